What follows belongs to an exercise in optimizing a design on an open flow for small area; a production flow would make more cautious choices.
RTL that was checked went through simulation tests only; none was proved equivalent to the original.
Order is by start time. A run may have started before the one above it ended, and the first run may already hold edits.
The series may have gaps, and a smaller design here may also do less where the tests do not look.
The RTL of run 1 was laid out without a check of its function.
Power figures rest on the tool's default switching activity, not on a simulated workload. The flow treats the clock pin as an ideal source, which a real chip does not have.

<file path="run.sh">
#!/bin/bash
# synth_recipe.tcl (not shown) runs the flow's synth.tcl, then flattens the netlist and writes it again
# the make line also repeats each setting of config.mk as NAME=value (left out here)
make -C /OpenROAD-flow-scripts/flow DESIGN_CONFIG=/design/flow/config.mk WORK_HOME=/design/flow/orfs CLKGATE_MAP_FILE= SYNTH_SCRIPT=/design/flow/synth_recipe.tcl finish
</file>
<file path="config.mk">
export PLATFORM = sky130hd
export DESIGN_NAME = NV_NVDLA_NOCIF_DRAM_READ_ig
export DESIGN_NICKNAME = NV_NVDLA_NOCIF_DRAM_READ_ig
export VERILOG_FILES = /design/flow/design.v
export SDC_FILE = /design/flow/constraint.sdc
export NUM_CORES = 4
export LEC_CHECK = 0
export CAP_MARGIN = 20
export CORE_MARGIN = 2
export CORE_UTILIZATION = 40
export SLEW_MARGIN = 20
</file>
<file path="constraint.sdc">
create_clock -name core_clock -period 6.0 [get_ports {nvdla_core_clk}]
set_input_delay 1.2000 -clock core_clock [delete_from_list [all_inputs] [get_ports {nvdla_core_clk}]]
set_output_delay 1.2000 -clock core_clock [all_outputs]
set_load 0.01 [all_outputs]
</file>
<file path="design.v">
module read_ig_arb (
   req0
  ,req1
  ,req2
  ,req3
  ,req4
  ,req5
  ,req6
  ,req7
  ,req8
  ,req9
  ,wt0
  ,wt1
  ,wt2
  ,wt3
  ,wt4
  ,wt5
  ,wt6
  ,wt7
  ,wt8
  ,wt9
  ,gnt_busy
  ,clk
  ,reset_
  ,gnt0
  ,gnt1
  ,gnt2
  ,gnt3
  ,gnt4
  ,gnt5
  ,gnt6
  ,gnt7
  ,gnt8
  ,gnt9
  );
input req0;
input req1;
input req2;
input req3;
input req4;
input req5;
input req6;
input req7;
input req8;
input req9;
input [7:0] wt0;
input [7:0] wt1;
input [7:0] wt2;
input [7:0] wt3;
input [7:0] wt4;
input [7:0] wt5;
input [7:0] wt6;
input [7:0] wt7;
input [7:0] wt8;
input [7:0] wt9;
input gnt_busy;
input clk;
input reset_;
output gnt0;
output gnt1;
output gnt2;
output gnt3;
output gnt4;
output gnt5;
output gnt6;
output gnt7;
output gnt8;
output gnt9;
reg [9:0] gnt;
reg [9:0] gnt_pre;
reg [9:0] wrr_gnt;
reg [7:0] wt_left;
reg [7:0] wt_left_nxt;
wire [7:0] new_wt_left0;
wire [7:0] new_wt_left1;
wire [7:0] new_wt_left2;
wire [7:0] new_wt_left3;
wire [7:0] new_wt_left4;
wire [7:0] new_wt_left5;
wire [7:0] new_wt_left6;
wire [7:0] new_wt_left7;
wire [7:0] new_wt_left8;
wire [7:0] new_wt_left9;
wire [9:0] req;
assign req = {
  (req9 & (|wt9))
, (req8 & (|wt8))
, (req7 & (|wt7))
, (req6 & (|wt6))
, (req5 & (|wt5))
, (req4 & (|wt4))
, (req3 & (|wt3))
, (req2 & (|wt2))
, (req1 & (|wt1))
, (req0 & (|wt0))
};
assign {
 gnt9
,gnt8
,gnt7
,gnt6
,gnt5
,gnt4
,gnt3
,gnt2
,gnt1
,gnt0
} = gnt;
always @(
  gnt_busy
  or gnt_pre
  ) begin
    gnt = {10{!gnt_busy}} & gnt_pre;
end
assign new_wt_left0[7:0] = wt0 - 1'b1;
assign new_wt_left1[7:0] = wt1 - 1'b1;
assign new_wt_left2[7:0] = wt2 - 1'b1;
assign new_wt_left3[7:0] = wt3 - 1'b1;
assign new_wt_left4[7:0] = wt4 - 1'b1;
assign new_wt_left5[7:0] = wt5 - 1'b1;
assign new_wt_left6[7:0] = wt6 - 1'b1;
assign new_wt_left7[7:0] = wt7 - 1'b1;
assign new_wt_left8[7:0] = wt8 - 1'b1;
assign new_wt_left9[7:0] = wt9 - 1'b1;
always @(
  wt_left
  or req
  or wrr_gnt
  or new_wt_left0
  or new_wt_left1
  or new_wt_left2
  or new_wt_left3
  or new_wt_left4
  or new_wt_left5
  or new_wt_left6
  or new_wt_left7
  or new_wt_left8
  or new_wt_left9
  ) begin
    gnt_pre = {10{1'b0}};
    wt_left_nxt = wt_left;
        if (wt_left == 0 | !(|(req & wrr_gnt)) ) begin
            case (wrr_gnt)
                10'b0000000000 : begin
                    if (req[0]) begin
                         gnt_pre = 10'b0000000001;
                         wt_left_nxt = new_wt_left0;
                     end
                    else if (req[1]) begin
                         gnt_pre = 10'b0000000010;
                         wt_left_nxt = new_wt_left1;
                    end
                    else if (req[2]) begin
                         gnt_pre = 10'b0000000100;
                         wt_left_nxt = new_wt_left2;
                    end
                    else if (req[3]) begin
                         gnt_pre = 10'b0000001000;
                         wt_left_nxt = new_wt_left3;
                    end
                    else if (req[4]) begin
                         gnt_pre = 10'b0000010000;
                         wt_left_nxt = new_wt_left4;
                    end
                    else if (req[5]) begin
                         gnt_pre = 10'b0000100000;
                         wt_left_nxt = new_wt_left5;
                    end
                    else if (req[6]) begin
                         gnt_pre = 10'b0001000000;
                         wt_left_nxt = new_wt_left6;
                    end
                    else if (req[7]) begin
                         gnt_pre = 10'b0010000000;
                         wt_left_nxt = new_wt_left7;
                    end
                    else if (req[8]) begin
                         gnt_pre = 10'b0100000000;
                         wt_left_nxt = new_wt_left8;
                    end
                    else if (req[9]) begin
                         gnt_pre = 10'b1000000000;
                         wt_left_nxt = new_wt_left9;
                    end
                end
                10'b0000000001 : begin
                    if (req[1]) begin
                        gnt_pre = 10'b0000000010;
                        wt_left_nxt = new_wt_left1;
                    end
                    else if (req[2]) begin
                        gnt_pre = 10'b0000000100;
                        wt_left_nxt = new_wt_left2;
                    end
                    else if (req[3]) begin
                        gnt_pre = 10'b0000001000;
                        wt_left_nxt = new_wt_left3;
                    end
                    else if (req[4]) begin
                        gnt_pre = 10'b0000010000;
                        wt_left_nxt = new_wt_left4;
                    end
                    else if (req[5]) begin
                        gnt_pre = 10'b0000100000;
                        wt_left_nxt = new_wt_left5;
                    end
                    else if (req[6]) begin
                        gnt_pre = 10'b0001000000;
                        wt_left_nxt = new_wt_left6;
                    end
                    else if (req[7]) begin
                        gnt_pre = 10'b0010000000;
                        wt_left_nxt = new_wt_left7;
                    end
                    else if (req[8]) begin
                        gnt_pre = 10'b0100000000;
                        wt_left_nxt = new_wt_left8;
                    end
                    else if (req[9]) begin
                        gnt_pre = 10'b1000000000;
                        wt_left_nxt = new_wt_left9;
                    end
                    else if (req[0]) begin
                        gnt_pre = 10'b0000000001;
                        wt_left_nxt = new_wt_left0;
                    end
               end
                10'b0000000010 : begin
                    if (req[2]) begin
                        gnt_pre = 10'b0000000100;
                        wt_left_nxt = new_wt_left2;
                    end
                    else if (req[3]) begin
                        gnt_pre = 10'b0000001000;
                        wt_left_nxt = new_wt_left3;
                    end
                    else if (req[4]) begin
                        gnt_pre = 10'b0000010000;
                        wt_left_nxt = new_wt_left4;
                    end
                    else if (req[5]) begin
                        gnt_pre = 10'b0000100000;
                        wt_left_nxt = new_wt_left5;
                    end
                    else if (req[6]) begin
                        gnt_pre = 10'b0001000000;
                        wt_left_nxt = new_wt_left6;
                    end
                    else if (req[7]) begin
                        gnt_pre = 10'b0010000000;
                        wt_left_nxt = new_wt_left7;
                    end
                    else if (req[8]) begin
                        gnt_pre = 10'b0100000000;
                        wt_left_nxt = new_wt_left8;
                    end
                    else if (req[9]) begin
                        gnt_pre = 10'b1000000000;
                        wt_left_nxt = new_wt_left9;
                    end
                    else if (req[0]) begin
                        gnt_pre = 10'b0000000001;
                        wt_left_nxt = new_wt_left0;
                    end
                    else if (req[1]) begin
                        gnt_pre = 10'b0000000010;
                        wt_left_nxt = new_wt_left1;
                    end
               end
                10'b0000000100 : begin
                    if (req[3]) begin
                        gnt_pre = 10'b0000001000;
                        wt_left_nxt = new_wt_left3;
                    end
                    else if (req[4]) begin
                        gnt_pre = 10'b0000010000;
                        wt_left_nxt = new_wt_left4;
                    end
                    else if (req[5]) begin
                        gnt_pre = 10'b0000100000;
                        wt_left_nxt = new_wt_left5;
                    end
                    else if (req[6]) begin
                        gnt_pre = 10'b0001000000;
                        wt_left_nxt = new_wt_left6;
                    end
                    else if (req[7]) begin
                        gnt_pre = 10'b0010000000;
                        wt_left_nxt = new_wt_left7;
                    end
                    else if (req[8]) begin
                        gnt_pre = 10'b0100000000;
                        wt_left_nxt = new_wt_left8;
                    end
                    else if (req[9]) begin
                        gnt_pre = 10'b1000000000;
                        wt_left_nxt = new_wt_left9;
                    end
                    else if (req[0]) begin
                        gnt_pre = 10'b0000000001;
                        wt_left_nxt = new_wt_left0;
                    end
                    else if (req[1]) begin
                        gnt_pre = 10'b0000000010;
                        wt_left_nxt = new_wt_left1;
                    end
                    else if (req[2]) begin
                        gnt_pre = 10'b0000000100;
                        wt_left_nxt = new_wt_left2;
                    end
               end
                10'b0000001000 : begin
                    if (req[4]) begin
                        gnt_pre = 10'b0000010000;
                        wt_left_nxt = new_wt_left4;
                    end
                    else if (req[5]) begin
                        gnt_pre = 10'b0000100000;
                        wt_left_nxt = new_wt_left5;
                    end
                    else if (req[6]) begin
                        gnt_pre = 10'b0001000000;
                        wt_left_nxt = new_wt_left6;
                    end
                    else if (req[7]) begin
                        gnt_pre = 10'b0010000000;
                        wt_left_nxt = new_wt_left7;
                    end
                    else if (req[8]) begin
                        gnt_pre = 10'b0100000000;
                        wt_left_nxt = new_wt_left8;
                    end
                    else if (req[9]) begin
                        gnt_pre = 10'b1000000000;
                        wt_left_nxt = new_wt_left9;
                    end
                    else if (req[0]) begin
                        gnt_pre = 10'b0000000001;
                        wt_left_nxt = new_wt_left0;
                    end
                    else if (req[1]) begin
                        gnt_pre = 10'b0000000010;
                        wt_left_nxt = new_wt_left1;
                    end
                    else if (req[2]) begin
                        gnt_pre = 10'b0000000100;
                        wt_left_nxt = new_wt_left2;
                    end
                    else if (req[3]) begin
                        gnt_pre = 10'b0000001000;
                        wt_left_nxt = new_wt_left3;
                    end
               end
                10'b0000010000 : begin
                    if (req[5]) begin
                        gnt_pre = 10'b0000100000;
                        wt_left_nxt = new_wt_left5;
                    end
                    else if (req[6]) begin
                        gnt_pre = 10'b0001000000;
                        wt_left_nxt = new_wt_left6;
                    end
                    else if (req[7]) begin
                        gnt_pre = 10'b0010000000;
                        wt_left_nxt = new_wt_left7;
                    end
                    else if (req[8]) begin
                        gnt_pre = 10'b0100000000;
                        wt_left_nxt = new_wt_left8;
                    end
                    else if (req[9]) begin
                        gnt_pre = 10'b1000000000;
                        wt_left_nxt = new_wt_left9;
                    end
                    else if (req[0]) begin
                        gnt_pre = 10'b0000000001;
                        wt_left_nxt = new_wt_left0;
                    end
                    else if (req[1]) begin
                        gnt_pre = 10'b0000000010;
                        wt_left_nxt = new_wt_left1;
                    end
                    else if (req[2]) begin
                        gnt_pre = 10'b0000000100;
                        wt_left_nxt = new_wt_left2;
                    end
                    else if (req[3]) begin
                        gnt_pre = 10'b0000001000;
                        wt_left_nxt = new_wt_left3;
                    end
                    else if (req[4]) begin
                        gnt_pre = 10'b0000010000;
                        wt_left_nxt = new_wt_left4;
                    end
               end
                10'b0000100000 : begin
                    if (req[6]) begin
                        gnt_pre = 10'b0001000000;
                        wt_left_nxt = new_wt_left6;
                    end
                    else if (req[7]) begin
                        gnt_pre = 10'b0010000000;
                        wt_left_nxt = new_wt_left7;
                    end
                    else if (req[8]) begin
                        gnt_pre = 10'b0100000000;
                        wt_left_nxt = new_wt_left8;
                    end
                    else if (req[9]) begin
                        gnt_pre = 10'b1000000000;
                        wt_left_nxt = new_wt_left9;
                    end
                    else if (req[0]) begin
                        gnt_pre = 10'b0000000001;
                        wt_left_nxt = new_wt_left0;
                    end
                    else if (req[1]) begin
                        gnt_pre = 10'b0000000010;
                        wt_left_nxt = new_wt_left1;
                    end
                    else if (req[2]) begin
                        gnt_pre = 10'b0000000100;
                        wt_left_nxt = new_wt_left2;
                    end
                    else if (req[3]) begin
                        gnt_pre = 10'b0000001000;
                        wt_left_nxt = new_wt_left3;
                    end
                    else if (req[4]) begin
                        gnt_pre = 10'b0000010000;
                        wt_left_nxt = new_wt_left4;
                    end
                    else if (req[5]) begin
                        gnt_pre = 10'b0000100000;
                        wt_left_nxt = new_wt_left5;
                    end
               end
                10'b0001000000 : begin
                    if (req[7]) begin
                        gnt_pre = 10'b0010000000;
                        wt_left_nxt = new_wt_left7;
                    end
                    else if (req[8]) begin
                        gnt_pre = 10'b0100000000;
                        wt_left_nxt = new_wt_left8;
                    end
                    else if (req[9]) begin
                        gnt_pre = 10'b1000000000;
                        wt_left_nxt = new_wt_left9;
                    end
                    else if (req[0]) begin
                        gnt_pre = 10'b0000000001;
                        wt_left_nxt = new_wt_left0;
                    end
                    else if (req[1]) begin
                        gnt_pre = 10'b0000000010;
                        wt_left_nxt = new_wt_left1;
                    end
                    else if (req[2]) begin
                        gnt_pre = 10'b0000000100;
                        wt_left_nxt = new_wt_left2;
                    end
                    else if (req[3]) begin
                        gnt_pre = 10'b0000001000;
                        wt_left_nxt = new_wt_left3;
                    end
                    else if (req[4]) begin
                        gnt_pre = 10'b0000010000;
                        wt_left_nxt = new_wt_left4;
                    end
                    else if (req[5]) begin
                        gnt_pre = 10'b0000100000;
                        wt_left_nxt = new_wt_left5;
                    end
                    else if (req[6]) begin
                        gnt_pre = 10'b0001000000;
                        wt_left_nxt = new_wt_left6;
                    end
               end
                10'b0010000000 : begin
                    if (req[8]) begin
                        gnt_pre = 10'b0100000000;
                        wt_left_nxt = new_wt_left8;
                    end
                    else if (req[9]) begin
                        gnt_pre = 10'b1000000000;
                        wt_left_nxt = new_wt_left9;
                    end
                    else if (req[0]) begin
                        gnt_pre = 10'b0000000001;
                        wt_left_nxt = new_wt_left0;
                    end
                    else if (req[1]) begin
                        gnt_pre = 10'b0000000010;
                        wt_left_nxt = new_wt_left1;
                    end
                    else if (req[2]) begin
                        gnt_pre = 10'b0000000100;
                        wt_left_nxt = new_wt_left2;
                    end
                    else if (req[3]) begin
                        gnt_pre = 10'b0000001000;
                        wt_left_nxt = new_wt_left3;
                    end
                    else if (req[4]) begin
                        gnt_pre = 10'b0000010000;
                        wt_left_nxt = new_wt_left4;
                    end
                    else if (req[5]) begin
                        gnt_pre = 10'b0000100000;
                        wt_left_nxt = new_wt_left5;
                    end
                    else if (req[6]) begin
                        gnt_pre = 10'b0001000000;
                        wt_left_nxt = new_wt_left6;
                    end
                    else if (req[7]) begin
                        gnt_pre = 10'b0010000000;
                        wt_left_nxt = new_wt_left7;
                    end
               end
                10'b0100000000 : begin
                    if (req[9]) begin
                        gnt_pre = 10'b1000000000;
                        wt_left_nxt = new_wt_left9;
                    end
                    else if (req[0]) begin
                        gnt_pre = 10'b0000000001;
                        wt_left_nxt = new_wt_left0;
                    end
                    else if (req[1]) begin
                        gnt_pre = 10'b0000000010;
                        wt_left_nxt = new_wt_left1;
                    end
                    else if (req[2]) begin
                        gnt_pre = 10'b0000000100;
                        wt_left_nxt = new_wt_left2;
                    end
                    else if (req[3]) begin
                        gnt_pre = 10'b0000001000;
                        wt_left_nxt = new_wt_left3;
                    end
                    else if (req[4]) begin
                        gnt_pre = 10'b0000010000;
                        wt_left_nxt = new_wt_left4;
                    end
                    else if (req[5]) begin
                        gnt_pre = 10'b0000100000;
                        wt_left_nxt = new_wt_left5;
                    end
                    else if (req[6]) begin
                        gnt_pre = 10'b0001000000;
                        wt_left_nxt = new_wt_left6;
                    end
                    else if (req[7]) begin
                        gnt_pre = 10'b0010000000;
                        wt_left_nxt = new_wt_left7;
                    end
                    else if (req[8]) begin
                        gnt_pre = 10'b0100000000;
                        wt_left_nxt = new_wt_left8;
                    end
               end
                10'b1000000000 : begin
                    if (req[0]) begin
                        gnt_pre = 10'b0000000001;
                        wt_left_nxt = new_wt_left0;
                    end
                    else if (req[1]) begin
                        gnt_pre = 10'b0000000010;
                        wt_left_nxt = new_wt_left1;
                    end
                    else if (req[2]) begin
                        gnt_pre = 10'b0000000100;
                        wt_left_nxt = new_wt_left2;
                    end
                    else if (req[3]) begin
                        gnt_pre = 10'b0000001000;
                        wt_left_nxt = new_wt_left3;
                    end
                    else if (req[4]) begin
                        gnt_pre = 10'b0000010000;
                        wt_left_nxt = new_wt_left4;
                    end
                    else if (req[5]) begin
                        gnt_pre = 10'b0000100000;
                        wt_left_nxt = new_wt_left5;
                    end
                    else if (req[6]) begin
                        gnt_pre = 10'b0001000000;
                        wt_left_nxt = new_wt_left6;
                    end
                    else if (req[7]) begin
                        gnt_pre = 10'b0010000000;
                        wt_left_nxt = new_wt_left7;
                    end
                    else if (req[8]) begin
                        gnt_pre = 10'b0100000000;
                        wt_left_nxt = new_wt_left8;
                    end
                    else if (req[9]) begin
                        gnt_pre = 10'b1000000000;
                        wt_left_nxt = new_wt_left9;
                    end
               end
                default : begin
                            gnt_pre[9:0] = {10{1'b0}};
                            wt_left_nxt[7:0] = {8{1'b0}};
                          end
            endcase
        end else begin
            gnt_pre = wrr_gnt;
            wt_left_nxt = wt_left - 1'b1;
        end
end
always @(posedge clk or negedge reset_) begin
  if (!reset_) begin
    wrr_gnt <= {10{1'b0}};
    wt_left <= {8{1'b0}};
  end else begin
    if (!gnt_busy & req != {10{1'b0}}) begin
        wrr_gnt <= gnt;
        wt_left <= wt_left_nxt;
    end
  end
end
endmodule  
module NV_NVDLA_NOCIF_DRAM_READ_IG_bpt (
   nvdla_core_clk  
  ,nvdla_core_rstn  
  ,bpt2arb_req_ready  
  ,dma2bpt_cdt_lat_fifo_pop  
  ,dma2bpt_req_pd  
  ,dma2bpt_req_valid  
  ,tieoff_axid  
  ,tieoff_lat_fifo_depth  
  ,bpt2arb_req_pd  
  ,bpt2arb_req_valid  
  ,dma2bpt_req_ready  
  );
input nvdla_core_clk;
input nvdla_core_rstn;
input dma2bpt_req_valid;  
output dma2bpt_req_ready;  
input [32 +14:0] dma2bpt_req_pd;
input dma2bpt_cdt_lat_fifo_pop;
output bpt2arb_req_valid;  
input bpt2arb_req_ready;  
output [32 +10:0] bpt2arb_req_pd;
input [3:0] tieoff_axid;
input [7:0] tieoff_lat_fifo_depth;
reg [15:0] count_req;
reg lat_adv;
reg [7:0] lat_cnt_cur;
reg [9:0] lat_cnt_ext;
reg [9:0] lat_cnt_mod;
reg [9:0] lat_cnt_new;
reg [9:0] lat_cnt_nxt;
reg [7:0] lat_count_cnt;
reg [0:0] lat_count_dec;
reg [32 -1:0] out_addr;
wire [2:0] out_size;
reg [15:0] req_num;
wire [2:0] slot_needed;
wire [1:0] beat_size_NC;
wire bpt2arb_accept;
wire [32 -1:0] bpt2arb_addr;
wire [3:0] bpt2arb_axid;
wire bpt2arb_ftran;
wire bpt2arb_ltran;
wire bpt2arb_odd;
wire [2:0] bpt2arb_size;
wire bpt2arb_swizzle;
wire [2:0] end_offset;
wire [3:0] ftran_num;
wire [2:0] ftran_size;
wire [32 -1:0] in_addr;
wire [32 +14:0] in_pd;
wire [32 +14:0] in_pd_p;
wire in_rdy;
wire in_rdy_p;
wire [14:0] in_size;
wire in_vld;
wire in_vld_p;
wire [32 +14:0] in_vld_pd;
wire is_ftran;
wire is_ltran;
wire is_mtran;
wire is_single_tran;
wire [2:0] lat_count_inc;
wire [7:0] lat_fifo_free_slot;
wire lat_fifo_stall_enable;
wire [3:0] ltran_num;
wire [2:0] ltran_size;
wire mon_end_offset_c;
wire mon_lat_fifo_free_slot_c;
wire mon_out_beats_c;
wire [14:0] mtran_num;
wire out_inc;
wire out_odd;
wire out_swizzle;
wire req_enable;
wire req_rdy;
wire req_vld;
wire [2:0] size_offset;
wire [2:0] stt_offset;
NV_NVDLA_NOCIF_DRAM_READ_IG_BPT_pipe_p1 pipe_p1 (
   .nvdla_core_clk (nvdla_core_clk)  
  ,.nvdla_core_rstn (nvdla_core_rstn)  
  ,.dma2bpt_req_pd (dma2bpt_req_pd[32 +14:0])  
  ,.dma2bpt_req_valid (dma2bpt_req_valid)  
  ,.dma2bpt_req_ready (dma2bpt_req_ready)  
  ,.in_pd_p (in_pd_p[32 +14:0])  
  ,.in_vld_p (in_vld_p)  
  ,.in_rdy_p (in_rdy_p)  
  );
NV_NVDLA_NOCIF_DRAM_READ_IG_BPT_pipe_p2 pipe_p2 (
   .nvdla_core_clk (nvdla_core_clk)  
  ,.nvdla_core_rstn (nvdla_core_rstn)  
  ,.in_pd_p (in_pd_p[32 +14:0])  
  ,.in_vld_p (in_vld_p)  
  ,.in_rdy_p (in_rdy_p)  
  ,.in_pd (in_pd[32 +14:0])  
  ,.in_vld (in_vld)  
  ,.in_rdy (in_rdy)  
  );
assign in_rdy = req_rdy & is_ltran;
assign in_vld_pd = {(32 +15){in_vld}} & in_pd;
assign in_addr[32 -1:0] = in_vld_pd[32 -1:0];
assign in_size[14:0] = in_vld_pd[32 +14:32];
assign slot_needed = 1;
assign lat_fifo_stall_enable = (tieoff_lat_fifo_depth!=0);
always @(posedge nvdla_core_clk or negedge nvdla_core_rstn) begin
  if (!nvdla_core_rstn) begin
    lat_count_dec <= 1'b0;
  end else begin
  lat_count_dec <= dma2bpt_cdt_lat_fifo_pop;
  end
end
assign lat_count_inc = (bpt2arb_accept && lat_fifo_stall_enable ) ? slot_needed : 0;
always @(
  lat_count_inc
  or lat_count_dec
  ) begin
  lat_adv = lat_count_inc[2:0] != {{2{1'b0}}, lat_count_dec[0:0]};
end
always @(
  lat_cnt_cur
  or lat_count_inc
  or lat_count_dec
  or lat_adv
  ) begin
  lat_cnt_ext[9:0] = {1'b0, 1'b0, lat_cnt_cur};
  lat_cnt_mod[9:0] = lat_cnt_cur + lat_count_inc[2:0] - lat_count_dec[0:0];  
  lat_cnt_new[9:0] = (lat_adv)? lat_cnt_mod[9:0] : lat_cnt_ext[9:0];
  lat_cnt_nxt[9:0] = lat_cnt_new[9:0];
end
always @(posedge nvdla_core_clk or negedge nvdla_core_rstn) begin
  if (!nvdla_core_rstn) begin
    lat_cnt_cur[7:0] <= 0;
  end else begin
  lat_cnt_cur[7:0] <= lat_cnt_nxt[7:0];
  end
end
always @(
  lat_cnt_cur
  ) begin
  lat_count_cnt[7:0] = lat_cnt_cur[7:0];
end
assign {mon_lat_fifo_free_slot_c,lat_fifo_free_slot[7:0]} = tieoff_lat_fifo_depth - lat_count_cnt;
assign req_enable = (!lat_fifo_stall_enable) || ({{5{1'b0}}, slot_needed} <= lat_fifo_free_slot);
assign out_swizzle = 1'b0;  
assign out_odd = 1'b0;  
assign out_size = 3'b0;
always @(posedge nvdla_core_clk) begin
    if (bpt2arb_accept) begin
        if (is_ftran) begin
            out_addr <= in_addr + 8;
        end else begin
            out_addr <= out_addr + 8;
        end
    end
end
always @(
  *
  ) begin
       req_num = in_size + 1;
end
always @(posedge nvdla_core_clk or negedge nvdla_core_rstn) begin
  if (!nvdla_core_rstn) begin
    count_req <= {15{1'b0}};
  end else begin
    if (bpt2arb_accept) begin
        if (is_ltran) begin
            count_req <= 0;
        end else begin
            count_req <= count_req + 1;
        end
    end
  end
end
assign is_ftran = (count_req==0);
assign is_mtran = (count_req>0 && count_req<req_num-1);
assign is_ltran = (count_req==req_num-1);
assign bpt2arb_addr = (is_ftran) ? in_addr : out_addr;
assign bpt2arb_size = out_size; 
assign bpt2arb_swizzle = out_swizzle; 
assign bpt2arb_odd = out_odd; 
assign bpt2arb_ltran = is_ltran;
assign bpt2arb_ftran = is_ftran;
assign bpt2arb_axid = tieoff_axid[3:0];
assign req_rdy = req_enable & bpt2arb_req_ready;
assign req_vld = req_enable & in_vld;
assign bpt2arb_req_valid = req_vld;
assign bpt2arb_accept = bpt2arb_req_valid & req_rdy;
assign bpt2arb_req_pd[3:0] = bpt2arb_axid[3:0];
assign bpt2arb_req_pd[32 +3:4] = bpt2arb_addr[32 -1:0];
assign bpt2arb_req_pd[32 +6:32 +4] = bpt2arb_size[2:0]; 
assign bpt2arb_req_pd[32 +7] = bpt2arb_swizzle ; 
assign bpt2arb_req_pd[32 +8] = bpt2arb_odd ; 
assign bpt2arb_req_pd[32 +9] = bpt2arb_ltran ;
assign bpt2arb_req_pd[32 +10] = bpt2arb_ftran ;
endmodule  
module NV_NVDLA_NOCIF_DRAM_READ_IG_BPT_pipe_p1 (
   nvdla_core_clk
  ,nvdla_core_rstn
  ,dma2bpt_req_pd
  ,dma2bpt_req_valid
  ,in_rdy_p
  ,dma2bpt_req_ready
  ,in_pd_p
  ,in_vld_p
  );
input nvdla_core_clk;
input nvdla_core_rstn;
input [32 +14:0] dma2bpt_req_pd;
input dma2bpt_req_valid;
input in_rdy_p;
output dma2bpt_req_ready;
output [32 +14:0] in_pd_p;
output in_vld_p;
reg dma2bpt_req_ready;
reg [32 +14:0] in_pd_p;
reg in_vld_p;
reg [32 +14:0] p1_pipe_data;
reg [32 +14:0] p1_pipe_rand_data;
reg p1_pipe_rand_ready;
reg p1_pipe_rand_valid;
reg p1_pipe_ready;
reg p1_pipe_ready_bc;
reg [32 +14:0] p1_pipe_skid_data;
reg p1_pipe_skid_ready;
reg p1_pipe_skid_valid;
reg p1_pipe_valid;
reg p1_skid_catch;
reg [32 +14:0] p1_skid_data;
reg p1_skid_ready;
reg p1_skid_ready_flop;
reg p1_skid_valid;
always @(
     dma2bpt_req_valid
  or p1_pipe_rand_ready
  or dma2bpt_req_pd
  ) begin
  p1_pipe_rand_valid = dma2bpt_req_valid;
  dma2bpt_req_ready = p1_pipe_rand_ready;
  p1_pipe_rand_data = dma2bpt_req_pd[32 +14:0];
end
always @(
  p1_pipe_ready
  or p1_pipe_valid
  ) begin
  p1_pipe_ready_bc = p1_pipe_ready || !p1_pipe_valid;
end
always @(posedge nvdla_core_clk or negedge nvdla_core_rstn) begin
  if (!nvdla_core_rstn) begin
    p1_pipe_valid <= 1'b0;
  end else begin
  p1_pipe_valid <= (p1_pipe_ready_bc)? p1_pipe_rand_valid : 1'd1;
  end
end
always @(posedge nvdla_core_clk) begin
  p1_pipe_data <= (p1_pipe_ready_bc && p1_pipe_rand_valid)? p1_pipe_rand_data : p1_pipe_data;
end
always @(
  p1_pipe_ready_bc
  ) begin
  p1_pipe_rand_ready = p1_pipe_ready_bc;
end
always @(
  p1_pipe_valid
  or p1_skid_ready_flop
  or p1_pipe_skid_ready
  or p1_skid_valid
  ) begin
  p1_skid_catch = p1_pipe_valid && p1_skid_ready_flop && !p1_pipe_skid_ready;
  p1_skid_ready = (p1_skid_valid)? p1_pipe_skid_ready : !p1_skid_catch;
end
always @(posedge nvdla_core_clk or negedge nvdla_core_rstn) begin
  if (!nvdla_core_rstn) begin
    p1_skid_valid <= 1'b0;
    p1_skid_ready_flop <= 1'b1;
    p1_pipe_ready <= 1'b1;
  end else begin
  p1_skid_valid <= (p1_skid_valid)? !p1_pipe_skid_ready : p1_skid_catch;
  p1_skid_ready_flop <= p1_skid_ready;
  p1_pipe_ready <= p1_skid_ready;
  end
end
always @(posedge nvdla_core_clk) begin
  p1_skid_data <= (p1_skid_catch)? p1_pipe_data : p1_skid_data;
end
always @(
  p1_skid_ready_flop
  or p1_pipe_valid
  or p1_skid_valid
  or p1_pipe_data
  or p1_skid_data
  ) begin
  p1_pipe_skid_valid = (p1_skid_ready_flop)? p1_pipe_valid : p1_skid_valid;
  p1_pipe_skid_data = (p1_skid_ready_flop)? p1_pipe_data : p1_skid_data;
end
always @(
  p1_pipe_skid_valid
  or in_rdy_p
  or p1_pipe_skid_data
  ) begin
  in_vld_p = p1_pipe_skid_valid;
  p1_pipe_skid_ready = in_rdy_p;
  in_pd_p = p1_pipe_skid_data;
end
wire p1_assert_clk = nvdla_core_clk;
endmodule  
module NV_NVDLA_NOCIF_DRAM_READ_IG_BPT_pipe_p2 (
   nvdla_core_clk
  ,nvdla_core_rstn
  ,in_pd_p
  ,in_rdy
  ,in_vld_p
  ,in_pd
  ,in_rdy_p
  ,in_vld
  );
input nvdla_core_clk;
input nvdla_core_rstn;
input [32 +14:0] in_pd_p;
input in_rdy;
input in_vld_p;
output [32 +14:0] in_pd;
output in_rdy_p;
output in_vld;
reg [32 +14:0] in_pd;
reg in_rdy_p;
reg in_vld;
reg [32 +14:0] p2_pipe_data;
reg [32 +14:0] p2_pipe_rand_data;
reg p2_pipe_rand_ready;
reg p2_pipe_rand_valid;
reg p2_pipe_ready;
reg p2_pipe_ready_bc;
reg p2_pipe_valid;
reg p2_skid_catch;
reg [32 +14:0] p2_skid_data;
reg [32 +14:0] p2_skid_pipe_data;
reg p2_skid_pipe_ready;
reg p2_skid_pipe_valid;
reg p2_skid_ready;
reg p2_skid_ready_flop;
reg p2_skid_valid;
always @(
     in_vld_p
  or p2_pipe_rand_ready
  or in_pd_p
  ) begin
  p2_pipe_rand_valid = in_vld_p;
  in_rdy_p = p2_pipe_rand_ready;
  p2_pipe_rand_data = in_pd_p[32 +14:0];
end
always @(
  p2_pipe_rand_valid
  or p2_skid_ready_flop
  or p2_skid_pipe_ready
  or p2_skid_valid
  ) begin
  p2_skid_catch = p2_pipe_rand_valid && p2_skid_ready_flop && !p2_skid_pipe_ready;
  p2_skid_ready = (p2_skid_valid)? p2_skid_pipe_ready : !p2_skid_catch;
end
always @(posedge nvdla_core_clk or negedge nvdla_core_rstn) begin
  if (!nvdla_core_rstn) begin
    p2_skid_valid <= 1'b0;
    p2_skid_ready_flop <= 1'b1;
    p2_pipe_rand_ready <= 1'b1;
  end else begin
  p2_skid_valid <= (p2_skid_valid)? !p2_skid_pipe_ready : p2_skid_catch;
  p2_skid_ready_flop <= p2_skid_ready;
  p2_pipe_rand_ready <= p2_skid_ready;
  end
end
always @(posedge nvdla_core_clk) begin
  p2_skid_data <= (p2_skid_catch)? p2_pipe_rand_data : p2_skid_data;
end
always @(
  p2_skid_ready_flop
  or p2_pipe_rand_valid
  or p2_skid_valid
  or p2_pipe_rand_data
  or p2_skid_data
  ) begin
  p2_skid_pipe_valid = (p2_skid_ready_flop)? p2_pipe_rand_valid : p2_skid_valid;
  p2_skid_pipe_data = (p2_skid_ready_flop)? p2_pipe_rand_data : p2_skid_data;
end
always @(
  p2_pipe_ready
  or p2_pipe_valid
  ) begin
  p2_pipe_ready_bc = p2_pipe_ready || !p2_pipe_valid;
end
always @(posedge nvdla_core_clk or negedge nvdla_core_rstn) begin
  if (!nvdla_core_rstn) begin
    p2_pipe_valid <= 1'b0;
  end else begin
  p2_pipe_valid <= (p2_pipe_ready_bc)? p2_skid_pipe_valid : 1'd1;
  end
end
always @(posedge nvdla_core_clk) begin
  p2_pipe_data <= (p2_pipe_ready_bc && p2_skid_pipe_valid)? p2_skid_pipe_data : p2_pipe_data;
end
always @(
  p2_pipe_ready_bc
  ) begin
  p2_skid_pipe_ready = p2_pipe_ready_bc;
end
always @(
  p2_pipe_valid
  or in_rdy
  or p2_pipe_data
  ) begin
  in_vld = p2_pipe_valid;
  p2_pipe_ready = in_rdy;
  in_pd = p2_pipe_data;
end
wire p2_assert_clk = nvdla_core_clk;
endmodule  
module NV_NVDLA_NOCIF_DRAM_READ_IG_arb (
   arb2spt_req_ready  
   ,arb2spt_req_valid
   ,arb2spt_req_pd
   ,nvdla_core_clk
   ,nvdla_core_rstn
,bpt2arb_req0_pd
,bpt2arb_req0_valid
,bpt2arb_req0_ready
,client02mcif_rd_wt
,bpt2arb_req1_pd
,bpt2arb_req1_valid
,bpt2arb_req1_ready
,client12mcif_rd_wt
,bpt2arb_req2_pd
,bpt2arb_req2_valid
,bpt2arb_req2_ready
,client22mcif_rd_wt
,bpt2arb_req3_pd
,bpt2arb_req3_valid
,bpt2arb_req3_ready
,client32mcif_rd_wt
,bpt2arb_req4_pd
,bpt2arb_req4_valid
,bpt2arb_req4_ready
,client42mcif_rd_wt
,bpt2arb_req5_pd
,bpt2arb_req5_valid
,bpt2arb_req5_ready
,client52mcif_rd_wt
,bpt2arb_req6_pd
,bpt2arb_req6_valid
,bpt2arb_req6_ready
,client62mcif_rd_wt
,bpt2arb_req7_pd 
,bpt2arb_req7_valid
,bpt2arb_req7_ready
,client72mcif_rd_wt
);
input nvdla_core_clk;
input nvdla_core_rstn;
input arb2spt_req_ready;
output arb2spt_req_valid;
output [32 +10:0] arb2spt_req_pd;
input bpt2arb_req0_valid;
output bpt2arb_req0_ready;
input [32 +10:0] bpt2arb_req0_pd;
input [7:0] client02mcif_rd_wt;
input bpt2arb_req1_valid;
output bpt2arb_req1_ready;
input [32 +10:0] bpt2arb_req1_pd;
input [7:0] client12mcif_rd_wt;
input bpt2arb_req2_valid;
output bpt2arb_req2_ready;
input [32 +10:0] bpt2arb_req2_pd;
input [7:0] client22mcif_rd_wt;
input bpt2arb_req3_valid;
output bpt2arb_req3_ready;
input [32 +10:0] bpt2arb_req3_pd;
input [7:0] client32mcif_rd_wt;
input bpt2arb_req4_valid;
output bpt2arb_req4_ready;
input [32 +10:0] bpt2arb_req4_pd;
input [7:0] client42mcif_rd_wt;
input bpt2arb_req5_valid;
output bpt2arb_req5_ready;
input [32 +10:0] bpt2arb_req5_pd;
input [7:0] client52mcif_rd_wt;
input bpt2arb_req6_valid;
output bpt2arb_req6_ready;
input [32 +10:0] bpt2arb_req6_pd;
input [7:0] client62mcif_rd_wt;
input bpt2arb_req7_valid;
output bpt2arb_req7_ready;
input [32 +10:0] bpt2arb_req7_pd;
input [7:0] client72mcif_rd_wt;
reg [32 +10:0] arb_pd;
wire [8 -1:0] arb_gnt; 
wire gnt_busy;
wire  src0_req;
wire  src0_gnt;
wire [7:0]  wt0;
wire [42:0] arb_src0_pd;
wire  src1_req;
wire  src1_gnt;
wire [7:0]  wt1;
wire [42:0] arb_src1_pd;
wire  src2_req;
wire  src2_gnt;
wire [7:0]  wt2;
wire [42:0] arb_src2_pd;
wire  src3_req;
wire  src3_gnt;
wire [7:0]  wt3;
wire [42:0] arb_src3_pd;
wire  src4_req;
wire  src4_gnt;
wire [7:0]  wt4;
wire [42:0] arb_src4_pd;
wire  src5_req;
wire  src5_gnt;
wire [7:0]  wt5;
wire [42:0] arb_src5_pd;
wire  src6_req;
wire  src6_gnt;
wire [7:0]  wt6;
wire [42:0] arb_src6_pd;
wire  src7_req; 
wire  src7_gnt;
wire [7:0]  wt7;
wire [42:0] arb_src7_pd;
wire [42:0] arb_src8_pd;
wire  src8_req;
wire  src8_gnt;
wire [42:0] arb_src9_pd;
wire  src9_req;
wire  src9_gnt;
wire [42:0] arb_src10_pd;
wire  src10_req;
wire  src10_gnt;
wire [42:0] arb_src11_pd;
wire  src11_req;
wire  src11_gnt;
wire [42:0] arb_src12_pd;
wire  src12_req;
wire  src12_gnt;
wire [42:0] arb_src13_pd;
wire  src13_req;
wire  src13_gnt;
wire [42:0] arb_src14_pd;
wire  src14_req;
wire  src14_gnt;
wire [42:0] arb_src15_pd;
wire  src15_req;
wire  src15_gnt;
wire arb_src0_rdy, arb_src0_vld;
NV_NVDLA_NOCIF_DRAM_READ_IG_ARB_pipe_p1 pipe_p1_0 (
.nvdla_core_clk(nvdla_core_clk)
,.nvdla_core_rstn(nvdla_core_rstn)
,.arb_src0_rdy(arb_src0_rdy)
,.bpt2arb_req0_pd(bpt2arb_req0_pd)
,.bpt2arb_req0_valid(bpt2arb_req0_valid)
,.arb_src0_pd(arb_src0_pd)
,.arb_src0_vld(arb_src0_vld)
,.bpt2arb_req0_ready(bpt2arb_req0_ready)
);
assign src0_req = arb_src0_vld;
assign arb_src0_rdy = src0_gnt;
wire arb_src1_rdy, arb_src1_vld;
NV_NVDLA_NOCIF_DRAM_READ_IG_ARB_pipe_p1 pipe_p1_1 (
.nvdla_core_clk(nvdla_core_clk)
,.nvdla_core_rstn(nvdla_core_rstn)
,.arb_src0_rdy(arb_src1_rdy)
,.bpt2arb_req0_pd(bpt2arb_req1_pd)
,.bpt2arb_req0_valid(bpt2arb_req1_valid)
,.arb_src0_pd(arb_src1_pd)
,.arb_src0_vld(arb_src1_vld)
,.bpt2arb_req0_ready(bpt2arb_req1_ready)
);
assign src1_req = arb_src1_vld;
assign arb_src1_rdy = src1_gnt;
wire arb_src2_rdy, arb_src2_vld;
NV_NVDLA_NOCIF_DRAM_READ_IG_ARB_pipe_p1 pipe_p1_2 (
.nvdla_core_clk(nvdla_core_clk)
,.nvdla_core_rstn(nvdla_core_rstn)
,.arb_src0_rdy(arb_src2_rdy)
,.bpt2arb_req0_pd(bpt2arb_req2_pd)
,.bpt2arb_req0_valid(bpt2arb_req2_valid)
,.arb_src0_pd(arb_src2_pd)
,.arb_src0_vld(arb_src2_vld)
,.bpt2arb_req0_ready(bpt2arb_req2_ready)
);
assign src2_req = arb_src2_vld;
assign arb_src2_rdy = src2_gnt;
wire arb_src3_rdy, arb_src3_vld;
NV_NVDLA_NOCIF_DRAM_READ_IG_ARB_pipe_p1 pipe_p1_3 (
.nvdla_core_clk(nvdla_core_clk)
,.nvdla_core_rstn(nvdla_core_rstn)
,.arb_src0_rdy(arb_src3_rdy)
,.bpt2arb_req0_pd(bpt2arb_req3_pd)
,.bpt2arb_req0_valid(bpt2arb_req3_valid)
,.arb_src0_pd(arb_src3_pd)
,.arb_src0_vld(arb_src3_vld)
,.bpt2arb_req0_ready(bpt2arb_req3_ready)
);
assign src3_req = arb_src3_vld;
assign arb_src3_rdy = src3_gnt;
wire arb_src4_rdy, arb_src4_vld;
NV_NVDLA_NOCIF_DRAM_READ_IG_ARB_pipe_p1 pipe_p1_4 (
.nvdla_core_clk(nvdla_core_clk)
,.nvdla_core_rstn(nvdla_core_rstn)
,.arb_src0_rdy(arb_src4_rdy)
,.bpt2arb_req0_pd(bpt2arb_req4_pd)
,.bpt2arb_req0_valid(bpt2arb_req4_valid)
,.arb_src0_pd(arb_src4_pd)
,.arb_src0_vld(arb_src4_vld)
,.bpt2arb_req0_ready(bpt2arb_req4_ready)
);
assign src4_req = arb_src4_vld;
assign arb_src4_rdy = src4_gnt;
wire arb_src5_rdy, arb_src5_vld;
NV_NVDLA_NOCIF_DRAM_READ_IG_ARB_pipe_p1 pipe_p1_5 (
.nvdla_core_clk(nvdla_core_clk)
,.nvdla_core_rstn(nvdla_core_rstn)
,.arb_src0_rdy(arb_src5_rdy)
,.bpt2arb_req0_pd(bpt2arb_req5_pd)
,.bpt2arb_req0_valid(bpt2arb_req5_valid)
,.arb_src0_pd(arb_src5_pd)
,.arb_src0_vld(arb_src5_vld)
,.bpt2arb_req0_ready(bpt2arb_req5_ready)
);
assign src5_req = arb_src5_vld;
assign arb_src5_rdy = src5_gnt;
wire arb_src6_rdy, arb_src6_vld;
NV_NVDLA_NOCIF_DRAM_READ_IG_ARB_pipe_p1 pipe_p1_6 (
.nvdla_core_clk(nvdla_core_clk)
,.nvdla_core_rstn(nvdla_core_rstn)
,.arb_src0_rdy(arb_src6_rdy)
,.bpt2arb_req0_pd(bpt2arb_req6_pd)
,.bpt2arb_req0_valid(bpt2arb_req6_valid)
,.arb_src0_pd(arb_src6_pd)
,.arb_src0_vld(arb_src6_vld)
,.bpt2arb_req0_ready(bpt2arb_req6_ready)
);
assign src6_req = arb_src6_vld;
assign arb_src6_rdy = src6_gnt;
wire arb_src7_rdy, arb_src7_vld;
NV_NVDLA_NOCIF_DRAM_READ_IG_ARB_pipe_p1 pipe_p1_7 (
.nvdla_core_clk(nvdla_core_clk)
,.nvdla_core_rstn(nvdla_core_rstn)
,.arb_src0_rdy(arb_src7_rdy)
,.bpt2arb_req0_pd(bpt2arb_req7_pd)
,.bpt2arb_req0_valid(bpt2arb_req7_valid)
,.arb_src0_pd(arb_src7_pd)
,.arb_src0_vld(arb_src7_vld)
,.bpt2arb_req0_ready(bpt2arb_req7_ready)
);
assign src7_req = arb_src7_vld;
assign arb_src7_rdy = src7_gnt;
assign src8_req = 1'b0;
wire [7:0] wt8 = 0;
assign src9_req = 1'b0;
wire [7:0] wt9 = 0;
assign wt0 = client02mcif_rd_wt;
assign wt1 = client12mcif_rd_wt;
assign wt2 = client22mcif_rd_wt;
assign wt3 = client32mcif_rd_wt;
assign wt4 = client42mcif_rd_wt;
assign wt5 = client52mcif_rd_wt;
assign wt6 = client62mcif_rd_wt;
assign wt7 = client72mcif_rd_wt; 
read_ig_arb u_read_ig_arb (
   .req0 (src0_req)  
  ,.req1 (src1_req)  
  ,.req2 (src2_req)  
  ,.req3 (src3_req)  
  ,.req4 (src4_req)  
  ,.req5 (src5_req)  
  ,.req6 (src6_req)  
  ,.req7 (src7_req)  
  ,.req8 (src8_req)  
  ,.req9 (src9_req)  
  ,.wt0 (wt0[7:0])  
  ,.wt1 (wt1[7:0])  
  ,.wt2 (wt2[7:0])  
  ,.wt3 (wt3[7:0])  
  ,.wt4 (wt4[7:0])  
  ,.wt5 (wt5[7:0])  
  ,.wt6 (wt6[7:0])  
  ,.wt7 (wt7[7:0])  
  ,.wt8 (wt8[7:0])  
  ,.wt9 (wt9[7:0])  
  ,.gnt_busy (gnt_busy)  
  ,.clk (nvdla_core_clk)  
  ,.reset_ (nvdla_core_rstn)  
  ,.gnt0 (src0_gnt)  
  ,.gnt1 (src1_gnt)  
  ,.gnt2 (src2_gnt)  
  ,.gnt3 (src3_gnt)  
  ,.gnt4 (src4_gnt)  
  ,.gnt5 (src5_gnt)  
  ,.gnt6 (src6_gnt)  
  ,.gnt7 (src7_gnt)  
  ,.gnt8 (src8_gnt)  
  ,.gnt9 (src9_gnt)  
  );
always @(
  src0_gnt
  or arb_src0_pd
  or src1_gnt
  or arb_src1_pd
  or src2_gnt
  or arb_src2_pd
  or src3_gnt
  or arb_src3_pd
  or src4_gnt
  or arb_src4_pd
  or src5_gnt
  or arb_src5_pd
  or src6_gnt
  or arb_src6_pd
  or src7_gnt
  or arb_src7_pd
  ) begin
    case (1'b1 )
       src0_gnt: arb_pd = arb_src0_pd;
       src1_gnt: arb_pd = arb_src1_pd;
       src2_gnt: arb_pd = arb_src2_pd;
       src3_gnt: arb_pd = arb_src3_pd;
       src4_gnt: arb_pd = arb_src4_pd;
       src5_gnt: arb_pd = arb_src5_pd;
       src6_gnt: arb_pd = arb_src6_pd;
       src7_gnt: arb_pd = arb_src7_pd;
    default : begin
                arb_pd[32 +10:0] = {32 +11{1'b0}};
              end
    endcase
end
assign arb_gnt = {  src7_gnt,src6_gnt, src5_gnt, src4_gnt, src3_gnt, src2_gnt, src1_gnt, src0_gnt};
assign arb2spt_req_valid = |arb_gnt;
assign gnt_busy = !arb2spt_req_ready;
assign arb2spt_req_pd = arb_pd;
endmodule
module NV_NVDLA_NOCIF_DRAM_READ_IG_ARB_pipe_p1 (
   nvdla_core_clk
  ,nvdla_core_rstn
  ,arb_src0_rdy
  ,bpt2arb_req0_pd
  ,bpt2arb_req0_valid
  ,arb_src0_pd
  ,arb_src0_vld
  ,bpt2arb_req0_ready
  );
input nvdla_core_clk;
input nvdla_core_rstn;
input arb_src0_rdy;
input [32 +10:0] bpt2arb_req0_pd;
input bpt2arb_req0_valid;
output [32 +10:0] arb_src0_pd;
output arb_src0_vld;
output bpt2arb_req0_ready;
reg [32 +10:0] arb_src0_pd;
reg arb_src0_vld;
reg bpt2arb_req0_ready;
reg [32 +10:0] p1_pipe_data;
reg p1_pipe_ready;
reg p1_pipe_ready_bc;
reg [32 +10:0] p1_pipe_skid_data;
reg p1_pipe_skid_ready;
reg p1_pipe_skid_valid;
reg p1_pipe_valid;
reg p1_skid_catch;
reg [32 +10:0] p1_skid_data;
reg p1_skid_ready;
reg p1_skid_ready_flop;
reg p1_skid_valid;
always @(
  p1_pipe_ready
  or p1_pipe_valid
  ) begin
  p1_pipe_ready_bc = p1_pipe_ready || !p1_pipe_valid;
end
always @(posedge nvdla_core_clk or negedge nvdla_core_rstn) begin
  if (!nvdla_core_rstn) begin
    p1_pipe_valid <= 1'b0;
  end else begin
  p1_pipe_valid <= (p1_pipe_ready_bc)? bpt2arb_req0_valid : 1'd1;
  end
end
always @(posedge nvdla_core_clk) begin
  p1_pipe_data <= (p1_pipe_ready_bc && bpt2arb_req0_valid)? bpt2arb_req0_pd[32 +10:0] : p1_pipe_data;
end
always @(
  p1_pipe_ready_bc
  ) begin
  bpt2arb_req0_ready = p1_pipe_ready_bc;
end
always @(
  p1_pipe_valid
  or p1_skid_ready_flop
  or p1_pipe_skid_ready
  or p1_skid_valid
  ) begin
  p1_skid_catch = p1_pipe_valid && p1_skid_ready_flop && !p1_pipe_skid_ready;
  p1_skid_ready = (p1_skid_valid)? p1_pipe_skid_ready : !p1_skid_catch;
end
always @(posedge nvdla_core_clk or negedge nvdla_core_rstn) begin
  if (!nvdla_core_rstn) begin
    p1_skid_valid <= 1'b0;
    p1_skid_ready_flop <= 1'b1;
    p1_pipe_ready <= 1'b1;
  end else begin
  p1_skid_valid <= (p1_skid_valid)? !p1_pipe_skid_ready : p1_skid_catch;
  p1_skid_ready_flop <= p1_skid_ready;
  p1_pipe_ready <= p1_skid_ready;
  end
end
always @(posedge nvdla_core_clk) begin
  p1_skid_data <= (p1_skid_catch)? p1_pipe_data : p1_skid_data;
end
always @(
  p1_skid_ready_flop
  or p1_pipe_valid
  or p1_skid_valid
  or p1_pipe_data
  or p1_skid_data
  ) begin
  p1_pipe_skid_valid = (p1_skid_ready_flop)? p1_pipe_valid : p1_skid_valid;
  p1_pipe_skid_data = (p1_skid_ready_flop)? p1_pipe_data : p1_skid_data;
end
always @(
  p1_pipe_skid_valid
  or arb_src0_rdy
  or p1_pipe_skid_data
  ) begin
  arb_src0_vld = p1_pipe_skid_valid;
  p1_pipe_skid_ready = arb_src0_rdy;
  arb_src0_pd = p1_pipe_skid_data;
end
wire p1_assert_clk = nvdla_core_clk;
endmodule  
module NV_NVDLA_NOCIF_DRAM_READ_IG_spt (
   nvdla_core_clk  
  ,nvdla_core_rstn  
  ,arb2spt_req_valid  
  ,arb2spt_req_ready  
  ,arb2spt_req_pd  
  ,spt2cvt_req_valid  
  ,spt2cvt_req_ready  
  ,spt2cvt_req_pd  
  );
input nvdla_core_clk;
input nvdla_core_rstn;
input arb2spt_req_valid;  
output arb2spt_req_ready;  
input [32 +10:0] arb2spt_req_pd;
output spt2cvt_req_valid;  
input spt2cvt_req_ready;  
output [32 +10:0] spt2cvt_req_pd;
reg is_2nd_req;
reg [32 +10:0] p2_pipe_data;
reg [32 +10:0] p2_pipe_rand_data;
reg p2_pipe_rand_ready;
reg p2_pipe_rand_valid;
reg p2_pipe_ready;
reg p2_pipe_ready_bc;
reg [32 +10:0] p2_pipe_skid_data;
reg p2_pipe_skid_ready;
reg p2_pipe_skid_valid;
reg p2_pipe_valid;
reg p2_skid_catch;
reg [32 +10:0] p2_skid_data;
reg p2_skid_ready;
reg p2_skid_ready_flop;
reg p2_skid_valid;
reg [32 +10:0] spt2cvt_req_pd;
reg spt2cvt_req_valid;
reg spt_out_rdy;
wire [2:0] end_offset;
wire end_offset_c;
wire [32 -1:0] first_req_addr;
wire [2:0] first_req_size;
wire is_cross_256byte_boundary;
wire req_accept;
wire [32 -1:0] second_req_addr;
wire [2:0] second_req_size;
wire [32 -1:0] spt2cvt_addr;
wire [3:0] spt2cvt_axid;
wire spt2cvt_ftran;
wire spt2cvt_ltran;
wire spt2cvt_odd;
wire [2:0] spt2cvt_size;
wire spt2cvt_swizzle;
wire [32 +10:0] spt_out_pd;
wire spt_out_vld;
wire [32 -1:0] spt_req_addr;
wire [3:0] spt_req_axid;
wire spt_req_ftran;
wire spt_req_ltran;
wire spt_req_odd;
wire [2:0] spt_req_offset;
wire [32 +10:0] spt_req_pd;
wire spt_req_rdy;
wire [2:0] spt_req_size;
wire spt_req_swizzle;
wire spt_req_vld;
NV_NVDLA_NOCIF_DRAM_READ_IG_SPT_pipe_p1 pipe_p1 (
   .nvdla_core_clk (nvdla_core_clk)  
  ,.nvdla_core_rstn (nvdla_core_rstn)  
  ,.arb2spt_req_pd (arb2spt_req_pd[32 +10:0])  
  ,.arb2spt_req_valid (arb2spt_req_valid)  
  ,.spt_req_rdy (spt_req_rdy)  
  ,.arb2spt_req_ready (arb2spt_req_ready)  
  ,.spt_req_pd (spt_req_pd[32 +10:0])  
  ,.spt_req_vld (spt_req_vld)  
  );
assign spt_req_rdy = spt_out_rdy & (!is_cross_256byte_boundary || (is_cross_256byte_boundary & is_2nd_req));
assign spt_req_axid[3:0] = spt_req_pd[3:0];
assign spt_req_addr[32 -1:0] = spt_req_pd[32 -1+4:4];
assign spt_req_size[2:0] = spt_req_pd[32 +6:32 +4];
assign spt_req_swizzle = spt_req_pd[32 +7];
assign spt_req_odd = spt_req_pd[32 +8];
assign spt_req_ltran = spt_req_pd[32 +9];
assign spt_req_ftran = spt_req_pd[32 +10];
assign spt_req_offset = spt_req_addr[3 +2:3];
assign {end_offset_c,end_offset[2:0]} = spt_req_offset + spt_req_size;
assign is_cross_256byte_boundary = 1'b0;
assign first_req_size = (is_cross_256byte_boundary) ? (7 - spt_req_offset) : spt_req_size;
assign first_req_addr = spt_req_addr;
reg [32 -1:0] second_req_addr_i;
always @(spt_req_addr) begin
second_req_addr_i = spt_req_addr;
second_req_addr_i[4:0] = 0;
end
assign second_req_addr = second_req_addr_i;
assign second_req_size = end_offset;  
always @(posedge nvdla_core_clk or negedge nvdla_core_rstn) begin
  if (!nvdla_core_rstn) begin
    is_2nd_req <= 1'b0;
  end else begin
    if (req_accept) begin
        if (is_2nd_req) begin
            is_2nd_req <= 0;
        end else if (is_cross_256byte_boundary) begin
            is_2nd_req <= 1;
        end
    end
  end
end
assign spt2cvt_addr = (is_2nd_req) ? second_req_addr : first_req_addr;
assign spt2cvt_size = (is_2nd_req) ? second_req_size : first_req_size;
assign spt2cvt_swizzle = spt_req_swizzle;
assign spt2cvt_odd = spt_req_odd;
assign spt2cvt_ltran = spt_req_ltran;
assign spt2cvt_ftran = spt_req_ftran;
assign spt2cvt_axid = spt_req_axid;
assign req_accept = spt_out_vld & spt_out_rdy;
assign spt_out_vld = spt_req_vld;
assign spt_out_pd[3:0] = spt2cvt_axid[3:0];
assign spt_out_pd[32 -1+4:4] = spt2cvt_addr[32 -1:0];
assign spt_out_pd[32 +6:32 +4] = spt2cvt_size[2:0];
assign spt_out_pd[32 +7] = spt2cvt_swizzle ;
assign spt_out_pd[32 +8] = spt2cvt_odd ;
assign spt_out_pd[32 +9] = spt2cvt_ltran ;
assign spt_out_pd[32 +10] = spt2cvt_ftran ;
always @(
     spt_out_vld
  or p2_pipe_rand_ready
  or spt_out_pd
  ) begin
  p2_pipe_rand_valid = spt_out_vld;
  spt_out_rdy = p2_pipe_rand_ready;
  p2_pipe_rand_data = spt_out_pd;
end
always @(
  p2_pipe_ready
  or p2_pipe_valid
  ) begin
  p2_pipe_ready_bc = p2_pipe_ready || !p2_pipe_valid;
end
always @(posedge nvdla_core_clk or negedge nvdla_core_rstn) begin
  if (!nvdla_core_rstn) begin
    p2_pipe_valid <= 1'b0;
  end else begin
  p2_pipe_valid <= (p2_pipe_ready_bc)? p2_pipe_rand_valid : 1'd1;
  end
end
always @(posedge nvdla_core_clk) begin
  p2_pipe_data <= (p2_pipe_ready_bc && p2_pipe_rand_valid)? p2_pipe_rand_data : p2_pipe_data;
end
always @(
  p2_pipe_ready_bc
  ) begin
  p2_pipe_rand_ready = p2_pipe_ready_bc;
end
always @(
  p2_pipe_valid
  or p2_skid_ready_flop
  or p2_pipe_skid_ready
  or p2_skid_valid
  ) begin
  p2_skid_catch = p2_pipe_valid && p2_skid_ready_flop && !p2_pipe_skid_ready;
  p2_skid_ready = (p2_skid_valid)? p2_pipe_skid_ready : !p2_skid_catch;
end
always @(posedge nvdla_core_clk or negedge nvdla_core_rstn) begin
  if (!nvdla_core_rstn) begin
    p2_skid_valid <= 1'b0;
    p2_skid_ready_flop <= 1'b1;
    p2_pipe_ready <= 1'b1;
  end else begin
  p2_skid_valid <= (p2_skid_valid)? !p2_pipe_skid_ready : p2_skid_catch;
  p2_skid_ready_flop <= p2_skid_ready;
  p2_pipe_ready <= p2_skid_ready;
  end
end
always @(posedge nvdla_core_clk) begin
  p2_skid_data <= (p2_skid_catch)? p2_pipe_data : p2_skid_data;
end
always @(
  p2_skid_ready_flop
  or p2_pipe_valid
  or p2_skid_valid
  or p2_pipe_data
  or p2_skid_data
  ) begin
  p2_pipe_skid_valid = (p2_skid_ready_flop)? p2_pipe_valid : p2_skid_valid;
  p2_pipe_skid_data = (p2_skid_ready_flop)? p2_pipe_data : p2_skid_data;
end
always @(
  p2_pipe_skid_valid
  or spt2cvt_req_ready
  or p2_pipe_skid_data
  ) begin
  spt2cvt_req_valid = p2_pipe_skid_valid;
  p2_pipe_skid_ready = spt2cvt_req_ready;
  spt2cvt_req_pd = p2_pipe_skid_data;
end
wire p2_assert_clk = nvdla_core_clk;
endmodule  
module NV_NVDLA_NOCIF_DRAM_READ_IG_SPT_pipe_p1 (
   nvdla_core_clk
  ,nvdla_core_rstn
  ,arb2spt_req_pd
  ,arb2spt_req_valid
  ,spt_req_rdy
  ,arb2spt_req_ready
  ,spt_req_pd
  ,spt_req_vld
  );
input nvdla_core_clk;
input nvdla_core_rstn;
input [32 +10:0] arb2spt_req_pd;
input arb2spt_req_valid;
input spt_req_rdy;
output arb2spt_req_ready;
output [32 +10:0] spt_req_pd;
output spt_req_vld;
reg arb2spt_req_ready;
reg [32 +10:0] p1_pipe_data;
reg [32 +10:0] p1_pipe_rand_data;
reg p1_pipe_rand_ready;
reg p1_pipe_rand_valid;
reg p1_pipe_ready;
reg p1_pipe_ready_bc;
reg p1_pipe_valid;
reg [32 +10:0] spt_req_pd;
reg spt_req_vld;
always @(
     arb2spt_req_valid
  or p1_pipe_rand_ready
  or arb2spt_req_pd
  ) begin
  p1_pipe_rand_valid = arb2spt_req_valid;
  arb2spt_req_ready = p1_pipe_rand_ready;
  p1_pipe_rand_data = arb2spt_req_pd[32 +10:0];
end
always @(
  p1_pipe_ready
  or p1_pipe_valid
  ) begin
  p1_pipe_ready_bc = p1_pipe_ready || !p1_pipe_valid;
end
always @(posedge nvdla_core_clk or negedge nvdla_core_rstn) begin
  if (!nvdla_core_rstn) begin
    p1_pipe_valid <= 1'b0;
  end else begin
  p1_pipe_valid <= (p1_pipe_ready_bc)? p1_pipe_rand_valid : 1'd1;
  end
end
always @(posedge nvdla_core_clk) begin
  p1_pipe_data <= (p1_pipe_ready_bc && p1_pipe_rand_valid)? p1_pipe_rand_data : p1_pipe_data;
end
always @(
  p1_pipe_ready_bc
  ) begin
  p1_pipe_rand_ready = p1_pipe_ready_bc;
end
always @(
  p1_pipe_valid
  or spt_req_rdy
  or p1_pipe_data
  ) begin
  spt_req_vld = p1_pipe_valid;
  p1_pipe_ready = spt_req_rdy;
  spt_req_pd = p1_pipe_data;
end
wire p1_assert_clk = nvdla_core_clk;
endmodule  
module NV_NVDLA_NOCIF_DRAM_READ_IG_cvt (
   nvdla_core_clk  
  ,nvdla_core_rstn  
  ,cq_wr_prdy  
  ,mcif2noc_axi_ar_arready  
  ,eg2ig_axi_vld  
  ,reg2dp_rd_os_cnt  
  ,spt2cvt_req_pd  
  ,spt2cvt_req_valid  
  ,cq_wr_pd  
  ,cq_wr_pvld  
  ,cq_wr_thread_id  
  ,mcif2noc_axi_ar_araddr  
  ,mcif2noc_axi_ar_arid  
  ,mcif2noc_axi_ar_arlen  
  ,mcif2noc_axi_ar_arvalid  
  ,spt2cvt_req_ready  
  );
input nvdla_core_clk;
input nvdla_core_rstn;
input spt2cvt_req_valid;  
output spt2cvt_req_ready;  
input [32 +10:0] spt2cvt_req_pd;
output cq_wr_pvld;  
input cq_wr_prdy;  
output [3:0] cq_wr_thread_id;
output [6:0] cq_wr_pd;
output mcif2noc_axi_ar_arvalid;  
input mcif2noc_axi_ar_arready;  
output [7:0] mcif2noc_axi_ar_arid;
output [3:0] mcif2noc_axi_ar_arlen;
output [32 -1:0] mcif2noc_axi_ar_araddr;
input [7:0] reg2dp_rd_os_cnt;
input eg2ig_axi_vld;
reg eg2ig_axi_vld_d;
reg os_adv;
reg [8:0] os_cnt;
reg [8:0] os_cnt_cur;
reg [10:0] os_cnt_ext;
reg [10:0] os_cnt_mod;
reg [10:0] os_cnt_new;
reg [10:0] os_cnt_nxt;
wire [32 -1:0] axi_addr;
wire [3:0] axi_axid;
wire [32 +5:0] axi_cmd_pd;
wire axi_cmd_rdy;
wire axi_cmd_vld;
wire [1:0] axi_len;
wire [7:0] cfg_rd_os_cnt;
wire [32 -1:0] cmd_addr;
wire [3:0] cmd_axid;
wire cmd_ftran;
wire cmd_ltran;
wire cmd_odd;
wire cmd_rdy;
wire [2:0] cmd_size;
wire cmd_swizzle;
wire cmd_vld;
wire end_addr_is_32_align;
wire [2:0] end_offset;
wire [1:0] end_offset_2_1_NC;
wire ig2cq_fdrop;
wire ig2cq_ldrop;
wire [1:0] ig2cq_lens;
wire ig2cq_ltran;
wire ig2cq_odd;
wire ig2cq_swizzle;
wire inc;
wire mon_axi_len_c;
wire mon_end_offset_c;
wire [32 -1:0] opipe_axi_addr;
wire [3:0] opipe_axi_axid;
wire [1:0] opipe_axi_len;
wire [32 +5:0] opipe_axi_pd;
wire opipe_axi_rdy;
wire opipe_axi_vld;
wire [2:0] os_cnt_add;
wire os_cnt_add_en;
wire os_cnt_cen;
wire os_cnt_full;
wire [0:0] os_cnt_sub;
wire os_cnt_sub_en;
wire [2:0] os_inp_add_nxt;
wire [9:0] os_inp_nxt;
wire [0:0] os_inp_sub_nxt;
wire [8:0] rd_os_cnt_ext;
wire stt_addr_is_32_align;
wire [2:0] stt_offset;
assign cmd_vld = spt2cvt_req_valid;
assign spt2cvt_req_ready = cmd_rdy;
assign cmd_axid[3:0] = spt2cvt_req_pd[3:0];
assign cmd_addr[32 -1:0] = spt2cvt_req_pd[32 +3:4];
assign cmd_size[2:0] = spt2cvt_req_pd[32 +6:32 +4]; 
assign cmd_swizzle = spt2cvt_req_pd[32 +7]; 
assign cmd_odd = spt2cvt_req_pd[32 +8]; 
assign cmd_ltran = spt2cvt_req_pd[32 +9];
assign cmd_ftran = spt2cvt_req_pd[32 +10];
assign stt_offset = cmd_addr[7:5];  
assign stt_addr_is_32_align = 1'b0;  
assign {mon_end_offset_c,end_offset[2:0]} = stt_offset + cmd_size;
assign end_offset_2_1_NC = end_offset[2:1];  
assign end_addr_is_32_align = 1'b0;  
assign axi_axid = cmd_axid;
reg [32 -1:0] axi_addr_i;
always @(cmd_addr) begin
axi_addr_i = cmd_addr;
axi_addr_i[3 -1:0] = 0;
end
assign axi_addr = axi_addr_i;
assign inc = cmd_ftran & cmd_ltran & (cmd_size[0]==1) & cmd_swizzle;
assign axi_len[1:0] = cmd_size[1:0];
assign cq_wr_pvld = cmd_vld & axi_cmd_rdy & !os_cnt_full;  
assign ig2cq_lens = axi_len;
assign ig2cq_swizzle = cmd_swizzle;
assign ig2cq_ltran = cmd_ltran;
assign ig2cq_odd = cmd_odd;
assign ig2cq_fdrop = cmd_ftran & stt_addr_is_32_align;
assign ig2cq_ldrop = cmd_ltran & end_addr_is_32_align;
assign cq_wr_pd[1:0] = ig2cq_lens[1:0];
assign cq_wr_pd[2] = ig2cq_swizzle ;
assign cq_wr_pd[3] = ig2cq_odd ;
assign cq_wr_pd[4] = ig2cq_ltran ;
assign cq_wr_pd[5] = ig2cq_fdrop ;
assign cq_wr_pd[6] = ig2cq_ldrop ;
assign cq_wr_thread_id = (cmd_axid == 8) ? 0 :(cmd_axid == 9) ? 1 :(cmd_axid == 3) ? 2 :(cmd_axid == 2) ? 3 :(cmd_axid == 1) ? 4 :(cmd_axid == 5) ? 5 :(cmd_axid == 6) ? 6 :(cmd_axid == 4) ? 7 :0; 
assign axi_cmd_vld = cmd_vld & cq_wr_prdy & !os_cnt_full;  
assign cmd_rdy = axi_cmd_rdy & cq_wr_prdy & !os_cnt_full;
assign os_inp_add_nxt[2:0] = cmd_vld ? (axi_len + 1) : 3'd0;
always @(posedge nvdla_core_clk or negedge nvdla_core_rstn) begin
  if (!nvdla_core_rstn) begin
    eg2ig_axi_vld_d <= 1'b0;
  end else begin
  eg2ig_axi_vld_d <= eg2ig_axi_vld;
  end
end
assign os_inp_sub_nxt[0:0] = eg2ig_axi_vld_d ? 1'd1 : 1'd0;
assign os_inp_nxt[9:0] = os_cnt + os_inp_add_nxt - os_inp_sub_nxt;
assign os_cnt_add_en = axi_cmd_vld & axi_cmd_rdy;
assign os_cnt_sub_en = eg2ig_axi_vld_d;
assign os_cnt_cen = os_cnt_add_en | os_cnt_sub_en;
assign os_cnt_add = os_cnt_add_en ? (axi_len + 1) : 3'd0;
assign os_cnt_sub = os_cnt_sub_en ? 1'd1 : 1'd0;
assign cfg_rd_os_cnt = reg2dp_rd_os_cnt[7:0];
assign rd_os_cnt_ext = {{1{1'b0}}, cfg_rd_os_cnt};
assign os_cnt_full = os_inp_nxt > (rd_os_cnt_ext + 1);
always @(
  os_cnt_add
  or os_cnt_sub
  ) begin
  os_adv = os_cnt_add[2:0] != {{2{1'b0}}, os_cnt_sub[0:0]};
end
always @(
  os_cnt_cur
  or os_cnt_add
  or os_cnt_sub
  or os_adv
  ) begin
  os_cnt_ext[10:0] = {1'b0, 1'b0, os_cnt_cur};
  os_cnt_mod[10:0] = os_cnt_cur + os_cnt_add[2:0] - os_cnt_sub[0:0];  
  os_cnt_new[10:0] = (os_adv)? os_cnt_mod[10:0] : os_cnt_ext[10:0];
  os_cnt_nxt[10:0] = os_cnt_new[10:0];
end
always @(posedge nvdla_core_clk or negedge nvdla_core_rstn) begin
  if (!nvdla_core_rstn) begin
    os_cnt_cur[8:0] <= 0;
  end else begin
  if (os_cnt_cen) begin
  os_cnt_cur[8:0] <= os_cnt_nxt[8:0];
  end
  end
end
always @(
  os_cnt_cur
  ) begin
  os_cnt[8:0] = os_cnt_cur[8:0];
end
NV_NVDLA_NOCIF_DRAM_READ_IG_CVT_pipe_p1 pipe_p1 (
   .nvdla_core_clk (nvdla_core_clk)  
  ,.nvdla_core_rstn (nvdla_core_rstn)  
  ,.axi_cmd_pd (axi_cmd_pd[32 +5:0])  
  ,.axi_cmd_vld (axi_cmd_vld)  
  ,.opipe_axi_rdy (opipe_axi_rdy)  
  ,.axi_cmd_rdy (axi_cmd_rdy)  
  ,.opipe_axi_pd (opipe_axi_pd[32 +5:0])  
  ,.opipe_axi_vld (opipe_axi_vld)  
  );
assign axi_cmd_pd = {axi_axid,axi_addr,axi_len};
assign {opipe_axi_axid,opipe_axi_addr,opipe_axi_len} = opipe_axi_pd;
assign mcif2noc_axi_ar_arid = {{4{1'b0}}, opipe_axi_axid};
assign mcif2noc_axi_ar_araddr = opipe_axi_addr;
assign mcif2noc_axi_ar_arlen = {{2{1'b0}}, opipe_axi_len}; 
assign mcif2noc_axi_ar_arvalid = opipe_axi_vld;
assign opipe_axi_rdy = mcif2noc_axi_ar_arready;
endmodule  
module NV_NVDLA_NOCIF_DRAM_READ_IG_CVT_pipe_p1 (
   nvdla_core_clk
  ,nvdla_core_rstn
  ,axi_cmd_pd
  ,axi_cmd_vld
  ,opipe_axi_rdy
  ,axi_cmd_rdy
  ,opipe_axi_pd
  ,opipe_axi_vld
  );
input nvdla_core_clk;
input nvdla_core_rstn;
input [32 +5:0] axi_cmd_pd;
input axi_cmd_vld;
input opipe_axi_rdy;
output axi_cmd_rdy;
output [32 +5:0] opipe_axi_pd;
output opipe_axi_vld;
reg axi_cmd_rdy;
reg [32 +5:0] opipe_axi_pd;
reg opipe_axi_vld;
reg [32 +5:0] p1_pipe_data;
reg p1_pipe_ready;
reg p1_pipe_ready_bc;
reg p1_pipe_valid;
reg p1_skid_catch;
reg [32 +5:0] p1_skid_data;
reg [32 +5:0] p1_skid_pipe_data;
reg p1_skid_pipe_ready;
reg p1_skid_pipe_valid;
reg p1_skid_ready;
reg p1_skid_ready_flop;
reg p1_skid_valid;
always @(
  axi_cmd_vld
  or p1_skid_ready_flop
  or p1_skid_pipe_ready
  or p1_skid_valid
  ) begin
  p1_skid_catch = axi_cmd_vld && p1_skid_ready_flop && !p1_skid_pipe_ready;
  p1_skid_ready = (p1_skid_valid)? p1_skid_pipe_ready : !p1_skid_catch;
end
always @(posedge nvdla_core_clk or negedge nvdla_core_rstn) begin
  if (!nvdla_core_rstn) begin
    p1_skid_valid <= 1'b0;
    p1_skid_ready_flop <= 1'b1;
    axi_cmd_rdy <= 1'b1;
  end else begin
  p1_skid_valid <= (p1_skid_valid)? !p1_skid_pipe_ready : p1_skid_catch;
  p1_skid_ready_flop <= p1_skid_ready;
  axi_cmd_rdy <= p1_skid_ready;
  end
end
always @(posedge nvdla_core_clk) begin
  p1_skid_data <= (p1_skid_catch)? axi_cmd_pd[32 +5:0] : p1_skid_data;
end
always @(
  p1_skid_ready_flop
  or axi_cmd_vld
  or p1_skid_valid
  or axi_cmd_pd
  or p1_skid_data
  ) begin
  p1_skid_pipe_valid = (p1_skid_ready_flop)? axi_cmd_vld : p1_skid_valid;
  p1_skid_pipe_data = (p1_skid_ready_flop)? axi_cmd_pd[32 +5:0] : p1_skid_data;
end
always @(
  p1_pipe_ready
  or p1_pipe_valid
  ) begin
  p1_pipe_ready_bc = p1_pipe_ready || !p1_pipe_valid;
end
always @(posedge nvdla_core_clk or negedge nvdla_core_rstn) begin
  if (!nvdla_core_rstn) begin
    p1_pipe_valid <= 1'b0;
  end else begin
  p1_pipe_valid <= (p1_pipe_ready_bc)? p1_skid_pipe_valid : 1'd1;
  end
end
always @(posedge nvdla_core_clk) begin
  p1_pipe_data <= (p1_pipe_ready_bc && p1_skid_pipe_valid)? p1_skid_pipe_data : p1_pipe_data;
end
always @(
  p1_pipe_ready_bc
  ) begin
  p1_skid_pipe_ready = p1_pipe_ready_bc;
end
always @(
  p1_pipe_valid
  or opipe_axi_rdy
  or p1_pipe_data
  ) begin
  opipe_axi_vld = p1_pipe_valid;
  p1_pipe_ready = opipe_axi_rdy;
  opipe_axi_pd = p1_pipe_data;
end
wire p1_assert_clk = nvdla_core_clk;
endmodule  
module NV_NVDLA_NOCIF_DRAM_READ_ig (
   nvdla_core_clk  
  ,nvdla_core_rstn  
  ,pwrbus_ram_pd
  ,eg2ig_axi_vld
,client02mcif_lat_fifo_depth
,client02mcif_rd_cdt_lat_fifo_pop
,client02mcif_rd_req_valid
,client02mcif_rd_req_ready
,client02mcif_rd_req_pd
,client02mcif_rd_wt
,client02mcif_rd_axid
,client12mcif_lat_fifo_depth
,client12mcif_rd_cdt_lat_fifo_pop
,client12mcif_rd_req_valid
,client12mcif_rd_req_ready
,client12mcif_rd_req_pd
,client12mcif_rd_wt
,client12mcif_rd_axid
,client22mcif_lat_fifo_depth
,client22mcif_rd_cdt_lat_fifo_pop
,client22mcif_rd_req_valid
,client22mcif_rd_req_ready
,client22mcif_rd_req_pd
,client22mcif_rd_wt
,client22mcif_rd_axid
,client32mcif_lat_fifo_depth
,client32mcif_rd_cdt_lat_fifo_pop
,client32mcif_rd_req_valid
,client32mcif_rd_req_ready
,client32mcif_rd_req_pd
,client32mcif_rd_wt
,client32mcif_rd_axid
,client42mcif_lat_fifo_depth
,client42mcif_rd_cdt_lat_fifo_pop
,client42mcif_rd_req_valid
,client42mcif_rd_req_ready
,client42mcif_rd_req_pd
,client42mcif_rd_wt
,client42mcif_rd_axid
,client52mcif_lat_fifo_depth
,client52mcif_rd_cdt_lat_fifo_pop
,client52mcif_rd_req_valid
,client52mcif_rd_req_ready
,client52mcif_rd_req_pd
,client52mcif_rd_wt
,client52mcif_rd_axid
,client62mcif_lat_fifo_depth
,client62mcif_rd_cdt_lat_fifo_pop
,client62mcif_rd_req_valid
,client62mcif_rd_req_ready
,client62mcif_rd_req_pd
,client62mcif_rd_wt
,client62mcif_rd_axid
,client72mcif_lat_fifo_depth 
,client72mcif_rd_cdt_lat_fifo_pop
,client72mcif_rd_req_valid
,client72mcif_rd_req_ready
,client72mcif_rd_req_pd
,client72mcif_rd_wt
,client72mcif_rd_axid
  ,reg2dp_rd_os_cnt
  ,cq_wr_pd  
  ,cq_wr_pvld  
  ,cq_wr_prdy  
  ,cq_wr_thread_id  
  ,mcif2noc_axi_ar_araddr  
  ,mcif2noc_axi_ar_arready  
  ,mcif2noc_axi_ar_arid  
  ,mcif2noc_axi_ar_arlen  
  ,mcif2noc_axi_ar_arvalid  
);
input nvdla_core_clk;
input nvdla_core_rstn;
input [31:0] pwrbus_ram_pd;
input client02mcif_rd_cdt_lat_fifo_pop;
input client02mcif_rd_req_valid;
output client02mcif_rd_req_ready;
input [32 +14:0] client02mcif_rd_req_pd;
input [7:0] client02mcif_rd_wt;
input [3:0] client02mcif_rd_axid;
input [7:0] client02mcif_lat_fifo_depth;
input client12mcif_rd_cdt_lat_fifo_pop;
input client12mcif_rd_req_valid;
output client12mcif_rd_req_ready;
input [32 +14:0] client12mcif_rd_req_pd;
input [7:0] client12mcif_rd_wt;
input [3:0] client12mcif_rd_axid;
input [7:0] client12mcif_lat_fifo_depth;
input client22mcif_rd_cdt_lat_fifo_pop;
input client22mcif_rd_req_valid;
output client22mcif_rd_req_ready;
input [32 +14:0] client22mcif_rd_req_pd;
input [7:0] client22mcif_rd_wt;
input [3:0] client22mcif_rd_axid;
input [7:0] client22mcif_lat_fifo_depth;
input client32mcif_rd_cdt_lat_fifo_pop;
input client32mcif_rd_req_valid;
output client32mcif_rd_req_ready;
input [32 +14:0] client32mcif_rd_req_pd;
input [7:0] client32mcif_rd_wt;
input [3:0] client32mcif_rd_axid;
input [7:0] client32mcif_lat_fifo_depth;
input client42mcif_rd_cdt_lat_fifo_pop;
input client42mcif_rd_req_valid;
output client42mcif_rd_req_ready;
input [32 +14:0] client42mcif_rd_req_pd;
input [7:0] client42mcif_rd_wt;
input [3:0] client42mcif_rd_axid;
input [7:0] client42mcif_lat_fifo_depth;
input client52mcif_rd_cdt_lat_fifo_pop;
input client52mcif_rd_req_valid;
output client52mcif_rd_req_ready;
input [32 +14:0] client52mcif_rd_req_pd;
input [7:0] client52mcif_rd_wt;
input [3:0] client52mcif_rd_axid;
input [7:0] client52mcif_lat_fifo_depth;
input client62mcif_rd_cdt_lat_fifo_pop;
input client62mcif_rd_req_valid;
output client62mcif_rd_req_ready;
input [32 +14:0] client62mcif_rd_req_pd;
input [7:0] client62mcif_rd_wt;
input [3:0] client62mcif_rd_axid;
input [7:0] client62mcif_lat_fifo_depth;
input client72mcif_rd_cdt_lat_fifo_pop;
input client72mcif_rd_req_valid;
output client72mcif_rd_req_ready;
input [32 +14:0] client72mcif_rd_req_pd;
input [7:0] client72mcif_rd_wt;
input [3:0] client72mcif_rd_axid;
input [7:0] client72mcif_lat_fifo_depth;
output cq_wr_pvld;  
input cq_wr_prdy;  
output [3:0] cq_wr_thread_id;
output [6:0] cq_wr_pd;
output mcif2noc_axi_ar_arvalid;  
input mcif2noc_axi_ar_arready;  
output [7:0] mcif2noc_axi_ar_arid;
output [3:0] mcif2noc_axi_ar_arlen;
output [32 -1:0] mcif2noc_axi_ar_araddr;
input eg2ig_axi_vld;
input [7:0] reg2dp_rd_os_cnt;
wire [32 +10:0] arb2spt_req_pd;
wire arb2spt_req_ready;
wire arb2spt_req_valid;
wire [32 +10:0] bpt2arb_req0_pd;
wire  bpt2arb_req0_ready;
wire  bpt2arb_req0_valid;
wire [32 +10:0] bpt2arb_req1_pd;
wire  bpt2arb_req1_ready;
wire  bpt2arb_req1_valid;
wire [32 +10:0] bpt2arb_req2_pd;
wire  bpt2arb_req2_ready;
wire  bpt2arb_req2_valid;
wire [32 +10:0] bpt2arb_req3_pd;
wire  bpt2arb_req3_ready;
wire  bpt2arb_req3_valid;
wire [32 +10:0] bpt2arb_req4_pd;
wire  bpt2arb_req4_ready;
wire  bpt2arb_req4_valid;
wire [32 +10:0] bpt2arb_req5_pd;
wire  bpt2arb_req5_ready;
wire  bpt2arb_req5_valid;
wire [32 +10:0] bpt2arb_req6_pd;
wire  bpt2arb_req6_ready;
wire  bpt2arb_req6_valid;
wire [32 +10:0] bpt2arb_req7_pd;
wire  bpt2arb_req7_ready;
wire  bpt2arb_req7_valid;
NV_NVDLA_NOCIF_DRAM_READ_IG_bpt u_bpt0 (
.nvdla_core_clk(nvdla_core_clk)
,.nvdla_core_rstn(nvdla_core_rstn)
,.dma2bpt_req_valid(client02mcif_rd_req_valid)
,.dma2bpt_req_ready(client02mcif_rd_req_ready)
,.dma2bpt_req_pd(client02mcif_rd_req_pd)
,.dma2bpt_cdt_lat_fifo_pop(client02mcif_rd_cdt_lat_fifo_pop)
,.bpt2arb_req_valid(bpt2arb_req0_valid)
,.bpt2arb_req_ready(bpt2arb_req0_ready)
,.bpt2arb_req_pd(bpt2arb_req0_pd)
,.tieoff_axid(client02mcif_rd_axid)
,.tieoff_lat_fifo_depth(client02mcif_lat_fifo_depth)
);
NV_NVDLA_NOCIF_DRAM_READ_IG_bpt u_bpt1 (
.nvdla_core_clk(nvdla_core_clk)
,.nvdla_core_rstn(nvdla_core_rstn)
,.dma2bpt_req_valid(client12mcif_rd_req_valid)
,.dma2bpt_req_ready(client12mcif_rd_req_ready)
,.dma2bpt_req_pd(client12mcif_rd_req_pd)
,.dma2bpt_cdt_lat_fifo_pop(client12mcif_rd_cdt_lat_fifo_pop)
,.bpt2arb_req_valid(bpt2arb_req1_valid)
,.bpt2arb_req_ready(bpt2arb_req1_ready)
,.bpt2arb_req_pd(bpt2arb_req1_pd)
,.tieoff_axid(client12mcif_rd_axid)
,.tieoff_lat_fifo_depth(client12mcif_lat_fifo_depth)
);
NV_NVDLA_NOCIF_DRAM_READ_IG_bpt u_bpt2 (
.nvdla_core_clk(nvdla_core_clk)
,.nvdla_core_rstn(nvdla_core_rstn)
,.dma2bpt_req_valid(client22mcif_rd_req_valid)
,.dma2bpt_req_ready(client22mcif_rd_req_ready)
,.dma2bpt_req_pd(client22mcif_rd_req_pd)
,.dma2bpt_cdt_lat_fifo_pop(client22mcif_rd_cdt_lat_fifo_pop)
,.bpt2arb_req_valid(bpt2arb_req2_valid)
,.bpt2arb_req_ready(bpt2arb_req2_ready)
,.bpt2arb_req_pd(bpt2arb_req2_pd)
,.tieoff_axid(client22mcif_rd_axid)
,.tieoff_lat_fifo_depth(client22mcif_lat_fifo_depth)
);
NV_NVDLA_NOCIF_DRAM_READ_IG_bpt u_bpt3 (
.nvdla_core_clk(nvdla_core_clk)
,.nvdla_core_rstn(nvdla_core_rstn)
,.dma2bpt_req_valid(client32mcif_rd_req_valid)
,.dma2bpt_req_ready(client32mcif_rd_req_ready)
,.dma2bpt_req_pd(client32mcif_rd_req_pd)
,.dma2bpt_cdt_lat_fifo_pop(client32mcif_rd_cdt_lat_fifo_pop)
,.bpt2arb_req_valid(bpt2arb_req3_valid)
,.bpt2arb_req_ready(bpt2arb_req3_ready)
,.bpt2arb_req_pd(bpt2arb_req3_pd)
,.tieoff_axid(client32mcif_rd_axid)
,.tieoff_lat_fifo_depth(client32mcif_lat_fifo_depth)
);
NV_NVDLA_NOCIF_DRAM_READ_IG_bpt u_bpt4 (
.nvdla_core_clk(nvdla_core_clk)
,.nvdla_core_rstn(nvdla_core_rstn)
,.dma2bpt_req_valid(client42mcif_rd_req_valid)
,.dma2bpt_req_ready(client42mcif_rd_req_ready)
,.dma2bpt_req_pd(client42mcif_rd_req_pd)
,.dma2bpt_cdt_lat_fifo_pop(client42mcif_rd_cdt_lat_fifo_pop)
,.bpt2arb_req_valid(bpt2arb_req4_valid)
,.bpt2arb_req_ready(bpt2arb_req4_ready)
,.bpt2arb_req_pd(bpt2arb_req4_pd)
,.tieoff_axid(client42mcif_rd_axid)
,.tieoff_lat_fifo_depth(client42mcif_lat_fifo_depth)
);
NV_NVDLA_NOCIF_DRAM_READ_IG_bpt u_bpt5 (
.nvdla_core_clk(nvdla_core_clk)
,.nvdla_core_rstn(nvdla_core_rstn)
,.dma2bpt_req_valid(client52mcif_rd_req_valid)
,.dma2bpt_req_ready(client52mcif_rd_req_ready)
,.dma2bpt_req_pd(client52mcif_rd_req_pd)
,.dma2bpt_cdt_lat_fifo_pop(client52mcif_rd_cdt_lat_fifo_pop)
,.bpt2arb_req_valid(bpt2arb_req5_valid)
,.bpt2arb_req_ready(bpt2arb_req5_ready)
,.bpt2arb_req_pd(bpt2arb_req5_pd)
,.tieoff_axid(client52mcif_rd_axid)
,.tieoff_lat_fifo_depth(client52mcif_lat_fifo_depth)
);
NV_NVDLA_NOCIF_DRAM_READ_IG_bpt u_bpt6 (
.nvdla_core_clk(nvdla_core_clk)
,.nvdla_core_rstn(nvdla_core_rstn)
,.dma2bpt_req_valid(client62mcif_rd_req_valid)
,.dma2bpt_req_ready(client62mcif_rd_req_ready)
,.dma2bpt_req_pd(client62mcif_rd_req_pd)
,.dma2bpt_cdt_lat_fifo_pop(client62mcif_rd_cdt_lat_fifo_pop)
,.bpt2arb_req_valid(bpt2arb_req6_valid)
,.bpt2arb_req_ready(bpt2arb_req6_ready)
,.bpt2arb_req_pd(bpt2arb_req6_pd)
,.tieoff_axid(client62mcif_rd_axid)
,.tieoff_lat_fifo_depth(client62mcif_lat_fifo_depth)
);
NV_NVDLA_NOCIF_DRAM_READ_IG_bpt u_bpt7 (
.nvdla_core_clk(nvdla_core_clk)
,.nvdla_core_rstn(nvdla_core_rstn)
,.dma2bpt_req_valid(client72mcif_rd_req_valid)
,.dma2bpt_req_ready(client72mcif_rd_req_ready)
,.dma2bpt_req_pd(client72mcif_rd_req_pd)
,.dma2bpt_cdt_lat_fifo_pop(client72mcif_rd_cdt_lat_fifo_pop)
,.bpt2arb_req_valid(bpt2arb_req7_valid)
,.bpt2arb_req_ready(bpt2arb_req7_ready)
,.bpt2arb_req_pd(bpt2arb_req7_pd)
,.tieoff_axid(client72mcif_rd_axid)
,.tieoff_lat_fifo_depth(client72mcif_lat_fifo_depth)
);
wire [32 +10:0] spt2cvt_req_pd;
wire spt2cvt_req_valid;
wire spt2cvt_req_ready;
NV_NVDLA_NOCIF_DRAM_READ_IG_spt u_spt (
   .nvdla_core_clk (nvdla_core_clk)  
  ,.nvdla_core_rstn (nvdla_core_rstn)  
  ,.arb2spt_req_valid (arb2spt_req_valid)  
  ,.arb2spt_req_ready (arb2spt_req_ready)  
  ,.arb2spt_req_pd (arb2spt_req_pd[32 +10:0])  
  ,.spt2cvt_req_valid (spt2cvt_req_valid)  
  ,.spt2cvt_req_ready (spt2cvt_req_ready)  
  ,.spt2cvt_req_pd (spt2cvt_req_pd[32 +10:0])  
  );
NV_NVDLA_NOCIF_DRAM_READ_IG_cvt u_cvt (
   .nvdla_core_clk (nvdla_core_clk)  
  ,.nvdla_core_rstn (nvdla_core_rstn)  
  ,.spt2cvt_req_valid (spt2cvt_req_valid)  
  ,.spt2cvt_req_ready (spt2cvt_req_ready)  
  ,.spt2cvt_req_pd (spt2cvt_req_pd[32 +10:0])  
  ,.cq_wr_pvld (cq_wr_pvld)  
  ,.cq_wr_prdy (cq_wr_prdy)  
  ,.cq_wr_thread_id (cq_wr_thread_id[3:0])  
  ,.cq_wr_pd (cq_wr_pd[6:0])  
  ,.mcif2noc_axi_ar_arvalid (mcif2noc_axi_ar_arvalid)  
  ,.mcif2noc_axi_ar_arready (mcif2noc_axi_ar_arready)  
  ,.mcif2noc_axi_ar_arid (mcif2noc_axi_ar_arid[7:0])  
  ,.mcif2noc_axi_ar_arlen (mcif2noc_axi_ar_arlen[3:0])  
  ,.mcif2noc_axi_ar_araddr (mcif2noc_axi_ar_araddr[32 -1:0])  
  ,.reg2dp_rd_os_cnt (reg2dp_rd_os_cnt[7:0])  
  ,.eg2ig_axi_vld (eg2ig_axi_vld)  
  );
NV_NVDLA_NOCIF_DRAM_READ_IG_arb u_arb (
   .nvdla_core_clk(nvdla_core_clk)
   ,.nvdla_core_rstn(nvdla_core_rstn)
,.bpt2arb_req0_valid (bpt2arb_req0_valid)
,.bpt2arb_req0_ready (bpt2arb_req0_ready)
,.bpt2arb_req0_pd (bpt2arb_req0_pd)
,.client02mcif_rd_wt (client02mcif_rd_wt)
,.bpt2arb_req1_valid (bpt2arb_req1_valid)
,.bpt2arb_req1_ready (bpt2arb_req1_ready)
,.bpt2arb_req1_pd (bpt2arb_req1_pd)
,.client12mcif_rd_wt (client12mcif_rd_wt)
,.bpt2arb_req2_valid (bpt2arb_req2_valid)
,.bpt2arb_req2_ready (bpt2arb_req2_ready)
,.bpt2arb_req2_pd (bpt2arb_req2_pd)
,.client22mcif_rd_wt (client22mcif_rd_wt)
,.bpt2arb_req3_valid (bpt2arb_req3_valid)
,.bpt2arb_req3_ready (bpt2arb_req3_ready)
,.bpt2arb_req3_pd (bpt2arb_req3_pd)
,.client32mcif_rd_wt (client32mcif_rd_wt)
,.bpt2arb_req4_valid (bpt2arb_req4_valid)
,.bpt2arb_req4_ready (bpt2arb_req4_ready)
,.bpt2arb_req4_pd (bpt2arb_req4_pd)
,.client42mcif_rd_wt (client42mcif_rd_wt)
,.bpt2arb_req5_valid (bpt2arb_req5_valid)
,.bpt2arb_req5_ready (bpt2arb_req5_ready)
,.bpt2arb_req5_pd (bpt2arb_req5_pd)
,.client52mcif_rd_wt (client52mcif_rd_wt)
,.bpt2arb_req6_valid (bpt2arb_req6_valid)
,.bpt2arb_req6_ready (bpt2arb_req6_ready)
,.bpt2arb_req6_pd (bpt2arb_req6_pd)
,.client62mcif_rd_wt (client62mcif_rd_wt)
,.bpt2arb_req7_valid (bpt2arb_req7_valid) 
,.bpt2arb_req7_ready (bpt2arb_req7_ready)
,.bpt2arb_req7_pd (bpt2arb_req7_pd)
,.client72mcif_rd_wt (client72mcif_rd_wt)
  ,.arb2spt_req_valid (arb2spt_req_valid)  
  ,.arb2spt_req_ready (arb2spt_req_ready)  
  ,.arb2spt_req_pd (arb2spt_req_pd[32 +10:0])  
);
endmodule  
</file>
==> summary.txt, run 1 <==
status=finished clean; placed cell count=between 10k and 15k; CTS sink cnt=2,659; VDD IR max=around 0.24 mV; Routed WL=between 300 and 400 mm; critical setup path kind=flip-flop to output pin; count of hold-fix buffers inserted at cts=0; Die H=~550 um; vias in the first global route=73.8k; Synth Cell Area=approximately 0.12 mm^2; Hold Slack=roughly 240 ps; Worst-Margin Slew=about 1100 ps; clock buffer depth=4; pwr dens=~450 mW/mm^2; Sw Pwr=20.9 mW; Core ar.=roughly 0.30 mm^2; fin area=0.141 mm^2; endpoints failing setup=0; worst r2r src=u_spt.p2_skid_ready_flop; final setup TNS=0 ps; Clk pwr share=~28%; Synth Instances=9,372; CTS tree=built; post-place setup slack=272 ps; startpoint types=flip-flop; Reg power frac=around 42%; DP Area=around 0.13 mm^2; synth top area cells=edfxtp_1 59%, dfrtp_1 5.9%, mux2_2 5.2%; via count=75.7k; Post-route DRC=0; top cells by count, synth=2,352 x edfxtp_1, 1,273 x nor2_1, 701 x nand2_1; Met3 Routed Length=about 18 mm; crit share post-route=90.0%; critical path required time=approximately 4800 ps; top sig layer=met5; Buffers on Ports=between 500 and 600; most frequent cell after synthesis=edfxtp_1; fin crit period=roughly 5400 ps; number of synthesis warnings=10; Final Max Tran Viols=0; Detail Route Antenna Nets=0; RR Endpoint=u_cvt.os_cnt_cur[6]; wire per inst=about 22 um; die width=552 um; Avg Vias per Cell=roughly 5.3; Metal-1 WL=148 mm; Post-DP HPWL=between 200 and 250 mm; Pre-Repair DR Iteration Count=8; initial antenna violation count=18; gr usage total=between 10% and 20%; Lkg Pwr=about 50 nW; Logic pwr share=about 29%; I/O Pins=roughly 660; Yosys top cell area share=58.8%; Switching Fraction=around a third; Reg2Reg Depth=23; # rows=around 200; synth unique cells=125; routability cong.=roughly 0.9; final core occ=a little under half; Worst Skew=about 64 ps; later-pin clock latency in the skew report=~910 ps; register area=0.0783 mm^2; Tot Pwr=approximately 64 mW; Int Power=between 40 and 50 mW; routed wl met2=131 mm; DR iter-0 viols=7,393; Clk pin slew, worst setup/hold paths=roughly 60 ps; CTS H-tree lvls=5; setup ws final=about 600 ps; Max Freq=185 MHz; Crit path arrival time=4200 ps; FF+latch count, synth=between 2k and 3k; RSZ-0062 raised after global routing=false; area delta synth->final=17.4%; crit path max fanout=3; Post-synth top flop=edfxtp_1; post-synth top area cell=edfxtp_1; TritonCTS buffer count=just under 300; filler cell count=26.2k; grt ovf=0; R2R setup slack=~1000 ps; worst hold-check path type=input pin to asynchronous set/reset pin; first-pass GRT wire length=between 400 and 500 mm; CP Capture Type=output pin; Post-synth ARST share=approximately 12%; die area=roughly 0.3 mm^2; Initial Util=between 40 and 50%; share of cells above drive strength 1=13.4%; Synth Area per Inst=about 13 um^2; root buf cell=clkbuf_16; largest net degree at the start of global routing=between 100 and 150; register area share after synthesis=65.2%; number of flops mapped to enable cells by yosys=~2.4k; area of the multi-input gates=0.0388 mm^2; maximum capacitance violations=0; post-route insts no fill=around 14k; final hold vios=0; Slew HR=between 20% and 30%; Total Nets Final=10.8k
## worst max-delay path, stage by stage (launching register included)
cell and delay (ps):
dfstp_2 540, mux2_4 340, ha_1 230, fa_2 380, a21o_1 170, a21oi_2 140
o21ai_0 120, xnor2_1 160, ha_1 310, nand2_1 80, nor3_2 160, nand2_1 60
o21ai_0 80, a21oi_1 70, nor2_2 150, and2_1 160, dlymetal6s2s_1 160
## power groups by stage
stage / combinational (mW) / sequential [mW] / clock, mW
floorplan: 12.2 / 26.4 / 0
global placement: 18.2 / 27.1 / 0
detailed placement: 18.5 / 27.2 / 0
CTS: 18.7 / 26.8 / 18.6
global route: 20.4 / 27.2 / 19.3
finish: 18.6 / 26.9 / 18.1
## layout make-up
type,instances,area share (%)
antenna,7,0.0124
clock buffer,375,5.60
clock inverter,161,1.28
inverter,438,1.17
multi-input combinational,5867,27.5
sequential,2659,55.6
tap,3958,3.51
timing repair buffer,784,5.37
## cells by family (layout without fill, tap and decap cells)
family / after synthesis / count (layout) / share of synthesized area (%)
flops: 2659 / 2659 / 65.2
mux: 846 / 846 / 7.65
compound gates: 1301 / 1301 / 7.02
other cells: 1 / 25 / 0.00312
buf+inv: 863 / 1758 / 2.88
simple gates: 3039 / 3039 / 11.7
fa+ha+maj: 197 / 197 / 2.16
xor+xnor: 466 / 466 / 3.40
## worst max-delay path by stage
stage / start / endpoint / slack (ps) / cells past startpoint
after floorplan: client62mcif_lat_fifo_depth[0] / u_bpt6.pipe_p2.p2_skid_data[10] / 390 / 10
after CTS: u_spt.p2_skid_ready_flop / cq_wr_pvld / 30 / 16
after global routing: u_spt.p2_skid_ready_flop / cq_wr_pvld / 330 / 16
final: u_spt.p2_skid_ready_flop / cq_wr_pvld / 600 / 16
after global placement: client62mcif_rd_wt[0] / u_spt.pipe_p1.p1_pipe_data[3] / 270 / 14
after detailed placement: client62mcif_rd_wt[0] / u_spt.pipe_p1.p1_pipe_data[3] / 270 / 14
## cell usage in the layout, fill, tap and decap left out, drive strengths merged, types with 198 or more instances in the layout
cell type	count
mux2	551
xnor2	320
a21oi	281
o21ai	394
inv	445
dfrtp	281
buf	198
nand3	301
clkdlybuf4s50	585
nor2	1278
clkbuf	375
nand2	704
mux2i	295
edfxtp	2352
## per-layer routing
| metal | global-route usage, % | vias to the layer above |
|---|---|---|
| li1 | - | 35600 |
| met1 | 29.9 | 37300 |
| met2 | 28.4 | 2363 |
| met3 | 2.60 | 433 |
| met4 | 6.26 | 2 |
| met5 | 0 | - |
## repair_timing
| item | 4_1_cts | 5_1_grt |
|---|---|---|
| gates resized for setup | 4 | 3 |
| setup buffers | 1 | 0 |
| pin swaps | 2 | 1 |
| setup endpoints to repair | 1 | 1 |
==> run 2, diff against run 1 <==
==> design.v (replaced) <==
module NV_NVDLA_NOCIF_DRAM_READ_ig (
   nvdla_core_clk
  ,nvdla_core_rstn
  ,pwrbus_ram_pd
  ,eg2ig_axi_vld
  ,client02mcif_lat_fifo_depth
  ,client02mcif_rd_cdt_lat_fifo_pop
  ,client02mcif_rd_req_valid
  ,client02mcif_rd_req_ready
  ,client02mcif_rd_req_pd
  ,client02mcif_rd_wt
  ,client02mcif_rd_axid
  ,client12mcif_lat_fifo_depth
  ,client12mcif_rd_cdt_lat_fifo_pop
  ,client12mcif_rd_req_valid
  ,client12mcif_rd_req_ready
  ,client12mcif_rd_req_pd
  ,client12mcif_rd_wt
  ,client12mcif_rd_axid
  ,client22mcif_lat_fifo_depth
  ,client22mcif_rd_cdt_lat_fifo_pop
  ,client22mcif_rd_req_valid
  ,client22mcif_rd_req_ready
  ,client22mcif_rd_req_pd
  ,client22mcif_rd_wt
  ,client22mcif_rd_axid
  ,client32mcif_lat_fifo_depth
  ,client32mcif_rd_cdt_lat_fifo_pop
  ,client32mcif_rd_req_valid
  ,client32mcif_rd_req_ready
  ,client32mcif_rd_req_pd
  ,client32mcif_rd_wt
  ,client32mcif_rd_axid
  ,client42mcif_lat_fifo_depth
  ,client42mcif_rd_cdt_lat_fifo_pop
  ,client42mcif_rd_req_valid
  ,client42mcif_rd_req_ready
  ,client42mcif_rd_req_pd
  ,client42mcif_rd_wt
  ,client42mcif_rd_axid
  ,client52mcif_lat_fifo_depth
  ,client52mcif_rd_cdt_lat_fifo_pop
  ,client52mcif_rd_req_valid
  ,client52mcif_rd_req_ready
  ,client52mcif_rd_req_pd
  ,client52mcif_rd_wt
  ,client52mcif_rd_axid
  ,client62mcif_lat_fifo_depth
  ,client62mcif_rd_cdt_lat_fifo_pop
  ,client62mcif_rd_req_valid
  ,client62mcif_rd_req_ready
  ,client62mcif_rd_req_pd
  ,client62mcif_rd_wt
  ,client62mcif_rd_axid
  ,client72mcif_lat_fifo_depth
  ,client72mcif_rd_cdt_lat_fifo_pop
  ,client72mcif_rd_req_valid
  ,client72mcif_rd_req_ready
  ,client72mcif_rd_req_pd
  ,client72mcif_rd_wt
  ,client72mcif_rd_axid
  ,reg2dp_rd_os_cnt
  ,cq_wr_pd
  ,cq_wr_pvld
  ,cq_wr_prdy
  ,cq_wr_thread_id
  ,mcif2noc_axi_ar_araddr
  ,mcif2noc_axi_ar_arready
  ,mcif2noc_axi_ar_arid
  ,mcif2noc_axi_ar_arlen
  ,mcif2noc_axi_ar_arvalid
);
input         nvdla_core_clk;
input         nvdla_core_rstn;
input  [31:0] pwrbus_ram_pd;
input         eg2ig_axi_vld;
input  [7:0]  client02mcif_lat_fifo_depth;
input         client02mcif_rd_cdt_lat_fifo_pop;
input         client02mcif_rd_req_valid;
output        client02mcif_rd_req_ready;
input  [46:0] client02mcif_rd_req_pd;
input  [7:0]  client02mcif_rd_wt;
input  [3:0]  client02mcif_rd_axid;
input  [7:0]  client12mcif_lat_fifo_depth;
input         client12mcif_rd_cdt_lat_fifo_pop;
input         client12mcif_rd_req_valid;
output        client12mcif_rd_req_ready;
input  [46:0] client12mcif_rd_req_pd;
input  [7:0]  client12mcif_rd_wt;
input  [3:0]  client12mcif_rd_axid;
input  [7:0]  client22mcif_lat_fifo_depth;
input         client22mcif_rd_cdt_lat_fifo_pop;
input         client22mcif_rd_req_valid;
output        client22mcif_rd_req_ready;
input  [46:0] client22mcif_rd_req_pd;
input  [7:0]  client22mcif_rd_wt;
input  [3:0]  client22mcif_rd_axid;
input  [7:0]  client32mcif_lat_fifo_depth;
input         client32mcif_rd_cdt_lat_fifo_pop;
input         client32mcif_rd_req_valid;
output        client32mcif_rd_req_ready;
input  [46:0] client32mcif_rd_req_pd;
input  [7:0]  client32mcif_rd_wt;
input  [3:0]  client32mcif_rd_axid;
input  [7:0]  client42mcif_lat_fifo_depth;
input         client42mcif_rd_cdt_lat_fifo_pop;
input         client42mcif_rd_req_valid;
output        client42mcif_rd_req_ready;
input  [46:0] client42mcif_rd_req_pd;
input  [7:0]  client42mcif_rd_wt;
input  [3:0]  client42mcif_rd_axid;
input  [7:0]  client52mcif_lat_fifo_depth;
input         client52mcif_rd_cdt_lat_fifo_pop;
input         client52mcif_rd_req_valid;
output        client52mcif_rd_req_ready;
input  [46:0] client52mcif_rd_req_pd;
input  [7:0]  client52mcif_rd_wt;
input  [3:0]  client52mcif_rd_axid;
input  [7:0]  client62mcif_lat_fifo_depth;
input         client62mcif_rd_cdt_lat_fifo_pop;
input         client62mcif_rd_req_valid;
output        client62mcif_rd_req_ready;
input  [46:0] client62mcif_rd_req_pd;
input  [7:0]  client62mcif_rd_wt;
input  [3:0]  client62mcif_rd_axid;
input  [7:0]  client72mcif_lat_fifo_depth;
input         client72mcif_rd_cdt_lat_fifo_pop;
input         client72mcif_rd_req_valid;
output        client72mcif_rd_req_ready;
input  [46:0] client72mcif_rd_req_pd;
input  [7:0]  client72mcif_rd_wt;
input  [3:0]  client72mcif_rd_axid;
input  [7:0]  reg2dp_rd_os_cnt;
output [6:0]  cq_wr_pd;
output        cq_wr_pvld;
input         cq_wr_prdy;
output [3:0]  cq_wr_thread_id;
output [31:0] mcif2noc_axi_ar_araddr;
input         mcif2noc_axi_ar_arready;
output [7:0]  mcif2noc_axi_ar_arid;
output [3:0]  mcif2noc_axi_ar_arlen;
output        mcif2noc_axi_ar_arvalid;
wire clk  = nvdla_core_clk;
wire rstn = nvdla_core_rstn;
wire [7:0] gnt;
wire [7:0] src_vld;
wire [7:0] a_sv;
wire [7:0] wt_nz;
wire [29:0] a_pd0, a_sd0;
wire [29:0] a_pd1, a_sd1;
wire [29:0] a_pd2, a_sd2;
wire [29:0] a_pd3, a_sd3;
wire [29:0] a_pd4, a_sd4;
wire [29:0] a_pd5, a_sd5;
wire [29:0] a_pd6, a_sd6;
wire [29:0] a_pd7, a_sd7;
NV_NVDLA_NOCIF_DRAM_READ_IG_client u_client0 (
   .clk(clk), .rstn(rstn)
  ,.req_valid(client02mcif_rd_req_valid), .req_ready(client02mcif_rd_req_ready), .req_pd(client02mcif_rd_req_pd)
  ,.lat_fifo_pop(client02mcif_rd_cdt_lat_fifo_pop), .lat_fifo_depth(client02mcif_lat_fifo_depth)
  ,.gnt(gnt[0]), .src_vld(src_vld[0]), .a_sv(a_sv[0]), .a_pd(a_pd0), .a_sd(a_sd0)
);
assign wt_nz[0] = |client02mcif_rd_wt;
NV_NVDLA_NOCIF_DRAM_READ_IG_client u_client1 (
   .clk(clk), .rstn(rstn)
  ,.req_valid(client12mcif_rd_req_valid), .req_ready(client12mcif_rd_req_ready), .req_pd(client12mcif_rd_req_pd)
  ,.lat_fifo_pop(client12mcif_rd_cdt_lat_fifo_pop), .lat_fifo_depth(client12mcif_lat_fifo_depth)
  ,.gnt(gnt[1]), .src_vld(src_vld[1]), .a_sv(a_sv[1]), .a_pd(a_pd1), .a_sd(a_sd1)
);
assign wt_nz[1] = |client12mcif_rd_wt;
NV_NVDLA_NOCIF_DRAM_READ_IG_client u_client2 (
   .clk(clk), .rstn(rstn)
  ,.req_valid(client22mcif_rd_req_valid), .req_ready(client22mcif_rd_req_ready), .req_pd(client22mcif_rd_req_pd)
  ,.lat_fifo_pop(client22mcif_rd_cdt_lat_fifo_pop), .lat_fifo_depth(client22mcif_lat_fifo_depth)
  ,.gnt(gnt[2]), .src_vld(src_vld[2]), .a_sv(a_sv[2]), .a_pd(a_pd2), .a_sd(a_sd2)
);
assign wt_nz[2] = |client22mcif_rd_wt;
NV_NVDLA_NOCIF_DRAM_READ_IG_client u_client3 (
   .clk(clk), .rstn(rstn)
  ,.req_valid(client32mcif_rd_req_valid), .req_ready(client32mcif_rd_req_ready), .req_pd(client32mcif_rd_req_pd)
  ,.lat_fifo_pop(client32mcif_rd_cdt_lat_fifo_pop), .lat_fifo_depth(client32mcif_lat_fifo_depth)
  ,.gnt(gnt[3]), .src_vld(src_vld[3]), .a_sv(a_sv[3]), .a_pd(a_pd3), .a_sd(a_sd3)
);
assign wt_nz[3] = |client32mcif_rd_wt;
NV_NVDLA_NOCIF_DRAM_READ_IG_client u_client4 (
   .clk(clk), .rstn(rstn)
  ,.req_valid(client42mcif_rd_req_valid), .req_ready(client42mcif_rd_req_ready), .req_pd(client42mcif_rd_req_pd)
  ,.lat_fifo_pop(client42mcif_rd_cdt_lat_fifo_pop), .lat_fifo_depth(client42mcif_lat_fifo_depth)
  ,.gnt(gnt[4]), .src_vld(src_vld[4]), .a_sv(a_sv[4]), .a_pd(a_pd4), .a_sd(a_sd4)
);
assign wt_nz[4] = |client42mcif_rd_wt;
NV_NVDLA_NOCIF_DRAM_READ_IG_client u_client5 (
   .clk(clk), .rstn(rstn)
  ,.req_valid(client52mcif_rd_req_valid), .req_ready(client52mcif_rd_req_ready), .req_pd(client52mcif_rd_req_pd)
  ,.lat_fifo_pop(client52mcif_rd_cdt_lat_fifo_pop), .lat_fifo_depth(client52mcif_lat_fifo_depth)
  ,.gnt(gnt[5]), .src_vld(src_vld[5]), .a_sv(a_sv[5]), .a_pd(a_pd5), .a_sd(a_sd5)
);
assign wt_nz[5] = |client52mcif_rd_wt;
NV_NVDLA_NOCIF_DRAM_READ_IG_client u_client6 (
   .clk(clk), .rstn(rstn)
  ,.req_valid(client62mcif_rd_req_valid), .req_ready(client62mcif_rd_req_ready), .req_pd(client62mcif_rd_req_pd)
  ,.lat_fifo_pop(client62mcif_rd_cdt_lat_fifo_pop), .lat_fifo_depth(client62mcif_lat_fifo_depth)
  ,.gnt(gnt[6]), .src_vld(src_vld[6]), .a_sv(a_sv[6]), .a_pd(a_pd6), .a_sd(a_sd6)
);
assign wt_nz[6] = |client62mcif_rd_wt;
NV_NVDLA_NOCIF_DRAM_READ_IG_client u_client7 (
   .clk(clk), .rstn(rstn)
  ,.req_valid(client72mcif_rd_req_valid), .req_ready(client72mcif_rd_req_ready), .req_pd(client72mcif_rd_req_pd)
  ,.lat_fifo_pop(client72mcif_rd_cdt_lat_fifo_pop), .lat_fifo_depth(client72mcif_lat_fifo_depth)
  ,.gnt(gnt[7]), .src_vld(src_vld[7]), .a_sv(a_sv[7]), .a_pd(a_pd7), .a_sd(a_sd7)
);
assign wt_nz[7] = |client72mcif_rd_wt;
reg  [7:0] wrr_gnt;
reg  [7:0] wt_left;
wire       gnt_busy;
wire [7:0] req = src_vld & wt_nz;
wire       stay = (wt_left != 8'd0) & (|(req & wrr_gnt));
wire [7:0] above = ~((wrr_gnt << 1) - 8'd1);    
wire [7:0] req_hi = req & above;
wire [7:0] req_rr = (|req_hi) ? req_hi : req;
wire [7:0] pick = req_rr & (~req_rr + 8'd1);
wire [7:0] gnt_pre = stay ? wrr_gnt : pick;
wire [7:0] wt_pick = ({8{pick[0]}} & client02mcif_rd_wt) | ({8{pick[1]}} & client12mcif_rd_wt) | ({8{pick[2]}} & client22mcif_rd_wt) | ({8{pick[3]}} & client32mcif_rd_wt) | ({8{pick[4]}} & client42mcif_rd_wt) | ({8{pick[5]}} & client52mcif_rd_wt) | ({8{pick[6]}} & client62mcif_rd_wt) | ({8{pick[7]}} & client72mcif_rd_wt);
wire [7:0] wt_left_nxt = (stay ? wt_left : wt_pick) - 8'd1;
assign gnt = gnt_busy ? 8'd0 : gnt_pre;
always @(posedge clk or negedge rstn) begin
  if (!rstn) begin
    wrr_gnt <= 8'd0;
    wt_left <= 8'd0;
  end else if (!gnt_busy & (|req)) begin
    wrr_gnt <= gnt_pre;
    wt_left <= wt_left_nxt;
  end
end
wire [29:0] arb_burst =
    ({30{gnt[0] & !a_sv[0]}} & a_pd0) | ({30{gnt[0] & a_sv[0]}} & a_sd0)
  | ({30{gnt[1] & !a_sv[1]}} & a_pd1) | ({30{gnt[1] & a_sv[1]}} & a_sd1)
  | ({30{gnt[2] & !a_sv[2]}} & a_pd2) | ({30{gnt[2] & a_sv[2]}} & a_sd2)
  | ({30{gnt[3] & !a_sv[3]}} & a_pd3) | ({30{gnt[3] & a_sv[3]}} & a_sd3)
  | ({30{gnt[4] & !a_sv[4]}} & a_pd4) | ({30{gnt[4] & a_sv[4]}} & a_sd4)
  | ({30{gnt[5] & !a_sv[5]}} & a_pd5) | ({30{gnt[5] & a_sv[5]}} & a_sd5)
  | ({30{gnt[6] & !a_sv[6]}} & a_pd6) | ({30{gnt[6] & a_sv[6]}} & a_sd6)
  | ({30{gnt[7] & !a_sv[7]}} & a_pd7) | ({30{gnt[7] & a_sv[7]}} & a_sd7);
wire [3:0] arb_axid =
    ({4{gnt[0]}} & client02mcif_rd_axid)
  | ({4{gnt[1]}} & client12mcif_rd_axid)
  | ({4{gnt[2]}} & client22mcif_rd_axid)
  | ({4{gnt[3]}} & client32mcif_rd_axid)
  | ({4{gnt[4]}} & client42mcif_rd_axid)
  | ({4{gnt[5]}} & client52mcif_rd_axid)
  | ({4{gnt[6]}} & client62mcif_rd_axid)
  | ({4{gnt[7]}} & client72mcif_rd_axid);
wire arb_vld = |gnt;
reg s1_pv, s2_pv, s2_sv;
reg [33:0] s1_pd, s2_pd, s2_sd;
wire cmd_rdy;
wire s2_ready_bc = !(s2_pv & s2_sv);
wire s1_ready_bc = s2_ready_bc | !s1_pv;
assign gnt_busy = !s1_ready_bc;
wire s2_catch = s2_pv & !s2_sv & !cmd_rdy;
always @(posedge clk or negedge rstn) begin
  if (!rstn) begin
    s1_pv <= 1'b0;
    s2_pv <= 1'b0;
    s2_sv <= 1'b0;
  end else begin
    s1_pv <= s1_ready_bc ? arb_vld : 1'b1;
    s2_pv <= s2_ready_bc ? s1_pv : 1'b1;
    s2_sv <= s2_sv ? !cmd_rdy : s2_catch;
  end
end
always @(posedge clk) begin
  if (s1_ready_bc & arb_vld) s1_pd <= {arb_axid, arb_burst};
  if (s2_ready_bc & s1_pv)   s2_pd <= s1_pd;
  if (s2_catch)              s2_sd <= s2_pd;
end
wire        cmd_vld = s2_pv | s2_sv;
wire [33:0] cmd_pd  = s2_sv ? s2_sd : s2_pd;
wire [3:0]  cmd_axid  = cmd_pd[33:30];
wire        cmd_ltran = cmd_pd[0];
reg        eg_d;
reg  [8:0] os_cnt;
reg        c_sv, c_pv;
reg [32:0] c_sd, c_pd;    
wire [9:0] os_inp_nxt = {1'b0, os_cnt} + {9'd0, cmd_vld} - {9'd0, eg_d};
wire       os_full = os_inp_nxt > ({2'b0, reg2dp_rd_os_cnt} + 10'd1);
wire       axi_cmd_rdy = !c_sv;
assign     cmd_rdy = axi_cmd_rdy & cq_wr_prdy & !os_full;
wire       axi_cmd_vld = cmd_vld & cq_wr_prdy & !os_full;
wire       os_add = axi_cmd_vld & axi_cmd_rdy;
wire       c_ready_bc = mcif2noc_axi_ar_arready | !c_pv;
wire       c_catch = axi_cmd_vld & !c_sv & !c_ready_bc;
wire       c_sp_vld = c_sv | axi_cmd_vld;
wire [32:0] cmd_ar = {cmd_axid, cmd_pd[29:1]};
always @(posedge clk or negedge rstn) begin
  if (!rstn) begin
    eg_d   <= 1'b0;
    os_cnt <= 9'd0;
    c_sv   <= 1'b0;
    c_pv   <= 1'b0;
  end else begin
    eg_d   <= eg2ig_axi_vld;
    os_cnt <= os_cnt + {8'd0, os_add} - {8'd0, eg_d};
    c_sv   <= c_sv ? !c_ready_bc : c_catch;
    c_pv   <= c_ready_bc ? c_sp_vld : 1'b1;
  end
end
always @(posedge clk) begin
  if (c_catch)                c_sd <= cmd_ar;
  if (c_ready_bc & c_sp_vld)  c_pd <= c_sv ? c_sd : cmd_ar;
end
assign cq_wr_pvld = cmd_vld & axi_cmd_rdy & !os_full;
assign cq_wr_pd   = {2'b00, cmd_ltran, 4'b0000};
assign cq_wr_thread_id = (cmd_axid == 4'd8) ? 4'd0 : (cmd_axid == 4'd9) ? 4'd1 :
                         (cmd_axid == 4'd3) ? 4'd2 : (cmd_axid == 4'd2) ? 4'd3 :
                         (cmd_axid == 4'd1) ? 4'd4 : (cmd_axid == 4'd5) ? 4'd5 :
                         (cmd_axid == 4'd6) ? 4'd6 : (cmd_axid == 4'd4) ? 4'd7 : 4'd0;
assign mcif2noc_axi_ar_arvalid = c_pv;
assign mcif2noc_axi_ar_arid    = {4'b0000, c_pd[32:29]};
assign mcif2noc_axi_ar_araddr  = {c_pd[28:0], 3'b000};
assign mcif2noc_axi_ar_arlen   = 4'b0000;
endmodule
module NV_NVDLA_NOCIF_DRAM_READ_IG_client (
   clk
  ,rstn
  ,req_valid
  ,req_ready
  ,req_pd
  ,lat_fifo_pop
  ,lat_fifo_depth
  ,gnt
  ,src_vld
  ,a_sv
  ,a_pd
  ,a_sd
  );
input         clk;
input         rstn;
input         req_valid;
output        req_ready;
input  [46:0] req_pd;
input         lat_fifo_pop;
input  [7:0]  lat_fifo_depth;
input         gnt;
output        src_vld;
output        a_sv;
output [29:0] a_pd;    
output [29:0] a_sd;
reg p1_pv, p1_sv, p2_sv, p2_pv;
wire ready_bc1 = !(p1_pv & p1_sv);
wire push      = ready_bc1 & req_valid;
wire in_rdy_p  = !p2_sv;
wire catch1    = p1_pv & !p1_sv & !in_rdy_p;
wire in_vld_p  = p1_pv | p1_sv;
wire in_rdy;
wire ready_bc2 = in_rdy | !p2_pv;
wire catch2    = in_vld_p & !p2_sv & !ready_bc2;
wire sp_vld    = p2_sv | in_vld_p;
wire hd_load   = ready_bc2 & sp_vld;
assign req_ready = ready_bc1;
always @(posedge clk or negedge rstn) begin
  if (!rstn) begin
    p1_pv <= 1'b0;
    p1_sv <= 1'b0;
    p2_sv <= 1'b0;
    p2_pv <= 1'b0;
  end else begin
    p1_pv <= ready_bc1 ? req_valid : 1'b1;
    p1_sv <= p1_sv ? !in_rdy_p : catch1;
    p2_sv <= p2_sv ? !ready_bc2 : catch2;
    p2_pv <= ready_bc2 ? sp_vld : 1'b1;
  end
end
reg [2:0] wp, rp;    
always @(posedge clk or negedge rstn) begin
  if (!rstn) begin
    wp <= 3'b001;
    rp <= 3'b001;
  end else begin
    if (push)    wp <= {wp[1:0], wp[2]};
    if (hd_load) rp <= {rp[1:0], rp[2]};
  end
end
wire [43:0] in_d = {req_pd[46:32], req_pd[31:3]};    
reg  [43:0] s0, s1, s2;
always @(posedge clk) begin
  if (push & wp[0]) s0 <= in_d;
  if (push & wp[1]) s1 <= in_d;
  if (push & wp[2]) s2 <= in_d;
end
wire [43:0] q_out = ({44{rp[0]}} & s0) | ({44{rp[1]}} & s1) | ({44{rp[2]}} & s2);
reg [28:0] hd_addr;
reg [14:0] hd_rem;
wire ltran = (hd_rem == 15'd0);
reg [7:0] lat_cnt;
reg       lat_dec;
wire req_enable = (lat_fifo_depth == 8'd0) | (lat_fifo_depth != lat_cnt);
wire a_ready_bc;
wire req_vld = req_enable & p2_pv;
wire accept  = req_vld & a_ready_bc;
assign in_rdy = req_enable & a_ready_bc & ltran;
wire adv = accept & !ltran;
always @(posedge clk) begin
  if (hd_load) begin
    hd_addr <= q_out[28:0];
    hd_rem  <= q_out[43:29];
  end else if (adv) begin
    hd_addr <= hd_addr + 29'd1;
    hd_rem  <= hd_rem - 15'd1;
  end
end
always @(posedge clk or negedge rstn) begin
  if (!rstn) begin
    lat_dec <= 1'b0;
    lat_cnt <= 8'd0;
  end else begin
    lat_dec <= lat_fifo_pop;
    lat_cnt <= lat_cnt + {7'd0, accept & (lat_fifo_depth != 8'd0)} - {7'd0, lat_dec};
  end
end
reg a_pv, a_sv_r;
reg [29:0] a_pd_r, a_sd_r;
assign a_ready_bc = !(a_pv & a_sv_r);
wire a_catch = a_pv & !a_sv_r & !gnt;
always @(posedge clk or negedge rstn) begin
  if (!rstn) begin
    a_pv   <= 1'b0;
    a_sv_r <= 1'b0;
  end else begin
    a_pv   <= a_ready_bc ? req_vld : 1'b1;
    a_sv_r <= a_sv_r ? !gnt : a_catch;
  end
end
always @(posedge clk) begin
  if (accept)  a_pd_r <= {hd_addr, ltran};
  if (a_catch) a_sd_r <= a_pd_r;
end
assign src_vld = a_pv | a_sv_r;
assign a_sv = a_sv_r;
assign a_pd = a_pd_r;
assign a_sd = a_sd_r;
endmodule
==> summary.txt, run 2 <==
clock buffer depth=3 (-1); synth unique cells=76 (-39%); status=finished clean; Detail Route Antenna Nets=0 (unchanged); CP Capture Type=output pin; startpoint types=flip-flop; filler cell count=19.5k (-26%); VDD IR max=0.310 mV (+28%); Buffers on Ports=587 (unchanged); final hold vios=0 (unchanged); top cells by count, synth=2,056 x edfxtp_1, 482 x nand2_1, 386 x o21ai_0; gr usage total=19.6% (+0.090 points); Synth Area per Inst=15.3 um^2 (+20%); Slew HR=25.4% (-2.8 points); most frequent cell after synthesis=edfxtp_1; FF+latch count, synth=2,255 (-15%); Logic pwr share=23.0% (-6.3 points); number of synthesis warnings=2 (-8); ordered cell list for the critical path=inv_1 -> ha_1 -> inv_1 -> ha_2 -> inv_1 -> fa_1 -> inv_1 -> ha_4 -> nor2b_1 -> o21a_1 -> o21a_1 -> o21a_1 -> o21a_1 -> o21a_1 -> o21a_1 -> o21a_1 -> o22ai_2 -> and2_4 -> and3_1 -> buf_2; vias in the first global route=53.2k (-28%); grt ovf=0 (unchanged); pwr dens=422 mW/mm^2 (-6.5%); Clk pwr share=31.0% (+2.5 points); Core ar.=0.228 mm^2 (-24%); endpoints failing setup=0 (unchanged); maximum capacitance violations=0 (unchanged); most frequent cells in the layout=2,056 x edfxtp_1, 585 x clkdlybuf4s50_1, 482 x nand2_1; area of the multi-input gates=0.0234 mm^2 (-40%); fin crit period=5750 ps (+345 ps); first-pass GRT wire length=343 mm (-26%); CTS H-tree lvls=4 (-1); Pre-Repair DR Iteration Count=7 (-1); critical path required time=4800 ps (about the same); count of hold-fix buffers inserted at cts=0 (unchanged); via count=53.6k (-29%); routability cong.=0.877 (-2.2%); Initial Util=40.3% (+0.14 points); Post-synth ARST share=8.82% (-2.7 points); CTS tree=built; die area=0.233 mm^2 (-23%); largest net degree at the start of global routing=102 (-13%); I/O Pins=662 (unchanged); later-pin clock latency in the skew report=870 ps (-40 ps); worst hold-check path type=input pin to asynchronous set/reset pin; Crit path arrival time=4550 ps (+350 ps); Critical Path Most Common Cell=o21a_1; DR iter-0 viols=5,900 (-20%); Routed WL=234 mm (-24%); die width=483 um (-13%); Post-synth top flop=edfxtp_1; crit path max-delay cell type=fa_1; number of flops mapped to enable cells by yosys=2,056 (-13%); Post-route DRC=0 (unchanged); crit share post-route=95.8% (+5.7 points); Reg power frac=46.0% (+3.8 points); Worst-Margin Slew=1120 ps (+42.2 ps); Switching Fraction=29.8% (-3.0 points); TritonCTS buffer count=230 (-21%); Yosys top cell area share=67.3% (+8.5 points); Worst Skew=56.4 ps (-7.49 ps); Sw Pwr=13.7 mW (-34%); slowest stage delay, CP=500 ps (-40 ps); Die H=483 um (-13%); register area share after synthesis=72.8% (+7.5 points); Lkg Pwr=38.5 nW (-23%); synth top area cells=edfxtp_1 67%, dfrtp_1 5.0%, a222oi_1 3.9%; Synth Cell Area=0.0917 mm^2 (-24%); final setup TNS=0 ps (unchanged); CTS sink cnt=2,255 (-15%); Final Max Tran Viols=0 (unchanged); Post-DP HPWL=160 mm (-27%); area delta synth->final=18.9%; Max Freq=174 MHz (-6.0%); Avg Vias per Cell=5.42 (+2.1%); crit path max fanout=3 (unchanged); Clk pin slew, worst setup/hold paths=70 ps (about the same); R2R setup slack=780 ps (-210 ps); Synth Instances=5,985 (-36%); initial antenna violation count=83 (+65); share of cells above drive strength 1=9.78% (-3.6 points); Total Nets Final=7,348 (-32%); # rows=175 (-13%); RSZ-0062 raised after global routing=false; wire per inst=23.7 um (+10%); critical setup path kind=flip-flop to output pin; root buf cell=clkbuf_16; register area=0.0668 mm^2 (-15%); commonest non-fill, non-tap cell in the layout=edfxtp_1; post-synth top area cell=edfxtp_1; final core occ=47.9% (+0.79 points); Int Power=32.3 mW (-24%)
run 2: metal layers:
layer,global-route usage (%),up-vias,wire [um]
met4,6.26,106,6930
met1,26.3,26700,99300
met3,5.18,390,18100
met2,31.1,1616,109000
met5,0,-,679
li1,-,24800,-
run 2: per-stage QoR:
step	instance area, um^2	setup WS (ps)	cells	hold WS, ps	total power, mW
after floorplan	91800	26.9	6002	400	28.0
after global placement	101000	61.7	9409	401	31.8
after detailed placement	101000	114	9409	405	32.0
after CTS	109000	17.7	9845	277	46.4
after global routing	109000	7.48	9859	271	48.2
final	109000	253	9872	264	46.0
run 2: final cells by class:
cell class,count,share of cell area [%]
Clock buffer,307,5.71
Antenna cell,23,0.0528
Timing Repair Buffer,702,6.22
Sequential cell,2255,61.2
Inverter,194,0.668
Tap cell,3009,3.45
Clock inverter,129,1.25
Multi-Input combinational cell,3253,21.4
run 2: path summary, 6_finish.rpt:
check / startpoint / endpoint / cells past startpoint
worst max-delay path: os_cnt[0] / cq_wr_pvld / 20
worst min-delay path: nvdla_core_rstn / u_client2.lat_cnt[7] / 1
worst max register to register: os_cnt[0] / os_cnt[6] / 29
worst min register to register: s1_pd[13] / s2_pd[13] / 0
max in group asynchronous: nvdla_core_rstn / u_client6.rp[2] / 2
min in group core_clock: s1_pd[13] / s2_pd[13] / 0
run 2: kinds of logic (layout without fill, tap and decap cells):
group                      Yosys count  after routing  synth area share [%]
buffers and inverters              494           1332                  2.14
xor gates and xnor gates           447            447                  4.27
AOI/OAI and AO/OA                 1164           1164                  9.21
muxes                              360            360                  4.05
DFF                               2255           2255                  72.8
and+or+nand+nor                   1149           1149                  5.92
adders and majority gates          115            115                  1.65
other                                1             41               0.00409
run 2: worst max-delay path: cells and delay by family, from the launching register on:
kind                     cells  cell delay [ps]
AO/OA/AOI/OAI                8             1350
flip-flops                   1              350
adder cells (fa/ha/maj)      4             1170
buffers and inverters        5              370
AND/OR/NAND/NOR              3              460
run 2: power groups by stage:
stage	clock (mW)	combinational (mW)	sequential (mW)
global route	15.2	11.7	21.4
detailed placement	0	10.5	21.5
floorplan	0	6.98	21.0
global placement	0	10.3	21.4
finish	14.3	10.6	21.2
CTS	14.6	10.6	21.2
run 2: what timing repair did:
item                                    CTS  global route
endpoints found under the setup margin    1             1
endpoints found under the hold margin     0             0
resized for setup                         4             4
pin swaps                                 0             2
setup buffers                             0             4
==> run 3, diff against run 2 <==
==> flow/run.sh (new file) <==
#!/bin/bash
# Standard ORFS layout, with smaller port buffers and a coarser clock tree
# without dummy loads. Each tool's output goes to its own log here.
cp standard.sh standard_sh.txt
cp config.mk config_mk.txt
export BUFFER_PORTS_ARGS="-buffer_cell sky130_fd_sc_hd__buf_1"
export CTS_ARGS="-sink_clustering_enable -repair_clock_nets -dont_use_dummy_load"
bash standard.sh > standard.log 2>&1
==> standard.sh (new file) <==
#!/bin/bash
# synth_recipe.tcl (not shown) runs the flow's synth.tcl, then flattens the netlist and writes it again
# the make line also repeats each setting of config.mk as NAME=value (left out here)
make -C /OpenROAD-flow-scripts/flow DESIGN_CONFIG=/design/flow/config.mk WORK_HOME=/design/flow/orfs CLKGATE_MAP_FILE= SYNTH_SCRIPT=/design/flow/synth_recipe.tcl "${@:-finish}"
--- a/config.mk
+++ b/config.mk
@@ -9,3 +9,4 @@
 export CORE_MARGIN = 2
-export CORE_UTILIZATION = 40
+export CORE_UTILIZATION = 65
+export PLACE_DENSITY = 0.75
 export SLEW_MARGIN = 20
removed: run.sh
==> summary.txt, run 3 <==
status=finished clean; routability cong.=0.965 (+10%); pwr dens=419 mW/mm^2 (-0.74%); Max Freq=174 MHz (about the same); met2 Usage GRT=47.9% (+17 points); crit path max fanout=5 (+2); I/O Pins=662 (unchanged); vias in the first global route=53.2k (-0.10%); Synth Instances=5,985 (unchanged); Post-DP HPWL=146 mm (-8.5%); Pre-Repair DR Iteration Count=14 (+7); post-CTS setup buffers=0 (unchanged); Post-synth ARST share=8.82% (unchanged); number of flops mapped to enable cells by yosys=2,056 (unchanged); startpoint types=flip-flop; Buffers on Ports=587 (unchanged); CTS tree=built; simple-gate share of the synthesized area=5.92% (unchanged); later-pin clock latency in the skew report=830 ps (-40 ps); Yosys top cell area share=67.3% (unchanged); area delta synth->final=10.9%; critical path required time=4800 ps (about the same); Synth Area per Inst=15.3 um^2 (unchanged); post-synth top area cell=edfxtp_1; die area=0.144 mm^2 (-38%); slowest stage delay, CP=490 ps (about the same); CTS H-tree lvls=4 (unchanged); filler cell count=8,996 (-54%); TritonCTS buffer count=213 (-7.4%); gr usage total=29.1% (+9.6 points); number of synthesis warnings=2 (unchanged); Avg Vias per Cell=6.33 (+17%); met1 Track Usage GR=39.1% (+13 points); Final Max Tran Viols=0 (unchanged); largest net degree at the start of global routing=97 (-4.9%); crit path max-delay cell type=fa_1; endpoints failing setup=0 (unchanged); FF+latch count, synth=2,255 (unchanged); final setup TNS=0 ps (unchanged); final hold vios=0 (unchanged); Post-synth top flop=edfxtp_1; Synth Area in Compound Gates=9.21% (unchanged); Die H=380 um (-21%); Critical Path Most Common Cell=o21a_1; GRT Max-Usage Layer=met2; CTS sink cnt=2,255 (unchanged); Routed WL=213 mm (-9.2%); # rows=137 (-22%); Synth Area in Adders=1.65% (unchanged); CP Capture Type=output pin; Detail Route Antenna Nets=0 (unchanged); most frequent cell after synthesis=edfxtp_1; post-synthesis xor/xnor area fraction=4.27% (unchanged); clock buffer depth=3 (unchanged); Lkg Pwr=35.7 nW (-7.1%); Crit path arrival time=4550 ps (about the same); Post-route DRC=0 (unchanged); VDD IR max=0.359 mV (+16%); root buf cell=clkbuf_16; top cells by count, synth=2,056 x edfxtp_1, 482 x nand2_1, 386 x o21ai_0; Total Nets Final=7,322 (-0.35%); most frequent cells in the layout=2,056 x edfxtp_1, 585 x buf_1, 482 x nand2_1; met3 Resource Use GR=6.00% (+0.83 points); ordered cell list for the critical path=ha_1 -> inv_1 -> ha_1 -> inv_1 -> fa_1 -> inv_1 -> ha_1 -> nor2b_1 -> o21a_1 -> o21a_1 -> o21a_1 -> o21a_1 -> o21a_1 -> o21a_1 -> o21a_1 -> o22ai_2 -> and2_4 -> and3_1 -> clkbuf_2; share of cells above drive strength 1=7.88% (-1.9 points); grt ovf=0 (unchanged); commonest non-fill, non-tap cell in the layout=edfxtp_1; synth unique cells=76 (unchanged); die width=380 um (-21%); via count=53.8k (+0.51%); synth top area cells=edfxtp_1 67%, dfrtp_1 5.0%, a222oi_1 3.9%; largest family of logic cells by synthesized area=compound AO/OA/AOI/OAI gates; DR iter-0 viols=6,957 (+18%); post-synthesis mux area share=4.05% (unchanged); Worst-Margin Slew=1110 ps (-12.8 ps); RSZ-0062 raised after global routing=false; register area share after synthesis=72.8% (unchanged); Synth Cell Area=0.0917 mm^2 (unchanged); critical setup path kind=flip-flop to output pin; fin crit period=5750 ps (-1.14 ps); maximum capacitance violations=0 (unchanged); Initial Util=65.6% (+25 points); worst hold-check path type=input pin to asynchronous set/reset pin; initial antenna violation count=46 (-45%); Clk pin slew, worst setup/hold paths=60 ps (about the same); Slew HR=25.6% (+0.18 points); wire per inst=25.0 um (+5.4%); Hold Slack=410 ps (+145 ps); Worst Skew=77.8 ps (+21.4 ps); crit share post-route=95.8% (about the same); Core ar.=0.140 mm^2 (-39%); first-pass GRT wire length=319 mm (-6.9%)
-- run 3: per-stage QoR --
| step | power, mW | util (%) | instances | setup WS (ps) | cell area, um^2 |
|---|---|---|---|---|---|
| 2_1_floorplan | 28.0 | - | 6002 | 26.9 | 91800 |
| 3_3_place_gp | 31.1 | 68.8 | 8265 | 436 | 96200 |
| 3_5_place_dp | 31.5 | 68.8 | 8266 | 438 | 96200 |
| 4_1_cts | 42.6 | 72.6 | 8479 | 16.5 | 102000 |
| 5_1_grt | 44.5 | 72.7 | 8499 | 10.3 | 102000 |
| 6_report | 42.6 | 72.8 | 8507 | 254 | 102000 |
-- run 3: critical path: cells and delay by family, from the launching register on --
kind / cells / cell delay (ps)
compound gates: 8 / 1310
fa+ha+maj: 4 / 1220
buf+inv: 4 / 300
flops: 1 / 390
simple gates: 3 / 510
-- run 3: cell type report --
cell class | count | area [um^2] | share of cell area, %
tap | 1876 | 2350 | 2.31
sequential | 2255 | 66800 | 65.6
inverter | 194 | 728 | 0.716
timing repair buffer | 693 | 3130 | 3.08
clock buffer | 213 | 5330 | 5.24
multi-input combinational | 3253 | 23400 | 23.0
antenna | 23 | 57.6 | 0.0566
-- run 3: power breakdown --
part	internal [mW]	switching [mW]	total (mW)
clock	6.17	5.10	11.3
sequential	19.8	1.27	21.1
combinational	3.97	6.29	10.3
-- run 3: timing repair --
| action | CTS | global route |
|---|---|---|
| setup endpoints to repair | 0 | 1 |
| gates resized for setup | 0 | 4 |
| hold buffers | 0 | 0 |
-- run 3: kinds of logic after synthesis --
kind of cell | count (synthesis)
flops | 2255
compound gates | 1164
simple gates | 1149
buf+inv | 494
xor+xnor | 447
mux | 360
fa+ha+maj | 115
other cells | 1
-- run 3: path summary, 6_finish.rpt --
| kind | from | end | slack, ps | cells past startpoint |
|---|---|---|---|---|
| worst min register to register | s1_pd[6] | s2_pd[6] | 420 | 0 |
| max in group asynchronous | nvdla_core_rstn | u_client4.rp[1] | 4390 | 2 |
| worst max register to register | eg_d | os_cnt[6] | 740 | 28 |
| worst min-delay path | nvdla_core_rstn | u_client1.lat_cnt[6] | 410 | 1 |
| worst max-delay path | eg_d | cq_wr_pvld | 250 | 19 |
| min in group core_clock | s1_pd[6] | s2_pd[6] | 420 | 0 |
-- run 3: per-layer routing --
metal / wire length, um / vias to the layer above
met5: 255 / -
met4: 7300 / 40
met3: 17200 / 371
met2: 105000 / 2178
met1: 83300 / 26700
li1: - / 24500
==> run 4, diff against run 3 <==
--- a/design.v
+++ b/design.v
@@ -147,2 +147,3 @@
 wire [7:0] a_sv;
+wire [7:0] a_sv_n;
 wire [7:0] wt_nz;
@@ -160,3 +161,3 @@
   ,.lat_fifo_pop(client02mcif_rd_cdt_lat_fifo_pop), .lat_fifo_depth(client02mcif_lat_fifo_depth)
-  ,.gnt(gnt[0]), .src_vld(src_vld[0]), .a_sv(a_sv[0]), .a_pd(a_pd0), .a_sd(a_sd0)
+  ,.gnt(gnt[0]), .src_vld(src_vld[0]), .a_sv(a_sv[0]), .a_sv_n(a_sv_n[0]), .a_pd(a_pd0), .a_sd(a_sd0)
 );
@@ -167,3 +168,3 @@
   ,.lat_fifo_pop(client12mcif_rd_cdt_lat_fifo_pop), .lat_fifo_depth(client12mcif_lat_fifo_depth)
-  ,.gnt(gnt[1]), .src_vld(src_vld[1]), .a_sv(a_sv[1]), .a_pd(a_pd1), .a_sd(a_sd1)
+  ,.gnt(gnt[1]), .src_vld(src_vld[1]), .a_sv(a_sv[1]), .a_sv_n(a_sv_n[1]), .a_pd(a_pd1), .a_sd(a_sd1)
 );
@@ -174,3 +175,3 @@
   ,.lat_fifo_pop(client22mcif_rd_cdt_lat_fifo_pop), .lat_fifo_depth(client22mcif_lat_fifo_depth)
-  ,.gnt(gnt[2]), .src_vld(src_vld[2]), .a_sv(a_sv[2]), .a_pd(a_pd2), .a_sd(a_sd2)
+  ,.gnt(gnt[2]), .src_vld(src_vld[2]), .a_sv(a_sv[2]), .a_sv_n(a_sv_n[2]), .a_pd(a_pd2), .a_sd(a_sd2)
 );
@@ -181,3 +182,3 @@
   ,.lat_fifo_pop(client32mcif_rd_cdt_lat_fifo_pop), .lat_fifo_depth(client32mcif_lat_fifo_depth)
-  ,.gnt(gnt[3]), .src_vld(src_vld[3]), .a_sv(a_sv[3]), .a_pd(a_pd3), .a_sd(a_sd3)
+  ,.gnt(gnt[3]), .src_vld(src_vld[3]), .a_sv(a_sv[3]), .a_sv_n(a_sv_n[3]), .a_pd(a_pd3), .a_sd(a_sd3)
 );
@@ -188,3 +189,3 @@
   ,.lat_fifo_pop(client42mcif_rd_cdt_lat_fifo_pop), .lat_fifo_depth(client42mcif_lat_fifo_depth)
-  ,.gnt(gnt[4]), .src_vld(src_vld[4]), .a_sv(a_sv[4]), .a_pd(a_pd4), .a_sd(a_sd4)
+  ,.gnt(gnt[4]), .src_vld(src_vld[4]), .a_sv(a_sv[4]), .a_sv_n(a_sv_n[4]), .a_pd(a_pd4), .a_sd(a_sd4)
 );
@@ -195,3 +196,3 @@
   ,.lat_fifo_pop(client52mcif_rd_cdt_lat_fifo_pop), .lat_fifo_depth(client52mcif_lat_fifo_depth)
-  ,.gnt(gnt[5]), .src_vld(src_vld[5]), .a_sv(a_sv[5]), .a_pd(a_pd5), .a_sd(a_sd5)
+  ,.gnt(gnt[5]), .src_vld(src_vld[5]), .a_sv(a_sv[5]), .a_sv_n(a_sv_n[5]), .a_pd(a_pd5), .a_sd(a_sd5)
 );
@@ -202,3 +203,3 @@
   ,.lat_fifo_pop(client62mcif_rd_cdt_lat_fifo_pop), .lat_fifo_depth(client62mcif_lat_fifo_depth)
-  ,.gnt(gnt[6]), .src_vld(src_vld[6]), .a_sv(a_sv[6]), .a_pd(a_pd6), .a_sd(a_sd6)
+  ,.gnt(gnt[6]), .src_vld(src_vld[6]), .a_sv(a_sv[6]), .a_sv_n(a_sv_n[6]), .a_pd(a_pd6), .a_sd(a_sd6)
 );
@@ -209,3 +210,3 @@
   ,.lat_fifo_pop(client72mcif_rd_cdt_lat_fifo_pop), .lat_fifo_depth(client72mcif_lat_fifo_depth)
-  ,.gnt(gnt[7]), .src_vld(src_vld[7]), .a_sv(a_sv[7]), .a_pd(a_pd7), .a_sd(a_sd7)
+  ,.gnt(gnt[7]), .src_vld(src_vld[7]), .a_sv(a_sv[7]), .a_sv_n(a_sv_n[7]), .a_pd(a_pd7), .a_sd(a_sd7)
 );
@@ -217,9 +218,28 @@
 wire       stay = (wt_left != 8'd0) & (|(req & wrr_gnt));
-wire [7:0] above = ~((wrr_gnt << 1) - 8'd1);    
+wire [7:0] above, req_rr, pick;
+wire [8:0] seen_g, seen_r;
+assign seen_g[0] = 1'b0;
+assign seen_r[0] = 1'b0;
+genvar gi;
+generate
+  for (gi = 0; gi < 8; gi = gi + 1) begin : g_rr
+    assign above[gi]    = seen_g[gi];
+    assign seen_g[gi+1] = seen_g[gi] | wrr_gnt[gi];
+    assign pick[gi]     = req_rr[gi] & !seen_r[gi];
+    assign seen_r[gi+1] = seen_r[gi] | req_rr[gi];
+  end
+endgenerate
 wire [7:0] req_hi = req & above;
-wire [7:0] req_rr = (|req_hi) ? req_hi : req;
-wire [7:0] pick = req_rr & (~req_rr + 8'd1);
+assign req_rr = (|req_hi) ? req_hi : req;
 wire [7:0] gnt_pre = stay ? wrr_gnt : pick;
 wire [7:0] wt_pick = ({8{pick[0]}} & client02mcif_rd_wt) | ({8{pick[1]}} & client12mcif_rd_wt) | ({8{pick[2]}} & client22mcif_rd_wt) | ({8{pick[3]}} & client32mcif_rd_wt) | ({8{pick[4]}} & client42mcif_rd_wt) | ({8{pick[5]}} & client52mcif_rd_wt) | ({8{pick[6]}} & client62mcif_rd_wt) | ({8{pick[7]}} & client72mcif_rd_wt);
-wire [7:0] wt_left_nxt = (stay ? wt_left : wt_pick) - 8'd1;
+wire [7:0] wt_base = stay ? wt_left : wt_pick;
+wire [8:0] wt_bw;
+assign wt_bw[0] = 1'b1;
+generate
+  for (gi = 0; gi < 8; gi = gi + 1) begin : g_wt
+    assign wt_bw[gi+1] = wt_bw[gi] & !wt_base[gi];
+  end
+endgenerate
+wire [7:0] wt_left_nxt = wt_base ^ wt_bw[7:0];
 assign gnt = gnt_busy ? 8'd0 : gnt_pre;
@@ -235,10 +255,10 @@
 wire [29:0] arb_burst =
-    ({30{gnt[0] & !a_sv[0]}} & a_pd0) | ({30{gnt[0] & a_sv[0]}} & a_sd0)
-  | ({30{gnt[1] & !a_sv[1]}} & a_pd1) | ({30{gnt[1] & a_sv[1]}} & a_sd1)
-  | ({30{gnt[2] & !a_sv[2]}} & a_pd2) | ({30{gnt[2] & a_sv[2]}} & a_sd2)
-  | ({30{gnt[3] & !a_sv[3]}} & a_pd3) | ({30{gnt[3] & a_sv[3]}} & a_sd3)
-  | ({30{gnt[4] & !a_sv[4]}} & a_pd4) | ({30{gnt[4] & a_sv[4]}} & a_sd4)
-  | ({30{gnt[5] & !a_sv[5]}} & a_pd5) | ({30{gnt[5] & a_sv[5]}} & a_sd5)
-  | ({30{gnt[6] & !a_sv[6]}} & a_pd6) | ({30{gnt[6] & a_sv[6]}} & a_sd6)
-  | ({30{gnt[7] & !a_sv[7]}} & a_pd7) | ({30{gnt[7] & a_sv[7]}} & a_sd7);
+    ({30{gnt[0] & a_sv_n[0]}} & a_pd0) | ({30{gnt[0] & a_sv[0]}} & a_sd0)
+  | ({30{gnt[1] & a_sv_n[1]}} & a_pd1) | ({30{gnt[1] & a_sv[1]}} & a_sd1)
+  | ({30{gnt[2] & a_sv_n[2]}} & a_pd2) | ({30{gnt[2] & a_sv[2]}} & a_sd2)
+  | ({30{gnt[3] & a_sv_n[3]}} & a_pd3) | ({30{gnt[3] & a_sv[3]}} & a_sd3)
+  | ({30{gnt[4] & a_sv_n[4]}} & a_pd4) | ({30{gnt[4] & a_sv[4]}} & a_sd4)
+  | ({30{gnt[5] & a_sv_n[5]}} & a_pd5) | ({30{gnt[5] & a_sv[5]}} & a_sd5)
+  | ({30{gnt[6] & a_sv_n[6]}} & a_pd6) | ({30{gnt[6] & a_sv[6]}} & a_sd6)
+  | ({30{gnt[7] & a_sv_n[7]}} & a_pd7) | ({30{gnt[7] & a_sv[7]}} & a_sd7);
 wire [3:0] arb_axid =
@@ -284,4 +304,18 @@
 reg [32:0] c_sd, c_pd;    
-wire [9:0] os_inp_nxt = {1'b0, os_cnt} + {9'd0, cmd_vld} - {9'd0, eg_d};
-wire       os_full = os_inp_nxt > ({2'b0, reg2dp_rd_os_cnt} + 10'd1);
+wire [9:0] os_diff;
+wire [9:0] os_bw;
+wire [8:0] os_cfg = {1'b0, reg2dp_rd_os_cnt};
+assign os_bw[0] = 1'b0;
+generate
+  for (gi = 0; gi < 9; gi = gi + 1) begin : g_osd
+    assign os_diff[gi]  = os_cnt[gi] ^ os_cfg[gi] ^ os_bw[gi];
+    assign os_bw[gi+1] = (!os_cnt[gi] & (os_cfg[gi] | os_bw[gi])) | (os_cfg[gi] & os_bw[gi]);
+  end
+endgenerate
+assign os_diff[9] = os_bw[9];
+wire os_ge1 = !os_diff[9] & (|os_diff[8:0]);
+wire os_ge2 = !os_diff[9] & (|os_diff[8:1]);
+wire os_ge3 = !os_diff[9] & ((|os_diff[8:2]) | (&os_diff[1:0]));
+wire os_wrap = (os_cnt == 9'd0);
+wire os_full = (cmd_vld & !eg_d) ? os_ge1 : (eg_d & !cmd_vld) ? (os_ge3 | os_wrap) : os_ge2;
 wire       axi_cmd_rdy = !c_sv;
@@ -294,2 +328,9 @@
 wire [32:0] cmd_ar = {cmd_axid, cmd_pd[29:1]};
+wire [8:0] os_t;    
+assign os_t[0] = 1'b1;
+generate
+  for (gi = 1; gi < 9; gi = gi + 1) begin : g_os
+    assign os_t[gi] = os_t[gi-1] & (os_cnt[gi-1] ^ eg_d);
+  end
+endgenerate
 always @(posedge clk or negedge rstn) begin
@@ -302,3 +343,3 @@
     eg_d   <= eg2ig_axi_vld;
-    os_cnt <= os_cnt + {8'd0, os_add} - {8'd0, eg_d};
+    if (os_add ^ eg_d) os_cnt <= os_cnt ^ os_t;
     c_sv   <= c_sv ? !c_ready_bc : c_catch;
@@ -333,2 +374,3 @@
   ,a_sv
+  ,a_sv_n
   ,a_pd
@@ -346,2 +388,3 @@
 output        a_sv;
+output        a_sv_n;
 output [29:0] a_pd;    
@@ -390,6 +433,5 @@
 end
-wire [43:0] q_out = ({44{rp[0]}} & s0) | ({44{rp[1]}} & s1) | ({44{rp[2]}} & s2);
 reg [28:0] hd_addr;
 reg [14:0] hd_rem;
-wire ltran = (hd_rem == 15'd0);
+wire ltran;
 reg [7:0] lat_cnt;
@@ -402,11 +444,31 @@
 wire adv = accept & !ltran;
-always @(posedge clk) begin
-  if (hd_load) begin
-    hd_addr <= q_out[28:0];
-    hd_rem  <= q_out[43:29];
-  end else if (adv) begin
-    hd_addr <= hd_addr + 29'd1;
-    hd_rem  <= hd_rem - 15'd1;
+wire [29:0] a_cy;
+wire [15:0] r_bw;
+assign a_cy[0] = 1'b1;
+assign r_bw[0] = 1'b1;
+genvar gi;
+generate
+  for (gi = 0; gi < 29; gi = gi + 1) begin : g_ainc
+    assign a_cy[gi+1] = a_cy[gi] & hd_addr[gi];
+  end
+  for (gi = 0; gi < 15; gi = gi + 1) begin : g_rdec
+    assign r_bw[gi+1] = r_bw[gi] & !hd_rem[gi];
   end
+endgenerate
+wire [28:0] hd_addr_inc = hd_addr ^ a_cy[28:0];
+wire [14:0] hd_rem_dec  = hd_rem ^ r_bw[14:0];
+assign ltran = r_bw[15];    
+wire [43:0] hd_d = ({44{hd_load & rp[0]}} & s0) | ({44{hd_load & rp[1]}} & s1) |
+                   ({44{hd_load & rp[2]}} & s2) | ({44{!hd_load}} & {hd_rem_dec, hd_addr_inc});
+always @(posedge clk) begin
+  if (hd_load | adv) {hd_rem, hd_addr} <= hd_d;
 end
+wire lat_up = accept & (lat_fifo_depth != 8'd0);
+wire [7:0] lat_t;    
+assign lat_t[0] = 1'b1;
+generate
+  for (gi = 1; gi < 8; gi = gi + 1) begin : g_lat
+    assign lat_t[gi] = lat_t[gi-1] & (lat_cnt[gi-1] ^ lat_dec);
+  end
+endgenerate
 always @(posedge clk or negedge rstn) begin
@@ -417,3 +479,3 @@
     lat_dec <= lat_fifo_pop;
-    lat_cnt <= lat_cnt + {7'd0, accept & (lat_fifo_depth != 8'd0)} - {7'd0, lat_dec};
+    if (lat_up ^ lat_dec) lat_cnt <= lat_cnt ^ lat_t;
   end
@@ -421,2 +483,3 @@
 reg a_pv, a_sv_r;
+reg a_sv_n_r;    
 reg [29:0] a_pd_r, a_sd_r;
@@ -426,7 +489,9 @@
   if (!rstn) begin
-    a_pv   <= 1'b0;
-    a_sv_r <= 1'b0;
+    a_pv     <= 1'b0;
+    a_sv_r   <= 1'b0;
+    a_sv_n_r <= 1'b1;
   end else begin
-    a_pv   <= a_ready_bc ? req_vld : 1'b1;
-    a_sv_r <= a_sv_r ? !gnt : a_catch;
+    a_pv     <= a_ready_bc ? req_vld : 1'b1;
+    a_sv_r   <= a_sv_r ? !gnt : a_catch;
+    a_sv_n_r <= a_sv_r ? gnt : !a_catch;
   end
@@ -439,2 +504,3 @@
 assign a_sv = a_sv_r;
+assign a_sv_n = a_sv_n_r;
 assign a_pd = a_pd_r;
==> run.sh (new file) <==
#!/bin/bash
# synth_recipe.tcl (not shown) runs the flow's synth.tcl, then flattens the netlist and writes it again
# the make line also repeats each setting of config.mk as NAME=value (left out here)
make -C /OpenROAD-flow-scripts/flow DESIGN_CONFIG=/design/flow/config.mk WORK_HOME=/design/flow/orfs CLKGATE_MAP_FILE= SYNTH_SCRIPT=/design/flow/synth_recipe.tcl finish
--- a/config.mk
+++ b/config.mk
@@ -9,4 +9,6 @@
 export CORE_MARGIN = 2
-export CORE_UTILIZATION = 65
-export PLACE_DENSITY = 0.75
+export CORE_UTILIZATION = 55
+export CTS_CLUSTER_DIAMETER = 80
+export CTS_CLUSTER_SIZE = 25
+export PLACE_DENSITY = 0.68
 export SLEW_MARGIN = 20
removed: flow/run.sh
removed: standard.sh
==> summary.txt, run 4 <==
die area=0.166 mm^2 (+15%); share of cells above drive strength 1=11.3% (+3.4 points); Hold Slack=424 ps (+14.8 ps); fin crit period=6040 ps (+297 ps); violated checks=setup timing; number of flops mapped to enable cells by yosys=2,056 (unchanged); Synth Area per Inst=16.8 um^2 (+9.6%); Crit path arrival time=4840 ps (+290 ps); Switching Fraction=29.2% (-0.50 points); CTS sink cnt=2,263 (+0.35%); Post-route DRC=0 (unchanged); routability cong.=0.933 (-3.3%); Reg power frac=55.4% (+5.9 points); Worst Skew=34.4 ps (-43.4 ps); setup ws final=-42.4 ps (-297 ps); later-pin clock latency in the skew report=770 ps (-60 ps); Post-DP HPWL=143 mm (-2.3%); crit share post-route=101% (+4.9 points); startpoint types=input pin; status=failed layout checks; die width=407 um (+7.2%); maximum capacitance violations=0 (unchanged); Initial Util=55.5% (-10 points); Int Power=27.5 mW (-8.4%); largest net degree at the start of global routing=97 (unchanged); # rows=147 (+7.3%); Pre-Repair DR Iteration Count=10 (-4); Avg Vias per Cell=6.08 (-4.0%); register area share after synthesis=75.0% (+2.2 points); area delta synth->final=14.9%; TritonCTS buffer count=112 (-47%); wire per inst=25.9 um (+3.5%); Synth Instances=5,315 (-11%); critical setup path kind=input pin to output pin; most frequent cell after synthesis=edfxtp_1; via count=49.8k (-7.5%); initial antenna violation count=54 (+17%); Post-synth ARST share=9.15% (+0.32 points); Final Max Tran Viols=0 (unchanged); pwr dens=378 mW/mm^2 (-9.7%); CP Capture Type=output pin; number of synthesis warnings=2 (unchanged); Die H=407 um (+7.2%); Clk pin slew, worst setup/hold paths=100 ps (+40 ps); VDD IR max=0.438 mV (+22%); Lkg Pwr=35.1 nW (-1.8%); area of the multi-input gates=0.0210 mm^2 (-10%); Clk pwr share=22.7% (-3.7 points); Sw Pwr=11.3 mW (-11%); crit path max fanout=2 (-3); register area=0.0670 mm^2 (+0.30%); Yosys top cell area share=69.1% (+1.8 points); vias in the first global route=48.1k (-9.6%); final setup TNS=-42.4 ps (-42.4 ps); I/O Pins=662 (unchanged); CTS tree=built; most frequent cells in the layout=2,056 x edfxtp_1, 583 x clkdlybuf4s50_1, 370 x a222oi_1; DP Area=0.0987 mm^2 (+2.5%); Tot Pwr=38.8 mW (-9.0%); CTS H-tree lvls=3 (-1); Post-synth top flop=edfxtp_1; filler cell count=11.6k (+29%); DR iter-0 viols=6,110 (-12%); final hold vios=0 (unchanged); Slew HR=24.7% (-0.83 points); commonest non-fill, non-tap cell in the layout=edfxtp_1; top cells by count, synth=2,056 x edfxtp_1, 370 x a222oi_1, 336 x ha_1; worst hold-check path type=flip-flop to flip-flop; FF+latch count, synth=2,263 (+0.35%); gr usage total=25.1% (-4.1 points); critical path required time=4800 ps (about the same); Routed WL=212 mm (-0.29%); synth unique cells=73 (-3.9%); synth top area cells=edfxtp_1 69%, dfrtp_1 5.1%, ha_1 4.7%; fin area=0.103 mm^2 (+0.79%); Logic pwr share=21.9% (-2.2 points); RSZ-0062 raised after global routing=true; Max Freq=165 MHz (-4.9%); Worst-Margin Slew=1130 ps (+22.7 ps); grt ovf=0 (unchanged); Total Nets Final=6,859 (-6.3%); post-synth top area cell=edfxtp_1; Detail Route Antenna Nets=0 (unchanged); Core ar.=0.161 mm^2 (+15%); endpoints failing setup=1 (+1); post-place setup slack=-1050 ps (-1490 ps); Synth Cell Area=0.0893 mm^2 (-2.7%); Buffers on Ports=587 (unchanged); clock buffer depth=3 (unchanged); root buf cell=clkbuf_16; first-pass GRT wire length=309 mm (-3.3%)
run 4: per-layer routing:
layer | global-route usage, % | share of wire [%] | vias to the layer above
met2 | 39.2 | 46 | 1968
met1 | 36.1 | 42 | 24900
met5 | 0 | 0.20 | -
met3 | 5.33 | 8.5 | 322
met4 | 6.70 | 2.7 | 64
li1 | - | - | 22500
run 4: layout make-up:
cell class / count / area share (%)
antenna: 16 / 0.0390
clock buffer: 167 / 3.00
clock inverter: 46 / 0.493
inverter: 156 / 0.571
multi-input combinational: 2590 / 20.5
sequential: 2263 / 65.3
tap: 2160 / 2.64
timing repair buffer: 796 / 7.45
run 4: path summary, 6_finish.rpt:
check,startpoint,end,slack (ps),cells after the start
max in group asynchronous,nvdla_core_rstn,u_client6.rp[2],4330,2
worst min-delay path,s1_pd[1],s2_pd[1],420,0
worst max register to register,u_client1.hd_addr[0],u_client1.hd_addr[28],200,30
worst min register to register,s1_pd[1],s2_pd[1],420,0
worst max-delay path,reg2dp_rd_os_cnt[0],cq_wr_pvld,-40,18
min in group asynchronous,nvdla_core_rstn,u_client5.lat_cnt[3],440,1
run 4: critical path, stage by stage:
cell and delay [ps]:
buf_6 100, ha_4 140, inv_2 40, fa_2 190
inv_2 40, fa_2 340, fa_2 350, fa_2 350
fa_2 340, fa_2 340, fa_2 360, ha_4 270
nand4_1 100, a211oi_2 180, a21oi_2 130, nor3_2 110
buf_4 140, buf_6 110
run 4: kinds of logic (layout without fill, tap and decap cells):
group / after synthesis / in the layout / synth area share, %
AOI/OAI and AO/OA: 1101 / 1101 / 9.78
xor gates and xnor gates: 167 / 167 / 1.64
adders and majority gates: 343 / 343 / 4.87
buffers and inverters: 479 / 1165 / 2.19
DFF: 2263 / 2263 / 75.0
muxes: 231 / 231 / 2.73
other: 1 / 34 / 0.00420
and+or+nand+nor: 730 / 730 / 3.81
run 4: stage by stage:
stage,instances,util (%)
3_3_place_gp,7956,61.3
5_1_grt,8184,63.7
2_1_floorplan,5332,-
3_5_place_dp,7956,61.3
4_1_cts,8171,63.6
6_report,8194,63.7
run 4: timing repair:
action / 4_1_cts / 5_1_grt
hold buffers: 0 / 0
endpoints found under the setup margin: 4 / 19
pin swaps: 1 / 9
gates resized for setup: 18 / 76
buffers inserted: 2 / 7
run 4: power by group through the flow:
stage	registers [mW]	logic, mW	clock network, mW
finish	21.5	8.48	8.81
global route	21.7	9.18	9.49
CTS	21.5	8.41	9.00
detailed placement	21.8	8.35	0
global placement	21.8	8.17	0
floorplan	21.1	4.82	0
==> run 5, diff against run 4 <==
--- a/design.v
+++ b/design.v
@@ -304,13 +304,3 @@
 reg [32:0] c_sd, c_pd;    
-wire [9:0] os_diff;
-wire [9:0] os_bw;
-wire [8:0] os_cfg = {1'b0, reg2dp_rd_os_cnt};
-assign os_bw[0] = 1'b0;
-generate
-  for (gi = 0; gi < 9; gi = gi + 1) begin : g_osd
-    assign os_diff[gi]  = os_cnt[gi] ^ os_cfg[gi] ^ os_bw[gi];
-    assign os_bw[gi+1] = (!os_cnt[gi] & (os_cfg[gi] | os_bw[gi])) | (os_cfg[gi] & os_bw[gi]);
-  end
-endgenerate
-assign os_diff[9] = os_bw[9];
+wire [9:0] os_diff = {1'b0, os_cnt} - {2'b00, reg2dp_rd_os_cnt};
 wire os_ge1 = !os_diff[9] & (|os_diff[8:0]);
@@ -416,12 +406,2 @@
 end
-reg [2:0] wp, rp;    
-always @(posedge clk or negedge rstn) begin
-  if (!rstn) begin
-    wp <= 3'b001;
-    rp <= 3'b001;
-  end else begin
-    if (push)    wp <= {wp[1:0], wp[2]};
-    if (hd_load) rp <= {rp[1:0], rp[2]};
-  end
-end
 wire [43:0] in_d = {req_pd[46:32], req_pd[31:3]};    
@@ -429,6 +409,12 @@
 always @(posedge clk) begin
-  if (push & wp[0]) s0 <= in_d;
-  if (push & wp[1]) s1 <= in_d;
-  if (push & wp[2]) s2 <= in_d;
+  if (push) begin
+    s0 <= in_d;
+    s1 <= s0;
+    s2 <= s1;
+  end
 end
+wire n3 = p1_pv & p1_sv & p2_sv;
+wire n1 = (p1_pv ^ p1_sv ^ p2_sv) & !n3;
+wire n2 = !n1 & !n3;    
+wire [2:0] rs = {n3, n2, n1};
 reg [28:0] hd_addr;
@@ -460,4 +446,4 @@
 assign ltran = r_bw[15];    
-wire [43:0] hd_d = ({44{hd_load & rp[0]}} & s0) | ({44{hd_load & rp[1]}} & s1) |
-                   ({44{hd_load & rp[2]}} & s2) | ({44{!hd_load}} & {hd_rem_dec, hd_addr_inc});
+wire [43:0] hd_d = ({44{hd_load & rs[0]}} & s0) | ({44{hd_load & rs[1]}} & s1) |
+                   ({44{hd_load & rs[2]}} & s2) | ({44{!hd_load}} & {hd_rem_dec, hd_addr_inc});
 always @(posedge clk) begin
==> flow/run.sh (new file) <==
#!/bin/bash
# The standard layout (standard.sh, standard synthesis unchanged), with
# two changes: the port buffers are buf_1 cells, and clock tree synthesis uses
# larger sink clusters and no dummy loads. Tool output goes to standard.log.
export BUFFER_PORTS_ARGS="-buffer_cell sky130_fd_sc_hd__buf_1"
export CTS_ARGS="-sink_clustering_enable -repair_clock_nets -dont_use_dummy_load -sink_clustering_size 25 -sink_clustering_max_diameter 80"
bash standard.sh > standard.log 2>&1
==> standard.sh (new file) <==
#!/bin/bash
# synth_recipe.tcl (not shown) runs the flow's synth.tcl, then flattens the netlist and writes it again
# the make line also repeats each setting of config.mk as NAME=value (left out here)
make -C /OpenROAD-flow-scripts/flow DESIGN_CONFIG=/design/flow/config.mk WORK_HOME=/design/flow/orfs CLKGATE_MAP_FILE= SYNTH_SCRIPT=/design/flow/synth_recipe.tcl "${@:-finish}"
--- a/config.mk
+++ b/config.mk
@@ -9,6 +9,5 @@
 export CORE_MARGIN = 2
-export CORE_UTILIZATION = 55
-export CTS_CLUSTER_DIAMETER = 80
-export CTS_CLUSTER_SIZE = 25
-export PLACE_DENSITY = 0.68
+export CORE_UTILIZATION = 65
+export PLACE_DENSITY = 0.75
+export SETUP_SLACK_MARGIN = 0.05
 export SLEW_MARGIN = 20
removed: run.sh
==> summary.txt, run 5 <==
status=finished clean; final hold vios=0 (unchanged); Worst-Margin Slew=1080 ps (-51.4 ps); DP Area=0.0927 mm^2 (-6.0%); Buffers on Ports=587 (unchanged); number of flops mapped to enable cells by yosys=2,056 (unchanged); Max Freq=172 MHz (+4.1%); critical setup path kind=flip-flop to flip-flop; post-route insts no fill=7,877 (-3.9%); RSZ-0062 raised after global routing=true; fin crit period=5810 ps (-237 ps); area delta synth->final=9.70%; CTS H-tree lvls=3 (unchanged); routability cong.=0.947 (+1.4%); most frequent cell after synthesis=edfxtp_1; Synth Area per Inst=16.0 um^2 (-4.8%); top cells by count, synth=2,056 x edfxtp_1, 748 x nand2_1, 366 x ha_1; startpoint types=flip-flop; FF+latch count, synth=2,215 (-2.1%); crit share post-route=96.8% (-3.9 points); count of hold-fix buffers inserted at cts=0 (unchanged); Initial Util=65.7% (+10 points); Final Max Tran Viols=0 (unchanged); via count=50.5k (+1.4%); share of cells above drive strength 1=9.84% (-1.5 points); CP delay by family, top=adder cells; largest net degree at the start of global routing=115 (+19%); crit path max fanout=2 (unchanged); Post-synth top flop=edfxtp_1; Tot Pwr=38.5 mW (-0.79%); TritonCTS buffer count=104 (-7.1%); DR iter-0 viols=7,085 (+16%); vias in the first global route=48.4k (+0.66%); gr usage total=28.8% (+3.8 points); maximum capacitance violations=0 (unchanged); Clk pin slew, worst setup/hold paths=100 ps (about the same); first-pass GRT wire length=297 mm (-3.8%); die width=371 um (-8.7%); critical path required time=6470 ps (+1670 ps); initial antenna violation count=32 (-41%); CP Launch Point=u_client5.hd_addr[0]; root buf cell=clkbuf_16; # rows=134 (-8.8%); Detail Route Antenna Nets=0 (unchanged); Yosys top cell area share=70.4% (+1.2 points); Crit path arrival time=6270 ps (+1430 ps); clock buffer depth=3 (unchanged); later-pin clock latency in the skew report=750 ps (-20 ps); most frequent cells in the layout=2,056 x edfxtp_1, 748 x nand2_1, 586 x buf_1; register area share after synthesis=74.9% (about the same); Routed WL=203 mm (-4.1%); final setup TNS=0 ps (+42.4 ps); wire per inst=25.8 um (-0.23%); Pre-Repair DR Iteration Count=13 (+3); VDD IR max=0.333 mV (-24%); Slew HR=27.9% (+3.2 points); top sig layer=met5; hold path startpoint=s1_pd[15]; Post-route DRC=0 (unchanged); Synth Cell Area=0.0877 mm^2 (-1.7%); worst hold-check path type=flip-flop to flip-flop; Metal-1 WL=80.4 mm (-10%); Total Nets Final=7,052 (+2.8%); synth unique cells=74 (+1.4%); Lkg Pwr=33.2 nW (-5.3%); placed cell count=7,738 (-2.7%); routed wl met2=97.3 mm (-1.3%); number of synthesis warnings=2 (unchanged); fin area=0.0962 mm^2 (-6.2%); final core occ=72.0% (+8.3 points); die area=0.138 mm^2 (-17%); grt ovf=0 (unchanged); Synth Instances=5,484 (+3.2%); pwr dens=400 mW/mm^2 (+5.7%); Worst Skew=51.9 ps (+17.6 ps); I/O Pins=662 (unchanged); commonest non-fill, non-tap cell in the layout=edfxtp_1; Avg Vias per Cell=6.41 (+5.5%); Core ar.=0.134 mm^2 (-17%); slowest stage delay, CP=410 ps (+50 ps); CTS tree=built; post-synth top area cell=edfxtp_1; endpoints failing setup=0 (-1); Met3 Routed Length=18.7 mm (+3.7%); CTS sink cnt=2,215 (-2.1%); worst r2r src=u_client5.hd_addr[0]; buffers and inverters on the worst path=0 (-5); Die H=371 um (-8.7%); Post-DP HPWL=139 mm (-2.6%); synth top area cells=edfxtp_1 70%, ha_1 5.2%, dfrtp_1 4.3%; Post-synth ARST share=7.18% (-2.0 points); filler cell count=8,523 (-26%); CP Capture Type=flip-flop; Critical Path Most Common Cell=ha_2; crit path max-delay cell type=edfxtp_1
[run 5: changes by cell type in the layout (fill, tap and decap cells not counted), moves of 130 or more]
cell	previous run	this run
buf_1	0	586
a222oi_1	370	240
a221o_1	7	157
nand2_1	168	748
nor2_1	302	141
a21oi_1	259	57
clkdlybuf4s50_1	583	0
o21ai_0	62	200
[run 5: what timing repair did]
action,in CTS,in global routing
pin swaps,24,25
endpoints found under the setup margin,21,21
resized for setup,104,92
setup buffers,7,4
[run 5: worst register-to-register path, delay by kind of cell (launching register included)]
family                     cells  cell delay, ps
adders and majority gates     27            4580
DFF                            1             410
AOI/OAI and AO/OA              1             290
xor gates and xnor gates       1             160
and+or+nand+nor                1             100
[run 5: through the flow]
stage               setup WS (ps)  hold WS [ps]
floorplan                    61.9           400
global placement            -74.4           401
detailed placement           -219           405
CTS                          47.9           427
global route                 3.70           434
finish                        195           421
[run 5: metal layers]
metal / vias up / global-route usage (%)
li1: 22500 / -
met1: 25100 / 40.6
met2: 2524 / 46.0
met3: 333 / 5.55
met4: 10 / 9.60
met5: - / 0
[run 5: path summary, 6_finish.rpt]
path                            cells after the start                     to  slack [ps]
worst max register to register                     30  u_client5.hd_addr[28]         190
worst min-delay path                                0              s2_pd[15]         420
max in group asynchronous                           2       u_client7.a_sv_r        4110
worst max-delay path                               30  u_client5.hd_addr[28]         190
worst min register to register                      0              s2_pd[15]         420
min in group asynchronous                           1   u_client4.lat_cnt[4]         530
[run 5: report_power, final]
part / internal, mW / leakage, nW / switching, mW / total (mW)
Clock: 3.09 / 1.28 / 4.42 / 7.51
Sequential: 21.1 / 20.5 / 1.93 / 23.1
Combinational: 2.76 / 11.4 / 5.14 / 7.91
[run 5: layout make-up]
cell class / count / area, um^2 / share of cell area (%)
flip-flops and latches: 2215 / 65700 / 68.3
multi-input cells: 2825 / 21300 / 22.1
repair buffers: 752 / 3650 / 3.79
clock buffers: 104 / 2600 / 2.70
well taps: 1768 / 2210 / 2.30
inverters: 190 / 713 / 0.741
diodes: 23 / 57.6 / 0.0598
[run 5: logic make-up after synthesis]
group / synth area share (%)
adder cells (fa/ha/maj): 5.24
multiplexers: 1.24
AND/OR/NAND/NOR: 5.78
buffers and inverters: 2.07
AO/OA/AOI/OAI: 9.06
flip-flops: 74.9
XOR/XNOR: 1.68
other: 0.00427
==> run 6, diff against run 5 <==
==> flow/run.sh (replaced) <==
#!/bin/bash
# The standard layout (standard.sh, standard synthesis unchanged), with
# these changes: the port buffers are buf_1 cells; clock tree synthesis uses
# larger sink clusters and no dummy loads; and after global routing, cells on
# paths with spare slack are downsized (RECOVER_POWER). Tool output goes to
# standard.log.
export BUFFER_PORTS_ARGS="-buffer_cell sky130_fd_sc_hd__buf_1"
export CTS_ARGS="-sink_clustering_enable -repair_clock_nets -dont_use_dummy_load -sink_clustering_size 30 -sink_clustering_max_diameter 100"
export RECOVER_POWER=100
bash standard.sh > standard.log 2>&1
==> summary.txt, run 6 <==
status=failed layout checks; violated checks=capacitance limit, slew limit; synth unique cells=74 (unchanged); grt ovf=0 (unchanged); share of cells above drive strength 1=7.67% (-2.2 points); Met3 Routed Length=18.9 mm (+1.1%); crit share post-route=97.4% (+0.69 points); synth top area cells=edfxtp_1 70%, ha_1 5.2%, dfrtp_1 4.3%; die area=0.138 mm^2 (unchanged); Post-synth ARST share=7.18% (unchanged); fin area=0.0951 mm^2 (-1.1%); later-pin clock latency in the skew report=740 ps (about the same); number of synthesis warnings=2 (unchanged); top cells by count, synth=2,056 x edfxtp_1, 748 x nand2_1, 366 x ha_1; CTS H-tree lvls=3 (unchanged); first-pass GRT wire length=296 mm (-0.30%); post-synth top area cell=edfxtp_1; crit path max fanout=2 (unchanged); Final Max Tran Viols=1,718 (+1,718); clock buffer depth=3 (unchanged); vias in the first global route=48.2k (-0.29%); wire per inst=25.8 um (-0.18%); # rows=134 (unchanged); setup ws final=153 ps (-41.2 ps); die width=371 um (unchanged); worst r2r src=u_client5.hd_addr[0]; critical setup path kind=flip-flop to flip-flop; crit path max-delay cell type=edfxtp_1; register area share after synthesis=74.9% (unchanged); Post-synth top flop=edfxtp_1; Synth Cell Area=0.0877 mm^2 (unchanged); fin crit period=5850 ps (+41.2 ps); VDD IR max=0.350 mV (+5.0%); pwr dens=396 mW/mm^2 (-0.91%); final hold vios=0 (unchanged); most frequent cells in the layout=2,056 x edfxtp_1, 748 x nand2_1, 579 x buf_1; largest net degree at the start of global routing=115 (unchanged); Routed WL=203 mm (-0.44%); Post-DP HPWL=139 mm (unchanged); Synth Area per Inst=16.0 um^2 (unchanged); area delta synth->final=8.46%; FF+latch count, synth=2,215 (unchanged); CTS tree=built; Worst-Margin Slew=4750 ps (+3670 ps); CP Launch Point=u_client5.hd_addr[0]; Die H=371 um (unchanged); CTS sink cnt=2,215 (unchanged); via count=50.4k (-0.23%); worst hold-check path type=flip-flop to flip-flop; Core ar.=0.134 mm^2 (unchanged); most frequent cell after synthesis=edfxtp_1; routability cong.=0.947 (unchanged); Max Freq=171 MHz (-0.70%); Slew HR=-217% (-240 points); gr usage total=28.8% (-0.088 points); Clk pin slew, worst setup/hold paths=110 ps (about the same); Worst Skew=58.2 ps (+6.26 ps); Synth Instances=5,484 (unchanged); CP Capture Type=flip-flop; Buffers on Ports=587 (unchanged); DP Area=0.0927 mm^2 (unchanged); final core occ=71.2% (-0.81 points); Avg Vias per Cell=6.41 (about the same); Total Nets Final=7,032 (-0.28%); slowest stage delay, CP=410 ps (about the same); Crit path arrival time=6330 ps (+60 ps); critical path required time=6480 ps (about the same); hold path startpoint=s1_pd[1]; commonest non-fill, non-tap cell in the layout=edfxtp_1; TritonCTS buffer count=84 (-19%); Yosys top cell area share=70.4% (unchanged); number of flops mapped to enable cells by yosys=2,056 (unchanged); Critical Path Most Common Cell=ha_2; maximum capacitance violations=39 (+39); Pre-Repair DR Iteration Count=10 (-3); post-place setup slack=-219 ps (unchanged); root buf cell=clkbuf_16; Metal-1 WL=79.6 mm (-0.97%); initial antenna violation count=29 (-9.4%); startpoint types=flip-flop; routed wl met2=96.6 mm (-0.72%); Post-route DRC=0 (unchanged); Initial Util=65.7% (unchanged); top sig layer=met5; Lkg Pwr=32.7 nW (-1.6%); endpoints failing setup=0 (unchanged); I/O Pins=662 (unchanged); count of hold-fix buffers inserted at cts=0 (unchanged); Tot Pwr=37.7 mW (-2.0%); Detail Route Antenna Nets=0 (unchanged); DR iter-0 viols=7,098 (+0.18%)
[run 6: cell types whose count changed in the layout (fill, tap and decap cells not counted), sizes merged]
| cell | previous run | this run |
|---|---|---|
| diode | 23 | 22 |
| buf | 751 | 664 |
| clkbuf | 105 | 172 |
[run 6: worst paths after layout]
path | end | slack, ps | depth (start not counted)
worst max-delay path | u_client5.hd_addr[28] | 150 | 30
worst min-delay path | s2_pd[1] | 400 | 0
worst max register to register | u_client5.hd_addr[28] | 150 | 30
worst min register to register | s2_pd[1] | 400 | 0
max in group asynchronous | u_client7.lat_cnt[2] | 1200 | 2
min in group asynchronous | u_client1.p2_sv | 1320 | 1
[run 6: where the power goes]
part	internal [mW]	switching [mW]
Combinational	2.56	5.09
Clock	2.54	4.30
Sequential	21.3	1.91
Total	26.4	11.3
[run 6: final cells by class]
| class | count | area (um^2) |
|---|---|---|
| Clock buffer | 84 | 2100 |
| Multi-Input combinational cell | 2825 | 21000 |
| Inverter | 190 | 713 |
| Timing Repair Buffer | 752 | 3340 |
| Fill cell | 8682 | 38500 |
| Tap cell | 1768 | 2210 |
| Antenna cell | 22 | 55.1 |
| Sequential cell | 2215 | 65700 |
[run 6: metal layers]
metal	vias to the layer above	global-route usage, %
met5	-	0
met4	12	9.98
met3	322	5.11
met2	2571	45.8
met1	25000	40.6
li1	22500	-
[run 6: repair_timing]
item                       CTS  global route
pin swaps                   25            27
buffers inserted             6             5
setup endpoints to repair   21            20
resized for setup          108            89
[run 6: critical path, delay by kind of cell, from the launching register on]
kind | cells | cell delay (ps)
AOI/OAI and AO/OA | 1 | 300
xor gates and xnor gates | 1 | 160
adders and majority gates | 27 | 4640
DFF | 1 | 410
and+or+nand+nor | 1 | 90
[run 6: per-stage QoR]
stage	instances	setup TNS [ps]	hold slack (ps)
floorplan	5501	0	400
global route	7849	-388	415
global placement	7735	-389	401
detailed placement	7738	-2040	405
finish	7856	0	396
CTS	7828	0	402
[run 6: cells by family after synthesis]
group                      count (synthesis)  synth area share [%]
DFF                                     2215                  74.9
and+or+nand+nor                         1169                  5.78
AOI/OAI and AO/OA                       1004                  9.06
buffers and inverters                    461                  2.07
adders and majority gates                367                  5.24
xor gates and xnor gates                 168                  1.68
muxes                                     99                  1.24
other                                      1               0.00427
==> run 7, diff against run 6 <==
--- a/design.v
+++ b/design.v
@@ -437,3 +437,7 @@
   for (gi = 0; gi < 29; gi = gi + 1) begin : g_ainc
-    assign a_cy[gi+1] = a_cy[gi] & hd_addr[gi];
+    if (gi == 14) begin : g_skip    
+      assign a_cy[gi+1] = &hd_addr[14:0];
+    end else begin : g_rip
+      assign a_cy[gi+1] = a_cy[gi] & hd_addr[gi];
+    end
   end
==> flow/run.sh (replaced) <==
#!/bin/bash
# The standard layout (standard.sh, standard synthesis unchanged), with
# two changes: the port buffers are buf_1 cells, and clock tree synthesis uses
# larger sink clusters and no dummy loads. Tool output goes to standard.log.
export BUFFER_PORTS_ARGS="-buffer_cell sky130_fd_sc_hd__buf_1"
export CTS_ARGS="-sink_clustering_enable -repair_clock_nets -dont_use_dummy_load -sink_clustering_size 25 -sink_clustering_max_diameter 80"
bash standard.sh > standard.log 2>&1
--- a/config.mk
+++ b/config.mk
@@ -9,4 +9,4 @@
 export CORE_MARGIN = 2
-export CORE_UTILIZATION = 65
-export PLACE_DENSITY = 0.75
+export CORE_UTILIZATION = 60
+export PLACE_DENSITY = 0.72
 export SETUP_SLACK_MARGIN = 0.05
==> summary.txt, run 7 <==
startpoint types=flip-flop; pwr dens=407 mW/mm^2 (+2.6%); CTS-repair resized insts=0 (-100%); count of hold-fix buffers inserted at cts=0 (unchanged); Final Max Tran Viols=0 (-100%); root buf cell=clkbuf_16; Post-synth ARST share=7.18% (unchanged); RSZ-0062 raised after global routing=false; post-CTS setup buffers=0 (-6); Critical Path Most Common Cell=ha_1; final hold vios=0 (unchanged); critical setup path kind=flip-flop to flip-flop; slowest stage delay, CP=750 ps (+340 ps); Logic pwr share=22.2% (+1.9 points); worst r2r src=u_client0.hd_rem[0]; Clk pin slew, worst setup/hold paths=90 ps (-20 ps); status=finished clean; DR iter-0 viols=6,119 (-14%); # rows=141 (+5.2%); Die H=389 um (+4.7%); crit path max fanout=29 (+27); Worst-Margin Slew=1130 ps (-3620 ps); Hold Path Depth=0 (unchanged); number of flops mapped to enable cells by yosys=2,056 (unchanged); clock buffer depth=3 (unchanged); Crit path arrival time=5670 ps (-660 ps); final setup TNS=0 ps (unchanged); CP Capture Type=flip-flop; buffers and inverters on the worst path=3 (+3); crit path max-delay cell type=nor2_2; Reg power frac=58.4% (-3.2 points); commonest non-fill, non-tap cell in the layout=edfxtp_1; Clk pwr share=19.5% (+1.4 points); TritonCTS buffer count=109 (+30%); CTS H-tree lvls=3 (unchanged); setup ws final=888 ps (+735 ps); Synth Cell Area=0.0889 mm^2 (+1.4%); grt ovf=0 (unchanged); crit share post-route=85.2% (-12 points); die area=0.151 mm^2 (+9.7%); worst hold-check path type=flip-flop to flip-flop; Tot Pwr=39.4 mW (+4.5%); VDD IR max=0.522 mV (+49%); most frequent cells in the layout=2,056 x edfxtp_1, 776 x nand2_1, 586 x buf_1; Buffers on Ports=587 (unchanged); Reg2Reg Depth=22 (-27%); synth unique cells=84 (+14%); maximum capacitance violations=0 (-100%); hold path startpoint=u_client7.s1[15]; Initial Util=60.3% (-5.4 points); Detail Route Antenna Nets=0 (unchanged); synth top area cells=edfxtp_1 69%, ha_1 5.0%, dfrtp_1 4.2%; R2R setup slack=890 ps (+730 ps); Core ar.=0.147 mm^2 (+10%); FF+latch count, synth=2,215 (unchanged); largest net degree at the start of global routing=133 (+16%); number of synthesis warnings=2 (unchanged); final core occ=65.7% (-5.5 points); post-synth top area cell=edfxtp_1; most frequent cell after synthesis=edfxtp_1; Yosys top cell area share=69.4% (-0.95 points); Avg Vias per Cell=6.25 (-2.5%); die width=389 um (+4.7%); Post-synth top flop=edfxtp_1; critical path required time=6560 ps (+80 ps); Int Power=27.5 mW (+4.1%); placed cell count=8,064 (+4.2%); endpoints failing setup=0 (unchanged); routability cong.=0.924 (-2.4%); CTS tree=built; Synth Instances=5,664 (+3.3%); via count=51.2k (+1.7%); Synth Area per Inst=15.7 um^2 (-1.9%); Worst Skew=104 ps (+46.0 ps); share of cells above drive strength 1=7.29% (-0.38 points); Slew HR=25.0% (+240 points); post-place setup slack=266 ps (+485 ps); Post-route DRC=0 (unchanged); later-pin clock latency in the skew report=770 ps (+30 ps); Sw Pwr=11.9 mW (+5.3%); Max Freq=196 MHz (+14%); vias in the first global route=49.4k (+2.4%); gr usage total=27.1% (-1.7 points); area delta synth->final=8.94%; Routed WL=209 mm (+3.1%); RR Endpoint=u_client0.hd_addr[3]; I/O Pins=662 (unchanged); Switching Fraction=30.2% (+0.24 points); Hold EP=u_client7.s2[15]; Total Nets Final=7,202 (+2.4%); post-route insts no fill=8,190 (+4.3%); CP delay by family, top=adder cells; fin crit period=5110 ps (-735 ps); top cells by count, synth=2,056 x edfxtp_1, 776 x nand2_1, 358 x ha_1; DP Area=0.0941 mm^2 (+1.4%); fin area=0.0969 mm^2 (+1.8%); Lkg Pwr=34.0 nW (+4.1%); Post-DP HPWL=146 mm (+5.0%); wire per inst=25.5 um (-1.1%); first-pass GRT wire length=308 mm (+4.1%); Pre-Repair DR Iteration Count=12 (+2); CTS sink cnt=2,215 (unchanged); ordered cell list for the critical path=inv_1 -> ha_1 -> ha_1 -> ha_1 -> ha_1 -> ha_1 -> ha_1 -> ha_1 -> ha_1 -> ha_1 -> ha_1 -> ha_1 -> ha_1 -> ha_1 -> ha_1 -> inv_1 -> o21ai_0 -> nand2_1 -> nor2_2 -> buf_4 -> a222oi_1 -> nand2_1; register area share after synthesis=73.9% (-1.0 points); initial antenna violation count=20 (-31%); Hold Slack=418 ps (+22.4 ps)
## run 7: worst max path at each step
stage / start / end / slack, ps / cells past startpoint
after detailed placement: client72mcif_rd_wt[0] / wt_left[7] / 270 / 20
after floorplan: client42mcif_rd_wt[4] / u_client6.a_sd_r[0] / 130 / 8
final: u_client0.hd_rem[0] / u_client0.hd_addr[3] / 890 / 22
after global routing: u_client0.hd_rem[0] / u_client0.hd_addr[28] / 380 / 22
after global placement: client02mcif_rd_wt[0] / wt_left[7] / 300 / 20
after CTS: u_client0.hd_rem[0] / u_client0.hd_addr[28] / 830 / 22
## run 7: power by group through the flow
stage	Sequential, mW	Combinational (mW)	Clock [mW]
3_5_place_dp	23.3	8.62	0
5_1_grt	23.3	9.47	8.29
3_3_place_gp	23.2	8.43	0
4_1_cts	23.0	8.67	7.83
2_1_floorplan	22.5	5.72	0
6_report	23.0	8.72	7.68
## run 7: layer usage
metal | up-vias | routed length, um | GRT usage (%)
li1 | 23200 | - | -
met1 | 25500 | 85200 | 38.4
met2 | 2238 | 100000 | 43.5
met3 | 272 | 17100 | 4.89
met4 | 2 | 6100 | 7.69
met5 | - | 11 | 0
## run 7: area by class of cell
| class | count | area [um^2] |
|---|---|---|
| sequential | 2215 | 65700 |
| multi-input combinational | 2978 | 21700 |
| timing repair buffer | 746 | 3550 |
| fill | 10400 | 50600 |
| tap | 1930 | 2410 |
| inverter | 196 | 736 |
| clock buffer | 109 | 2730 |
| antenna | 16 | 40.0 |
## run 7: worst reg2reg max path, delay by kind of cell (launching register included)
kind / cells / cell delay, ps
compound gates: 2 / 570
buf+inv: 3 / 610
fa+ha+maj: 14 / 2140
simple gates: 3 / 1250
flops: 1 / 390
## run 7: logic make-up after synthesis
kind of cell / Yosys count / share of synthesized area (%)
DFF: 2215 / 73.9
and+or+nand+nor: 1285 / 6.47
AOI/OAI and AO/OA: 1034 / 9.34
buffers and inverters: 488 / 2.19
adders and majority gates: 359 / 5.06
xor gates and xnor gates: 178 / 1.75
muxes: 104 / 1.27
other: 1 / 0.00422
==> run 8, diff against run 7 <==
--- a/design.v
+++ b/design.v
@@ -437,7 +437,3 @@
   for (gi = 0; gi < 29; gi = gi + 1) begin : g_ainc
-    if (gi == 14) begin : g_skip    
-      assign a_cy[gi+1] = &hd_addr[14:0];
-    end else begin : g_rip
-      assign a_cy[gi+1] = a_cy[gi] & hd_addr[gi];
-    end
+    assign a_cy[gi+1] = a_cy[gi] & hd_addr[gi];
   end
--- a/config.mk
+++ b/config.mk
@@ -7,7 +7,7 @@
 export LEC_CHECK = 0
-export CAP_MARGIN = 20
+export CAP_MARGIN = 5
 export CORE_MARGIN = 2
-export CORE_UTILIZATION = 60
-export PLACE_DENSITY = 0.72
+export CORE_UTILIZATION = 65
+export PLACE_DENSITY = 0.75
 export SETUP_SLACK_MARGIN = 0.05
-export SLEW_MARGIN = 20
+export SLEW_MARGIN = 5
==> summary.txt, run 8 <==
status=finished clean; VDD IR max=0.322 mV (-38%); filler cell count=8,527 (-18%); pwr dens=400 mW/mm^2 (-1.6%); fin crit period=5810 ps (+694 ps); crit path max-delay cell type=edfxtp_1; area delta synth->final=9.55%; first-pass GRT wire length=295 mm (-4.2%); root buf cell=clkbuf_16; TritonCTS buffer count=104 (-4.6%); Crit path arrival time=6290 ps (+620 ps); Buffers on Ports=587 (unchanged); Post-DP HPWL=139 mm (-5.0%); I/O Pins=662 (unchanged); initial antenna violation count=23 (+15%); gr usage total=28.7% (+1.6 points); Worst-Margin Slew=1220 ps (+91.2 ps); Total Nets Final=7,049 (-2.1%); die width=371 um (-4.5%); final hold vios=0 (unchanged); # rows=134 (-5.0%); Max Freq=172 MHz (-12%); RR Endpoint=u_client5.hd_addr[28]; Final Max Tran Viols=0 (unchanged); Die H=371 um (-4.5%); Slew HR=18.8% (-6.2 points); routability cong.=0.947 (+2.5%); Post-route DRC=0 (unchanged); R2R setup slack=190 ps (-690 ps); number of flops mapped to enable cells by yosys=2,056 (unchanged); worst r2r src=u_client5.hd_addr[0]; vias in the first global route=48.3k (-2.3%); DR iter-0 viols=7,125 (+16%); clock buffer depth=3 (unchanged); Critical Path Most Common Cell=ha_2; CP delay by family, top=adder cells; Post-synth top flop=edfxtp_1; area of the multi-input gates=0.0213 mm^2 (-2.0%); via count=50.3k (-1.8%); Detail Route Antenna Nets=0 (unchanged); CP Capture Type=flip-flop; FF+latch count, synth=2,215 (unchanged); Yosys top cell area share=70.4% (+0.95 points); register area share after synthesis=74.9% (+1.0 points); synth unique cells=74 (-12%); critical path depth=30 (+36%); Synth Instances=5,484 (-3.2%); Avg Vias per Cell=6.39 (+2.2%); count of hold-fix buffers inserted at cts=0 (unchanged); crit path max fanout=2 (-93%); register area=0.0657 mm^2 (about the same); critical path required time=6490 ps (-70 ps); largest net degree at the start of global routing=115 (-14%); wire per inst=25.7 um (+0.89%); final core occ=71.9% (+6.2 points); top cells by count, synth=2,056 x edfxtp_1, 748 x nand2_1, 366 x ha_1; CTS H-tree lvls=3 (unchanged); CTS tree=built; most frequent cells in the layout=2,056 x edfxtp_1, 748 x nand2_1, 586 x buf_1; most frequent cell after synthesis=edfxtp_1; share of cells above drive strength 1=9.81% (+2.5 points); Tot Pwr=38.4 mW (-2.4%); worst hold-check path type=flip-flop to flip-flop; buffers and inverters on the worst path=0 (-3); synth top area cells=edfxtp_1 70%, ha_1 5.2%, dfrtp_1 4.3%; critical setup path kind=flip-flop to flip-flop; Post-synth ARST share=7.18% (unchanged); die area=0.138 mm^2 (-8.9%); grt ovf=0 (unchanged); Worst Skew=68.4 ps (-35.7 ps); Pre-Repair DR Iteration Count=10 (-2); Reg2Reg Depth=30 (+36%); later-pin clock latency in the skew report=750 ps (-20 ps); crit share post-route=96.8% (+12 points); CP Launch Point=u_client5.hd_addr[0]; commonest non-fill, non-tap cell in the layout=edfxtp_1; Routed WL=202 mm (-3.0%); Initial Util=65.7% (+5.4 points); Clk pin slew, worst setup/hold paths=90 ps (about the same); post-synth top area cell=edfxtp_1; Synth Area per Inst=16.0 um^2 (+1.9%); CTS sink cnt=2,215 (unchanged); RSZ-0062 raised after global routing=true; Synth Cell Area=0.0877 mm^2 (-1.4%); Core ar.=0.134 mm^2 (-9.4%); slowest stage delay, CP=410 ps (-340 ps); maximum capacitance violations=0 (unchanged); number of synthesis warnings=2 (unchanged); Lkg Pwr=33.2 nW (-2.5%); crit path capture=u_client5.hd_addr[28]; endpoints failing setup=0 (unchanged); startpoint types=flip-flop
run 8: changes by cell type after synthesis, moves of 13 or more:
cell	before	now
a211oi_1	10	31
a21oi_1	116	62
a221o_1	126	157
a22o_1	62	12
a22oi_1	154	187
a32oi_1	24	1
and3_1	45	18
and4_1	15	2
clkbuf_1	245	232
nand2_1	776	748
nand3_1	58	32
o21ai_0	167	208
o221ai_1	14	0
o22a_1	1	28
run 8: power by group:
| group | leakage, nW | total [mW] | switching [mW] | internal (mW) |
|---|---|---|---|---|
| clock | 1.28 | 7.51 | 4.42 | 3.09 |
| sequential | 20.5 | 23.0 | 1.91 | 21.1 |
| combinational | 11.4 | 7.87 | 5.12 | 2.75 |
| total | 33.2 | 38.4 | 11.5 | 27.0 |
run 8: cell families after synthesis:
family,after synthesis,synth area share [%]
AND/OR/NAND/NOR,1169,5.78
flip-flops,2215,74.9
AO/OA/AOI/OAI,1004,9.06
multiplexers,99,1.24
other,1,0.00427
XOR/XNOR,168,1.68
buffers and inverters,461,2.07
adder cells (fa/ha/maj),367,5.24
run 8: how the worst min path moves through the flow:
stage | from | end | cells past startpoint
after CTS | s1_pd[21] | s2_pd[21] | 0
after floorplan | s1_pd[0] | s2_pd[0] | 0
after detailed placement | s1_pd[17] | s2_pd[17] | 0
final | s1_pd[14] | s2_pd[14] | 0
after global routing | s1_pd[21] | s2_pd[21] | 0
after global placement | s1_pd[0] | s2_pd[0] | 0
run 8: metrics by stage:
stage	setup TNS, ps	hold WS (ps)	instance area, um^2	cells	worst slack [ps]
finish	0	419	96100	7871	194
global route	0	430	96100	7863	15.7
CTS	0	416	95600	7846	50.9
detailed placement	-1920	405	92700	7735	-216
global placement	-389	401	92700	7735	-74.4
floorplan	0	400	87800	5501	61.9
run 8: routing by layer:
layer / up-vias / track usage [%] / part of all wire, %
met1: 25000 / 40.1 / 39
met2: 2469 / 46.0 / 48
met4: 10 / 9.19 / 3.3
met3: 323 / 5.75 / 9.3
li1: 22500 / - / -
met5: - / 0 / 0.038
run 8: final cells by class:
class                   instances  share of cell area, %
flip-flops and latches       2215                   68.4
multi-input cells            2825                   22.1
repair buffers                749                   3.69
clock buffers                 104                   2.71
well taps                    1768                   2.30
inverters                     190                  0.742
diodes                         20                 0.0521
run 8: what timing repair did:
item                                    in CTS  in global routing
endpoints found under the setup margin      21                 20
pin swaps                                   25                 27
buffers inserted                             7                  5
resized for setup                          103                 93
run 8: worst register-to-register path, delay by kind of cell, from the launching register on:
family / cells / cell delay (ps)
AO/OA/AOI/OAI: 1 / 300
XOR/XNOR: 1 / 160
adder cells (fa/ha/maj): 27 / 4610
flip-flops: 1 / 410
AND/OR/NAND/NOR: 1 / 90
==> run 9, diff against run 8 <==
--- a/config.mk
+++ b/config.mk
@@ -9,5 +9,5 @@
 export CORE_MARGIN = 2
-export CORE_UTILIZATION = 65
-export PLACE_DENSITY = 0.75
-export SETUP_SLACK_MARGIN = 0.05
+export CORE_UTILIZATION = 70
+export PLACE_DENSITY = 0.8
+export SETUP_SLACK_MARGIN = 0.0
 export SLEW_MARGIN = 5
==> summary.txt, run 9 <==
routability cong.=0.952 (+0.59%); register area share after synthesis=74.9% (unchanged); post-synth top area cell=edfxtp_1; fin crit period=5910 ps (+106 ps); Switching Fraction=29.8% (+0.041 points); wire per inst=26.5 um (+3.2%); VDD IR max=0.341 mV (+5.9%); later-pin clock latency in the skew report=750 ps (about the same); most frequent cells in the layout=2,056 x edfxtp_1, 748 x nand2_1, 586 x buf_1; R2R setup slack=90 ps (-110 ps); slowest stage delay, CP=420 ps (about the same); critical setup path kind=flip-flop to flip-flop; startpoint types=flip-flop; die area=0.128 mm^2 (-7.1%); Buffers on Ports=587 (unchanged); largest net degree at the start of global routing=133 (+16%); share of cells above drive strength 1=9.92% (+0.11 points); via count=51.2k (+1.8%); Core ar.=0.124 mm^2 (-7.2%); initial antenna violation count=20 (-13%); synth top area cells=edfxtp_1 70%, ha_1 5.2%, dfrtp_1 4.3%; Routed WL=206 mm (+1.6%); Initial Util=70.8% (+5.1 points); number of synthesis warnings=2 (unchanged); Yosys top cell area share=70.4% (unchanged); clock buffer depth=3 (unchanged); Tot Pwr=38.4 mW (about the same); vias in the first global route=49.6k (+2.7%); GRT Max-Usage Layer=met2; count of hold-fix buffers inserted at cts=0 (unchanged); register area=0.0657 mm^2 (unchanged); status=finished clean; # rows=129 (-3.7%); worst r2r src=u_client0.hd_addr[0]; synth unique cells=74 (unchanged); pwr dens=400 mW/mm^2 (+0.15%); DP Area=0.0926 mm^2 (about the same); Slew HR=19.2% (+0.43 points); area of the multi-input gates=0.0212 mm^2 (about the same); Reg2Reg Depth=29 (-3.3%); die width=358 um (-3.6%); Post-DP HPWL=140 mm (+0.70%); worst hold-check path type=input pin to asynchronous set/reset pin; gr usage total=31.2% (+2.5 points); Worst-Margin Slew=1210 ps (-6.45 ps); Post-route DRC=0 (unchanged); Clk pin slew, worst setup/hold paths=90 ps (about the same); Post-synth top flop=edfxtp_1; Clk pwr share=19.2% (-0.3 points); Total Nets Final=7,062 (+0.18%); met3 Resource Use GR=7.14% (+1.4 points); Synth Cell Area=0.0877 mm^2 (unchanged); TritonCTS buffer count=101 (-2.9%); area delta synth->final=9.44%; RR Endpoint=u_client0.hd_addr[27]; DR iter-0 viols=8,171 (+15%); final setup TNS=0 ps (unchanged); top cells by count, synth=2,056 x edfxtp_1, 748 x nand2_1, 366 x ha_1; Crit path arrival time=6370 ps (+80 ps); Post-synth ARST share=7.18% (unchanged); Int Power=27.0 mW (about the same); crit share post-route=98.5% (+1.8 points); met2 Usage GRT=50.1% (+4.1 points); critical path required time=6460 ps (-30 ps); most frequent cell after synthesis=edfxtp_1; met1 Track Usage GR=42.2% (+2.1 points); Avg Vias per Cell=6.60 (+3.4%); crit path max-delay cell type=edfxtp_1; filler cell count=7,067 (-17%); Die H=358 um (-3.6%); Sw Pwr=11.5 mW (+0.18%); Detail Route Antenna Nets=0 (unchanged); I/O Pins=662 (unchanged); Critical Path Most Common Cell=ha_2; CTS tree=built; endpoints failing setup=0 (unchanged); maximum capacitance violations=0 (unchanged); Pre-Repair DR Iteration Count=10 (unchanged); Final Max Tran Viols=0 (unchanged); crit path max fanout=2 (unchanged); Worst Skew=48.5 ps (-19.9 ps); commonest non-fill, non-tap cell in the layout=edfxtp_1; FF+latch count, synth=2,215 (unchanged); Synth Instances=5,484 (unchanged); final hold vios=0 (unchanged); root buf cell=clkbuf_16; first-pass GRT wire length=298 mm (+0.91%); number of flops mapped to enable cells by yosys=2,056 (unchanged); Lkg Pwr=33.3 nW (+0.16%); Max Freq=169 MHz (-1.8%); Logic pwr share=20.8% (+0.3 points); Hold Slack=333 ps (-85.8 ps); CTS H-tree lvls=3 (unchanged); CP Capture Type=flip-flop; Synth Area per Inst=16.0 um^2 (unchanged); CTS sink cnt=2,215 (unchanged); Reg power frac=60.0% (about the same); fin area=0.0960 mm^2 (-0.11%); grt ovf=0 (unchanged)
==> run 9: layout make-up <==
class                      instances  share of cell area (%)
multi-input combinational       2825                    22.1
inverter                         190                   0.743
timing repair buffer             765                    3.86
clock buffer                     101                    2.63
sequential                      2215                    68.5
tap                             1637                    2.13
antenna                           16                  0.0417
==> run 9: how the worst max path moves through the flow <==
stage	slack [ps]	from	endpoint	depth (start not counted)
2_1_floorplan	30	client42mcif_rd_wt[4]	u_client6.a_sd_r[0]	8
3_3_place_gp	-70	u_client0.hd_addr[0]	u_client0.hd_addr[27]	29
3_5_place_dp	-300	u_client1.hd_addr[1]	u_client1.hd_addr[28]	30
4_1_cts	0.7	u_client6.hd_addr[1]	u_client6.hd_addr[28]	30
5_1_grt	-100	u_client0.hd_addr[0]	u_client0.hd_addr[27]	29
6_report	90	u_client0.hd_addr[0]	u_client0.hd_addr[27]	29
==> run 9: stage by stage <==
stage          std cells  utilization, %  setup WS (ps)
3_5_place_dp        7613            74.7           -298
4_1_cts             7725            77.0          0.657
2_1_floorplan       5501               -           32.6
6_report            7749            77.4           88.3
5_1_grt             7748            77.4          -95.4
3_3_place_gp        7613            74.7          -72.4
==> run 9: power groups by stage <==
stage | combinational (mW) | clock (mW) | sequential (mW)
4_1_cts | 7.83 | 7.49 | 23.0
5_1_grt | 8.64 | 7.94 | 23.3
3_3_place_gp | 7.49 | 0 | 23.1
2_1_floorplan | 5.10 | 0 | 22.6
6_report | 7.98 | 7.39 | 23.1
3_5_place_dp | 7.75 | 0 | 23.3
==> run 9: kinds of logic after synthesis <==
logic type	Yosys count	synth area share [%]
DFF	2215	74.9
xor gates and xnor gates	168	1.68
adders and majority gates	367	5.24
and+or+nand+nor	1169	5.78
buffers and inverters	461	2.07
other	1	0.00427
muxes	99	1.24
AOI/OAI and AO/OA	1004	9.06
==> run 9: repair_timing <==
action | in CTS | in global routing
resized for setup | 101 | 92
buffers inserted | 11 | 8
hold endpoints to repair | 0 | 0
endpoints found under the setup margin | 23 | 19
pin swaps | 24 | 26
==> run 9: critical path, delay by kind of cell, from the launching register on <==
family | cells | cell delay [ps]
adders and majority gates | 27 | 4720
and+or+nand+nor | 1 | 130
DFF | 1 | 420
AOI/OAI and AO/OA | 1 | 380
==> run 9: routing by layer <==
metal  wire, um  up-vias
met1      76300    25300
met3      20800      423
met4       8520        8
met5         64        -
li1           -    22500
met2      99900     2954
==> run 10, diff against run 9 <==
==> flow/run.sh (replaced) <==
#!/bin/bash
# The standard layout (standard.sh, standard synthesis unchanged), with
# two changes: the port buffers are buf_1 cells, and clock tree synthesis uses
# clkbuf_8 buffers, set sink clusters and no dummy loads. Tool output goes to standard.log.
export BUFFER_PORTS_ARGS="-buffer_cell sky130_fd_sc_hd__buf_1"
export CTS_ARGS="-sink_clustering_enable -repair_clock_nets -dont_use_dummy_load -sink_clustering_size 15 -sink_clustering_max_diameter 60 -buf_list sky130_fd_sc_hd__clkbuf_8"
bash standard.sh > standard.log 2>&1
--- a/config.mk
+++ b/config.mk
@@ -9,5 +9,5 @@
 export CORE_MARGIN = 2
-export CORE_UTILIZATION = 70
-export PLACE_DENSITY = 0.8
-export SETUP_SLACK_MARGIN = 0.0
+export CORE_UTILIZATION = 65
+export PLACE_DENSITY = 0.75
+export SETUP_SLACK_MARGIN = 0.05
 export SLEW_MARGIN = 5
==> summary.txt, run 10 <==
status=finished clean; synth top area cells=edfxtp_1 70%, ha_1 5.2%, dfrtp_1 4.3%; CTS H-tree lvls=4 (+1); number of synthesis warnings=2 (unchanged); Post-synth ARST share=7.18% (unchanged); area delta synth->final=9.22%; FF+latch count, synth=2,215 (unchanged); top cells by count, synth=2,056 x edfxtp_1, 748 x nand2_1, 366 x ha_1; grt ovf=0 (unchanged); CP Launch Point=u_client5.hd_addr[0]; Detail Route Antenna Nets=0 (unchanged); critical setup path kind=flip-flop to flip-flop; Synth Instances=5,484 (unchanged); later-pin clock latency in the skew report=940 ps (+190 ps); Yosys top cell area share=70.4% (unchanged); Initial Util=65.7% (-5.1 points); number of flops mapped to enable cells by yosys=2,056 (unchanged); maximum capacitance violations=0 (unchanged); Hold Slack=348 ps (+15.6 ps); endpoints failing setup=0 (unchanged); crit share post-route=96.5% (-2.0 points); pwr dens=396 mW/mm^2 (-1.0%); post-synth top area cell=edfxtp_1; gr usage total=29.0% (-2.2 points); Post-route DRC=0 (unchanged); # rows=134 (+3.9%); Buffers on Ports=587 (unchanged); crit path capture=u_client5.hd_addr[28]; Crit path arrival time=6460 ps (+90 ps); Synth Cell Area=0.0877 mm^2 (unchanged); routability cong.=0.947 (-0.59%); Critical Path Most Common Cell=ha_2; Tot Pwr=38.0 mW (-1.2%); Total Nets Final=7,118 (+0.79%); crit path max-delay cell type=edfxtp_1; most frequent cells in the layout=2,056 x edfxtp_1, 748 x nand2_1, 586 x buf_1; worst r2r src=u_client5.hd_addr[0]; CP Capture Type=flip-flop; startpoint types=flip-flop; die width=371 um (+3.7%); Max Freq=173 MHz (+2.1%); Lkg Pwr=33.1 nW (-0.32%); Synth Area per Inst=16.0 um^2 (unchanged); largest net degree at the start of global routing=115 (-14%); Worst Skew=77.9 ps (+29.4 ps); wire per inst=25.6 um (-3.5%); root buf cell=clkbuf_8; DR iter-0 viols=7,106 (-13%); slowest stage delay, CP=410 ps (about the same); via count=50.5k (-1.4%); final hold vios=0 (unchanged); Post-synth top flop=edfxtp_1; VDD IR max=0.292 mV (-14%); fin crit period=5790 ps (-121 ps); Routed WL=203 mm (-1.2%); register area share after synthesis=74.9% (unchanged); TritonCTS buffer count=172 (+70%); final setup TNS=0 ps (unchanged); CTS sink cnt=2,215 (unchanged); synth unique cells=74 (unchanged); Post-DP HPWL=139 mm (-0.70%); Core ar.=0.134 mm^2 (+7.8%); Final Max Tran Viols=0 (unchanged); I/O Pins=662 (unchanged); share of cells above drive strength 1=10.8% (+0.92 points); clock buffer depth=3 (unchanged); initial antenna violation count=23 (+15%); most frequent cell after synthesis=edfxtp_1; vias in the first global route=48.9k (-1.3%); CTS tree=built; Die H=371 um (+3.7%); RR Endpoint=u_client5.hd_addr[28]; worst hold-check path type=input pin to flip-flop; Clk pin slew, worst setup/hold paths=90 ps (about the same); commonest non-fill, non-tap cell in the layout=edfxtp_1; Avg Vias per Cell=6.36 (-3.8%); Slew HR=18.7% (-0.49 points); die area=0.138 mm^2 (+7.6%); R2R setup slack=210 ps (+120 ps); crit path max fanout=2 (unchanged); Worst-Margin Slew=1220 ps (+7.33 ps); first-pass GRT wire length=298 mm (-0.17%); RSZ-0062 raised after global routing=true; Reg2Reg Depth=30 (+3.4%); Pre-Repair DR Iteration Count=13 (+3); critical path required time=6670 ps (+210 ps)
-- run 10: cells by family after synthesis --
logic type      synth area share, %
flops                          74.9
simple gates                   5.78
compound gates                 9.06
buf+inv                        2.07
fa+ha+maj                      5.24
xor+xnor                       1.68
mux                            1.24
other cells                 0.00427
-- run 10: critical path, delay by kind of cell (launching register included) --
| kind | cells | cell delay [ps] |
|---|---|---|
| flops | 1 | 410 |
| xor+xnor | 1 | 160 |
| simple gates | 1 | 90 |
| fa+ha+maj | 27 | 4580 |
| compound gates | 1 | 270 |
-- run 10: worst min-delay path by stage --
stage,start,end,cells past startpoint
final,client72mcif_rd_cdt_lat_fifo_pop,u_client7.lat_dec,1
after global routing,client72mcif_rd_cdt_lat_fifo_pop,u_client7.lat_dec,1
after detailed placement,s1_pd[17],s2_pd[17],0
after CTS,client72mcif_rd_cdt_lat_fifo_pop,u_client7.lat_dec,1
after floorplan,s1_pd[0],s2_pd[0],0
after global placement,s1_pd[0],s2_pd[0],0
-- run 10: what timing repair did --
action | CTS | global route
hold buffers | 0 | 0
gates resized for setup | 99 | 91
pin swaps | 25 | 25
cloned | 0 | 0
setup endpoints to repair | 20 | 20
setup buffers | 7 | 6
-- run 10: report_power, final --
part / internal (mW) / switching, mW / total (mW) / leakage, nW
Clock: 2.56 / 4.50 / 7.06 / 1.24
Combinational: 2.75 / 5.13 / 7.88 / 11.4
Sequential: 21.1 / 1.90 / 23.0 / 20.5
Total: 26.4 / 11.5 / 38.0 / 33.1
-- run 10: metal layers --
metal  up-vias  global-route usage, %  part of all wire, %  wire (um)
met3       373                   6.33                  9.9      20100
met2      2528                   45.9                   48      96700
li1      22600                      -                    -          -
met1     24900                   40.3                   39      79500
met4         8                   10.2                  3.4       6950
met5         -                      0                0.028         57
-- run 10: cell type report --
class | count | area (um^2)
Sequential cell | 2215 | 65700
Fill cell | 8552 | 37800
Multi-Input combinational cell | 2825 | 21200
Timing Repair Buffer | 750 | 3560
Clock buffer | 172 | 2370
Tap cell | 1768 | 2210
Inverter | 190 | 713
Antenna cell | 19 | 47.5
-- run 10: per-stage QoR --
stage          util (%)  instance area (um^2)  setup slack [ps]  cells
2_1_floorplan         -                 87800              61.9   5501
3_3_place_gp       69.4                 92700             -74.4   7735
3_5_place_dp       69.4                 92700              -216   7735
4_1_cts            71.4                 95400              44.5   7914
5_1_grt            71.7                 95800              9.15   7931
6_report           71.7                 95800               210   7939
==> run 11, diff against run 10 <==
--- a/flow/run.sh
+++ b/flow/run.sh
@@ -5,3 +5,3 @@
 export BUFFER_PORTS_ARGS="-buffer_cell sky130_fd_sc_hd__buf_1"
-export CTS_ARGS="-sink_clustering_enable -repair_clock_nets -dont_use_dummy_load -sink_clustering_size 15 -sink_clustering_max_diameter 60 -buf_list sky130_fd_sc_hd__clkbuf_8"
+export CTS_ARGS="-sink_clustering_enable -repair_clock_nets -dont_use_dummy_load -sink_clustering_size 18 -sink_clustering_max_diameter 60 -buf_list sky130_fd_sc_hd__clkbuf_8"
 bash standard.sh > standard.log 2>&1
==> summary.txt, run 11 <==
status=finished clean; startpoint types=flip-flop; RR Endpoint=u_client6.hd_addr[28]; crit path max-delay cell type=edfxtp_1; Worst Skew=90.5 ps (+12.6 ps); Hold Path Depth=1 (unchanged); post-place setup slack=-216 ps (unchanged); worst hold-check path type=input pin to flip-flop; gr usage total=28.8% (-0.17 points); largest net degree at the start of global routing=115 (unchanged); endpoints failing setup=0 (unchanged); synth unique cells=74 (unchanged); Post-DP HPWL=139 mm (unchanged); R2R setup slack=180 ps (-30 ps); Detail Route Antenna Nets=0 (unchanged); Yosys top cell area share=70.4% (unchanged); Total Nets Final=7,098 (-0.28%); final hold vios=0 (unchanged); FF+latch count, synth=2,215 (unchanged); critical path required time=6610 ps (-60 ps); Avg Vias per Cell=6.37 (+0.27%); Reg2Reg Depth=30 (unchanged); final setup TNS=0 ps (unchanged); CP Capture Type=flip-flop; routability cong.=0.947 (unchanged); die area=0.138 mm^2 (unchanged); fin crit period=5820 ps (+29.6 ps); Initial Util=65.7% (unchanged); Hold EP=u_client5.lat_dec; Routed WL=203 mm (-0.21%); slowest stage delay, CP=420 ps (about the same); Worst-Margin Slew=1230 ps (+14.5 ps); Post-synth top flop=edfxtp_1; I/O Pins=662 (unchanged); placed cell count=7,735 (unchanged); Crit path arrival time=6430 ps (-30 ps); share of cells above drive strength 1=10.6% (-0.29 points); Synth Cell Area=0.0877 mm^2 (unchanged); crit share post-route=97.0% (+0.49 points); root buf cell=clkbuf_8; Tot Pwr=37.6 mW (-1.0%); top cells by count, synth=2,056 x edfxtp_1, 748 x nand2_1, 366 x ha_1; via count=50.4k (-0.0099%); register area share after synthesis=74.9% (unchanged); number of flops mapped to enable cells by yosys=2,056 (unchanged); TritonCTS buffer count=152 (-12%); grt ovf=0 (unchanged); Synth Area per Inst=16.0 um^2 (unchanged); post-route insts no fill=7,917 (-0.28%); Lkg Pwr=33.0 nW (-0.43%); wire per inst=25.6 um (about the same); Buffers on Ports=587 (unchanged); die width=371 um (unchanged); Final Max Tran Viols=0 (unchanged); DP Area=0.0927 mm^2 (unchanged); CTS tree=built; Max Freq=172 MHz (-0.51%); Die H=371 um (unchanged); first-pass GRT wire length=296 mm (-0.45%); Post-route DRC=0 (unchanged); fin area=0.0955 mm^2 (-0.28%); hold path startpoint=client52mcif_rd_cdt_lat_fifo_pop; Pre-Repair DR Iteration Count=10 (-3); maximum capacitance violations=0 (unchanged); Critical Path Most Common Cell=ha_2; worst r2r src=u_client6.hd_addr[0]; most frequent cell after synthesis=edfxtp_1; Core ar.=0.134 mm^2 (unchanged); Clk pin slew, worst setup/hold paths=110 ps (+20 ps); Synth Instances=5,484 (unchanged); VDD IR max=0.292 mV (-0.10%); vias in the first global route=48.6k (-0.72%); Slew HR=17.8% (-0.97 points); number of synthesis warnings=2 (unchanged); post-synth top area cell=edfxtp_1; area delta synth->final=8.91%; later-pin clock latency in the skew report=910 ps (-30 ps); initial antenna violation count=27 (+17%); most frequent cells in the layout=2,056 x edfxtp_1, 748 x nand2_1, 586 x buf_1; crit path max fanout=2 (unchanged); commonest non-fill, non-tap cell in the layout=edfxtp_1; clock buffer depth=3 (unchanged); DR iter-0 viols=7,328 (+3.1%); setup ws final=180 ps (-29.6 ps); Post-synth ARST share=7.18% (unchanged); pwr dens=393 mW/mm^2 (-0.76%); RSZ-0062 raised after global routing=true; CTS sink cnt=2,215 (unchanged); synth top area cells=edfxtp_1 70%, ha_1 5.2%, dfrtp_1 4.3%; critical setup path kind=flip-flop to flip-flop; CTS H-tree lvls=4 (unchanged); count of hold-fix buffers inserted at cts=0 (unchanged); # rows=134 (unchanged)
[run 11: stage by stage]
| step | hold slack [ps] | util (%) |
|---|---|---|
| final | 390 | 71.5 |
| after global placement | 401 | 69.4 |
| after global routing | 329 | 71.5 |
| after floorplan | 400 | - |
| after detailed placement | 405 | 69.4 |
| after CTS | 308 | 71.2 |
[run 11: area by class of cell]
type,count,area [um^2]
Inverter,190,713
Clock buffer,152,2090
Antenna cell,17,42.5
Fill cell,8582,38100
Multi-Input combinational cell,2825,21200
Sequential cell,2215,65700
Timing Repair Buffer,750,3560
Tap cell,1768,2210
[run 11: metal layers]
layer / part of all wire (%) / track usage [%]
met5: 0.028 / 0
met4: 3.2 / 9.69
met3: 9.5 / 5.63
met2: 48 / 45.9
met1: 39 / 40.6
[run 11: worst max-delay path, delay by kind of cell, from the launching register on]
| family | cells | cell delay [ps] |
|---|---|---|
| compound gates | 1 | 270 |
| xor+xnor | 1 | 160 |
| fa+ha+maj | 27 | 4580 |
| flops | 1 | 420 |
| simple gates | 1 | 100 |
[run 11: kinds of logic after synthesis]
kind of cell             count (synthesis)  synth area share [%]
flip-flops                            2215                  74.9
adder cells (fa/ha/maj)                367                  5.24
XOR/XNOR                               168                  1.68
other                                    1               0.00427
buffers and inverters                  461                  2.07
AO/OA/AOI/OAI                         1004                  9.06
multiplexers                            99                  1.24
AND/OR/NAND/NOR                       1169                  5.78
[run 11: worst max-delay path by stage]
stage / start / to / slack, ps
after floorplan: client42mcif_rd_wt[4] / u_client1.a_sd_r[0] / 60
after global placement: u_client0.hd_addr[0] / u_client0.hd_addr[28] / -70
after detailed placement: u_client5.hd_addr[0] / u_client5.hd_addr[28] / -220
after CTS: u_client5.hd_addr[1] / u_client5.hd_addr[28] / 40
after global routing: u_client6.hd_addr[0] / u_client6.hd_addr[28] / -10
final: u_client6.hd_addr[0] / u_client6.hd_addr[28] / 180
[run 11: power breakdown]
group	internal (mW)	total, mW	switching [mW]
Combinational	2.75	7.88	5.13
Clock	2.28	6.67	4.39
Sequential	21.1	23.0	1.91
[run 11: what timing repair did]
item | 4_1_cts | 5_1_grt
pin swaps | 25 | 27
resized for setup | 101 | 90
setup buffers | 7 | 6
setup endpoints to repair | 22 | 20
==> run 12, diff against run 11 <==
--- a/config.mk
+++ b/config.mk
@@ -10,2 +10,3 @@
 export CORE_UTILIZATION = 65
+export GPL_TIMING_DRIVEN = 0
 export PLACE_DENSITY = 0.75
==> summary.txt, run 12 <==
Switching Fraction=30.6% (+0.22 points); clock buffer depth=3 (unchanged); fin area=0.0972 mm^2 (+1.7%); FF+latch count, synth=2,215 (unchanged); placed cell count=7,927 (+2.5%); final setup TNS=0 ps (unchanged); Post-route DRC=0 (unchanged); Total Nets Final=7,297 (+2.8%); count of hold-fix buffers inserted at cts=0 (unchanged); VDD IR max=0.357 mV (+22%); gr usage total=29.9% (+1.0 points); Post-DP HPWL=152 mm (+9.2%); top cells by count, synth=2,056 x edfxtp_1, 748 x nand2_1, 366 x ha_1; Synth Cell Area=0.0877 mm^2 (unchanged); commonest non-fill, non-tap cell in the layout=edfxtp_1; critical path required time=6660 ps (+50 ps); Reg2Reg Depth=30 (unchanged); Worst-Margin Slew=1130 ps (-105 ps); area delta synth->final=10.8%; Core ar.=0.134 mm^2 (unchanged); most frequent cell after synthesis=edfxtp_1; maximum capacitance violations=0 (unchanged); CTS sink cnt=2,215 (unchanged); # rows=134 (unchanged); Clk pin slew, worst setup/hold paths=110 ps (about the same); die width=371 um (unchanged); Clk pwr share=17.5% (-0.2 points); CTS tree=built; Buffers on Ports=587 (unchanged); worst hold-check path type=input pin to asynchronous set/reset pin; DR iter-0 viols=6,882 (-6.1%); RR Endpoint=u_client3.hd_addr[28]; die area=0.138 mm^2 (unchanged); crit share post-route=96.6% (-0.40 points); DP Area=0.0939 mm^2 (+1.4%); Avg Vias per Cell=6.37 (about the same); startpoint types=flip-flop; Yosys top cell area share=70.4% (unchanged); initial antenna violation count=31 (+15%); Final Max Tran Viols=0 (unchanged); number of flops mapped to enable cells by yosys=2,056 (unchanged); pwr dens=392 mW/mm^2 (-0.26%); Logic pwr share=22.7% (+1.7 points); routability cong.=0.961 (+1.6%); Post-synth top flop=edfxtp_1; vias in the first global route=50.1k (+3.2%); Hold Slack=314 ps (-76.1 ps); largest net degree at the start of global routing=44 (-62%); Routed WL=208 mm (+2.6%); most frequent cells in the layout=2,056 x edfxtp_1, 748 x nand2_1, 594 x buf_1; RSZ-0062 raised after global routing=false; I/O Pins=662 (unchanged); post-place setup slack=-1000 ps (-784 ps); fin crit period=5800 ps (-24.0 ps); Sw Pwr=11.7 mW (+2.2%); status=finished clean; Critical Path Most Common Cell=ha_2; register area share after synthesis=74.9% (unchanged); final core occ=72.7% (+1.2 points); Max Freq=173 MHz (+0.41%); R2R setup slack=200 ps (+20 ps); Tot Pwr=38.1 mW (+1.5%); Post-synth ARST share=7.18% (unchanged); CTS H-tree lvls=4 (unchanged); wire per inst=25.6 um (about the same); crit path max fanout=2 (unchanged); grt ovf=0 (unchanged); first-pass GRT wire length=305 mm (+3.1%); Synth Area per Inst=16.0 um^2 (unchanged); Lkg Pwr=33.3 nW (+1.0%); crit path max-delay cell type=edfxtp_1; register area=0.0657 mm^2 (about the same); share of cells above drive strength 1=9.48% (-1.1 points); endpoints failing setup=0 (unchanged); post-route insts no fill=8,120 (+2.6%); slowest stage delay, CP=450 ps (+30 ps); later-pin clock latency in the skew report=910 ps (about the same); root buf cell=clkbuf_8; synth top area cells=edfxtp_1 70%, ha_1 5.2%, dfrtp_1 4.3%; post-synth top area cell=edfxtp_1; CP Capture Type=flip-flop; area of the multi-input gates=0.0215 mm^2 (+1.3%); Detail Route Antenna Nets=0 (unchanged); setup ws final=204 ps (+24.0 ps); Pre-Repair DR Iteration Count=10 (unchanged); Crit path arrival time=6450 ps (+20 ps); Synth Instances=5,484 (unchanged); Die H=371 um (unchanged); Initial Util=65.7% (unchanged); number of synthesis warnings=2 (unchanged); Reg power frac=59.8% (-1.5 points); Worst Skew=84.6 ps (-5.87 ps); via count=51.7k (+2.5%); critical setup path kind=flip-flop to flip-flop; TritonCTS buffer count=151 (-0.66%); synth unique cells=74 (unchanged); Slew HR=24.9% (+7.1 points); Int Power=26.5 mW (+1.1%); filler cell count=8,441 (-1.6%); final hold vios=0 (unchanged); worst r2r src=u_client3.hd_addr[0]
## run 12: cell count changes in the layout (fill, tap and decap cells not counted), sizes merged
cell and change:
diode +4, clkbuf +230, buf -31
## run 12: power by group through the flow
stage / Clock, mW / Sequential, mW / Combinational (mW)
after floorplan: 0 / 22.6 / 5.10
after global routing: 7.28 / 23.0 / 9.37
after detailed placement: 0 / 23.1 / 8.37
final: 6.66 / 22.8 / 8.65
after CTS: 6.79 / 22.8 / 8.45
after global placement: 0 / 23.4 / 7.39
## run 12: critical path: cells and delay by family, from the launching register on
kind                       cells  cell delay, ps
AOI/OAI and AO/OA              1             230
xor gates and xnor gates       1             160
adders and majority gates     27            4630
DFF                            1             450
and+or+nand+nor                1             100
## run 12: area by class of cell
cell class / count / share of cell area [%]
tap: 1768 / 2.28
timing repair buffer: 679 / 3.95
buffer: 271 / 1.14
clock buffer: 151 / 2.14
inverter: 190 / 0.734
multi-input combinational: 2825 / 22.1
sequential: 2215 / 67.6
antenna: 21 / 0.0541
## run 12: worst max-delay path by stage
| stage | depth (start not counted) | end | startpoint |
|---|---|---|---|
| after floorplan | 9 | u_client1.a_sd_r[0] | client42mcif_rd_wt[4] |
| after global placement | 1 | u_client5.p1_pv | nvdla_core_rstn |
| after detailed placement | 19 | wt_left[7] | client72mcif_rd_wt[0] |
| after CTS | 30 | u_client6.hd_addr[28] | u_client6.hd_addr[1] |
| after global routing | 30 | u_client5.hd_addr[28] | u_client5.hd_addr[0] |
| final | 30 | u_client3.hd_addr[28] | u_client3.hd_addr[0] |
## run 12: cells by family (layout without fill, tap and decap cells)
family                     count (synthesis)  in the layout  share of synthesized area, %
adders and majority gates                367            367                          5.24
buffers and inverters                    461           1291                          2.07
other                                      1             39                       0.00427
xor gates and xnor gates                 168            168                          1.68
DFF                                     2215           2215                          74.9
AOI/OAI and AO/OA                       1004           1004                          9.06
muxes                                     99             99                          1.24
and+or+nand+nor                         1169           1169                          5.78
## run 12: what timing repair did
action                                  CTS  global route
cloned                                    0             0
endpoints found under the setup margin   30            69
setup buffers                            15             6
resized for setup                       134            99
pin swaps                                26            26
hold endpoints to repair                  0             0
## run 12: metal layers
layer  share of wire, %  routed length [um]  global-route usage (%)  vias up
li1                   -                   -                       -    23000
met1                 39               82000                    41.3    25700
met2                 48               99200                    47.7     2566
met3                9.2               19100                    5.98      412
met4                3.6                7540                    10.9       16
met5              0.058                 120                       0        -
==> run 13, diff against run 12 <==
--- a/design.v
+++ b/design.v
@@ -437,3 +437,7 @@
   for (gi = 0; gi < 29; gi = gi + 1) begin : g_ainc
-    assign a_cy[gi+1] = a_cy[gi] & hd_addr[gi];
+    if (gi == 14) begin : g_skip    
+      assign a_cy[gi+1] = &hd_addr[14:0];
+    end else begin : g_rip
+      assign a_cy[gi+1] = a_cy[gi] & hd_addr[gi];
+    end
   end
--- a/config.mk
+++ b/config.mk
@@ -10,3 +10,2 @@
 export CORE_UTILIZATION = 65
-export GPL_TIMING_DRIVEN = 0
 export PLACE_DENSITY = 0.75
==> summary.txt, run 13 <==
Post-DP HPWL=146 mm (-3.8%); count of hold-fix buffers inserted at cts=0 (unchanged); final setup TNS=0 ps (unchanged); most frequent cells in the layout=2,056 x edfxtp_1, 776 x nand2_1, 586 x buf_1; fin crit period=5360 ps (-435 ps); CP Capture Type=output pin; Avg Vias per Cell=6.41 (+0.60%); routability cong.=0.961 (unchanged); VDD IR max=0.390 mV (+9.4%); FF+latch count, synth=2,215 (unchanged); post-CTS setup buffers=0 (-15); endpoints failing setup=0 (unchanged); ordered cell list for the critical path=inv_1 -> ha_1 -> inv_1 -> fa_1 -> a211oi_1 -> nor3b_1 -> o31ai_1 -> mux2i_1 -> nand4b_1 -> a21oi_1 -> nor2_1 -> nor2_1 -> and2_1 -> buf_1; Core ar.=0.136 mm^2 (+1.5%); vias in the first global route=50.5k (+0.78%); die width=374 um (+0.68%); critical setup path kind=flip-flop to output pin; Post-synth top flop=edfxtp_1; CTS tree=built; most frequent cell after synthesis=edfxtp_1; I/O Pins=662 (unchanged); # rows=135 (+0.75%); crit path max-delay cell type=dfrtp_1; clock buffer depth=3 (unchanged); Reg2Reg Depth=21 (-30%); top cells by count, synth=2,056 x edfxtp_1, 776 x nand2_1, 358 x ha_1; CP delay by family, top=compound AO/OA/AOI/OAI gates; critical path required time=4800 ps (-1860 ps); TritonCTS buffer count=151 (unchanged); pwr dens=398 mW/mm^2 (+1.4%); Initial Util=65.6% (-0.087 points); Yosys top cell area share=69.4% (-0.95 points); status=finished clean; share of cells above drive strength 1=7.83% (-1.6 points); register area share after synthesis=73.9% (-1.0 points); Synth Cell Area=0.0889 mm^2 (+1.4%); DR iter-0 viols=6,907 (+0.36%); Total Nets Final=7,242 (-0.75%); first-pass GRT wire length=310 mm (+1.5%); area delta synth->final=7.99%; Synth Area per Inst=15.7 um^2 (-1.9%); commonest non-fill, non-tap cell in the layout=edfxtp_1; synth unique cells=84 (+14%); filler cell count=8,982 (+6.4%); CTS sink cnt=2,215 (unchanged); final hold vios=0 (unchanged); largest net degree at the start of global routing=133 (+200%); number of flops mapped to enable cells by yosys=2,056 (unchanged); buffers and inverters on the worst path=3 (+3); number of synthesis warnings=2 (unchanged); crit path max fanout=6 (+4); CTS H-tree lvls=4 (unchanged); Clk pin slew, worst setup/hold paths=110 ps (about the same); via count=51.8k (+0.18%); Slew HR=13.7% (-11 points); gr usage total=29.5% (-0.39 points); root buf cell=clkbuf_8; RR Endpoint=u_client0.hd_rem[2]; Detail Route Antenna Nets=0 (unchanged); Post-route DRC=0 (unchanged); Pre-Repair DR Iteration Count=10 (unchanged); Lkg Pwr=33.8 nW (+1.3%); post-synth top area cell=edfxtp_1; Worst-Margin Slew=1290 ps (+165 ps); Max Freq=187 MHz (+8.1%); later-pin clock latency in the skew report=930 ps (+20 ps); Routed WL=208 mm (+0.13%); CTS-repair resized insts=0 (-100%); grt ovf=0 (unchanged); initial antenna violation count=21 (-32%); Tot Pwr=38.2 mW (+0.23%); die area=0.140 mm^2 (+1.4%); Synth Instances=5,664 (+3.3%); wire per inst=25.8 um (+0.55%); crit share post-route=89.3% (-7.3 points); Worst Skew=95.4 ps (+10.8 ps); Buffers on Ports=587 (unchanged); Crit path arrival time=4160 ps (-2290 ps); worst r2r src=u_client0.hd_rem[0]; Post-synth ARST share=7.18% (unchanged); startpoint types=flip-flop; worst hold-check path type=input pin to asynchronous set/reset pin; synth top area cells=edfxtp_1 69%, ha_1 5.0%, dfrtp_1 4.2%; R2R setup slack=820 ps (+620 ps); RSZ-0062 raised after global routing=false; Final Max Tran Viols=0 (unchanged); Die H=374 um (+0.68%); slowest stage delay, CP=450 ps (about the same); maximum capacitance violations=0 (unchanged)
[run 13: metrics by stage]
stage	hold slack, ps	std cells	setup slack, ps	instance area [um^2]	util (%)
after floorplan	400	5681	130	89000	-
after global placement	405	7914	273	93900	69.2
after detailed placement	405	7914	274	93900	69.2
after CTS	299	8065	546	96000	70.8
after global routing	314	8082	271	96000	70.8
final	332	8086	639	96000	70.8
[run 13: power by group]
| group | leakage, nW | switching, mW | internal (mW) |
|---|---|---|---|
| logic | 12.1 | 5.40 | 3.12 |
| clock network | 1.09 | 4.39 | 2.27 |
| registers | 20.6 | 1.97 | 21.1 |
| total | 33.8 | 11.8 | 26.5 |
[run 13: cells by family after synthesis]
| logic type | count (synthesis) | share of synthesized area [%] |
|---|---|---|
| AOI/OAI and AO/OA | 1034 | 9.34 |
| xor gates and xnor gates | 178 | 1.75 |
| adders and majority gates | 359 | 5.06 |
| buffers and inverters | 488 | 2.19 |
| DFF | 2215 | 73.9 |
| muxes | 104 | 1.27 |
| other | 1 | 0.00422 |
| and+or+nand+nor | 1285 | 6.47 |
[run 13: worst max-delay path by stage]
stage | startpoint | to | slack (ps) | cells after the start
after floorplan | client42mcif_rd_wt[4] | u_client6.a_sd_r[0] | 130 | 8
after global placement | client22mcif_rd_wt[7] | wt_left[7] | 270 | 20
after detailed placement | client12mcif_rd_wt[0] | wt_left[7] | 270 | 18
after CTS | os_cnt[0] | cq_wr_pvld | 550 | 14
after global routing | os_cnt[0] | cq_wr_pvld | 270 | 14
final | os_cnt[0] | cq_wr_pvld | 640 | 14
[run 13: area by class of cell]
cell class / instances / area [um^2] / share of cell area (%)
Multi-Input combinational cell: 2978 / 21700 / 22.6
Inverter: 196 / 736 / 0.766
Antenna cell: 21 / 52.6 / 0.0547
Sequential cell: 2215 / 65700 / 68.4
Clock buffer: 151 / 2080 / 2.16
Timing Repair Buffer: 744 / 3520 / 3.67
Tap cell: 1781 / 2230 / 2.32
[run 13: worst reg2reg max path: cells and delay by family, from the launching register on]
kind	cells	cell delay, ps
adder cells (fa/ha/maj)	14	2150
flip-flops	1	390
buffers and inverters	3	540
AND/OR/NAND/NOR	2	1420
AO/OA/AOI/OAI	2	550
[run 13: per-layer routing]
layer  wire length [um]  share of wire, %  vias up  track usage [%]
met1              83900                40    25900             41.7
li1                   -                 -    23200                -
met3              18100               8.7      330             6.04
met4               6290               3.0        2             9.17
met5                 13            0.0062        -                0
met2             100000                48     2384             46.7

[what the ideal ports hide]
How much do the figures lean on ideal ports? The routed layouts below were timed once more, with nothing changed but the port constraints. Step 1 assumes that a clkbuf_16 drives the clock port and a buf_2 every other input. Step 2 times the ports against the registers' clock, not the clock port: input delays grow and output delays shrink by t, the midpoint of the rising clock arrivals with the driver on. Three values: ideal ports, drivers, drivers and shift; two values: the first two.
run | t, ns | slack for setup (ns) | hold WS [ns] | pins driven straight from the clock port
run 1 | 0.967 | 0.598 / 0.501 / 0.246 | 0.240 / 0.223 / 0.425 | 1
run 2 | 0.940 | 0.253 / 0.160 / 0.134 | 0.264 / 0.223 / 0.418 | 1
run 3 | 0.876 | 0.254 / 0.173 / 0.365 | 0.410 / 0.354 / 0.418 | 1
run 4 | 0.840 | -0.042 / -0.075 / -0.243 | 0.424 / 0.405 / 0.424 | 1
run 5 | 0.809 | 0.195 / 0.195 / -0.052 | 0.421 / 0.421 / 0.421 | 1
run 6 | 0.799 | 0.153 / 0.153 / -0.442 | 0.396 / 0.396 / 0.396 | 1
run 7 | 0.802 | 0.888 / 0.884 / 0.204 | 0.418 / 0.418 / 0.418 | 1
run 8 | 0.801 | 0.194 / 0.194 / 0.002 | 0.419 / 0.419 / 0.419 | 1
run 9 | 0.807 | 0.088 / 0.088 / -0.131 | 0.333 / 0.283 / 0.427 | 1
run 10 | 0.984 | 0.210 / 0.210 / -0.032 | 0.348 / 0.295 / 0.402 | 1
run 11 | 0.942 | 0.180 / 0.180 / -0.074 | 0.390 / 0.338 / 0.401 | 1
run 12 | 0.952 | 0.204 / 0.204 / -0.678 | 0.314 / 0.263 / 0.387 | 1
run 13 | 0.960 | 0.639 / 0.563 / 0.196 | 0.332 / 0.324 / 0.350 | 1
The setup slack of run 12, which loses most, moves by 0.000 ns with the drivers and by -0.882 ns with both steps.
